Source: an optimization exercise on an open RTL-to-GDS flow (aim: small area, a short achievable clock period and few clock cycles). Production flows keep margins and buffers that such runs may drop.
RTL that was checked went through simulation tests only; none was proved equivalent to the original.
Runs are listed by start time; runs that overlapped did not see each other's results, and the first one shown may already differ from the original design.
The series may have gaps, and a smaller design here may also do less where the tests do not look.
The RTL of run 4 was laid out without a check of its function.
No activity file was given, so power comes from the tool's default toggle rates.

===== design/flow/config.mk =====
export PLATFORM = sky130hd
export DESIGN_NAME = md5
export DESIGN_NICKNAME = md5
export VERILOG_FILES = /design/flow/design.v
export SDC_FILE = /design/flow/constraint.sdc
export NUM_CORES = 4
export LEC_CHECK = 0
export CAP_MARGIN = 20
export CORE_MARGIN = 2
export CORE_UTILIZATION = 40
export SLEW_MARGIN = 20

===== design/flow/constraint.sdc =====
create_clock -name core_clock -period 8.5 [get_ports {clk}]
set_input_delay 1.7000 -clock core_clock [delete_from_list [all_inputs] [get_ports {clk}]]
set_output_delay 1.7000 -clock core_clock [all_outputs]
set_load 0.01 [all_outputs]

===== design/flow/design.v =====
`timescale 1ns / 1ps
module md5(
    input clk,
    input reset,
    input [0:8*8-1] input_num,
    input input_valid,
    output  [0:128-1] output_hash,
    output  output_valid
);
localparam [2:0] S_WAIT = 3'b000, S_CAL_F = 3'b001, S_ROTATE = 3'b010,S_ADD = 3'b011, S_DONE = 3'b100;  
localparam [0:32*64 -1] r ={
    32'd7, 32'd12, 32'd17, 32'd22, 32'd7, 32'd12, 32'd17, 32'd22, 32'd7, 32'd12, 32'd17, 32'd22, 32'd7, 32'd12, 32'd17, 32'd22,
    32'd5, 32'd9  , 32'd14, 32'd20, 32'd5,  32'd9 , 32'd14, 32'd20, 32'd5, 32'd9  , 32'd14, 32'd20, 32'd5,  32'd9 , 32'd14, 32'd20,
    32'd4, 32'd11, 32'd16, 32'd23, 32'd4, 32'd11, 32'd16, 32'd23, 32'd4, 32'd11, 32'd16, 32'd23, 32'd4, 32'd11, 32'd16, 32'd23,
    32'd6, 32'd10, 32'd15, 32'd21, 32'd6, 32'd10, 32'd15, 32'd21, 32'd6, 32'd10, 32'd15, 32'd21, 32'd6, 32'd10, 32'd15, 32'd21
};
localparam [0:32*64-1]k = {
    32'hd76aa478, 32'he8c7b756, 32'h242070db, 32'hc1bdceee,
    32'hf57c0faf, 32'h4787c62a, 32'ha8304613, 32'hfd469501,
    32'h698098d8, 32'h8b44f7af, 32'hffff5bb1, 32'h895cd7be,
    32'h6b901122, 32'hfd987193, 32'ha679438e, 32'h49b40821,
    32'hf61e2562, 32'hc040b340, 32'h265e5a51, 32'he9b6c7aa,
    32'hd62f105d, 32'h02441453, 32'hd8a1e681, 32'he7d3fbc8,
    32'h21e1cde6, 32'hc33707d6, 32'hf4d50d87, 32'h455a14ed,
    32'ha9e3e905, 32'hfcefa3f8, 32'h676f02d9, 32'h8d2a4c8a,
    32'hfffa3942, 32'h8771f681, 32'h6d9d6122, 32'hfde5380c,
    32'ha4beea44, 32'h4bdecfa9, 32'hf6bb4b60, 32'hbebfbc70,
    32'h289b7ec6, 32'heaa127fa, 32'hd4ef3085, 32'h04881d05,
    32'hd9d4d039, 32'he6db99e5, 32'h1fa27cf8, 32'hc4ac5665,
    32'hf4292244, 32'h432aff97, 32'hab9423a7, 32'hfc93a039,
    32'h655b59c3, 32'h8f0ccc92, 32'hffeff47d, 32'h85845dd1,
    32'h6fa87e4f, 32'hfe2ce6e0, 32'ha3014314, 32'h4e0811a1,
    32'hf7537e82, 32'hbd3af235, 32'h2ad7d2bb, 32'heb86d391
};
localparam [31:0] h0 = 32'h67452301;
localparam [31:0] h1 = 32'hefcdab89;
localparam [31:0] h2 = 32'h98badcfe;
localparam [31:0] h3 = 32'h10325476;
reg [31:0] a, b, c, d, f, g, temp, temp2,temp3;
reg cal_done, cal_start;
reg [0:512-1] msg;
integer shift_amt, idx;
reg [2:0] P, P_next;
wire finished;
reg [0:128-1]  output_temp;
assign output_valid = cal_done;
assign output_hash = {  output_temp[24+:8], output_temp[16+:8], output_temp[8+:8], output_temp[0+:8],
                        output_temp[56+:8], output_temp[48+:8], output_temp[40+:8], output_temp[32+:8],
                        output_temp[88+:8], output_temp[80+:8], output_temp[72+:8], output_temp[64+:8],
                        output_temp[120+:8], output_temp[112+:8], output_temp[104+:8], output_temp[96+:8]};
assign finished = (idx >= 64);
always @(posedge clk) begin
  if (reset) output_temp <=0;
  else output_temp <= {h0+a, h1+b, h2+c, h3+d};
end
always @(posedge clk) begin
    if (reset)begin
        cal_start <= 0;
        msg <= 0;
    end
    else if (input_valid == 1)begin
        msg[0:(8*8)-1] <= {input_num[8*3+:8],input_num[8*2+:8],input_num[8*1+:8],input_num[8*0+:8],
                                        input_num[8*7+:8],input_num[8*6+:8],input_num[8*5+:8],input_num[8*4+:8]};
        msg[(32*2)+:32] <= 32'd128;
        msg[(32*14)+:32] <= 32'd64;
        cal_start <=1;
    end
    else if (P == S_DONE)begin
        cal_start <=0;
    end
end
always @(posedge clk) begin
    if (reset)begin
        f <=0;
        g<=0;
    end
    else if(P == S_CAL_F && !finished) begin
        shift_amt <= r[(idx*32)+:32];
        if(idx<16)begin
            f  <= (b & c) | ((~b) & d);
            g <= idx;
        end
        else if (idx<32)begin
            f <= (d & b) | ((~d) & c);
            g <= (5*idx + 1) % 16;
        end
        else if (idx<48)begin
            f <= b ^ c ^ d;
            g <= (3*idx + 5) % 16;  
        end
        else if (idx<64)begin
            f <= c ^ (b | (~d));
            g <= (7*idx) % 16;
        end
    end
end
reg [63:0] sum;
always @(posedge clk) begin
    if (reset)begin
        temp <= 0;
    end
    else if(P == S_ROTATE && !finished)begin
        temp <=  a+ f+  k[(idx*32)+:32]+ msg[(g*32)+:32];
    end
end
reg [31:0] d_temp;
always @(posedge clk) begin
    if (reset)begin
        idx <= 0;
        a <= h0;
        b <= h1;
        c <= h2;
        d <= h3;
    end
    else if(P == S_ADD&& !finished) begin
        d<=c;
        c<=b;
        b<= b + (   (temp<<shift_amt) | (temp>>(32-shift_amt) )  );
        a<= d;
        idx <=idx +1;
    end
end
always @(posedge clk) begin
    if (reset) cal_done <= 0;
    else if(idx >= 64) cal_done <= 1;
end
always @(posedge clk) begin
  if (reset) P <= S_WAIT;
  else P <= P_next;
end
always @(*) begin
    case (P)
        S_WAIT:
            if(cal_start) P_next = S_CAL_F;
            else P_next = S_WAIT;
        S_CAL_F:
            P_next = S_ROTATE;
        S_ROTATE:
            P_next = S_ADD;
        S_ADD:
            if (idx <= 64) P_next = S_CAL_F;
            else P_next = S_DONE;
        S_DONE:
            P_next = S_WAIT;
        default:
            P_next = S_WAIT;
    endcase
end
endmodule

===== design/flow/run.sh =====
#!/bin/bash
# synth_recipe.tcl (not shown) runs the flow's synth.tcl, then flattens the netlist and writes it again
# the make line also repeats each setting of config.mk as NAME=value (left out here)
make -C /OpenROAD-flow-scripts/flow DESIGN_CONFIG=/design/flow/config.mk WORK_HOME=/design/flow/orfs CLKGATE_MAP_FILE= SYNTH_SCRIPT=/design/flow/synth_recipe.tcl finish

==> impl_metrics.ini, run 1 <==
[setup_path]
timing.rr.start = idx[4]
crit_fanout = 18
crit_arrival_ns = 7.58
rrSetupSlack_ns = 1.46
cp-end-kind = register
worstPathRequired_ns = 9.04
crit_type = register to register
r2r_cells = 23
timing.rr.end = temp[31]
cp-start-kind = register

[routing]
avgRoutedWirePerCell_um = 22.0
via_per_inst = 5.73
first_pass_iters = 6
drc = 0
wl_mm = 122
vias = 31700
drtIter0Drc = 2682
ant_nets = 0

[clocking]
postCtsResizedCells = 0
cts-root-buf = clkbuf_16
numCtsBuffers = 51
clk_path_buf_depth = 3
cts.sinks = 433
path_clk_slew_ns = 0.07
htreeDepth = 2
postCtsHoldBufs = 0
cts_setup_buffers = 0
insertion_delay_ns = 0.67
cts_tree = built

[synth]
synthArstFlopShare_pct = 0
synth.distinct_cells = 93
ys_seq_area_share_pct = 25.4
synth_ff_type = dfxtp_1
synthCells = 4359
synth_seq_cells = 433
yosysWarningCount = 1
synth_edf_count = 5
syn_area_per_cell_um2 = 7.87
synth.cell_area_um2 = 34300
syn-num-nets = 4795

[floorplan]
num_rows = 107
dieArea_um2 = 88100
dieHeight_um = 297
core_area_um2 = 85000
ios = 196
start_util_pct = 40.3
die_x_um = 297

[timing]
slew_headroom_pct = 29.9
tns_ns = 0
fmaxAchievable_mhz = 142
post-route-period-util_pct = 82.8
timing.hold.ws_ns = 0.458
skew_ns = 0.0583
max_slew.worst_pin.slew_ns = 1.05
period_needed_ns = 7.04
drv_slew = 0
setup_violations = 0
rsz0062_at_grt = no
hold_violations = 0

[power_and_ir_drop]
vdd_ir_drop_max_mv = 0.162
p_leak_nw = 16.2
powerDensity_nw_per_um2 = 191

[global_route]
grt-ovfl-total = 0
grt_usage_pct = 26.8
grt_max_degree = 165
grt_pass1_vias = 30200
antenna_found_initial = 6
grt_pass1_wl_mm = 186

[cells_and_area]
syn_to_final_growth_pct = 13.3
fin_nets = 4781
diodes = 0
drive_gt1_share_pct = 7.18

[worst_hold_path]
min_to = a[11]
holdPathStages = 2
holdCritStartpoint = a[11]
hp-class = register to register

[place]
hpwl_mm = 90.3
io_buffer_count = 195
place.gp.congestion = 0.981

[job]
max_cap_viol_count = 0

[run_status]
outcome = no timing/DRC/antenna violations
==> area by class of cell <==
class / count / area (um^2)
Tap cell: 1144 / 1430
Multi-Input combinational cell: 3356 / 23400
Sequential cell: 433 / 8730
Timing Repair Buffer: 257 / 2460
Fill cell: 8455 / 46200
Clock inverter: 31 / 452
Inverter: 246 / 923
Clock buffer: 64 / 1410
==> synthesized netlist by cell type (all sizes together), types with 7 or more instances <==
| cell | instances | share of area (%) |
|---|---|---|
| nor2 | 457 | 5.0 |
| o22ai | 44 | 0.80 |
| mux2i | 134 | 3.9 |
| a22oi | 10 | 0.22 |
| a21oi | 463 | 6.8 |
| a31oi | 27 | 0.51 |
| o21ai | 240 | 3.6 |
| o21a | 21 | 0.46 |
| maj3 | 18 | 0.53 |
| mux2 | 49 | 1.6 |
| nor3 | 65 | 1.0 |
| o31ai | 33 | 0.74 |
| a221oi | 12 | 0.31 |
| and3 | 22 | 0.42 |
| o211ai | 69 | 1.5 |
| a2111oi | 10 | 0.26 |
| xor2 | 46 | 1.2 |
| nand3 | 96 | 1.4 |
| buf | 75 | 1.0 |
| a21o | 38 | 0.83 |
| or3 | 22 | 0.42 |
| mux4 | 45 | 3.0 |
| o2111ai | 8 | 0.20 |
| o21bai | 15 | 0.33 |
| and2 | 7 | 0.14 |
| o221ai | 34 | 0.87 |
| nand4 | 32 | 0.63 |
| a221o | 8 | 0.23 |
| or2 | 10 | 0.18 |
| nand2 | 562 | 6.2 |
| dfxtp | 428 | 25 |
| fa | 91 | 5.3 |
| xnor2 | 165 | 4.3 |
| nand2b | 31 | 0.57 |
| clkbuf | 249 | 2.7 |
| nor2b | 26 | 0.47 |
| a211oi | 58 | 1.3 |
| inv | 241 | 2.6 |
| a311oi | 20 | 0.51 |
| nor4 | 12 | 0.31 |
| a21boi | 12 | 0.26 |
| ha | 278 | 10 |
==> layer usage <==
metal | up-vias | routed length (um) | global-route usage (%)
met5 | - | 0 | 0
met1 | 15000 | 51300 | 34.7
met4 | 0 | 5990 | 12.0
met2 | 1163 | 56600 | 44.3
li1 | 15300 | - | -
met3 | 252 | 7650 | 3.62
==> where the power goes <==
part	switching (mW)	leakage [nW]	internal, mW	total (mW)
Sequential	0.266	3.54	2.21	2.48
Combinational	1.44	11.8	1.07	2.52
Clock	1.01	0.885	1.41	2.42
Total	2.72	16.2	4.69	7.41
==> per-stage QoR <==
| step | util, % | area [um^2] | power, mW | setup WS [ns] | std cells |
|---|---|---|---|---|---|
| after floorplan | - | 34300 | 4.22 | 2.70 | 4359 |
| after global placement | 43.5 | 37000 | 5.01 | 1.77 | 5436 |
| after detailed placement | 43.5 | 37000 | 5.00 | 1.66 | 5436 |
| after CTS | 45.7 | 38800 | 7.42 | 1.63 | 5531 |
| after global routing | 45.7 | 38800 | 7.80 | 1.01 | 5531 |
| final | 45.7 | 38800 | 7.41 | 1.46 | 5531 |
==> flip-flops by register name (all words and copies together), names as in the netlist <==
name / cells
msg: 65
temp: 32
g: 6
a: 32
d: 32
f: 32
idx: 32
cal_start: 1
cal_done: 1
b: 32
P: 3
c: 32
shift_amt: 5
output_temp: 128
==> how the worst max path moves through the flow <==
stage                 start       end  cells after the start
2_1_floorplan  shift_amt[1]     b[30]                     24
3_3_place_gp         idx[4]  temp[30]                     21
3_5_place_dp         idx[4]  temp[31]                     23
4_1_cts              idx[4]  temp[31]                     23
5_1_grt              idx[4]  temp[31]                     23
6_report             idx[4]  temp[31]                     23
==> worst max-delay path, cell delays in order (launching register included) <==
cell and delay [ns]:
dfxtp_1 0.76, clkinv_1 0.76, nor2_1 0.32, nor2_1 0.07, o21ai_0 0.15, o21ai_0 0.09
a2111oi_0 0.78, o21ai_0 0.27, fa_1 0.53, inv_1 0.05, fa_1 0.54, ha_1 0.19
inv_1 0.06, fa_1 0.37, nor2b_1 0.19, o31a_1 0.20, o31ai_1 0.11, a21oi_1 0.34
a31o_2 0.28, a41o_1 0.23, a31oi_1 0.12, o21ai_0 0.24, xnor2_1 0.10, o31ai_1 0.20
==> cell usage in the layout (no fill, tap or decap), types with 21 or more instances in the layout <==
master,netlist,layout
mux4_2,45,45
clkdlybuf4s50_1,0,193
o31ai_1,32,32
dfxtp_1,428,422
o21a_1,21,21
buf_4,5,59
clkbuf_16,0,51
o22ai_1,44,44
nand2_1,562,561
xor2_1,46,45
a31oi_1,26,26
a21o_1,38,38
inv_1,239,238
mux2_2,49,49
o211ai_1,69,69
nand2b_1,31,30
ha_1,278,278
o21ai_0,225,225
nor2b_1,26,26
or3_1,21,21
xnor2_1,163,159
mux2i_1,133,133
nand3_1,95,95
fa_1,91,91
nor3_1,62,60
nand4_1,31,31
a21oi_1,461,461
o221ai_1,34,34
a211oi_1,56,56
nor2_1,456,456
==> logic make-up (layout without fill, tap and decap cells) <==
kind of cell | Yosys count | count (layout) | share of synthesized area, %
AND/OR/NAND/NOR | 1360 | 1360 | 17.2
AO/OA/AOI/OAI | 1170 | 1170 | 21.1
buffers and inverters | 570 | 598 | 6.44
flip-flops | 433 | 433 | 25.4
adder cells (fa/ha/maj) | 387 | 387 | 16.0
multiplexers | 228 | 228 | 8.49
XOR/XNOR | 211 | 211 | 5.43
Testbench counts, summed over its fixed seeds: cycles 156,800.
==> run 2, diff against run 1 <==
==> design/flow/design.v (replaced) <==
`timescale 1ns / 1ps
module md5(
    input clk,
    input reset,
    input [0:8*8-1] input_num,
    input input_valid,
    output  [0:128-1] output_hash,
    output  output_valid
);
localparam [31:0] H0 = 32'h67452301;
localparam [31:0] H1 = 32'hefcdab89;
localparam [31:0] H2 = 32'h98badcfe;
localparam [31:0] H3 = 32'h10325476;
reg [31:0] ap, b, c, d;
reg [31:0] m0, m1;
reg [6:0] cnt;
reg pre, vld;
wire [31:0] w0 = {input_num[8*3+:8], input_num[8*2+:8], input_num[8*1+:8], input_num[8*0+:8]};
wire [31:0] w1 = {input_num[8*7+:8], input_num[8*6+:8], input_num[8*5+:8], input_num[8*4+:8]};
wire run = ~pre & ~vld;
wire rnd = run & ~cnt[6];
wire fin = run & cnt[6];
reg [31:0] f;
always @(*) begin
    case (cnt[5:4])
        2'd0: f = (b & c) | (~b & d);
        2'd1: f = (d & b) | (~d & c);
        2'd2: f = b ^ c ^ d;
        default: f = c ^ (b | ~d);
    endcase
end
wire [31:0] t = ap + f;
wire [31:0] t4 = {t[27:0], t[31:28]};
reg [1:0] lo;
always @(*) begin
    case ({cnt[5:4], cnt[1:0]})
        4'd0: lo = 3;  4'd1: lo = 3;  4'd2: lo = 3;  4'd3: lo = 2;
        4'd4: lo = 1;  4'd5: lo = 0;  4'd6: lo = 0;  4'd7: lo = 0;
        4'd8: lo = 0;  4'd9: lo = 2;  4'd10: lo = 2; 4'd11: lo = 3;
        4'd12: lo = 2; 4'd13: lo = 1; 4'd14: lo = 1; default: lo = 1;
    endcase
end
reg [31:0] tl;
always @(*) begin
    case (lo)
        2'd0: tl = t4;
        2'd1: tl = {t4[30:0], t4[31]};
        2'd2: tl = {t4[29:0], t4[31:30]};
        default: tl = {t4[28:0], t4[31:29]};
    endcase
end
reg [31:0] x;
always @(*) begin
    if (!rnd) x = 32'd0;
    else case (cnt[1:0])
        2'd0: x = tl;
        2'd1: x = {tl[26:0], tl[31:27]};
        2'd2: x = {tl[21:0], tl[31:22]};
        default: x = {tl[15:0], tl[31:16]};
    endcase
end
wire [31:0] y = fin ? ap : b;
wire [31:0] bn = y + x;
reg [31:0] kc;
always @(*) begin
    if (pre) kc = 32'h2e7d7303;
    else case (cnt)
        7'd0: kc = 32'he8c7b756;
        7'd1: kc = 32'h2420715b;
        7'd2: kc = 32'hc1bdceee;
        7'd3: kc = 32'hf57c0faf;
        7'd4: kc = 32'h4787c62a;
        7'd5: kc = 32'ha8304613;
        7'd6: kc = 32'hfd469501;
        7'd7: kc = 32'h698098d8;
        7'd8: kc = 32'h8b44f7af;
        7'd9: kc = 32'hffff5bb1;
        7'd10: kc = 32'h895cd7be;
        7'd11: kc = 32'h6b901122;
        7'd12: kc = 32'hfd987193;
        7'd13: kc = 32'ha67943ce;
        7'd14: kc = 32'h49b40821;
        7'd15: kc = 32'hf61e2562;
        7'd16: kc = 32'hc040b340;
        7'd17: kc = 32'h265e5a51;
        7'd18: kc = 32'he9b6c7aa;
        7'd19: kc = 32'hd62f105d;
        7'd20: kc = 32'h02441453;
        7'd21: kc = 32'hd8a1e681;
        7'd22: kc = 32'he7d3fbc8;
        7'd23: kc = 32'h21e1cde6;
        7'd24: kc = 32'hc3370816;
        7'd25: kc = 32'hf4d50d87;
        7'd26: kc = 32'h455a14ed;
        7'd27: kc = 32'ha9e3e905;
        7'd28: kc = 32'hfcefa478;
        7'd29: kc = 32'h676f02d9;
        7'd30: kc = 32'h8d2a4c8a;
        7'd31: kc = 32'hfffa3942;
        7'd32: kc = 32'h8771f681;
        7'd33: kc = 32'h6d9d6122;
        7'd34: kc = 32'hfde5384c;
        7'd35: kc = 32'ha4beea44;
        7'd36: kc = 32'h4bdecfa9;
        7'd37: kc = 32'hf6bb4b60;
        7'd38: kc = 32'hbebfbc70;
        7'd39: kc = 32'h289b7ec6;
        7'd40: kc = 32'heaa127fa;
        7'd41: kc = 32'hd4ef3085;
        7'd42: kc = 32'h04881d05;
        7'd43: kc = 32'hd9d4d039;
        7'd44: kc = 32'he6db99e5;
        7'd45: kc = 32'h1fa27cf8;
        7'd46: kc = 32'hc4ac56e5;
        7'd47: kc = 32'hf4292244;
        7'd48: kc = 32'h432aff97;
        7'd49: kc = 32'hab9423e7;
        7'd50: kc = 32'hfc93a039;
        7'd51: kc = 32'h655b59c3;
        7'd52: kc = 32'h8f0ccc92;
        7'd53: kc = 32'hffeff47d;
        7'd54: kc = 32'h85845dd1;
        7'd55: kc = 32'h6fa87e4f;
        7'd56: kc = 32'hfe2ce6e0;
        7'd57: kc = 32'ha3014314;
        7'd58: kc = 32'h4e0811a1;
        7'd59: kc = 32'hf7537e82;
        7'd60: kc = 32'hbd3af235;
        7'd61: kc = 32'h2ad7d33b;
        7'd62: kc = 32'heb86d391;
        7'd63: kc = 32'h67452301;
        7'd64: kc = 32'h10325476;
        7'd65: kc = 32'h98badcfe;
        7'd66: kc = 32'hefcdab89;
        default: kc = 32'd0;
    endcase
end
wire s0 = cnt == 7'd18 || cnt == 7'd40 || cnt == 7'd47;
wire s1 = cnt == 7'd0 || cnt == 7'd15 || cnt == 7'd35 || cnt == 7'd54;
wire [31:0] ms = pre ? w0 : ((s0 && !vld) ? m0 : ((s1 && !vld) ? m1 : 32'd0));
wire [31:0] pn = d + kc + ms;
always @(posedge clk) begin
    if (reset) begin
        pre <= 1'b1;
        vld <= 1'b0;
        cnt <= 7'd0;
        b <= H1;
        c <= H2;
        d <= H3;
    end else begin
        b <= bn;
        if (pre) begin
            if (input_valid) pre <= 1'b0;
        end else if (!vld) begin
            cnt <= cnt + 7'd1;
            c <= b;
            d <= c;
            if (cnt == 7'd66) vld <= 1'b1;
        end
    end
end
always @(posedge clk) begin
    if (!vld) ap <= pn;
end
always @(posedge clk) begin
    if (pre && input_valid) begin
        m0 <= w0;
        m1 <= w1;
    end
end
assign output_valid = vld;
assign output_hash = {d[7:0], d[15:8], d[23:16], d[31:24],
                      ap[7:0], ap[15:8], ap[23:16], ap[31:24],
                      b[7:0], b[15:8], b[23:16], b[31:24],
                      c[7:0], c[15:8], c[23:16], c[31:24]};
endmodule
==> impl_metrics.ini, run 2 <==
[run_status]
outcome = no timing/DRC/antenna violations

[clocking]
cts_setup_buffers = 0
postCtsResizedCells = 0
path_clk_slew_ns = 0.06
cts-root-buf = clkbuf_16
postCtsHoldBufs = 0
cts_tree = built
numCtsBuffers = 28
insertion_delay_ns = 0.59
clk_path_buf_depth = 3
cts.sinks = 235
htreeDepth = 1

[setup_path]
cp_num_buf_inv = 2
crit_fanout = 33
crit_start = cnt[5]
cp.depth = 29
cp_slowest_stage_delay_ns = 0.58
rrSetupSlack_ns = 0.67
slowest_stage = dfxtp_2
r2r_cells = 29
cp-end-kind = register
crit_family = compound AO/OA/AOI/OAI gates
crit_end = b[21]
crit_arrival_ns = 8.28
crit_type = register to register
timing.rr.start = cnt[5]
worstPathRequired_ns = 8.95
cp-start-kind = register
timing.rr.end = b[21]

[synth]
synth_edf_count = 96
ys_seq_area_share_pct = 27.6
synthArstFlopShare_pct = 0
yosys.area.top_type_share_pct = 14.0
syn_area_per_cell_um2 = 7.68
synth_area_leaders = edfxtp_1, dfxtp_1, ha_1
synth_seq_cells = 235
synthTopCellsByCount = nand2_1, a21oi_1, o21ai_0, nor2_1, clkbuf_1
yosys.cell_count.top_type = nand2_1
synth.cell_area_um2 = 20500
post-synth-top-area-cell = edfxtp_1
yosysWarningCount = 1
synth.distinct_cells = 75
synthCells = 2672
synth_ff_type = dfxtp_1
syn-num-nets = 2894

[place]
placed_cells = 3418
hpwl_mm = 65.0
dp_slack_ns = 0.837
io_buffer_count = 195
place.gp.congestion = 1.02

[floorplan]
ios = 196
start_util_pct = 40.3
num_rows = 83
die_x_um = 231
dieHeight_um = 231
dieArea_um2 = 53200
core_area_um2 = 51000

[timing]
post-route-period-util_pct = 92.1
fin_ws_ns = 0.673
drv_slew = 0
skew_ns = 0.0214
hold_violations = 0
fmaxAchievable_mhz = 128
tns_ns = 0
rsz0062_at_grt = no
setup_violations = 0
max_slew.worst_pin.slew_ns = 1.13
slew_headroom_pct = 24.7
period_needed_ns = 7.83

[global_route]
grt_pass1_vias = 20000
grt_max_degree = 67
grt_pass1_wl_mm = 129
grt-ovfl-total = 0
grt_usage_pct = 31.9
antenna_found_initial = 2

[cells_and_area]
mostFrequentLayoutCells = nand2_1, a21oi_1, o21ai_0, nor2_1, clkdlybuf4s50_1
final_common_cell = nand2_1
drive_gt1_share_pct = 7.24
finalNonFillerCells = 3471
syn_to_final_growth_pct = 16.9
fin_nets = 2990

[routing]
vias = 21500
via_per_inst = 6.21
avgRoutedWirePerCell_um = 25.2
first_pass_iters = 6
drtIter0Drc = 2449
wl_mm = 87.4
drc = 0
ant_nets = 0

[power_and_ir_drop]
p_leak_nw = 9.35
vdd_ir_drop_max_mv = 0.206
powerDensity_nw_per_um2 = 337

[worst_hold_path]
hp-class = register to register

[job]
max_cap_viol_count = 0
-- run 2: cell types whose count changed in the layout (fill, tap and decap cells not counted), sizes merged, moves of 68 or more --
cell,previous run,this run
a21oi,463,277
mux2i,134,52
inv,245,101
edfxtp,5,96
ha,278,121
nand2,562,338
xnor2,165,97
nor2,457,224
dfxtp,428,139
-- run 2: report_power, final --
part,switching [mW],internal (mW)
registers,0.423,1.42
logic,3.04,2.01
clock network,0.525,0.659
-- run 2: tightest hold or removal path: stages, from the launching register on --
cell and delay [ns]:
dfxtp_1 0.36, nand2_1 0.08, a21oi_1 0.06
-- run 2: logic make-up after synthesis --
family                   after synthesis  synth area share [%]
AND/OR/NAND/NOR                      848                  18.7
flip-flops                           235                  27.6
multiplexers                          85                  4.40
AO/OA/AOI/OAI                        943                  28.3
adder cells (fa/ha/maj)              155                  10.7
XOR/XNOR                             117                  5.03
buffers and inverters                289                  5.31
-- run 2: area by class of cell --
cell class | instances | area, um^2
antenna | 1 | 2.50
clock buffer | 35 | 747
clock inverter | 17 | 145
fill | 5092 | 27000
inverter | 101 | 379
multi-input combinational | 2148 | 13800
sequential | 235 | 5670
tap | 680 | 851
timing repair buffer | 254 | 2400
-- run 2: stage by stage --
step                power, mW  util (%)  hold slack [ns]  cell area, um^2
floorplan                4.93         -            0.516            20500
global placement         6.75      45.3            0.512            23100
detailed placement       6.77      45.3            0.523            23100
CTS                      7.98      47.1            0.524            24000
global route             8.57      47.1            0.569            24000
finish                   8.08      47.1            0.530            24000
-- run 2: worst min path at each step --
| stage | from | end | slack, ns | cells after the start |
|---|---|---|---|---|
| after floorplan | cnt[6] | vld | 0.52 | 2 |
| after global placement | c[31] | d[31] | 0.51 | 2 |
| after detailed placement | c[31] | d[31] | 0.52 | 2 |
| after CTS | c[31] | d[31] | 0.52 | 2 |
| after global routing | c[31] | c[31] | 0.57 | 2 |
| final | c[31] | d[31] | 0.53 | 2 |
-- run 2: routing by layer --
layer / part of all wire, % / track usage, %
met3: 7.0 / 3.45
met2: 46 / 51.3
met1: 43 / 43.6
met5: 0 / 0
met4: 4.5 / 12.9
Testbench counts for the RTL of run 2, summed over its fixed seeds: cycles 55,200.
==> run 3, diff against run 2 <==
--- a/design/flow/config.mk
+++ b/design/flow/config.mk
@@ -6,6 +6,8 @@
 export NUM_CORES = 4
 export LEC_CHECK = 0
+export ABC_CLOCK_PERIOD_IN_PS = 3500
 export CAP_MARGIN = 20
 export CORE_MARGIN = 2
-export CORE_UTILIZATION = 40
+export CORE_UTILIZATION = 50
+export SETUP_SLACK_MARGIN = 4.5
 export SLEW_MARGIN = 20
==> impl_metrics.ini, run 3 <==
[run_status]
outcome = no timing/DRC/antenna violations

[setup_path]
worstPathRequired_ns = 9.01
crit_arrival_ns = 7.17
slowest_stage = or4_4
timing.rr.start = cnt[5]
crit_start = cnt[5]
r2r_cells = 30
cp-end-kind = register
cp-start-kind = register
cp_slowest_stage_delay_ns = 0.56
crit_type = register to register
crit_fanout = 7
rrSetupSlack_ns = 1.84
timing.rr.end = b[24]
crit_end = b[24]
path_common_cell = a21o_1

[clocking]
clk_path_buf_depth = 3
numCtsBuffers = 27
htreeDepth = 1
path_clk_slew_ns = 0.06
cts-root-buf = clkbuf_16
cts_tree = built
insertion_delay_ns = 0.59
cts.sinks = 235
postCtsHoldBufs = 0

[routing]
drtIter0Drc = 2733
via_per_inst = 6.74
wl_mm = 94.7
avgRoutedWirePerCell_um = 27.4
drc = 0
vias = 23300
ant_nets = 0
first_pass_iters = 8

[timing]
hold_violations = 0
drv_slew = 0
period_needed_ns = 6.66
rsz0062_at_grt = yes
slew_headroom_pct = 25.2
fmaxAchievable_mhz = 150
post-route-period-util_pct = 78.3
skew_ns = 0.0211
max_slew.worst_pin.slew_ns = 1.12
tns_ns = 0
setup_violations = 0

[place]
hpwl_mm = 62.8
place.gp.congestion = 0.993
placed_area_um2 = 23000
io_buffer_count = 195

[global_route]
grt_pass1_vias = 21800
grt-ovfl-total = 0
grt_max_degree = 73
grt_usage_pct = 42.2
antenna_found_initial = 4
grt_pass1_wl_mm = 135

[power_and_ir_drop]
vdd_ir_drop_max_mv = 0.228
p_leak_nw = 10.5
powerDensity_nw_per_um2 = 361
report.power.total_mw = 9.84

[cells_and_area]
final_common_cell = nand2_1
finalInstanceArea_um2 = 27300
drive_gt1_share_pct = 22.0
diodes = 0
fin_nets = 3132
syn_to_final_growth_pct = 32.8
mostFrequentLayoutCells = nand2_1, o21ai_0, a21oi_1, nor2_1, clkdlybuf4s50_1

[synth]
synth_compound_area_share_pct = 28.3
synthCells = 2672
post-synth-top-area-cell = edfxtp_1
synthArstFlopShare_pct = 0
synth_edf_count = 96
syn_area_per_cell_um2 = 7.68
synth_mux_area_share_pct = 4.40
synth_top_family_by_area = compound AO/OA/AOI/OAI gates
synth.cell_area_um2 = 20500
synth.distinct_cells = 75
yosys.area_share.adder_pct = 10.7
yosys.cell_count.top_type = nand2_1
synthSimpleGateAreaFrac_pct = 18.7
synth_xor_xnor_area_share_pct = 5.03
ys_seq_area_share_pct = 27.6
yosysWarningCount = 1
yosys.area.top_type_share_pct = 14.0
syn-num-nets = 2894
synthTopCellsByCount = nand2_1, a21oi_1, o21ai_0, nor2_1, clkbuf_1
synth_area_leaders = edfxtp_1, dfxtp_1, ha_1
synth_seq_cells = 235
synth_ff_type = dfxtp_1

[floorplan]
ios = 196
num_rows = 74
start_util_pct = 50.5
core_area_um2 = 40600
die_x_um = 207
dieArea_um2 = 42700
dieHeight_um = 207

[worst_hold_path]
hp-class = register to register

[job]
max_cap_viol_count = 0
==> run 3: changes by cell type in the layout (fill, tap and decap cells not counted), sizes merged <==
cell	delta
buf	+135
clkinv	-9
clkinvlp	+6
bufbuf	+3
clkbuf	+2
inv	-2
or2	+2
bufinv	+1
diode	-1
nor2	+1
==> run 3: critical path, delay by kind of cell, from the launching register on <==
family | cells | cell delay (ns)
AOI/OAI and AO/OA | 19 | 3.76
xor gates and xnor gates | 1 | 0.16
adders and majority gates | 2 | 0.61
buffers and inverters | 3 | 0.47
DFF | 1 | 0.42
muxes | 3 | 0.47
and+or+nand+nor | 2 | 0.66
==> run 3: area by class of cell <==
| class | count | area, um^2 |
|---|---|---|
| clock buffer | 37 | 773 |
| inverter | 101 | 408 |
| fill | 3258 | 13400 |
| timing repair inverter | 2 | 13.8 |
| timing repair buffer | 392 | 3930 |
| clock inverter | 11 | 135 |
| sequential | 235 | 5700 |
| tap | 532 | 666 |
| multi-input combinational | 2151 | 15600 |
==> run 3: logic make-up (layout without fill, tap and decap cells) <==
family / count (synthesis) / count (layout)
buffers and inverters: 289 / 543
XOR/XNOR: 117 / 117
AND/OR/NAND/NOR: 848 / 851
adder cells (fa/ha/maj): 155 / 155
multiplexers: 85 / 85
AO/OA/AOI/OAI: 943 / 943
flip-flops: 235 / 235
==> run 3: repair_timing <==
item,in CTS,in global routing
pin swaps,92,110
buffers inserted,115,38
endpoints found under the setup margin,97,89
resized for setup,268,155
cloned,8,1
==> run 3: layer usage <==
metal	wire [um]	track usage [%]	vias to the layer above
li1	-	-	10200
met1	34600	52.4	11100
met2	41500	64.4	1582
met3	10500	10.2	420
met4	8150	29.7	6
met5	31	0	-
==> run 3: stage by stage <==
step,utilization [%],setup slack [ns],std cells,hold WS (ns)
after global placement,56.7,0.940,3250,0.511
final,67.1,1.84,3461,0.530
after floorplan,-,2.41,2672,0.517
after detailed placement,56.7,0.965,3251,0.526
after CTS,64.6,2.13,3422,0.534
after global routing,67.1,1.64,3461,0.575
==> run 3: how the worst min path moves through the flow <==
stage	from	end	slack, ns	cells past startpoint
finish	c[30]	d[30]	0.53	2
global route	c[30]	c[30]	0.57	2
CTS	c[30]	d[30]	0.53	2
detailed placement	c[30]	d[30]	0.53	2
global placement	c[30]	d[30]	0.51	2
floorplan	d[0]	d[0]	0.52	2
==> run 3: where the power goes <==
part	leakage (nW)	internal [mW]	switching, mW
Sequential	2.10	1.42	0.452
Combinational	8.00	2.99	3.75
Clock	0.439	0.700	0.524
==> run 4, diff against run 3 <==
--- a/design/flow/design.v
+++ b/design/flow/design.v
@@ -8,62 +8,37 @@
     output  output_valid
 );
-localparam [31:0] H0 = 32'h67452301;
 localparam [31:0] H1 = 32'hefcdab89;
 localparam [31:0] H2 = 32'h98badcfe;
 localparam [31:0] H3 = 32'h10325476;
+localparam [31:0] AP0 = 32'hd76aa477;
 reg [31:0] ap, b, c, d;
 reg [31:0] m0, m1;
 reg [6:0] cnt;
 reg pre, vld;
-wire [31:0] w0 = {input_num[8*3+:8], input_num[8*2+:8], input_num[8*1+:8], input_num[8*0+:8]};
-wire [31:0] w1 = {input_num[8*7+:8], input_num[8*6+:8], input_num[8*5+:8], input_num[8*4+:8]};
+reg fs0, fs1, fs2, fs3, fsm;    
+reg [3:0] rlo;                  
+reg [3:0] rhi;                  
 wire run = ~pre & ~vld;
-wire rnd = run & ~cnt[6];
 wire fin = run & cnt[6];
-reg [31:0] f;
-always @(*) begin
-    case (cnt[5:4])
-        2'd0: f = (b & c) | (~b & d);
-        2'd1: f = (d & b) | (~d & c);
-        2'd2: f = b ^ c ^ d;
-        default: f = c ^ (b | ~d);
-    endcase
-end
+wire [31:0] f = ({32{fs0}} & ((b & c) | (~b & d)))
+              | ({32{fs1}} & ((d & b) | (~d & c)))
+              | ({32{fs2}} & (b ^ c ^ d))
+              | ({32{fs3}} & (c ^ (b | ~d)))
+              | ({32{fsm}} & m0);
 wire [31:0] t = ap + f;
 wire [31:0] t4 = {t[27:0], t[31:28]};
-reg [1:0] lo;
-always @(*) begin
-    case ({cnt[5:4], cnt[1:0]})
-        4'd0: lo = 3;  4'd1: lo = 3;  4'd2: lo = 3;  4'd3: lo = 2;
-        4'd4: lo = 1;  4'd5: lo = 0;  4'd6: lo = 0;  4'd7: lo = 0;
-        4'd8: lo = 0;  4'd9: lo = 2;  4'd10: lo = 2; 4'd11: lo = 3;
-        4'd12: lo = 2; 4'd13: lo = 1; 4'd14: lo = 1; default: lo = 1;
-    endcase
-end
-reg [31:0] tl;
-always @(*) begin
-    case (lo)
-        2'd0: tl = t4;
-        2'd1: tl = {t4[30:0], t4[31]};
-        2'd2: tl = {t4[29:0], t4[31:30]};
-        default: tl = {t4[28:0], t4[31:29]};
-    endcase
-end
-reg [31:0] x;
-always @(*) begin
-    if (!rnd) x = 32'd0;
-    else case (cnt[1:0])
-        2'd0: x = tl;
-        2'd1: x = {tl[26:0], tl[31:27]};
-        2'd2: x = {tl[21:0], tl[31:22]};
-        default: x = {tl[15:0], tl[31:16]};
-    endcase
-end
-wire [31:0] y = fin ? ap : b;
+wire [31:0] tl = ({32{rlo[0]}} & t4)
+               | ({32{rlo[1]}} & {t4[30:0], t4[31]})
+               | ({32{rlo[2]}} & {t4[29:0], t4[31:30]})
+               | ({32{rlo[3]}} & {t4[28:0], t4[31:29]});
+wire [31:0] x = ({32{rhi[0]}} & tl)
+              | ({32{rhi[1]}} & {tl[26:0], tl[31:27]})
+              | ({32{rhi[2]}} & {tl[21:0], tl[31:22]})
+              | ({32{rhi[3]}} & {tl[15:0], tl[31:16]});
+wire [31:0] y = fin ? ap : (pre ? H1 : b);
 wire [31:0] bn = y + x;
 reg [31:0] kc;
 always @(*) begin
-    if (pre) kc = 32'h2e7d7303;
-    else case (cnt)
+    case (cnt)
         7'd0: kc = 32'he8c7b756;
         7'd1: kc = 32'h2420715b;
@@ -138,6 +113,9 @@
 wire s0 = cnt == 7'd18 || cnt == 7'd40 || cnt == 7'd47;
 wire s1 = cnt == 7'd0 || cnt == 7'd15 || cnt == 7'd35 || cnt == 7'd54;
-wire [31:0] ms = pre ? w0 : ((s0 && !vld) ? m0 : ((s1 && !vld) ? m1 : 32'd0));
+wire [31:0] ms = ({32{s0}} & m0) | ({32{s1}} & m1);
 wire [31:0] pn = d + kc + ms;
+wire [6:0] cn = pre ? 7'd0 : cnt + 7'd1;
+wire go = pre ? input_valid : run;
+wire nr = go & ~cn[6];           
 always @(posedge clk) begin
     if (reset) begin
@@ -145,26 +123,45 @@
         vld <= 1'b0;
         cnt <= 7'd0;
-        b <= H1;
-        c <= H2;
-        d <= H3;
+        fs0 <= 1'b0; fs1 <= 1'b0; fs2 <= 1'b0; fs3 <= 1'b0; fsm <= 1'b0;
+        rlo <= 4'd0;
+        rhi <= 4'd0;
     end else begin
-        b <= bn;
-        if (pre) begin
-            if (input_valid) pre <= 1'b0;
-        end else if (!vld) begin
-            cnt <= cnt + 7'd1;
-            c <= b;
-            d <= c;
+        if (go) begin
+            pre <= 1'b0;
+            cnt <= cn;
             if (cnt == 7'd66) vld <= 1'b1;
+        end
+        if (go || vld) begin
+            fsm <= nr & pre;
+            fs0 <= nr & ~pre & (cn[5:4] == 2'd0);
+            fs1 <= nr & (cn[5:4] == 2'd1);
+            fs2 <= nr & (cn[5:4] == 2'd2);
+            fs3 <= nr & (cn[5:4] == 2'd3);
+            rhi <= nr ? (4'd1 << cn[1:0]) : 4'd0;
+            case ({cn[5:4], cn[1:0]})
+                4'd0, 4'd1, 4'd2, 4'd11: rlo <= 4'b1000;
+                4'd3, 4'd9, 4'd10, 4'd12: rlo <= 4'b0100;
+                4'd4, 4'd13, 4'd14, 4'd15: rlo <= 4'b0010;
+                default: rlo <= 4'b0001;
+            endcase
         end
     end
 end
 always @(posedge clk) begin
-    if (!vld) ap <= pn;
+    b <= bn;
+    if (pre) begin
+        c <= H2;
+        d <= H3;
+        ap <= AP0;
+    end else if (!vld) begin
+        c <= b;
+        d <= c;
+        ap <= pn;
+    end
 end
 always @(posedge clk) begin
-    if (pre && input_valid) begin
-        m0 <= w0;
-        m1 <= w1;
+    if (input_valid) begin
+        m0 <= {input_num[8*3+:8], input_num[8*2+:8], input_num[8*1+:8], input_num[8*0+:8]};
+        m1 <= {input_num[8*7+:8], input_num[8*6+:8], input_num[8*5+:8], input_num[8*4+:8]};
     end
 end
==> design/flow/config.mk (replaced) <==
export PLATFORM = sky130hd
export DESIGN_NAME = md5
export DESIGN_NICKNAME = md5
export VERILOG_FILES = /design/flow/design.v
export SDC_FILE = /design/flow/constraint.sdc
export NUM_CORES = 4
export LEC_CHECK = 0
export CAP_MARGIN = 20
export CORE_MARGIN = 2
export CORE_UTILIZATION = 55
export SETUP_SLACK_MARGIN = 5
export SLEW_MARGIN = 20
==> impl_metrics.ini, run 4 <==
[run_status]
outcome = no timing/DRC/antenna violations

[power_and_ir_drop]
report.power.total_mw = 8.18
p_leak_nw = 11.2
vdd_ir_drop_max_mv = 0.226
powerDensity_nw_per_um2 = 279

[routing]
wl_mm = 100
ant_nets = 0
first_pass_iters = 13
avgRoutedWirePerCell_um = 28.4
vias = 25600
drc = 0
via_per_inst = 7.24
drtIter0Drc = 4503

[cells_and_area]
syn_to_final_growth_pct = 39.4
mostFrequentLayoutCells = nand2_1, buf_4, clkdlybuf4s50_1, nor2_1, a21oi_1
final_common_cell = nand2_1
finalInstanceArea_um2 = 29400
fin_nets = 3227
n_fill_cell = 2537
drive_gt1_share_pct = 27.2

[global_route]
grt_usage_pct = 46.6
grt_max_degree = 70
antenna_found_initial = 2
grt-ovfl-total = 0
grt_pass1_vias = 23400
grt_pass1_wl_mm = 141

[synth]
syn_area_per_cell_um2 = 7.85
synth_edf_count = 64
synthCells = 2682
yosys.area.top_type_share_pct = 17.3
syn-num-nets = 2907
synth_ff_type = dfxtp_1
yosys.cell_count.top_type = nand2_1
ys_seq_area_share_pct = 26.4
yosysWarningCount = 1
synth.cell_area_um2 = 21100
post-synth-top-area-cell = dfxtp_1
synth_seq_cells = 246
synthTopCellsByCount = nand2_1, o21ai_0, a21oi_1, nor2_1, dfxtp_1
synth_area_leaders = dfxtp_1, edfxtp_1, ha_1
synth.distinct_cells = 91
synthArstFlopShare_pct = 0

[place]
io_buffer_count = 195
place.gp.congestion = 1.10
dp_slack_ns = 1.40
hpwl_mm = 60.8
placed_area_um2 = 23600

[floorplan]
dieArea_um2 = 39900
die_x_um = 200
num_rows = 71
core_area_um2 = 37700
start_util_pct = 55.9
ios = 196
dieHeight_um = 200

[clocking]
cts-root-buf = clkbuf_16
htreeDepth = 1
cts_tree = built
insertion_delay_ns = 0.62
cts.sinks = 246
numCtsBuffers = 30
clk_path_buf_depth = 3
path_clk_slew_ns = 0.06

[timing]
slew_headroom_pct = 36.5
period_needed_ns = 6.45
timing.hold.ws_ns = 0.530
drv_slew = 0
setup_violations = 0
tns_ns = 0
max_slew.worst_pin.slew_ns = 0.953
post-route-period-util_pct = 75.9
fmaxAchievable_mhz = 155
skew_ns = 0.0265
rsz0062_at_grt = yes
fin_ws_ns = 2.05
hold_violations = 0

[setup_path]
cp_num_buf_inv = 4
worstPathRequired_ns = 9.01
crit_family = compound AO/OA/AOI/OAI gates
cp_slowest_stage_delay_ns = 0.48
slowest_stage = a211oi_4
crit_fanout = 5
crit_type = register to register
crit_arrival_ns = 6.96
cp-end-kind = register
cp-start-kind = register

[worst_hold_path]
hp-class = register to register

[job]
max_cap_viol_count = 0
run 4: area by class of cell:
type                    instances  area [um^2]  area share, %
repair inverters                7         61.3          0.209
well taps                     511          639           2.18
clock buffers                  38          821           2.80
multi-input cells            2164        16700           57.0
repair buffers                497         4870           16.6
diodes                          1         2.50        0.00852
flip-flops and latches        246         5720           19.5
clock inverters                18          218          0.742
inverters                      56          285          0.972
run 4: path summary, 6_finish.rpt:
path,start,end,slack (ns),depth (start not counted)
worst min-delay path,d[1],d[1],0.53,2
worst max-delay path,fs3,b[30],2.05,29
worst max register to register,fs3,b[30],2.05,29
worst min register to register,d[1],d[1],0.53,2
run 4: cell families after synthesis:
group | Yosys count | share of synthesized area (%)
buffers and inverters | 274 | 5.07
multiplexers | 80 | 3.83
adder cells (fa/ha/maj) | 158 | 10.6
flip-flops | 246 | 26.4
XOR/XNOR | 118 | 4.91
AND/OR/NAND/NOR | 778 | 16.3
AO/OA/AOI/OAI | 1028 | 32.9
run 4: layer usage:
metal	vias up	global-route usage, %	routed length (um)
li1	10700	-	-
met2	2258	71.9	43200
met5	-	0	12
met3	725	13.7	14200
met4	2	30.6	8980
met1	11900	56.5	34100
run 4: through the flow:
step / util, % / cells
2_1_floorplan: - / 2682
3_3_place_gp: 62.6 / 3206
3_5_place_dp: 62.6 / 3206
4_1_cts: 73.8 / 3471
5_1_grt: 77.9 / 3538
6_report: 77.9 / 3538
run 4: worst min-delay path: stages (launching register included):
cell,delay (ns)
dfxtp_4,0.37
mux2i_1,0.07
nand2_1,0.06
run 4: power breakdown:
part           leakage [nW]  switching (mW)  internal, mW
Clock                 0.494           0.572         0.805
Combinational          8.54            2.65          2.26
Sequential             2.14           0.481          1.42
Total                  11.2            3.70          4.48
run 4: timing repair:
| action | CTS | global route |
|---|---|---|
| endpoints found under the setup margin | 114 | 110 |
| hold buffers | 0 | 0 |
| pin swaps | 163 | 135 |
| gates cloned | 18 | 3 |
| setup buffers | 191 | 63 |
| resized for setup | 343 | 237 |
==> run 5, diff against run 4 <==
==> design/flow/design.v (replaced) <==
`timescale 1ns / 1ps
module md5(
    input clk,
    input reset,
    input [0:8*8-1] input_num,
    input input_valid,
    output  [0:128-1] output_hash,
    output  output_valid
);
localparam [31:0] H0 = 32'h67452301;
localparam [31:0] H1 = 32'hefcdab89;
localparam [31:0] H2 = 32'h98badcfe;
localparam [31:0] H3 = 32'h10325476;
reg [31:0] ap, b, c, d;
reg [31:0] m0, m1;
reg [6:0] cnt;
reg pre, vld;
reg [31:0] u, v;
wire [31:0] w0 = {input_num[8*3+:8], input_num[8*2+:8], input_num[8*1+:8], input_num[8*0+:8]};
wire [31:0] w1 = {input_num[8*7+:8], input_num[8*6+:8], input_num[8*5+:8], input_num[8*4+:8]};
wire run = ~pre & ~vld;
wire rnd = run & ~cnt[6];
wire fin = run & cnt[6];
wire [31:0] f = (b & u) | (~b & v);
wire [31:0] t = ap + f;
reg [3:0] lo;
always @(*) begin
    case ({cnt[5:4], cnt[1:0]})
        4'd0, 4'd1, 4'd2, 4'd11: lo = 4'b1000;
        4'd3, 4'd9, 4'd10, 4'd12: lo = 4'b0100;
        4'd4, 4'd13, 4'd14, 4'd15: lo = 4'b0010;
        default: lo = 4'b0001;
    endcase
end
wire [3:0] hi = {4{rnd}} & (4'd1 << cnt[1:0]);
wire [31:0] t4 = {t[27:0], t[31:28]};
wire [31:0] tl = ({32{lo[0]}} & t4)
               | ({32{lo[1]}} & {t4[30:0], t4[31]})
               | ({32{lo[2]}} & {t4[29:0], t4[31:30]})
               | ({32{lo[3]}} & {t4[28:0], t4[31:29]});
wire [31:0] x = ({32{hi[0]}} & tl)
              | ({32{hi[1]}} & {tl[26:0], tl[31:27]})
              | ({32{hi[2]}} & {tl[21:0], tl[31:22]})
              | ({32{hi[3]}} & {tl[15:0], tl[31:16]});
wire [31:0] y = fin ? ap : (pre ? H1 : b);
wire [31:0] bn = y + x;
wire [31:0] kr;
wire kr_new_n39, kr_new_n40, kr_new_n41, kr_new_n42, kr_new_n43, kr_new_n44, kr_new_n45, kr_new_n46;
wire kr_new_n47, kr_new_n48, kr_new_n49, kr_new_n50, kr_new_n51, kr_new_n52, kr_new_n53, kr_new_n54;
wire kr_new_n55, kr_new_n56, kr_new_n57, kr_new_n58, kr_new_n59, kr_new_n60, kr_new_n61, kr_new_n62;
wire kr_new_n63, kr_new_n64, kr_new_n65, kr_new_n66, kr_new_n67, kr_new_n68, kr_new_n69, kr_new_n70;
wire kr_new_n71, kr_new_n72, kr_new_n73, kr_new_n74, kr_new_n75, kr_new_n76, kr_new_n77, kr_new_n78;
wire kr_new_n79, kr_new_n80, kr_new_n81, kr_new_n83, kr_new_n84, kr_new_n85, kr_new_n86, kr_new_n87;
wire kr_new_n88, kr_new_n89, kr_new_n90, kr_new_n91, kr_new_n92, kr_new_n93, kr_new_n94, kr_new_n95;
wire kr_new_n96, kr_new_n97, kr_new_n98, kr_new_n99, kr_new_n100, kr_new_n101, kr_new_n102, kr_new_n103;
wire kr_new_n104, kr_new_n105, kr_new_n106, kr_new_n107, kr_new_n108, kr_new_n109, kr_new_n110, kr_new_n111;
wire kr_new_n112, kr_new_n113, kr_new_n114, kr_new_n115, kr_new_n116, kr_new_n117, kr_new_n118, kr_new_n119;
wire kr_new_n120, kr_new_n121, kr_new_n123, kr_new_n124, kr_new_n125, kr_new_n126, kr_new_n127, kr_new_n128;
wire kr_new_n129, kr_new_n130, kr_new_n131, kr_new_n132, kr_new_n133, kr_new_n134, kr_new_n135, kr_new_n136;
wire kr_new_n137, kr_new_n138, kr_new_n139, kr_new_n140, kr_new_n141, kr_new_n142, kr_new_n143, kr_new_n144;
wire kr_new_n145, kr_new_n146, kr_new_n147, kr_new_n148, kr_new_n149, kr_new_n151, kr_new_n152, kr_new_n153;
wire kr_new_n154, kr_new_n155, kr_new_n156, kr_new_n157, kr_new_n158, kr_new_n159, kr_new_n160, kr_new_n161;
wire kr_new_n162, kr_new_n163, kr_new_n164, kr_new_n165, kr_new_n166, kr_new_n167, kr_new_n168, kr_new_n169;
wire kr_new_n170, kr_new_n171, kr_new_n172, kr_new_n173, kr_new_n175, kr_new_n176, kr_new_n177, kr_new_n178;
wire kr_new_n179, kr_new_n180, kr_new_n181, kr_new_n182, kr_new_n183, kr_new_n184, kr_new_n185, kr_new_n186;
wire kr_new_n187, kr_new_n188, kr_new_n189, kr_new_n190, kr_new_n191, kr_new_n192, kr_new_n193, kr_new_n194;
wire kr_new_n195, kr_new_n196, kr_new_n197, kr_new_n198, kr_new_n199, kr_new_n201, kr_new_n202, kr_new_n203;
wire kr_new_n204, kr_new_n205, kr_new_n206, kr_new_n207, kr_new_n208, kr_new_n209, kr_new_n210, kr_new_n211;
wire kr_new_n212, kr_new_n213, kr_new_n214, kr_new_n215, kr_new_n216, kr_new_n217, kr_new_n218, kr_new_n219;
wire kr_new_n220, kr_new_n221, kr_new_n222, kr_new_n223, kr_new_n224, kr_new_n225, kr_new_n226, kr_new_n227;
wire kr_new_n229, kr_new_n230, kr_new_n231, kr_new_n232, kr_new_n233, kr_new_n234, kr_new_n235, kr_new_n236;
wire kr_new_n237, kr_new_n238, kr_new_n239, kr_new_n240, kr_new_n241, kr_new_n242, kr_new_n243, kr_new_n244;
wire kr_new_n245, kr_new_n246, kr_new_n247, kr_new_n248, kr_new_n249, kr_new_n250, kr_new_n251, kr_new_n252;
wire kr_new_n253, kr_new_n255, kr_new_n256, kr_new_n257, kr_new_n258, kr_new_n259, kr_new_n260, kr_new_n261;
wire kr_new_n262, kr_new_n263, kr_new_n264, kr_new_n265, kr_new_n266, kr_new_n267, kr_new_n268, kr_new_n269;
wire kr_new_n270, kr_new_n271, kr_new_n272, kr_new_n273, kr_new_n274, kr_new_n275, kr_new_n276, kr_new_n277;
wire kr_new_n278, kr_new_n279, kr_new_n280, kr_new_n282, kr_new_n283, kr_new_n284, kr_new_n285, kr_new_n286;
wire kr_new_n287, kr_new_n288, kr_new_n289, kr_new_n290, kr_new_n291, kr_new_n292, kr_new_n293, kr_new_n294;
wire kr_new_n295, kr_new_n296, kr_new_n297, kr_new_n298, kr_new_n299, kr_new_n300, kr_new_n301, kr_new_n302;
wire kr_new_n303, kr_new_n304, kr_new_n305, kr_new_n306, kr_new_n307, kr_new_n308, kr_new_n309, kr_new_n310;
wire kr_new_n311, kr_new_n312, kr_new_n313, kr_new_n314, kr_new_n316, kr_new_n317, kr_new_n318, kr_new_n319;
wire kr_new_n320, kr_new_n321, kr_new_n322, kr_new_n323, kr_new_n324, kr_new_n325, kr_new_n326, kr_new_n327;
wire kr_new_n328, kr_new_n329, kr_new_n330, kr_new_n331, kr_new_n333, kr_new_n334, kr_new_n335, kr_new_n336;
wire kr_new_n337, kr_new_n338, kr_new_n339, kr_new_n340, kr_new_n341, kr_new_n342, kr_new_n343, kr_new_n344;
wire kr_new_n345, kr_new_n346, kr_new_n347, kr_new_n348, kr_new_n349, kr_new_n351, kr_new_n352, kr_new_n353;
wire kr_new_n354, kr_new_n355, kr_new_n356, kr_new_n357, kr_new_n358, kr_new_n359, kr_new_n360, kr_new_n361;
wire kr_new_n362, kr_new_n363, kr_new_n364, kr_new_n365, kr_new_n366, kr_new_n367, kr_new_n368, kr_new_n370;
wire kr_new_n371, kr_new_n372, kr_new_n373, kr_new_n374, kr_new_n375, kr_new_n376, kr_new_n377, kr_new_n378;
wire kr_new_n379, kr_new_n380, kr_new_n381, kr_new_n382, kr_new_n383, kr_new_n385, kr_new_n386, kr_new_n387;
wire kr_new_n388, kr_new_n389, kr_new_n390, kr_new_n391, kr_new_n392, kr_new_n393, kr_new_n394, kr_new_n395;
wire kr_new_n396, kr_new_n397, kr_new_n399, kr_new_n400, kr_new_n401, kr_new_n402, kr_new_n403, kr_new_n404;
wire kr_new_n405, kr_new_n406, kr_new_n407, kr_new_n408, kr_new_n409, kr_new_n410, kr_new_n411, kr_new_n412;
wire kr_new_n413, kr_new_n415, kr_new_n416, kr_new_n417, kr_new_n418, kr_new_n419, kr_new_n420, kr_new_n421;
wire kr_new_n422, kr_new_n423, kr_new_n424, kr_new_n425, kr_new_n426, kr_new_n427, kr_new_n429, kr_new_n430;
wire kr_new_n431, kr_new_n432, kr_new_n433, kr_new_n434, kr_new_n435, kr_new_n436, kr_new_n437, kr_new_n438;
wire kr_new_n439, kr_new_n441, kr_new_n442, kr_new_n443, kr_new_n444, kr_new_n445, kr_new_n446, kr_new_n447;
wire kr_new_n448, kr_new_n449, kr_new_n450, kr_new_n451, kr_new_n453, kr_new_n454, kr_new_n455, kr_new_n456;
wire kr_new_n457, kr_new_n458, kr_new_n459, kr_new_n460, kr_new_n461, kr_new_n463, kr_new_n464, kr_new_n465;
wire kr_new_n466, kr_new_n467, kr_new_n468, kr_new_n469, kr_new_n470, kr_new_n471, kr_new_n472, kr_new_n473;
wire kr_new_n474, kr_new_n475, kr_new_n476, kr_new_n477, kr_new_n479, kr_new_n480, kr_new_n481, kr_new_n482;
wire kr_new_n483, kr_new_n484, kr_new_n485, kr_new_n486, kr_new_n487, kr_new_n488, kr_new_n489, kr_new_n490;
wire kr_new_n492, kr_new_n493, kr_new_n494, kr_new_n495, kr_new_n496, kr_new_n497, kr_new_n498, kr_new_n499;
wire kr_new_n500, kr_new_n501, kr_new_n503, kr_new_n504, kr_new_n505, kr_new_n506, kr_new_n507, kr_new_n508;
wire kr_new_n509, kr_new_n510, kr_new_n511, kr_new_n512, kr_new_n513, kr_new_n514, kr_new_n515, kr_new_n516;
wire kr_new_n517, kr_new_n519, kr_new_n520, kr_new_n521, kr_new_n522, kr_new_n523, kr_new_n524, kr_new_n525;
wire kr_new_n526, kr_new_n527, kr_new_n528, kr_new_n529, kr_new_n531, kr_new_n532, kr_new_n533, kr_new_n534;
wire kr_new_n535, kr_new_n536, kr_new_n537, kr_new_n538, kr_new_n539, kr_new_n540, kr_new_n542, kr_new_n543;
wire kr_new_n544, kr_new_n545, kr_new_n546, kr_new_n547, kr_new_n548, kr_new_n549, kr_new_n550, kr_new_n551;
wire kr_new_n552, kr_new_n553, kr_new_n555, kr_new_n556, kr_new_n557, kr_new_n558, kr_new_n559, kr_new_n560;
wire kr_new_n561, kr_new_n563, kr_new_n564, kr_new_n565, kr_new_n566, kr_new_n567, kr_new_n568, kr_new_n569;
wire kr_new_n570, kr_new_n571, kr_new_n572, kr_new_n573, kr_new_n574, kr_new_n575, kr_new_n576, kr_new_n577;
wire kr_new_n578, kr_new_n579, kr_new_n580, kr_new_n582, kr_new_n584, kr_new_n585, kr_new_n586, kr_new_n587;
wire kr_new_n588, kr_new_n589, kr_new_n590, kr_new_n591, kr_new_n592, kr_new_n593, kr_new_n594, kr_new_n595;
wire kr_new_n597, kr_new_n598, kr_new_n599, kr_new_n600, kr_new_n601, kr_new_n602, kr_new_n603, kr_new_n604;
wire kr_new_n605, kr_new_n606, kr_new_n607, kr_new_n608, kr_new_n609, kr_new_n610, kr_new_n611, kr_new_n612;
wire kr_new_n614, kr_new_n615;
assign kr_new_n39 = (cnt[2] & cnt[0]);
assign kr_new_n40 = (cnt[3] & kr_new_n39);
assign kr_new_n41 = (~cnt[1] & kr_new_n40);
assign kr_new_n42 = (~cnt[2] & ~cnt[0]);
assign kr_new_n43 = (~cnt[3] & ~cnt[1]);
assign kr_new_n44 = (kr_new_n42 & kr_new_n43);
assign kr_new_n45 = (cnt[5] & kr_new_n44);
assign kr_new_n46 = (~kr_new_n41 & ~kr_new_n45);
assign kr_new_n47 = (cnt[4] & ~kr_new_n46);
assign kr_new_n48 = (~cnt[2] & cnt[1]);
assign kr_new_n49 = (cnt[5] & cnt[3]);
assign kr_new_n50 = (~cnt[0] & kr_new_n49);
assign kr_new_n51 = (kr_new_n48 & kr_new_n50);
assign kr_new_n52 = (~cnt[3] & cnt[1]);
assign kr_new_n53 = (kr_new_n39 & kr_new_n52);
assign kr_new_n54 = (~kr_new_n51 & ~kr_new_n53);
assign kr_new_n55 = (cnt[5] & ~cnt[1]);
assign kr_new_n56 = (kr_new_n40 & kr_new_n55);
assign kr_new_n57 = (cnt[3] & cnt[1]);
assign kr_new_n58 = (~cnt[0] & kr_new_n57);
assign kr_new_n59 = (cnt[4] & ~cnt[2]);
assign kr_new_n60 = (kr_new_n58 & kr_new_n59);
assign kr_new_n61 = (~kr_new_n56 & ~kr_new_n60);
assign kr_new_n62 = (kr_new_n54 & kr_new_n61);
assign kr_new_n63 = (~kr_new_n47 & kr_new_n62);
assign kr_new_n64 = (~kr_new_n39 & ~kr_new_n42);
assign kr_new_n65 = (~cnt[5] & ~cnt[3]);
assign kr_new_n66 = (cnt[4] & ~kr_new_n65);
assign kr_new_n67 = (~cnt[5] & cnt[3]);
assign kr_new_n68 = (cnt[1] & kr_new_n67);
assign kr_new_n69 = (~kr_new_n43 & ~kr_new_n68);
assign kr_new_n70 = (~kr_new_n66 & ~kr_new_n69);
assign kr_new_n71 = (kr_new_n64 & kr_new_n70);
assign kr_new_n72 = (~cnt[5] & cnt[1]);
assign kr_new_n73 = (~kr_new_n55 & ~kr_new_n72);
assign kr_new_n74 = (kr_new_n40 & kr_new_n73);
assign kr_new_n75 = (cnt[5] & ~cnt[3]);
assign kr_new_n76 = (cnt[1] & kr_new_n75);
assign kr_new_n77 = (~cnt[2] & kr_new_n76);
assign kr_new_n78 = (~kr_new_n74 & ~kr_new_n77);
assign kr_new_n79 = (cnt[4] & cnt[0]);
assign kr_new_n80 = (~kr_new_n78 & kr_new_n79);
assign kr_new_n81 = (~kr_new_n71 & ~kr_new_n80);
assign kr[31] = (kr_new_n63 & kr_new_n81);
assign kr_new_n83 = (~cnt[1] & kr_new_n65);
assign kr_new_n84 = (~cnt[2] & cnt[0]);
assign kr_new_n85 = (kr_new_n83 & kr_new_n84);
assign kr_new_n86 = (~cnt[4] & ~cnt[2]);
assign kr_new_n87 = (~cnt[0] & kr_new_n86);
assign kr_new_n88 = (~kr_new_n85 & ~kr_new_n87);
assign kr_new_n89 = (cnt[5] & ~cnt[4]);
assign kr_new_n90 = (~cnt[0] & ~kr_new_n89);
assign kr_new_n91 = (~kr_new_n59 & kr_new_n90);
assign kr_new_n92 = (~cnt[5] & cnt[4]);
assign kr_new_n93 = (kr_new_n43 & ~kr_new_n92);
assign kr_new_n94 = (kr_new_n91 & kr_new_n93);
assign kr_new_n95 = (~kr_new_n48 & kr_new_n49);
assign kr_new_n96 = (~kr_new_n65 & ~kr_new_n95);
assign kr_new_n97 = (kr_new_n42 & ~kr_new_n96);
assign kr_new_n98 = (~kr_new_n40 & ~kr_new_n76);
assign kr_new_n99 = (~cnt[4] & ~kr_new_n98);
assign kr_new_n100 = (~kr_new_n97 & ~kr_new_n99);
assign kr_new_n101 = (~kr_new_n94 & kr_new_n100);
assign kr_new_n102 = (~kr_new_n88 & kr_new_n101);
assign kr_new_n103 = (~cnt[0] & kr_new_n75);
assign kr_new_n104 = (kr_new_n65 & kr_new_n79);
assign kr_new_n105 = (~kr_new_n103 & ~kr_new_n104);
assign kr_new_n106 = (cnt[2] & cnt[1]);
assign kr_new_n107 = (~kr_new_n105 & kr_new_n106);
assign kr_new_n108 = (~cnt[4] & cnt[0]);
assign kr_new_n109 = (kr_new_n76 & kr_new_n108);
assign kr_new_n110 = (~kr_new_n56 & ~kr_new_n109);
assign kr_new_n111 = (~kr_new_n107 & kr_new_n110);
assign kr_new_n112 = (kr_new_n64 & kr_new_n66);
assign kr_new_n113 = (~kr_new_n73 & kr_new_n112);
assign kr_new_n114 = (cnt[2] & ~cnt[1]);
assign kr_new_n115 = (~cnt[5] & kr_new_n108);
assign kr_new_n116 = (cnt[4] & ~cnt[0]);
assign kr_new_n117 = (~cnt[3] & kr_new_n116);
assign kr_new_n118 = (~kr_new_n115 & ~kr_new_n117);
assign kr_new_n119 = (kr_new_n114 & ~kr_new_n118);
assign kr_new_n120 = (~kr_new_n113 & ~kr_new_n119);
assign kr_new_n121 = (kr_new_n111 & kr_new_n120);
assign kr[30] = (~kr_new_n102 & kr_new_n121);
assign kr_new_n123 = (cnt[0] & kr_new_n89);
assign kr_new_n124 = (cnt[3] & kr_new_n123);
assign kr_new_n125 = (~kr_new_n103 & ~kr_new_n124);
assign kr_new_n126 = (kr_new_n89 & kr_new_n106);
assign kr_new_n127 = (cnt[0] & kr_new_n59);
assign kr_new_n128 = (kr_new_n65 & kr_new_n127);
assign kr_new_n129 = (~kr_new_n126 & ~kr_new_n128);
assign kr_new_n130 = (~kr_new_n64 & ~kr_new_n92);
assign kr_new_n131 = (kr_new_n52 & kr_new_n130);
assign kr_new_n132 = (kr_new_n129 & ~kr_new_n131);
assign kr_new_n133 = (~kr_new_n125 & kr_new_n132);
assign kr_new_n134 = (~cnt[4] & ~cnt[3]);
assign kr_new_n135 = (kr_new_n114 & kr_new_n134);
assign kr_new_n136 = (kr_new_n72 & kr_new_n86);
assign kr_new_n137 = (kr_new_n67 & ~kr_new_n114);
assign kr_new_n138 = (~kr_new_n136 & ~kr_new_n137);
assign kr_new_n139 = (~kr_new_n135 & kr_new_n138);
assign kr_new_n140 = (~cnt[0] & ~kr_new_n139);
assign kr_new_n141 = (cnt[2] & ~cnt[0]);
assign kr_new_n142 = (cnt[4] & kr_new_n141);
assign kr_new_n143 = (kr_new_n58 & ~kr_new_n142);
assign kr_new_n144 = (~cnt[1] & kr_new_n117);
assign kr_new_n145 = (~kr_new_n48 & ~kr_new_n114);
assign kr_new_n146 = (kr_new_n104 & ~kr_new_n145);
assign kr_new_n147 = (~kr_new_n144 & ~kr_new_n146);
assign kr_new_n148 = (~kr_new_n143 & kr_new_n147);
assign kr_new_n149 = (~kr_new_n140 & kr_new_n148);
assign kr[29] = (~kr_new_n133 & kr_new_n149);
assign kr_new_n151 = (cnt[1] & kr_new_n39);
assign kr_new_n152 = (~cnt[1] & kr_new_n64);
assign kr_new_n153 = (~kr_new_n151 & ~kr_new_n152);
assign kr_new_n154 = (kr_new_n67 & ~kr_new_n153);
assign kr_new_n155 = (cnt[0] & kr_new_n48);
assign kr_new_n156 = (~cnt[1] & kr_new_n116);
assign kr_new_n157 = (~kr_new_n155 & ~kr_new_n156);
assign kr_new_n158 = (kr_new_n49 & ~kr_new_n157);
assign kr_new_n159 = (kr_new_n114 & kr_new_n123);
assign kr_new_n160 = (~kr_new_n124 & ~kr_new_n159);
assign kr_new_n161 = (~kr_new_n158 & kr_new_n160);
assign kr_new_n162 = (~cnt[3] & cnt[2]);
assign kr_new_n163 = (kr_new_n79 & kr_new_n162);
assign kr_new_n164 = (~cnt[1] & kr_new_n163);
assign kr_new_n165 = (kr_new_n42 & kr_new_n76);
assign kr_new_n166 = (~kr_new_n164 & ~kr_new_n165);
assign kr_new_n167 = (kr_new_n106 & kr_new_n134);
assign kr_new_n168 = (~cnt[0] & kr_new_n167);
assign kr_new_n169 = (kr_new_n72 & kr_new_n84);
assign kr_new_n170 = (~cnt[3] & kr_new_n169);
assign kr_new_n171 = (~kr_new_n168 & ~kr_new_n170);
assign kr_new_n172 = (kr_new_n166 & kr_new_n171);
assign kr_new_n173 = (kr_new_n161 & kr_new_n172);
assign kr[28] = ~((~kr_new_n154 & kr_new_n173));
assign kr_new_n175 = (~cnt[2] & ~cnt[1]);
assign kr_new_n176 = (~cnt[5] & ~cnt[0]);
assign kr_new_n177 = (kr_new_n175 & kr_new_n176);
assign kr_new_n178 = (~kr_new_n67 & ~kr_new_n177);
assign kr_new_n179 = (kr_new_n86 & ~kr_new_n178);
assign kr_new_n180 = (kr_new_n48 & ~kr_new_n79);
assign kr_new_n181 = (~kr_new_n89 & kr_new_n180);
assign kr_new_n182 = (~kr_new_n86 & kr_new_n178);
assign kr_new_n183 = (kr_new_n181 & kr_new_n182);
assign kr_new_n184 = (~kr_new_n179 & ~kr_new_n183);
assign kr_new_n185 = (~kr_new_n56 & ~kr_new_n167);
assign kr_new_n186 = (kr_new_n39 & kr_new_n83);
assign kr_new_n187 = (~cnt[4] & cnt[3]);
assign kr_new_n188 = (kr_new_n155 & kr_new_n187);
assign kr_new_n189 = (~kr_new_n186 & ~kr_new_n188);
assign kr_new_n190 = (kr_new_n185 & kr_new_n189);
assign kr_new_n191 = (kr_new_n166 & kr_new_n190);
assign kr_new_n192 = (kr_new_n42 & kr_new_n55);
assign kr_new_n193 = (kr_new_n72 & kr_new_n79);
assign kr_new_n194 = (~kr_new_n192 & ~kr_new_n193);
assign kr_new_n195 = (~kr_new_n91 & kr_new_n194);
assign kr_new_n196 = (cnt[3] & ~kr_new_n195);
assign kr_new_n197 = (kr_new_n75 & ~kr_new_n153);
assign kr_new_n198 = (~kr_new_n196 & ~kr_new_n197);
assign kr_new_n199 = (kr_new_n191 & kr_new_n198);
assign kr[27] = ~((kr_new_n184 & kr_new_n199));
assign kr_new_n201 = (~cnt[4] & ~cnt[0]);
assign kr_new_n202 = (kr_new_n75 & kr_new_n152);
assign kr_new_n203 = (~kr_new_n68 & ~kr_new_n202);
assign kr_new_n204 = (kr_new_n201 & ~kr_new_n203);
assign kr_new_n205 = (~cnt[4] & ~cnt[1]);
assign kr_new_n206 = (kr_new_n42 & kr_new_n205);
assign kr_new_n207 = (cnt[3] & kr_new_n206);
assign kr_new_n208 = (kr_new_n55 & kr_new_n127);
assign kr_new_n209 = (~kr_new_n177 & ~kr_new_n208);
assign kr_new_n210 = (~kr_new_n207 & kr_new_n209);
assign kr_new_n211 = (kr_new_n106 & ~kr_new_n201);
assign kr_new_n212 = (~kr_new_n50 & ~kr_new_n134);
assign kr_new_n213 = (kr_new_n211 & ~kr_new_n212);
assign kr_new_n214 = (cnt[4] & cnt[3]);
assign kr_new_n215 = (cnt[0] & kr_new_n55);
assign kr_new_n216 = (kr_new_n214 & kr_new_n215);
assign kr_new_n217 = (~kr_new_n188 & ~kr_new_n216);
assign kr_new_n218 = (~kr_new_n213 & kr_new_n217);
assign kr_new_n219 = (kr_new_n64 & ~kr_new_n156);
assign kr_new_n220 = (kr_new_n65 & ~kr_new_n219);
assign kr_new_n221 = (kr_new_n43 & kr_new_n59);
assign kr_new_n222 = (~kr_new_n155 & ~kr_new_n221);
assign kr_new_n223 = (~kr_new_n67 & ~kr_new_n156);
assign kr_new_n224 = (~kr_new_n222 & ~kr_new_n223);
assign kr_new_n225 = (~kr_new_n220 & ~kr_new_n224);
assign kr_new_n226 = (kr_new_n218 & kr_new_n225);
assign kr_new_n227 = (kr_new_n210 & kr_new_n226);
assign kr[26] = (~kr_new_n204 & kr_new_n227);
assign kr_new_n229 = (~kr_new_n43 & ~kr_new_n75);
assign kr_new_n230 = (kr_new_n48 & kr_new_n79);
assign kr_new_n231 = (~kr_new_n142 & ~kr_new_n230);
assign kr_new_n232 = (~kr_new_n229 & ~kr_new_n231);
assign kr_new_n233 = (~kr_new_n142 & kr_new_n229);
assign kr_new_n234 = (~kr_new_n232 & ~kr_new_n233);
assign kr_new_n235 = (~kr_new_n75 & ~kr_new_n201);
assign kr_new_n236 = (cnt[1] & ~kr_new_n235);
assign kr_new_n237 = (~kr_new_n234 & kr_new_n236);
assign kr_new_n238 = (cnt[3] & kr_new_n84);
assign kr_new_n239 = (kr_new_n92 & kr_new_n238);
assign kr_new_n240 = (~kr_new_n123 & ~kr_new_n239);
assign kr_new_n241 = (cnt[3] & kr_new_n156);
assign kr_new_n242 = (kr_new_n240 & ~kr_new_n241);
assign kr_new_n243 = (cnt[0] & ~kr_new_n205);
assign kr_new_n244 = (~kr_new_n64 & ~kr_new_n243);
assign kr_new_n245 = (~kr_new_n242 & ~kr_new_n244);
assign kr_new_n246 = (~cnt[5] & kr_new_n162);
assign kr_new_n247 = (~kr_new_n177 & ~kr_new_n246);
assign kr_new_n248 = (kr_new_n176 & kr_new_n247);
assign kr_new_n249 = (kr_new_n65 & ~kr_new_n141);
assign kr_new_n250 = (~kr_new_n127 & kr_new_n249);
assign kr_new_n251 = (~kr_new_n77 & ~kr_new_n250);
assign kr_new_n252 = (~kr_new_n248 & kr_new_n251);
assign kr_new_n253 = (~kr_new_n245 & kr_new_n252);
assign kr[25] = (~kr_new_n237 & kr_new_n253);
assign kr_new_n255 = (cnt[4] & kr_new_n49);
assign kr_new_n256 = (cnt[0] & kr_new_n255);
assign kr_new_n257 = (kr_new_n114 & kr_new_n256);
assign kr_new_n258 = (kr_new_n129 & ~kr_new_n257);
assign kr_new_n259 = (cnt[0] & ~kr_new_n92);
assign kr_new_n260 = (~cnt[2] & ~kr_new_n259);
assign kr_new_n261 = (~kr_new_n72 & ~kr_new_n201);
assign kr_new_n262 = (~kr_new_n156 & kr_new_n261);
assign kr_new_n263 = (kr_new_n260 & kr_new_n262);
assign kr_new_n264 = (cnt[0] & ~kr_new_n49);
assign kr_new_n265 = (~kr_new_n50 & ~kr_new_n264);
assign kr_new_n266 = (kr_new_n244 & ~kr_new_n265);
assign kr_new_n267 = (~kr_new_n263 & ~kr_new_n266);
assign kr_new_n268 = (kr_new_n258 & kr_new_n267);
assign kr_new_n269 = (~cnt[5] & kr_new_n156);
assign kr_new_n270 = (cnt[1] & kr_new_n40);
assign kr_new_n271 = (~kr_new_n269 & ~kr_new_n270);
assign kr_new_n272 = (cnt[2] & ~kr_new_n79);
assign kr_new_n273 = (~kr_new_n271 & kr_new_n272);
assign kr_new_n274 = (cnt[0] & ~kr_new_n175);
assign kr_new_n275 = (cnt[5] & kr_new_n187);
assign kr_new_n276 = (~kr_new_n274 & kr_new_n275);
assign kr_new_n277 = (kr_new_n83 & ~kr_new_n141);
assign kr_new_n278 = (~kr_new_n109 & ~kr_new_n277);
assign kr_new_n279 = (~kr_new_n276 & kr_new_n278);
assign kr_new_n280 = (~kr_new_n273 & kr_new_n279);
assign kr[24] = (kr_new_n268 & kr_new_n280);
assign kr_new_n282 = (cnt[0] & ~kr_new_n65);
assign kr_new_n283 = (kr_new_n48 & ~kr_new_n282);
assign kr_new_n284 = (kr_new_n72 & kr_new_n116);
assign kr_new_n285 = (cnt[5] & cnt[4]);
assign kr_new_n286 = (kr_new_n39 & kr_new_n285);
assign kr_new_n287 = (kr_new_n141 & kr_new_n214);
assign kr_new_n288 = (~kr_new_n286 & ~kr_new_n287);
assign kr_new_n289 = (~kr_new_n284 & kr_new_n288);
assign kr_new_n290 = (~kr_new_n283 & kr_new_n289);
assign kr_new_n291 = (~kr_new_n49 & ~kr_new_n290);
assign kr_new_n292 = (~cnt[4] & kr_new_n141);
assign kr_new_n293 = (~kr_new_n155 & ~kr_new_n292);
assign kr_new_n294 = (~kr_new_n124 & ~kr_new_n135);
assign kr_new_n295 = (~kr_new_n293 & ~kr_new_n294);
assign kr_new_n296 = (~kr_new_n41 & ~kr_new_n207);
assign kr_new_n297 = (~kr_new_n295 & kr_new_n296);
assign kr_new_n298 = (~kr_new_n291 & kr_new_n297);
assign kr_new_n299 = (kr_new_n67 & ~kr_new_n156);
assign kr_new_n300 = (~kr_new_n298 & kr_new_n299);
assign kr_new_n301 = (kr_new_n156 & kr_new_n298);
assign kr_new_n302 = (kr_new_n215 & ~kr_new_n238);
assign kr_new_n303 = (~cnt[3] & kr_new_n127);
assign kr_new_n304 = (kr_new_n46 & ~kr_new_n303);
assign kr_new_n305 = (~kr_new_n302 & ~kr_new_n304);
assign kr_new_n306 = (~kr_new_n59 & ~kr_new_n270);
assign kr_new_n307 = (kr_new_n49 & ~kr_new_n306);
assign kr_new_n308 = (~kr_new_n48 & kr_new_n115);
assign kr_new_n309 = (kr_new_n70 & kr_new_n308);
assign kr_new_n310 = (~kr_new_n103 & ~kr_new_n171);
assign kr_new_n311 = (~kr_new_n309 & ~kr_new_n310);
assign kr_new_n312 = (~kr_new_n307 & kr_new_n311);
assign kr_new_n313 = (~kr_new_n305 & kr_new_n312);
assign kr_new_n314 = (~kr_new_n301 & kr_new_n313);
assign kr[23] = (~kr_new_n300 & kr_new_n314);
assign kr_new_n316 = (~kr_new_n58 & ~kr_new_n76);
assign kr_new_n317 = (kr_new_n176 & kr_new_n205);
assign kr_new_n318 = (~kr_new_n123 & ~kr_new_n317);
assign kr_new_n319 = (kr_new_n316 & kr_new_n318);
assign kr_new_n320 = (cnt[2] & ~kr_new_n319);
assign kr_new_n321 = (~kr_new_n186 & ~kr_new_n320);
assign kr_new_n322 = (kr_new_n229 & kr_new_n260);
assign kr_new_n323 = (~kr_new_n299 & kr_new_n322);
assign kr_new_n324 = (~kr_new_n75 & ~kr_new_n106);
assign kr_new_n325 = (~kr_new_n68 & kr_new_n324);
assign kr_new_n326 = (kr_new_n108 & ~kr_new_n325);
assign kr_new_n327 = (kr_new_n43 & kr_new_n108);
assign kr_new_n328 = (~kr_new_n274 & kr_new_n285);
assign kr_new_n329 = (~kr_new_n327 & ~kr_new_n328);
assign kr_new_n330 = (~kr_new_n326 & kr_new_n329);
assign kr_new_n331 = (~kr_new_n323 & kr_new_n330);
assign kr[22] = (kr_new_n321 & kr_new_n331);
assign kr_new_n333 = (~kr_new_n48 & kr_new_n89);
assign kr_new_n334 = (~kr_new_n64 & kr_new_n333);
assign kr_new_n335 = (cnt[1] & ~kr_new_n334);
assign kr_new_n336 = (~kr_new_n108 & ~kr_new_n116);
assign kr_new_n337 = (~cnt[3] & ~kr_new_n115);
assign kr_new_n338 = (~kr_new_n336 & ~kr_new_n337);
assign kr_new_n339 = (~kr_new_n335 & kr_new_n338);
assign kr_new_n340 = (~kr_new_n126 & ~kr_new_n274);
assign kr_new_n341 = (~kr_new_n259 & ~kr_new_n340);
assign kr_new_n342 = (~cnt[3] & kr_new_n48);
assign kr_new_n343 = (~kr_new_n285 & kr_new_n342);
assign kr_new_n344 = (~kr_new_n159 & ~kr_new_n343);
assign kr_new_n345 = (kr_new_n68 & kr_new_n141);
assign kr_new_n346 = (~kr_new_n163 & ~kr_new_n192);
assign kr_new_n347 = (~kr_new_n345 & kr_new_n346);
assign kr_new_n348 = (kr_new_n344 & kr_new_n347);
assign kr_new_n349 = (~kr_new_n341 & kr_new_n348);
assign kr[21] = ~((~kr_new_n339 & kr_new_n349));
assign kr_new_n351 = (~kr_new_n151 & ~kr_new_n292);
assign kr_new_n352 = (kr_new_n65 & ~kr_new_n351);
assign kr_new_n353 = (kr_new_n40 & kr_new_n89);
assign kr_new_n354 = (~kr_new_n144 & ~kr_new_n207);
assign kr_new_n355 = (~kr_new_n353 & kr_new_n354);
assign kr_new_n356 = (~kr_new_n352 & kr_new_n355);
assign kr_new_n357 = (cnt[4] & ~kr_new_n49);
assign kr_new_n358 = (cnt[2] & ~kr_new_n72);
assign kr_new_n359 = (~kr_new_n169 & ~kr_new_n358);
assign kr_new_n360 = (~kr_new_n345 & kr_new_n359);
assign kr_new_n361 = (kr_new_n357 & ~kr_new_n360);
assign kr_new_n362 = (~kr_new_n42 & ~kr_new_n145);
assign kr_new_n363 = (~cnt[4] & kr_new_n83);
assign kr_new_n364 = (kr_new_n48 & kr_new_n89);
assign kr_new_n365 = (~kr_new_n49 & ~kr_new_n364);
assign kr_new_n366 = (~kr_new_n363 & kr_new_n365);
assign kr_new_n367 = (~kr_new_n362 & ~kr_new_n366);
assign kr_new_n368 = (~kr_new_n361 & ~kr_new_n367);
assign kr[20] = (kr_new_n356 & kr_new_n368);
assign kr_new_n370 = (~kr_new_n65 & ~kr_new_n205);
assign kr_new_n371 = (~kr_new_n134 & ~kr_new_n370);
assign kr_new_n372 = (~cnt[5] & kr_new_n292);
assign kr_new_n373 = (~kr_new_n238 & ~kr_new_n372);
assign kr_new_n374 = (~kr_new_n83 & kr_new_n373);
assign kr_new_n375 = (~kr_new_n371 & ~kr_new_n374);
assign kr_new_n376 = (~cnt[3] & kr_new_n284);
assign kr_new_n377 = (~kr_new_n206 & ~kr_new_n256);
assign kr_new_n378 = (~kr_new_n376 & kr_new_n377);
assign kr_new_n379 = (kr_new_n219 & kr_new_n328);
assign kr_new_n380 = (~kr_new_n56 & ~kr_new_n165);
assign kr_new_n381 = (kr_new_n247 & kr_new_n380);
assign kr_new_n382 = (~kr_new_n379 & kr_new_n381);
assign kr_new_n383 = (kr_new_n378 & kr_new_n382);
assign kr[19] = (~kr_new_n375 & kr_new_n383);
assign kr_new_n385 = (~kr[30] & kr_new_n363);
assign kr_new_n386 = (kr_new_n48 & kr_new_n66);
assign kr_new_n387 = (~kr_new_n334 & ~kr_new_n386);
assign kr_new_n388 = (kr_new_n54 & kr_new_n387);
assign kr_new_n389 = (~kr_new_n186 & ~kr_new_n224);
assign kr_new_n390 = (kr_new_n92 & kr_new_n106);
assign kr_new_n391 = (kr_new_n238 & kr_new_n285);
assign kr_new_n392 = (~kr_new_n390 & ~kr_new_n391);
assign kr_new_n393 = (~kr_new_n50 & ~kr_new_n187);
assign kr_new_n394 = (kr_new_n114 & ~kr_new_n393);
assign kr_new_n395 = (kr_new_n392 & ~kr_new_n394);
assign kr_new_n396 = (kr_new_n389 & kr_new_n395);
assign kr_new_n397 = (kr_new_n388 & kr_new_n396);
assign kr[18] = (~kr_new_n385 & kr_new_n397);
assign kr_new_n399 = (kr_new_n141 & ~kr_new_n261);
assign kr_new_n400 = (kr_new_n184 & ~kr_new_n399);
assign kr_new_n401 = (~cnt[3] & ~kr_new_n400);
assign kr_new_n402 = (~kr_new_n230 & ~kr_new_n287);
assign kr_new_n403 = (kr_new_n67 & kr_new_n116);
assign kr_new_n404 = (kr_new_n49 & kr_new_n114);
assign kr_new_n405 = (~kr_new_n403 & ~kr_new_n404);
assign kr_new_n406 = (kr_new_n402 & kr_new_n405);
assign kr_new_n407 = (~kr_new_n109 & kr_new_n406);
assign kr_new_n408 = (cnt[2] & ~kr_new_n73);
assign kr_new_n409 = (kr_new_n282 & kr_new_n408);
assign kr_new_n410 = (kr_new_n84 & kr_new_n371);
assign kr_new_n411 = (~kr_new_n409 & ~kr_new_n410);
assign kr_new_n412 = (kr_new_n407 & kr_new_n411);
assign kr_new_n413 = (~kr_new_n47 & kr_new_n412);
assign kr[17] = ~((~kr_new_n401 & kr_new_n413));
assign kr_new_n415 = (kr_new_n114 & ~kr_new_n125);
assign kr_new_n416 = (~kr_new_n130 & kr_new_n180);
assign kr_new_n417 = (kr_new_n65 & kr_new_n108);
assign kr_new_n418 = (~kr_new_n58 & ~kr_new_n221);
assign kr_new_n419 = (~kr_new_n417 & kr_new_n418);
assign kr_new_n420 = (~kr_new_n416 & kr_new_n419);
assign kr_new_n421 = (kr_new_n67 & ~kr_new_n201);
assign kr_new_n422 = (~kr_new_n223 & ~kr_new_n421);
assign kr_new_n423 = (~kr_new_n49 & kr_new_n106);
assign kr_new_n424 = (~kr_new_n89 & kr_new_n423);
assign kr_new_n425 = (~kr_new_n371 & kr_new_n424);
assign kr_new_n426 = (~kr_new_n422 & ~kr_new_n425);
assign kr_new_n427 = (kr_new_n420 & kr_new_n426);
assign kr[16] = (~kr_new_n415 & kr_new_n427);
assign kr_new_n429 = (kr_new_n116 & kr[29]);
assign kr_new_n430 = (kr_new_n48 & ~kr_new_n240);
assign kr_new_n431 = (cnt[5] & kr_new_n114);
assign kr_new_n432 = (kr_new_n240 & kr_new_n431);
assign kr_new_n433 = (kr_new_n162 & ~kr_new_n261);
assign kr_new_n434 = (kr_new_n86 & kr_new_n176);
assign kr_new_n435 = (~kr_new_n44 & ~kr_new_n434);
assign kr_new_n436 = (~kr_new_n164 & kr_new_n435);
assign kr_new_n437 = (~kr_new_n433 & kr_new_n436);
assign kr_new_n438 = (~kr_new_n432 & kr_new_n437);
assign kr_new_n439 = (~kr_new_n430 & kr_new_n438);
assign kr[15] = ~((~kr_new_n429 & kr_new_n439));
assign kr_new_n441 = (~cnt[4] & kr_new_n72);
assign kr_new_n442 = (~kr_new_n42 & ~kr_new_n441);
assign kr_new_n443 = (~cnt[4] & kr_new_n137);
assign kr_new_n444 = (~kr_new_n39 & ~kr_new_n443);
assign kr_new_n445 = (kr_new_n73 & ~kr_new_n444);
assign kr_new_n446 = (kr_new_n134 & kr_new_n362);
assign kr_new_n447 = (kr_new_n95 & ~kr_new_n205);
assign kr_new_n448 = (~kr_new_n221 & ~kr_new_n434);
assign kr_new_n449 = (~kr_new_n447 & kr_new_n448);
assign kr_new_n450 = (~kr_new_n446 & kr_new_n449);
assign kr_new_n451 = (kr_new_n378 & kr_new_n450);
assign kr[9] = ~((~kr_new_n445 & kr_new_n451));
assign kr_new_n453 = (~kr_new_n442 & ~kr[9]);
assign kr_new_n454 = (~kr_new_n276 & ~kr_new_n303);
assign kr_new_n455 = (kr_new_n55 & ~kr_new_n454);
assign kr_new_n456 = (~cnt[1] & kr_new_n214);
assign kr_new_n457 = (~kr_new_n44 & ~kr_new_n456);
assign kr_new_n458 = (~cnt[5] & ~kr_new_n457);
assign kr_new_n459 = (kr_new_n171 & kr_new_n271);
assign kr_new_n460 = (~kr_new_n458 & kr_new_n459);
assign kr_new_n461 = (~kr_new_n455 & kr_new_n460);
assign kr[14] = (~kr_new_n453 & kr_new_n461);
assign kr_new_n463 = (~kr_new_n141 & ~kr_new_n214);
assign kr_new_n464 = (~kr_new_n90 & ~kr_new_n463);
assign kr_new_n465 = (~kr_new_n446 & ~kr_new_n464);
assign kr_new_n466 = (~cnt[1] & ~kr_new_n465);
assign kr_new_n467 = (~kr_new_n114 & ~kr_new_n342);
assign kr_new_n468 = (cnt[5] & ~kr_new_n116);
assign kr_new_n469 = (~kr_new_n64 & ~kr_new_n468);
assign kr_new_n470 = (~kr_new_n467 & kr_new_n469);
assign kr_new_n471 = (cnt[3] & ~kr_new_n470);
assign kr_new_n472 = (~kr_new_n234 & ~kr_new_n471);
assign kr_new_n473 = (~kr_new_n128 & ~kr_new_n137);
assign kr_new_n474 = (kr_new_n261 & ~kr_new_n473);
assign kr_new_n475 = (~kr_new_n58 & ~kr_new_n188);
assign kr_new_n476 = (~kr_new_n474 & kr_new_n475);
assign kr_new_n477 = (~kr_new_n472 & kr_new_n476);
assign kr[13] = (~kr_new_n466 & kr_new_n477);
assign kr_new_n479 = (cnt[0] & kr_new_n92);
assign kr_new_n480 = (~kr[25] & kr_new_n479);
assign kr_new_n481 = (kr_new_n176 & kr_new_n456);
assign kr_new_n482 = (~kr_new_n345 & ~kr_new_n481);
assign kr_new_n483 = (~kr_new_n202 & kr_new_n482);
assign kr_new_n484 = (~kr_new_n446 & ~kr_new_n470);
assign kr_new_n485 = (~kr_new_n92 & kr_new_n270);
assign kr_new_n486 = (~kr_new_n50 & ~kr_new_n214);
assign kr_new_n487 = (kr_new_n175 & ~kr_new_n486);
assign kr_new_n488 = (~kr_new_n485 & ~kr_new_n487);
assign kr_new_n489 = (kr_new_n484 & kr_new_n488);
assign kr_new_n490 = (kr_new_n483 & kr_new_n489);
assign kr[12] = (~kr_new_n480 & kr_new_n490);
assign kr_new_n492 = (kr_new_n103 & kr_new_n388);
assign kr_new_n493 = (~kr_new_n53 & ~kr_new_n390);
assign kr_new_n494 = (~kr_new_n474 & kr_new_n493);
assign kr_new_n495 = (~kr_new_n230 & ~kr_new_n345);
assign kr_new_n496 = (~kr_new_n65 & ~kr_new_n495);
assign kr_new_n497 = (~kr_new_n342 & ~kr_new_n431);
assign kr_new_n498 = (~kr_new_n51 & kr_new_n497);
assign kr_new_n499 = (~cnt[4] & ~kr_new_n498);
assign kr_new_n500 = (~kr_new_n496 & ~kr_new_n499);
assign kr_new_n501 = (kr_new_n494 & kr_new_n500);
assign kr[11] = ~((~kr_new_n492 & kr_new_n501));
assign kr_new_n503 = (kr_new_n162 & ~kr_new_n336);
assign kr_new_n504 = (kr_new_n121 & kr_new_n503);
assign kr_new_n505 = (~kr_new_n188 & ~kr_new_n303);
assign kr_new_n506 = (kr_new_n175 & kr_new_n259);
assign kr_new_n507 = (~cnt[4] & cnt[1]);
assign kr_new_n508 = (~kr_new_n175 & ~kr_new_n507);
assign kr_new_n509 = (kr_new_n50 & kr_new_n508);
assign kr_new_n510 = (~kr_new_n506 & ~kr_new_n509);
assign kr_new_n511 = (kr_new_n505 & kr_new_n510);
assign kr_new_n512 = (kr_new_n67 & ~kr_new_n293);
assign kr_new_n513 = (~kr_new_n40 & ~kr_new_n177);
assign kr_new_n514 = (cnt[4] & ~kr_new_n513);
assign kr_new_n515 = (kr_new_n78 & ~kr_new_n514);
assign kr_new_n516 = (~kr_new_n512 & kr_new_n515);
assign kr_new_n517 = (kr_new_n511 & kr_new_n516);
assign kr[10] = (~kr_new_n504 & kr_new_n517);
assign kr_new_n519 = (kr_new_n43 & ~kr_new_n321);
assign kr_new_n520 = (~kr_new_n162 & kr_new_n201);
assign kr_new_n521 = (~kr_new_n324 & kr_new_n520);
assign kr_new_n522 = (~kr_new_n519 & ~kr_new_n521);
assign kr_new_n523 = (~kr_new_n123 & ~kr_new_n522);
assign kr_new_n524 = (kr_new_n114 & kr_new_n357);
assign kr_new_n525 = (~kr_new_n43 & kr_new_n123);
assign kr_new_n526 = (~kr_new_n403 & ~kr_new_n525);
assign kr_new_n527 = (~kr_new_n524 & kr_new_n526);
assign kr_new_n528 = (~kr_new_n158 & kr_new_n527);
assign kr_new_n529 = (kr_new_n132 & kr_new_n528);
assign kr[8] = (~kr_new_n523 & kr_new_n529);
assign kr_new_n531 = (~kr_new_n286 & ~kr_new_n327);
assign kr_new_n532 = (~kr_new_n364 & kr_new_n531);
assign kr_new_n533 = (~kr_new_n165 & kr_new_n532);
assign kr_new_n534 = (kr_new_n217 & kr_new_n271);
assign kr_new_n535 = (~kr_new_n287 & ~kr_new_n423);
assign kr_new_n536 = (~kr_new_n211 & ~kr_new_n535);
assign kr_new_n537 = (~kr_new_n83 & ~kr_new_n193);
assign kr_new_n538 = (~kr_new_n39 & ~kr_new_n537);
assign kr_new_n539 = (~kr_new_n536 & ~kr_new_n538);
assign kr_new_n540 = (kr_new_n534 & kr_new_n539);
assign kr[7] = (kr_new_n533 & kr_new_n540);
assign kr_new_n542 = (kr_new_n118 & kr_new_n393);
assign kr_new_n543 = (kr_new_n48 & ~kr_new_n542);
assign kr_new_n544 = (~kr_new_n175 & kr_new_n255);
assign kr_new_n545 = (~kr_new_n186 & ~kr_new_n544);
assign kr_new_n546 = (kr_new_n57 & kr_new_n142);
assign kr_new_n547 = (~cnt[1] & kr_new_n103);
assign kr_new_n548 = (~kr_new_n546 & ~kr_new_n547);
assign kr_new_n549 = (kr_new_n545 & kr_new_n548);
assign kr_new_n550 = (kr_new_n175 & ~kr_new_n285);
assign kr_new_n551 = (kr_new_n96 & kr_new_n550);
assign kr_new_n552 = (kr_new_n373 & ~kr_new_n551);
assign kr_new_n553 = (kr_new_n549 & kr_new_n552);
assign kr[6] = (~kr_new_n543 & kr_new_n553);
assign kr_new_n555 = (~kr_new_n181 & ~kr_new_n302);
assign kr_new_n556 = (~kr_new_n443 & kr_new_n555);
assign kr_new_n557 = (kr_new_n229 & ~kr_new_n346);
assign kr_new_n558 = (~kr_new_n89 & ~kr_new_n456);
assign kr_new_n559 = (kr_new_n141 & ~kr_new_n558);
assign kr_new_n560 = (~kr_new_n557 & ~kr_new_n559);
assign kr_new_n561 = (kr_new_n556 & kr_new_n560);
assign kr[5] = ~((~kr_new_n295 & kr_new_n561));
assign kr_new_n563 = (kr[27] & kr_new_n308);
assign kr_new_n564 = (~kr_new_n188 & kr_new_n296);
assign kr_new_n565 = (cnt[5] & ~kr_new_n564);
assign kr_new_n566 = (~kr_new_n128 & ~kr_new_n216);
assign kr_new_n567 = (kr_new_n66 & kr_new_n114);
assign kr_new_n568 = (~cnt[4] & ~kr_new_n106);
assign kr_new_n569 = (kr_new_n103 & ~kr_new_n568);
assign kr_new_n570 = (~kr_new_n567 & ~kr_new_n569);
assign kr_new_n571 = (kr_new_n566 & kr_new_n570);
assign kr_new_n572 = (kr_new_n68 & kr_new_n87);
assign kr_new_n573 = (~kr_new_n481 & ~kr_new_n572);
assign kr_new_n574 = (kr_new_n90 & kr_new_n358);
assign kr_new_n575 = (~kr_new_n363 & kr_new_n574);
assign kr_new_n576 = (kr_new_n363 & ~kr_new_n574);
assign kr_new_n577 = (~kr_new_n575 & ~kr_new_n576);
assign kr_new_n578 = (kr_new_n573 & kr_new_n577);
assign kr_new_n579 = (kr_new_n571 & kr_new_n578);
assign kr_new_n580 = (~kr_new_n565 & kr_new_n579);
assign kr[4] = ~((~kr_new_n563 & kr_new_n580));
assign kr_new_n582 = (~kr_new_n114 & kr_new_n417);
assign kr[3] = ~((kr_new_n298 & ~kr_new_n582));
assign kr_new_n584 = (kr_new_n49 & kr_new_n152);
assign kr_new_n585 = (~kr_new_n170 & ~kr_new_n434);
assign kr_new_n586 = (~kr_new_n584 & kr_new_n585);
assign kr_new_n587 = (kr_new_n67 & kr_new_n244);
assign kr_new_n588 = (~kr_new_n163 & ~kr_new_n221);
assign kr_new_n589 = (~kr_new_n83 & ~kr_new_n588);
assign kr_new_n590 = (~kr_new_n587 & ~kr_new_n589);
assign kr_new_n591 = (kr_new_n586 & kr_new_n590);
assign kr_new_n592 = (~kr_new_n240 & ~kr_new_n568);
assign kr_new_n593 = (~kr_new_n276 & ~kr_new_n343);
assign kr_new_n594 = (~kr_new_n371 & ~kr_new_n593);
assign kr_new_n595 = (~kr_new_n592 & ~kr_new_n594);
assign kr[2] = ~((kr_new_n591 & kr_new_n595));
assign kr_new_n597 = (~kr_new_n163 & ~kr_new_n421);
assign kr_new_n598 = (kr_new_n145 & ~kr_new_n597);
assign kr_new_n599 = (cnt[5] & kr_new_n230);
assign kr_new_n600 = (~kr_new_n598 & ~kr_new_n599);
assign kr_new_n601 = (~kr_new_n86 & ~kr_new_n600);
assign kr_new_n602 = (cnt[5] & kr_new_n221);
assign kr_new_n603 = (~kr_new_n136 & ~kr_new_n317);
assign kr_new_n604 = (~kr_new_n207 & kr_new_n603);
assign kr_new_n605 = (~kr_new_n602 & kr_new_n604);
assign kr_new_n606 = (~kr_new_n119 & ~kr_new_n257);
assign kr_new_n607 = (kr_new_n108 & kr_new_n145);
assign kr_new_n608 = (~kr_new_n229 & kr_new_n607);
assign kr_new_n609 = (kr_new_n180 & kr_new_n371);
assign kr_new_n610 = (~kr_new_n608 & ~kr_new_n609);
assign kr_new_n611 = (kr_new_n606 & kr_new_n610);
assign kr_new_n612 = (kr_new_n605 & kr_new_n611);
assign kr[1] = ~((~kr_new_n601 & kr_new_n612));
assign kr_new_n614 = (~kr_new_n326 & kr_new_n392);
assign kr_new_n615 = (kr_new_n573 & kr_new_n614);
assign kr[0] = (kr_new_n101 & kr_new_n615);
reg [31:0] kc;
always @(*) begin
    if (pre) kc = 32'h2e7d7303;
    else if (!cnt[6]) kc = kr;
    else case (cnt[1:0])
        2'd0: kc = H3;
        2'd1: kc = H2;
        default: kc = H1;
    endcase
end
wire s0 = cnt == 7'd18 || cnt == 7'd40 || cnt == 7'd47;
wire s1 = cnt == 7'd0 || cnt == 7'd15 || cnt == 7'd35 || cnt == 7'd54;
wire [31:0] ms = pre ? w0 : (({32{s0}} & m0) | ({32{s1}} & m1));
wire [31:0] pn = d + kc + ms;
always @(posedge clk) begin
    if (reset) begin
        pre <= 1'b1;
        vld <= 1'b0;
        cnt <= 7'd0;
    end else if (pre) begin
        if (input_valid) pre <= 1'b0;
    end else if (!vld) begin
        cnt <= cnt + 7'd1;
        if (cnt == 7'd66) vld <= 1'b1;
    end
end
wire [1:0] gn = cnt[5:4] + {1'b0, &cnt[3:0]};
always @(posedge clk) begin
    if (pre) begin
        u <= H2;
        v <= H3;
    end else begin
        case (gn)
            2'd0: begin u <= b;        v <= c; end
            2'd1: begin u <= b | c;    v <= b & ~c; end
            2'd2: begin u <= ~(b ^ c); v <= b ^ c; end
            default: begin u <= ~b;    v <= ~(b ^ c); end
        endcase
    end
end
always @(posedge clk) begin
    b <= bn;
    if (!vld) ap <= pn;
    if (reset || pre) begin
        c <= H2;
        d <= H3;
    end else if (!vld) begin
        c <= b;
        d <= c;
    end
end
always @(posedge clk) begin
    if (input_valid) begin
        m0 <= w0;
        m1 <= w1;
    end
end
assign output_valid = vld;
assign output_hash = {d[7:0], d[15:8], d[23:16], d[31:24],
                      ap[7:0], ap[15:8], ap[23:16], ap[31:24],
                      b[7:0], b[15:8], b[23:16], b[31:24],
                      c[7:0], c[15:8], c[23:16], c[31:24]};
endmodule
--- a/design/flow/config.mk
+++ b/design/flow/config.mk
@@ -9,4 +9,4 @@
 export CORE_MARGIN = 2
 export CORE_UTILIZATION = 55
-export SETUP_SLACK_MARGIN = 5
+export SETUP_SLACK_MARGIN = 3
 export SLEW_MARGIN = 20
==> impl_metrics.ini, run 5 <==
[routing]
via_per_inst = 6.98
drc = 0
first_pass_iters = 8
avgRoutedWirePerCell_um = 28.2
vias = 24000
ant_nets = 0
wl_mm = 96.8
drtIter0Drc = 3454

[power_and_ir_drop]
report.power.total_mw = 10.3
p_leak_nw = 10.9
powerDensity_nw_per_um2 = 374
vdd_ir_drop_max_mv = 0.234

[floorplan]
ios = 196
num_rows = 73
dieHeight_um = 204
dieArea_um2 = 41500
core_area_um2 = 39500
start_util_pct = 55.4
die_x_um = 204

[cells_and_area]
seqCellArea_um2 = 6430
drive_gt1_share_pct = 17.5
multiInputGateArea_um2 = 15800
fin_nets = 3167
mostFrequentLayoutCells = nand2_1, nor2_1, clkdlybuf4s50_1, o21ai_0, a21oi_1
syn_to_final_growth_pct = 25.9
n_fill_cell = 2926
post-route-util_pct = 69.8
final_common_cell = nand2_1

[timing]
slew_headroom_pct = 24.6
rsz0062_at_grt = yes
skew_ns = 0.0346
hold_violations = 0
setup_violations = 0
tns_ns = 0
max_slew.worst_pin.slew_ns = 1.13
period_needed_ns = 5.95
fmaxAchievable_mhz = 168
post-route-period-util_pct = 70.0
drv_slew = 0

[synth]
synthTopCellsByCount = nand2_1, nor2_1, o21ai_0, a21oi_1, ha_1
syn_area_per_cell_um2 = 8.12
yosys.cell_count.top_type = nand2_1
synthArstFlopShare_pct = 0
synth_edf_count = 96
synth_seq_cells = 269
synth_area_leaders = dfxtp_1, edfxtp_1, ha_1
synth.distinct_cells = 80
post-synth-top-area-cell = dfxtp_1
synth_ff_type = dfxtp_1
synthCells = 2698
yosys.area.top_type_share_pct = 15.8
ys_seq_area_share_pct = 29.0
syn-num-nets = 2978
yosysWarningCount = 1
synth.cell_area_um2 = 21900

[setup_path]
crit_fanout = 5
crit_start = b[0]
cp-start-kind = register
crit_arrival_ns = 6.43
worstPathRequired_ns = 8.99
crit_type = register to register
cp-end-kind = register
timing.rr.start = b[0]

[clocking]
clk_path_buf_depth = 3
insertion_delay_ns = 0.60
htreeDepth = 1
postCtsHoldBufs = 0
cts-root-buf = clkbuf_16
cts_tree = built
cts.sinks = 269
numCtsBuffers = 31
path_clk_slew_ns = 0.08

[run_status]
outcome = no timing/DRC/antenna violations

[global_route]
antenna_found_initial = 1
top_usage_layer = met2
grt_use_met2_pct = 69.6
grt_max_degree = 95
grt_use_met1_pct = 57.5
grt_pass1_wl_mm = 141
grt-ovfl-total = 0
grt_pass1_vias = 22800
grt_usage_pct = 44.7
met3_usage_pct = 8.76

[job]
max_cap_viol_count = 0

[place]
place.gp.congestion = 1.06
io_buffer_count = 195
hpwl_mm = 66.9

[worst_hold_path]
holdCritStartpoint = c[1]
hp-class = register to register
## run 5: cell count changes after synthesis, sizes merged, moves of 20 or more
cell / previous run / this run
nand2: 365 / 287
and2: 7 / 27
a21oi: 223 / 203
nor2: 205 / 264
ha: 124 / 179
a222oi: 54 / 26
edfxtp: 64 / 96
buf: 46 / 23
mux2: 5 / 35
o21ai: 257 / 224
a22o: 39 / 11
inv: 52 / 111
## run 5: layer usage
metal	part of all wire, %	up-vias
met5	0	-
met4	7.7	0
met3	12	464
met2	44	1833
met1	37	11400
li1	-	10300
## run 5: kinds of logic after synthesis
group           Yosys count  synth area share [%]
simple gates            805                  16.3
buf+inv                 302                  5.25
compound gates          913                  27.5
xor+xnor                 98                  3.92
flops                   269                  29.0
fa+ha+maj               213                  13.3
mux                      98                  4.68
## run 5: through the flow
stage | instance area (um^2) | hold slack [ns] | std cells | setup slack (ns)
2_1_floorplan | 21900 | 0.521 | 2698 | 3.02
3_3_place_gp | 24100 | 0.481 | 3260 | 1.56
3_5_place_dp | 24100 | 0.503 | 3260 | 1.54
4_1_cts | 26800 | 0.514 | 3407 | 2.95
5_1_grt | 27600 | 0.545 | 3436 | 2.46
6_report | 27600 | 0.513 | 3437 | 2.55
## run 5: worst paths after layout
| kind | end | slack [ns] | cells past startpoint |
|---|---|---|---|
| worst min register to register | c[1] | 0.51 | 2 |
| worst max-delay path | b[20] | 2.55 | 24 |
| worst min-delay path | c[1] | 0.51 | 2 |
| worst max register to register | b[20] | 2.55 | 24 |
## run 5: area by class of cell
| class | instances | share of cell area, % |
|---|---|---|
| repair inverters | 2 | 0.0363 |
| clock inverters | 23 | 0.871 |
| well taps | 525 | 2.38 |
| flip-flops and latches | 269 | 23.3 |
| inverters | 112 | 1.57 |
| repair buffers | 344 | 11.8 |
| clock buffers | 34 | 2.92 |
| diodes | 1 | 0.00907 |
| multi-input cells | 2127 | 57.1 |
## run 5: worst max-delay path, cell delays in order, from the launching register on
cell and delay [ns]:
dfxtp_4 0.36, mux2_4 0.31, ha_4 0.17, fa_2 0.39, a211oi_4 0.31, nor4_4 0.10
buf_4 0.16, o31ai_4 0.31, nand2_2 0.16, a21oi_4 0.28, o211ai_1 0.18, a2111o_1 0.44
buf_4 0.17, a221oi_2 0.25, o21ai_2 0.13, ha_1 0.40, a21o_1 0.20, a221oi_2 0.27
nor2b_2 0.20, o21ai_2 0.09, and2_4 0.17, o21ai_1 0.12, nand2b_1 0.11, a311oi_2 0.37
xnor2_1 0.18
## run 5: where the power goes
| part | switching [mW] | leakage [nW] | total [mW] | internal [mW] |
|---|---|---|---|---|
| clock network | 0.585 | 0.509 | 1.39 | 0.808 |
| logic | 3.90 | 7.96 | 6.86 | 2.96 |
| registers | 0.426 | 2.40 | 2.07 | 1.65 |
## run 5: repair_timing
action	in CTS	in global routing
gates resized for setup	250	128
pin swaps	91	66
endpoints found under the setup margin	53	35
buffers inserted	88	27
cloned	2	2
Testbench counts for the RTL of run 5, summed over its fixed seeds: cycles 55,200.
==> run 6, diff against run 5 <==
--- a/design/flow/design.v
+++ b/design/flow/design.v
@@ -706,5 +706,25 @@
 wire s1 = cnt == 7'd0 || cnt == 7'd15 || cnt == 7'd35 || cnt == 7'd54;
 wire [31:0] ms = pre ? w0 : (({32{s0}} & m0) | ({32{s1}} & m1));
-wire [31:0] pn = d + kc + ms;
+wire [31:0] cs = d ^ kc ^ ms;
+wire [31:0] cc = {(d[30:0] & kc[30:0]) | (d[30:0] & ms[30:0]) | (kc[30:0] & ms[30:0]), 1'b0};
+reg [31:0] pg, pp;
+integer l, j;
+always @(*) begin
+    pg = cs & cc;
+    pp = cs ^ cc;
+    for (l = 0; l < 5; l = l + 1)
+        for (j = 0; j < 32; j = j + 1)
+            if (((j + 1) % (1 << (l + 1))) == 0) begin
+                pg[j] = pg[j] | (pp[j] & pg[j - (1 << l)]);
+                pp[j] = pp[j] & pp[j - (1 << l)];
+            end
+    for (l = 3; l >= 0; l = l - 1)
+        for (j = 0; j < 32; j = j + 1)
+            if (((j + 1) % (1 << (l + 1))) == (1 << l) && j >= (1 << (l + 1))) begin
+                pg[j] = pg[j] | (pp[j] & pg[j - (1 << l)]);
+                pp[j] = pp[j] & pp[j - (1 << l)];
+            end
+end
+wire [31:0] pn = cs ^ cc ^ {pg[30:0], 1'b0};
 always @(posedge clk) begin
     if (reset) begin
==> design/flow/flow/run.sh (new file) <==
#!/bin/bash
# The standard layout (standard.sh, with its standard synthesis), except that
# the input and output ports are buffered with sky130_fd_sc_hd__buf_1 instead of the
# larger cell buffer_ports picks by default. Every port still gets its own buffer.
set -euo pipefail
cd "$(dirname "${BASH_SOURCE[0]}")/.."
bash standard.sh "BUFFER_PORTS_ARGS=-buffer_cell sky130_fd_sc_hd__buf_1" finish > flow_make.log 2>&1
==> design/flow/standard.sh (new file) <==
#!/bin/bash
# synth_recipe.tcl (not shown) runs the flow's synth.tcl, then flattens the netlist and writes it again
# the make line also repeats each setting of config.mk as NAME=value (left out here)
make -C /OpenROAD-flow-scripts/flow DESIGN_CONFIG=/design/flow/config.mk WORK_HOME=/design/flow/orfs CLKGATE_MAP_FILE= SYNTH_SCRIPT=/design/flow/synth_recipe.tcl "${@:-finish}"
removed: design/flow/run.sh
==> impl_metrics.ini, run 6 <==
[run_status]
outcome = no timing/DRC/antenna violations

[synth]
syn_area_per_cell_um2 = 8.23
syn-num-nets = 2877
synthArstFlopShare_pct = 0
synth_seq_cells = 269
ys_seq_area_share_pct = 29.9
synth.distinct_cells = 74
yosys.area.top_type_share_pct = 16.3
synthCells = 2582
synth.cell_area_um2 = 21200
yosys.cell_count.top_type = nand2_1
synth_ff_type = dfxtp_1
synth_edf_count = 96
post-synth-top-area-cell = dfxtp_1
yosysWarningCount = 1
synth_area_leaders = dfxtp_1, edfxtp_1, ha_1
synthTopCellsByCount = nand2_1, nor2_1, a21oi_1, o21ai_0, ha_1

[floorplan]
core_area_um2 = 37800
dieArea_um2 = 40200
ios = 196
die_x_um = 201
start_util_pct = 56.1
num_rows = 71
dieHeight_um = 201

[cells_and_area]
finalInstanceArea_um2 = 25700
final_common_cell = nand2_1
diodes = 0
drive_gt1_share_pct = 17.0
fin_nets = 3087
mostFrequentLayoutCells = nand2_1, nor2_1, buf_1, a21oi_1, o21ai_0
syn_to_final_growth_pct = 21.1

[timing]
fmaxAchievable_mhz = 167
hold_violations = 0
post-route-period-util_pct = 70.3
rsz0062_at_grt = yes
setup_violations = 0
drv_slew = 0
max_slew.worst_pin.slew_ns = 0.968
slew_headroom_pct = 34.8
skew_ns = 0.0195
tns_ns = 0
timing.hold.ws_ns = 0.506
period_needed_ns = 5.97

[setup_path]
crit_fanout = 4
cp-end-kind = register
crit_type = register to register
crit_arrival_ns = 6.42
cp-start-kind = register
worstPathRequired_ns = 8.94

[global_route]
grt_usage_pct = 41.3
grt-ovfl-total = 0
antenna_found_initial = 0
grt_pass1_wl_mm = 129
grt_max_degree = 77
grt_pass1_vias = 21100

[routing]
drtIter0Drc = 3236
avgRoutedWirePerCell_um = 26.4
wl_mm = 87.8
drc = 0
first_pass_iters = 10
ant_nets = 0
vias = 22700
via_per_inst = 6.83

[worst_hold_path]
hp-class = register to register

[power_and_ir_drop]
p_leak_nw = 10.4
vdd_ir_drop_max_mv = 0.191
powerDensity_nw_per_um2 = 366

[clocking]
path_clk_slew_ns = 0.06
numCtsBuffers = 34
cts_tree = built
cts.sinks = 269
postCtsHoldBufs = 0
clk_path_buf_depth = 3
insertion_delay_ns = 0.56
htreeDepth = 2
cts-root-buf = clkbuf_16

[place]
place.gp.congestion = 1.10
hpwl_mm = 61.1
io_buffer_count = 195
placed_area_um2 = 22500

[job]
max_cap_viol_count = 0
## run 6: cell count changes after synthesis, moves of 15 or more
cell,change
nor2b_1,-15
nand3_1,-16
clkbuf_1,-21
mux2i_1,-23
a221o_1,-18
a211oi_1,+19
o21ai_0,-39
o22ai_1,-16
xor2_1,-18
a21o_1,-16
inv_1,+49
nor3_1,-21
## run 6: power breakdown
part | internal, mW | switching (mW) | leakage [nW] | total (mW)
clock network | 0.829 | 0.631 | 0.533 | 1.46
logic | 2.50 | 3.38 | 7.44 | 5.88
registers | 1.64 | 0.434 | 2.40 | 2.08
## run 6: per-stage QoR
step	setup slack [ns]	utilization (%)	std cells	total power [mW]
floorplan	2.96	-	2582	5.13
CTS	2.67	65.1	3273	8.56
global placement	1.69	59.5	3161	6.39
finish	2.53	68.0	3327	9.42
detailed placement	1.75	59.5	3161	6.52
global route	2.35	68.0	3327	9.86
## run 6: path summary, 6_finish.rpt
kind                            startpoint     to  slack, ns  cells past startpoint
worst max-delay path                  b[0]  b[29]       2.53                     23
worst min-delay path                 c[21]  c[21]       0.51                      2
worst max register to register        b[0]  b[29]       2.53                     23
worst min register to register       c[21]  c[21]       0.51                      2
## run 6: layer usage
metal	global-route usage, %	share of wire, %	vias up	wire length, um
met5	0	0	-	0
met4	23.8	7.1	0	6190
met3	7.82	11	396	9640
met2	63.7	43	1536	38000
met1	54.5	39	10900	33900
li1	-	-	9869	-
## run 6: cell families after synthesis
logic type / Yosys count / synth area share (%)
adders and majority gates: 228 / 15.1
muxes: 72 / 3.58
DFF: 269 / 29.9
buffers and inverters: 336 / 5.99
AOI/OAI and AO/OA: 865 / 27.3
xor gates and xnor gates: 81 / 3.34
and+or+nand+nor: 731 / 14.8
## run 6: timing repair
action | CTS | global route
endpoints found under the hold margin | 0 | 0
cloned | 2 | 2
resized for setup | 139 | 157
endpoints found under the setup margin | 41 | 35
pin swaps | 49 | 90
buffers inserted | 50 | 52
## run 6: area by class of cell
cell class | instances | area [um^2]
inverters | 161 | 623
repair inverters | 1 | 5.00
multi-input cells | 1977 | 14900
flip-flops and latches | 269 | 6420
fillers | 3066 | 12100
clock buffers | 43 | 946
repair buffers | 348 | 2060
clock inverters | 17 | 156
well taps | 511 | 639
## run 6: critical path, cell delays in order, from the launching register on
cell and delay, ns:
dfxtp_4 0.35, mux2_4 0.32, ha_4 0.17, fa_2 0.33
a21o_1 0.19, a221oi_2 0.32, or3_4 0.23, a31oi_1 0.11
a2111o_1 0.47, a222oi_1 0.36, a21boi_4 0.26, o22ai_1 0.08
or3_4 0.39, ha_4 0.32, nand2_4 0.07, o31ai_4 0.31
o31ai_4 0.12, o21ai_4 0.25, a311oi_2 0.15, o21ai_1 0.21
a21oi_2 0.09, o21a_1 0.23, o31a_1 0.29, o211a_1 0.24
Testbench counts for the RTL of run 6, summed over its fixed seeds: cycles 55,200.
==> run 7, diff against run 6 <==
--- a/design/flow/config.mk
+++ b/design/flow/config.mk
@@ -6,7 +6,10 @@
 export NUM_CORES = 4
 export LEC_CHECK = 0
+export ABC_AREA = 1
 export CAP_MARGIN = 20
 export CORE_MARGIN = 2
 export CORE_UTILIZATION = 55
+export CTS_BUF_LIST = sky130_fd_sc_hd__clkbuf_8
 export SETUP_SLACK_MARGIN = 3
 export SLEW_MARGIN = 20
+export TNS_END_PERCENT = 0
==> impl_metrics.ini, run 7 <==
[job]
max_cap_viol_count = 0

[synth]
synth_ff_type = dfxtp_1
synthTopCellsByCount = nand2_1, inv_1, a21oi_1, nor2_1, o21ai_0
synth_seq_cells = 269
synthArstFlopShare_pct = 0
synth.cell_area_um2 = 21700
yosys.area.top_type_share_pct = 16.0
synth_area_leaders = dfxtp_1, edfxtp_1, nand2_1
synth_xor_xnor_area_share_pct = 2.26
synthSimpleGateAreaFrac_pct = 25.1
syn_area_per_cell_um2 = 7.22
synthCells = 3000
yosys.cell_count.top_type = nand2_1
synth_compound_area_share_pct = 19.0
syn-num-nets = 3295
synth_mux_area_share_pct = 0.0520
yosysWarningCount = 1
yosys.area_share.adder_pct = 14.8
synth_top_family_by_area = simple AND/OR/NAND/NOR gates
synth_edf_count = 96
post-synth-top-area-cell = dfxtp_1
synth.distinct_cells = 62
ys_seq_area_share_pct = 29.3

[routing]
drc = 0
vias = 25000
via_per_inst = 6.66
drtIter0Drc = 4489
wl_mm = 103
ant_nets = 0
avgRoutedWirePerCell_um = 27.5
first_pass_iters = 10

[power_and_ir_drop]
combPwrFrac_pct = 61.1
sequentialPowerShare_pct = 25.0
powerDensity_nw_per_um2 = 358
p_int_mw = 3.94
p_sw_mw = 4.87
power.share.clock_pct = 13.9
vdd_ir_drop_max_mv = 0.201
report.power.total_mw = 8.80
p_sw_share_pct = 55.3
p_leak_nw = 11.2

[floorplan]
start_util_pct = 55.9
ios = 196
core_area_um2 = 38700
dieArea_um2 = 41000
dieHeight_um = 202
num_rows = 72
die_x_um = 202

[clocking]
path_clk_slew_ns = 0.07
clk_path_buf_depth = 3
numCtsBuffers = 46
cts-root-buf = clkbuf_8
cts_tree = built
htreeDepth = 2
insertion_delay_ns = 0.64
postCtsHoldBufs = 0
cts.sinks = 269

[timing]
post-route-period-util_pct = 66.4
slew_headroom_pct = 29.8
drv_slew = 0
tns_ns = 0
hold_violations = 0
fmaxAchievable_mhz = 177
max_slew.worst_pin.slew_ns = 1.05
skew_ns = 0.0339
setup_violations = 0
period_needed_ns = 5.65
timing.hold.ws_ns = 0.513
rsz0062_at_grt = yes

[place]
place.gp.congestion = 1.20
io_buffer_count = 195
hpwl_mm = 76.7

[worst_hold_path]
hp-class = register to register
holdPathStages = 2

[global_route]
grt_usage_pct = 48.6
grt_pass1_wl_mm = 148
grt-ovfl-total = 0
grt_max_degree = 76
antenna_found_initial = 7
grt_pass1_vias = 23800

[cells_and_area]
syn_to_final_growth_pct = 13.6
fin_nets = 3492
mostFrequentLayoutCells = nand2_1, inv_1, a21oi_1, buf_1, nor2_1
drive_gt1_share_pct = 10.6
final_common_cell = nand2_1
n_fill_cell = 3260

[setup_path]
crit_type = register to register
r2r_cells = 24
cp-start-kind = register
worstPathRequired_ns = 8.88
rrSetupSlack_ns = 2.85
crit_fanout = 10
crit_arrival_ns = 6.03
cp-end-kind = register

[run_status]
outcome = no timing/DRC/antenna violations
[run 7: changes by cell type after synthesis, moves of 32 or more]
cell,delta
nand2_1,+381
inv_1,+228
nand3_1,+143
clkbuf_1,-60
nor2_1,-57
a211oi_1,-49
a21o_1,-42
mux2i_1,-40
a22oi_1,-39
xnor2_1,-36
a222oi_1,-32
[run 7: worst max-delay path, cell delays in order, from the launching register on]
cell        delay [ns]
dfxtp_4           0.42
clkinvlp_2        0.55
nand2_1           0.37
nor2_1            0.11
a32oi_1           0.42
nand3_1           0.12
nand2_1           0.14
nand2_1           0.07
nand3_1           0.13
nand2_2           0.10
fa_1              0.45
ha_1              0.41
nand2_1           0.13
inv_1             0.09
a221oi_4          0.31
inv_1             0.11
a21oi_2           0.16
nand2_2           0.12
nand2_2           0.09
nand2_2           0.08
nand3_2           0.10
nand2_1           0.08
fa_1              0.43
xor2_1            0.27
xnor2_1           0.14
[run 7: layout make-up]
| type | count | area [um^2] | area share (%) |
|---|---|---|---|
| multi-input cells | 2202 | 13600 | 55.4 |
| flip-flops and latches | 269 | 6380 | 25.9 |
| inverters | 407 | 1590 | 6.45 |
| repair buffers | 269 | 1420 | 5.78 |
| clock buffers | 52 | 716 | 2.91 |
| well taps | 518 | 648 | 2.63 |
| clock inverters | 29 | 195 | 0.793 |
| repair inverters | 2 | 12.5 | 0.0509 |
| diodes | 3 | 7.51 | 0.0305 |
[run 7: worst paths after layout]
kind,start,to
worst min-delay path,c[0],v[0]
worst max-delay path,cnt[0],ap[31]
worst min register to register,c[0],v[0]
worst max register to register,cnt[0],ap[31]
[run 7: cell families after synthesis]
logic type,count (synthesis)
compound gates,682
xor+xnor,56
fa+ha+maj,228
buf+inv,529
flops,269
mux,1
simple gates,1235
[run 7: stage by stage]
step                std cells  cell area (um^2)  setup WS (ns)  util (%)
floorplan                3000             21700           3.42         -
CTS                      3734             24200           3.01      62.6
detailed placement       3622             22800           1.91      58.8
finish                   3751             24600           2.85      63.5
global placement         3622             22800           1.96      58.8
global route             3748             24600           2.93      63.5
[run 7: metal layers]
metal / global-route usage (%) / routed length (um) / vias up
met1: 57.7 / 34700 / 11500
met3: 13.4 / 14200 / 662
met5: 0 / 27 / -
met2: 74.1 / 43900 / 2263
met4: 38.9 / 10400 / 4
li1: - / - / 10600
[run 7: timing repair]
action	CTS	global route
setup endpoints to repair	24	29
gates resized for setup	74	74
gates cloned	3	1
buffers inserted	28	13
pin swaps	6	19
[run 7: power by group through the flow]
stage / clock network, mW / registers [mW] / logic (mW)
after floorplan: 0 / 1.91 / 3.37
after global placement: 0 / 2.13 / 4.81
after detailed placement: 0 / 2.14 / 4.93
after CTS: 1.21 / 2.12 / 5.03
after global routing: 1.26 / 2.17 / 5.76
final: 1.22 / 2.20 / 5.38
==> run 8, diff against run 7 <==
--- a/design/flow/design.v
+++ b/design/flow/design.v
@@ -706,25 +706,5 @@
 wire s1 = cnt == 7'd0 || cnt == 7'd15 || cnt == 7'd35 || cnt == 7'd54;
 wire [31:0] ms = pre ? w0 : (({32{s0}} & m0) | ({32{s1}} & m1));
-wire [31:0] cs = d ^ kc ^ ms;
-wire [31:0] cc = {(d[30:0] & kc[30:0]) | (d[30:0] & ms[30:0]) | (kc[30:0] & ms[30:0]), 1'b0};
-reg [31:0] pg, pp;
-integer l, j;
-always @(*) begin
-    pg = cs & cc;
-    pp = cs ^ cc;
-    for (l = 0; l < 5; l = l + 1)
-        for (j = 0; j < 32; j = j + 1)
-            if (((j + 1) % (1 << (l + 1))) == 0) begin
-                pg[j] = pg[j] | (pp[j] & pg[j - (1 << l)]);
-                pp[j] = pp[j] & pp[j - (1 << l)];
-            end
-    for (l = 3; l >= 0; l = l - 1)
-        for (j = 0; j < 32; j = j + 1)
-            if (((j + 1) % (1 << (l + 1))) == (1 << l) && j >= (1 << (l + 1))) begin
-                pg[j] = pg[j] | (pp[j] & pg[j - (1 << l)]);
-                pp[j] = pp[j] & pp[j - (1 << l)];
-            end
-end
-wire [31:0] pn = cs ^ cc ^ {pg[30:0], 1'b0};
+wire [31:0] pn = d + kc + ms;
 always @(posedge clk) begin
     if (reset) begin
--- a/design/flow/config.mk
+++ b/design/flow/config.mk
@@ -11,5 +11,5 @@
 export CORE_UTILIZATION = 55
 export CTS_BUF_LIST = sky130_fd_sc_hd__clkbuf_8
-export SETUP_SLACK_MARGIN = 3
+export SETUP_SLACK_MARGIN = 3.5
 export SLEW_MARGIN = 20
 export TNS_END_PERCENT = 0
==> impl_metrics.ini, run 8 <==
[synth]
post-synth-top-area-cell = dfxtp_1
syn_area_per_cell_um2 = 6.91
synth_compound_area_share_pct = 19.3
yosys.cell_count.top_type = nand2_1
synth_area_leaders = dfxtp_1, edfxtp_1, nand2_1
yosys.area.top_type_share_pct = 15.7
syn-num-nets = 3471
synth_mux_area_share_pct = 0.0511
synth.distinct_cells = 63
yosys.area_share.adder_pct = 13.2
ys_seq_area_share_pct = 28.8
synthCells = 3191
synthArstFlopShare_pct = 0
synth.cell_area_um2 = 22100
synthTopCellsByCount = nand2_1, inv_1, a21oi_1, nor2_1, o21ai_0
synth_top_family_by_area = simple AND/OR/NAND/NOR gates
synth_edf_count = 96
yosysWarningCount = 1
synth_seq_cells = 269
synthSimpleGateAreaFrac_pct = 26.7
synth_ff_type = dfxtp_1
synth_xor_xnor_area_share_pct = 2.54

[routing]
dr.max_layer_used = met5
drc = 0
ant_nets = 0
first_pass_iters = 12
avgRoutedWirePerCell_um = 26.3
drtIter0Drc = 4132
wl_mm = 103
via_per_inst = 6.56
drt-met1-wl_mm = 35.8
vias = 25800
wl_met2_mm = 44.8
wl_met3_mm = 13.5

[power_and_ir_drop]
report.power.total_mw = 8.91
vdd_ir_drop_max_mv = 0.179
powerDensity_nw_per_um2 = 357
p_leak_nw = 11.5

[floorplan]
start_util_pct = 55.6
core_area_um2 = 39600
ios = 196
die_x_um = 204
dieArea_um2 = 41700
num_rows = 73
dieHeight_um = 204

[run_status]
outcome = no timing/DRC/antenna violations

[global_route]
grt_usage_pct = 48.2
grt_max_degree = 70
antenna_found_initial = 4
grt_pass1_wl_mm = 149
grt_pass1_vias = 24300
grt-ovfl-total = 0

[setup_path]
cp-end-kind = register
timing.rr.start = cnt[4]
r2r_cells = 17
crit_fanout = 24
worstPathRequired_ns = 8.92
rrSetupSlack_ns = 3.52
cp_slowest_stage_delay_ns = 0.54
crit_type = register to register
cp-start-kind = register
crit_arrival_ns = 5.41
slowest_stage = o21ai_0
crit_path_cell_trace = buf_8 -> ha_1 -> inv_1 -> o21ai_0 -> nor3_1 -> and3_1 -> o21ai_0 -> fa_1 -> ha_1 -> nand2_1 -> nor2_1 -> inv_1 -> nor3_1 -> nand2_1 -> o21ai_1 -> a31oi_1 -> xnor2_1
timing.rr.end = ap[26]

[clocking]
cts-root-buf = clkbuf_8
clk_path_buf_depth = 3
cts.sinks = 269
cts_tree = built
insertion_delay_ns = 0.69
htreeDepth = 2
numCtsBuffers = 46
path_clk_slew_ns = 0.07

[cells_and_area]
finalNonFillerCells = 3928
drive_gt1_share_pct = 9.53
fin_nets = 3643
final_common_cell = nand2_1
mostFrequentLayoutCells = nand2_1, inv_1, a21oi_1, nor2_1, o21ai_0
syn_to_final_growth_pct = 13.2

[timing]
skew_ns = 0.0485
period_needed_ns = 4.98
post-route-period-util_pct = 58.6
drv_slew = 0
setup_violations = 0
slew_headroom_pct = 25.5
rsz0062_at_grt = yes
tns_ns = 0
fmaxAchievable_mhz = 201
max_slew.worst_pin.slew_ns = 1.12
hold_violations = 0

[worst_hold_path]
hp-class = register to register
holdCritStartpoint = c[20]
min_to = c[20]
holdPathStages = 2

[job]
max_cap_viol_count = 0

[place]
placed_cells = 3812
io_buffer_count = 195
hpwl_mm = 77.7
place.gp.congestion = 1.13
-- run 8: cell count changes in the layout (fill, tap and decap cells not counted), sizes merged, moves of 14 or more --
cell	delta
a21oi	+40
a221o	-14
a221oi	-29
buf	-20
fa	-14
inv	+17
nand2	+75
nor2	+59
o21ai	+34
-- run 8: final cells by class --
| cell class | instances | area [um^2] |
|---|---|---|
| multi-input cells | 2388 | 14200 |
| repair buffers | 246 | 1170 |
| inverters | 412 | 1580 |
| clock buffers | 53 | 729 |
| flip-flops and latches | 269 | 6430 |
| fillers | 3443 | 14700 |
| clock inverters | 33 | 243 |
| well taps | 525 | 657 |
| diodes | 2 | 5.00 |
-- run 8: critical path: cells and delay by family (launching register included) --
kind	cells	cell delay, ns
AOI/OAI and AO/OA	4	1.37
DFF	1	0.35
and+or+nand+nor	6	0.99
adders and majority gates	3	1.41
xor gates and xnor gates	1	0.15
buffers and inverters	3	0.47
-- run 8: power breakdown --
group	internal, mW	total (mW)	switching [mW]
Clock	0.669	1.30	0.629
Sequential	1.66	2.16	0.509
Combinational	1.73	5.45	3.72
-- run 8: worst max-delay path by stage --
| stage | start | to | slack, ns | depth (start not counted) |
|---|---|---|---|---|
| finish | cnt[4] | ap[26] | 3.52 | 17 |
| global route | b[9] | b[18] | 3.36 | 27 |
| CTS | b[13] | b[18] | 3.43 | 27 |
| global placement | cnt[0] | ap[26] | 2.06 | 19 |
| floorplan | input_num[6] | ap[17] | 4.20 | 14 |
| detailed placement | cnt[0] | ap[29] | 2.13 | 18 |
-- run 8: per-stage QoR --
stage / hold WS (ns) / instance area (um^2) / setup slack (ns) / utilization [%]
after CTS: 0.515 / 24400 / 3.43 / 61.5
after detailed placement: 0.499 / 23100 / 2.13 / 58.3
after global placement: 0.484 / 23100 / 2.06 / 58.3
after floorplan: 0.521 / 22100 / 4.20 / -
after global routing: 0.552 / 25000 / 3.36 / 63.0
final: 0.518 / 25000 / 3.52 / 63.0
-- run 8: logic make-up after synthesis --
| family | count (synthesis) |
|---|---|
| AOI/OAI and AO/OA | 731 |
| xor gates and xnor gates | 64 |
| adders and majority gates | 213 |
| buffers and inverters | 534 |
| DFF | 269 |
| muxes | 1 |
| and+or+nand+nor | 1379 |
-- run 8: metal layers --
layer  up-vias  GRT usage, %
li1      11100             -
met5         -             0
met2      2240          73.9
met3       614          13.0
met1     11800          57.4
met4         4          37.0
-- run 8: what timing repair did --
action | CTS | global route
setup buffers | 14 | 14
resized for setup | 48 | 149
hold buffers | 0 | 0
setup endpoints to repair | 48 | 42
pin swaps | 2 | 11
Testbench counts for the RTL of run 8, summed over its fixed seeds: cycles 55,200.
==> run 9, diff against run 8 <==
--- a/design/flow/design.v
+++ b/design/flow/design.v
@@ -12,4 +12,5 @@
 localparam [31:0] H2 = 32'h98badcfe;
 localparam [31:0] H3 = 32'h10325476;
+localparam [31:0] AP0 = 32'hd76aa477;
 reg [31:0] ap, b, c, d;
 reg [31:0] m0, m1;
@@ -45,4 +46,5 @@
 wire [31:0] y = fin ? ap : (pre ? H1 : b);
 wire [31:0] bn = y + x;
+wire [6:0] cn = pre ? 7'd0 : cnt + 7'd1;
 wire [31:0] kr;
 wire kr_new_n39, kr_new_n40, kr_new_n41, kr_new_n42, kr_new_n43, kr_new_n44, kr_new_n45, kr_new_n46;
@@ -115,25 +117,25 @@
 wire kr_new_n605, kr_new_n606, kr_new_n607, kr_new_n608, kr_new_n609, kr_new_n610, kr_new_n611, kr_new_n612;
 wire kr_new_n614, kr_new_n615;
-assign kr_new_n39 = (cnt[2] & cnt[0]);
-assign kr_new_n40 = (cnt[3] & kr_new_n39);
-assign kr_new_n41 = (~cnt[1] & kr_new_n40);
-assign kr_new_n42 = (~cnt[2] & ~cnt[0]);
-assign kr_new_n43 = (~cnt[3] & ~cnt[1]);
+assign kr_new_n39 = (cn[2] & cn[0]);
+assign kr_new_n40 = (cn[3] & kr_new_n39);
+assign kr_new_n41 = (~cn[1] & kr_new_n40);
+assign kr_new_n42 = (~cn[2] & ~cn[0]);
+assign kr_new_n43 = (~cn[3] & ~cn[1]);
 assign kr_new_n44 = (kr_new_n42 & kr_new_n43);
-assign kr_new_n45 = (cnt[5] & kr_new_n44);
+assign kr_new_n45 = (cn[5] & kr_new_n44);
 assign kr_new_n46 = (~kr_new_n41 & ~kr_new_n45);
-assign kr_new_n47 = (cnt[4] & ~kr_new_n46);
-assign kr_new_n48 = (~cnt[2] & cnt[1]);
-assign kr_new_n49 = (cnt[5] & cnt[3]);
-assign kr_new_n50 = (~cnt[0] & kr_new_n49);
+assign kr_new_n47 = (cn[4] & ~kr_new_n46);
+assign kr_new_n48 = (~cn[2] & cn[1]);
+assign kr_new_n49 = (cn[5] & cn[3]);
+assign kr_new_n50 = (~cn[0] & kr_new_n49);
 assign kr_new_n51 = (kr_new_n48 & kr_new_n50);
-assign kr_new_n52 = (~cnt[3] & cnt[1]);
+assign kr_new_n52 = (~cn[3] & cn[1]);
 assign kr_new_n53 = (kr_new_n39 & kr_new_n52);
 assign kr_new_n54 = (~kr_new_n51 & ~kr_new_n53);
-assign kr_new_n55 = (cnt[5] & ~cnt[1]);
+assign kr_new_n55 = (cn[5] & ~cn[1]);
 assign kr_new_n56 = (kr_new_n40 & kr_new_n55);
-assign kr_new_n57 = (cnt[3] & cnt[1]);
-assign kr_new_n58 = (~cnt[0] & kr_new_n57);
-assign kr_new_n59 = (cnt[4] & ~cnt[2]);
+assign kr_new_n57 = (cn[3] & cn[1]);
+assign kr_new_n58 = (~cn[0] & kr_new_n57);
+assign kr_new_n59 = (cn[4] & ~cn[2]);
 assign kr_new_n60 = (kr_new_n58 & kr_new_n59);
 assign kr_new_n61 = (~kr_new_n56 & ~kr_new_n60);
@@ -141,32 +143,32 @@
 assign kr_new_n63 = (~kr_new_n47 & kr_new_n62);
 assign kr_new_n64 = (~kr_new_n39 & ~kr_new_n42);
-assign kr_new_n65 = (~cnt[5] & ~cnt[3]);
-assign kr_new_n66 = (cnt[4] & ~kr_new_n65);
-assign kr_new_n67 = (~cnt[5] & cnt[3]);
-assign kr_new_n68 = (cnt[1] & kr_new_n67);
+assign kr_new_n65 = (~cn[5] & ~cn[3]);
+assign kr_new_n66 = (cn[4] & ~kr_new_n65);
+assign kr_new_n67 = (~cn[5] & cn[3]);
+assign kr_new_n68 = (cn[1] & kr_new_n67);
 assign kr_new_n69 = (~kr_new_n43 & ~kr_new_n68);
 assign kr_new_n70 = (~kr_new_n66 & ~kr_new_n69);
 assign kr_new_n71 = (kr_new_n64 & kr_new_n70);
-assign kr_new_n72 = (~cnt[5] & cnt[1]);
+assign kr_new_n72 = (~cn[5] & cn[1]);
 assign kr_new_n73 = (~kr_new_n55 & ~kr_new_n72);
 assign kr_new_n74 = (kr_new_n40 & kr_new_n73);
-assign kr_new_n75 = (cnt[5] & ~cnt[3]);
-assign kr_new_n76 = (cnt[1] & kr_new_n75);
-assign kr_new_n77 = (~cnt[2] & kr_new_n76);
+assign kr_new_n75 = (cn[5] & ~cn[3]);
+assign kr_new_n76 = (cn[1] & kr_new_n75);
+assign kr_new_n77 = (~cn[2] & kr_new_n76);
 assign kr_new_n78 = (~kr_new_n74 & ~kr_new_n77);
-assign kr_new_n79 = (cnt[4] & cnt[0]);
+assign kr_new_n79 = (cn[4] & cn[0]);
 assign kr_new_n80 = (~kr_new_n78 & kr_new_n79);
 assign kr_new_n81 = (~kr_new_n71 & ~kr_new_n80);
 assign kr[31] = (kr_new_n63 & kr_new_n81);
-assign kr_new_n83 = (~cnt[1] & kr_new_n65);
-assign kr_new_n84 = (~cnt[2] & cnt[0]);
+assign kr_new_n83 = (~cn[1] & kr_new_n65);
+assign kr_new_n84 = (~cn[2] & cn[0]);
 assign kr_new_n85 = (kr_new_n83 & kr_new_n84);
-assign kr_new_n86 = (~cnt[4] & ~cnt[2]);
-assign kr_new_n87 = (~cnt[0] & kr_new_n86);
+assign kr_new_n86 = (~cn[4] & ~cn[2]);
+assign kr_new_n87 = (~cn[0] & kr_new_n86);
 assign kr_new_n88 = (~kr_new_n85 & ~kr_new_n87);
-assign kr_new_n89 = (cnt[5] & ~cnt[4]);
-assign kr_new_n90 = (~cnt[0] & ~kr_new_n89);
+assign kr_new_n89 = (cn[5] & ~cn[4]);
+assign kr_new_n90 = (~cn[0] & ~kr_new_n89);
 assign kr_new_n91 = (~kr_new_n59 & kr_new_n90);
-assign kr_new_n92 = (~cnt[5] & cnt[4]);
+assign kr_new_n92 = (~cn[5] & cn[4]);
 assign kr_new_n93 = (kr_new_n43 & ~kr_new_n92);
 assign kr_new_n94 = (kr_new_n91 & kr_new_n93);
@@ -175,14 +177,14 @@
 assign kr_new_n97 = (kr_new_n42 & ~kr_new_n96);
 assign kr_new_n98 = (~kr_new_n40 & ~kr_new_n76);
-assign kr_new_n99 = (~cnt[4] & ~kr_new_n98);
+assign kr_new_n99 = (~cn[4] & ~kr_new_n98);
 assign kr_new_n100 = (~kr_new_n97 & ~kr_new_n99);
 assign kr_new_n101 = (~kr_new_n94 & kr_new_n100);
 assign kr_new_n102 = (~kr_new_n88 & kr_new_n101);
-assign kr_new_n103 = (~cnt[0] & kr_new_n75);
+assign kr_new_n103 = (~cn[0] & kr_new_n75);
 assign kr_new_n104 = (kr_new_n65 & kr_new_n79);
 assign kr_new_n105 = (~kr_new_n103 & ~kr_new_n104);
-assign kr_new_n106 = (cnt[2] & cnt[1]);
+assign kr_new_n106 = (cn[2] & cn[1]);
 assign kr_new_n107 = (~kr_new_n105 & kr_new_n106);
-assign kr_new_n108 = (~cnt[4] & cnt[0]);
+assign kr_new_n108 = (~cn[4] & cn[0]);
 assign kr_new_n109 = (kr_new_n76 & kr_new_n108);
 assign kr_new_n110 = (~kr_new_n56 & ~kr_new_n109);
@@ -190,8 +192,8 @@
 assign kr_new_n112 = (kr_new_n64 & kr_new_n66);
 assign kr_new_n113 = (~kr_new_n73 & kr_new_n112);
-assign kr_new_n114 = (cnt[2] & ~cnt[1]);
-assign kr_new_n115 = (~cnt[5] & kr_new_n108);
-assign kr_new_n116 = (cnt[4] & ~cnt[0]);
-assign kr_new_n117 = (~cnt[3] & kr_new_n116);
+assign kr_new_n114 = (cn[2] & ~cn[1]);
+assign kr_new_n115 = (~cn[5] & kr_new_n108);
+assign kr_new_n116 = (cn[4] & ~cn[0]);
+assign kr_new_n117 = (~cn[3] & kr_new_n116);
 assign kr_new_n118 = (~kr_new_n115 & ~kr_new_n117);
 assign kr_new_n119 = (kr_new_n114 & ~kr_new_n118);
@@ -199,9 +201,9 @@
 assign kr_new_n121 = (kr_new_n111 & kr_new_n120);
 assign kr[30] = (~kr_new_n102 & kr_new_n121);
-assign kr_new_n123 = (cnt[0] & kr_new_n89);
-assign kr_new_n124 = (cnt[3] & kr_new_n123);
+assign kr_new_n123 = (cn[0] & kr_new_n89);
+assign kr_new_n124 = (cn[3] & kr_new_n123);
 assign kr_new_n125 = (~kr_new_n103 & ~kr_new_n124);
 assign kr_new_n126 = (kr_new_n89 & kr_new_n106);
-assign kr_new_n127 = (cnt[0] & kr_new_n59);
+assign kr_new_n127 = (cn[0] & kr_new_n59);
 assign kr_new_n128 = (kr_new_n65 & kr_new_n127);
 assign kr_new_n129 = (~kr_new_n126 & ~kr_new_n128);
@@ -210,5 +212,5 @@
 assign kr_new_n132 = (kr_new_n129 & ~kr_new_n131);
 assign kr_new_n133 = (~kr_new_n125 & kr_new_n132);
-assign kr_new_n134 = (~cnt[4] & ~cnt[3]);
+assign kr_new_n134 = (~cn[4] & ~cn[3]);
 assign kr_new_n135 = (kr_new_n114 & kr_new_n134);
 assign kr_new_n136 = (kr_new_n72 & kr_new_n86);
@@ -216,9 +218,9 @@
 assign kr_new_n138 = (~kr_new_n136 & ~kr_new_n137);
 assign kr_new_n139 = (~kr_new_n135 & kr_new_n138);
-assign kr_new_n140 = (~cnt[0] & ~kr_new_n139);
-assign kr_new_n141 = (cnt[2] & ~cnt[0]);
-assign kr_new_n142 = (cnt[4] & kr_new_n141);
+assign kr_new_n140 = (~cn[0] & ~kr_new_n139);
+assign kr_new_n141 = (cn[2] & ~cn[0]);
+assign kr_new_n142 = (cn[4] & kr_new_n141);
 assign kr_new_n143 = (kr_new_n58 & ~kr_new_n142);
-assign kr_new_n144 = (~cnt[1] & kr_new_n117);
+assign kr_new_n144 = (~cn[1] & kr_new_n117);
 assign kr_new_n145 = (~kr_new_n48 & ~kr_new_n114);
 assign kr_new_n146 = (kr_new_n104 & ~kr_new_n145);
@@ -227,10 +229,10 @@
 assign kr_new_n149 = (~kr_new_n140 & kr_new_n148);
 assign kr[29] = (~kr_new_n133 & kr_new_n149);
-assign kr_new_n151 = (cnt[1] & kr_new_n39);
-assign kr_new_n152 = (~cnt[1] & kr_new_n64);
+assign kr_new_n151 = (cn[1] & kr_new_n39);
+assign kr_new_n152 = (~cn[1] & kr_new_n64);
 assign kr_new_n153 = (~kr_new_n151 & ~kr_new_n152);
 assign kr_new_n154 = (kr_new_n67 & ~kr_new_n153);
-assign kr_new_n155 = (cnt[0] & kr_new_n48);
-assign kr_new_n156 = (~cnt[1] & kr_new_n116);
+assign kr_new_n155 = (cn[0] & kr_new_n48);
+assign kr_new_n156 = (~cn[1] & kr_new_n116);
 assign kr_new_n157 = (~kr_new_n155 & ~kr_new_n156);
 assign kr_new_n158 = (kr_new_n49 & ~kr_new_n157);
@@ -238,19 +240,19 @@
 assign kr_new_n160 = (~kr_new_n124 & ~kr_new_n159);
 assign kr_new_n161 = (~kr_new_n158 & kr_new_n160);
-assign kr_new_n162 = (~cnt[3] & cnt[2]);
+assign kr_new_n162 = (~cn[3] & cn[2]);
 assign kr_new_n163 = (kr_new_n79 & kr_new_n162);
-assign kr_new_n164 = (~cnt[1] & kr_new_n163);
+assign kr_new_n164 = (~cn[1] & kr_new_n163);
 assign kr_new_n165 = (kr_new_n42 & kr_new_n76);
 assign kr_new_n166 = (~kr_new_n164 & ~kr_new_n165);
 assign kr_new_n167 = (kr_new_n106 & kr_new_n134);
-assign kr_new_n168 = (~cnt[0] & kr_new_n167);
+assign kr_new_n168 = (~cn[0] & kr_new_n167);
 assign kr_new_n169 = (kr_new_n72 & kr_new_n84);
-assign kr_new_n170 = (~cnt[3] & kr_new_n169);
+assign kr_new_n170 = (~cn[3] & kr_new_n169);
 assign kr_new_n171 = (~kr_new_n168 & ~kr_new_n170);
 assign kr_new_n172 = (kr_new_n166 & kr_new_n171);
 assign kr_new_n173 = (kr_new_n161 & kr_new_n172);
 assign kr[28] = ~((~kr_new_n154 & kr_new_n173));
-assign kr_new_n175 = (~cnt[2] & ~cnt[1]);
-assign kr_new_n176 = (~cnt[5] & ~cnt[0]);
+assign kr_new_n175 = (~cn[2] & ~cn[1]);
+assign kr_new_n176 = (~cn[5] & ~cn[0]);
 assign kr_new_n177 = (kr_new_n175 & kr_new_n176);
 assign kr_new_n178 = (~kr_new_n67 & ~kr_new_n177);
@@ -263,5 +265,5 @@
 assign kr_new_n185 = (~kr_new_n56 & ~kr_new_n167);
 assign kr_new_n186 = (kr_new_n39 & kr_new_n83);
-assign kr_new_n187 = (~cnt[4] & cnt[3]);
+assign kr_new_n187 = (~cn[4] & cn[3]);
 assign kr_new_n188 = (kr_new_n155 & kr_new_n187);
 assign kr_new_n189 = (~kr_new_n186 & ~kr_new_n188);
@@ -272,16 +274,16 @@
 assign kr_new_n194 = (~kr_new_n192 & ~kr_new_n193);
 assign kr_new_n195 = (~kr_new_n91 & kr_new_n194);
-assign kr_new_n196 = (cnt[3] & ~kr_new_n195);
+assign kr_new_n196 = (cn[3] & ~kr_new_n195);
 assign kr_new_n197 = (kr_new_n75 & ~kr_new_n153);
 assign kr_new_n198 = (~kr_new_n196 & ~kr_new_n197);
 assign kr_new_n199 = (kr_new_n191 & kr_new_n198);
 assign kr[27] = ~((kr_new_n184 & kr_new_n199));
-assign kr_new_n201 = (~cnt[4] & ~cnt[0]);
+assign kr_new_n201 = (~cn[4] & ~cn[0]);
 assign kr_new_n202 = (kr_new_n75 & kr_new_n152);
 assign kr_new_n203 = (~kr_new_n68 & ~kr_new_n202);
 assign kr_new_n204 = (kr_new_n201 & ~kr_new_n203);
-assign kr_new_n205 = (~cnt[4] & ~cnt[1]);
+assign kr_new_n205 = (~cn[4] & ~cn[1]);
 assign kr_new_n206 = (kr_new_n42 & kr_new_n205);
-assign kr_new_n207 = (cnt[3] & kr_new_n206);
+assign kr_new_n207 = (cn[3] & kr_new_n206);
 assign kr_new_n208 = (kr_new_n55 & kr_new_n127);
 assign kr_new_n209 = (~kr_new_n177 & ~kr_new_n208);
@@ -290,6 +292,6 @@
 assign kr_new_n212 = (~kr_new_n50 & ~kr_new_n134);
 assign kr_new_n213 = (kr_new_n211 & ~kr_new_n212);
-assign kr_new_n214 = (cnt[4] & cnt[3]);
-assign kr_new_n215 = (cnt[0] & kr_new_n55);
+assign kr_new_n214 = (cn[4] & cn[3]);
+assign kr_new_n215 = (cn[0] & kr_new_n55);
 assign kr_new_n216 = (kr_new_n214 & kr_new_n215);
 assign kr_new_n217 = (~kr_new_n188 & ~kr_new_n216);
@@ -312,15 +314,15 @@
 assign kr_new_n234 = (~kr_new_n232 & ~kr_new_n233);
 assign kr_new_n235 = (~kr_new_n75 & ~kr_new_n201);
-assign kr_new_n236 = (cnt[1] & ~kr_new_n235);
+assign kr_new_n236 = (cn[1] & ~kr_new_n235);
 assign kr_new_n237 = (~kr_new_n234 & kr_new_n236);
-assign kr_new_n238 = (cnt[3] & kr_new_n84);
+assign kr_new_n238 = (cn[3] & kr_new_n84);
 assign kr_new_n239 = (kr_new_n92 & kr_new_n238);
 assign kr_new_n240 = (~kr_new_n123 & ~kr_new_n239);
-assign kr_new_n241 = (cnt[3] & kr_new_n156);
+assign kr_new_n241 = (cn[3] & kr_new_n156);
 assign kr_new_n242 = (kr_new_n240 & ~kr_new_n241);
-assign kr_new_n243 = (cnt[0] & ~kr_new_n205);
+assign kr_new_n243 = (cn[0] & ~kr_new_n205);
 assign kr_new_n244 = (~kr_new_n64 & ~kr_new_n243);
 assign kr_new_n245 = (~kr_new_n242 & ~kr_new_n244);
-assign kr_new_n246 = (~cnt[5] & kr_new_n162);
+assign kr_new_n246 = (~cn[5] & kr_new_n162);
 assign kr_new_n247 = (~kr_new_n177 & ~kr_new_n246);
 assign kr_new_n248 = (kr_new_n176 & kr_new_n247);
@@ -331,25 +333,25 @@
 assign kr_new_n253 = (~kr_new_n245 & kr_new_n252);
 assign kr[25] = (~kr_new_n237 & kr_new_n253);
-assign kr_new_n255 = (cnt[4] & kr_new_n49);
-assign kr_new_n256 = (cnt[0] & kr_new_n255);
+assign kr_new_n255 = (cn[4] & kr_new_n49);
+assign kr_new_n256 = (cn[0] & kr_new_n255);
 assign kr_new_n257 = (kr_new_n114 & kr_new_n256);
 assign kr_new_n258 = (kr_new_n129 & ~kr_new_n257);
-assign kr_new_n259 = (cnt[0] & ~kr_new_n92);
-assign kr_new_n260 = (~cnt[2] & ~kr_new_n259);
+assign kr_new_n259 = (cn[0] & ~kr_new_n92);
+assign kr_new_n260 = (~cn[2] & ~kr_new_n259);
 assign kr_new_n261 = (~kr_new_n72 & ~kr_new_n201);
 assign kr_new_n262 = (~kr_new_n156 & kr_new_n261);
 assign kr_new_n263 = (kr_new_n260 & kr_new_n262);
-assign kr_new_n264 = (cnt[0] & ~kr_new_n49);
+assign kr_new_n264 = (cn[0] & ~kr_new_n49);
 assign kr_new_n265 = (~kr_new_n50 & ~kr_new_n264);
 assign kr_new_n266 = (kr_new_n244 & ~kr_new_n265);
 assign kr_new_n267 = (~kr_new_n263 & ~kr_new_n266);
 assign kr_new_n268 = (kr_new_n258 & kr_new_n267);
-assign kr_new_n269 = (~cnt[5] & kr_new_n156);
-assign kr_new_n270 = (cnt[1] & kr_new_n40);
+assign kr_new_n269 = (~cn[5] & kr_new_n156);
+assign kr_new_n270 = (cn[1] & kr_new_n40);
 assign kr_new_n271 = (~kr_new_n269 & ~kr_new_n270);
-assign kr_new_n272 = (cnt[2] & ~kr_new_n79);
+assign kr_new_n272 = (cn[2] & ~kr_new_n79);
 assign kr_new_n273 = (~kr_new_n271 & kr_new_n272);
-assign kr_new_n274 = (cnt[0] & ~kr_new_n175);
-assign kr_new_n275 = (cnt[5] & kr_new_n187);
+assign kr_new_n274 = (cn[0] & ~kr_new_n175);
+assign kr_new_n275 = (cn[5] & kr_new_n187);
 assign kr_new_n276 = (~kr_new_n274 & kr_new_n275);
 assign kr_new_n277 = (kr_new_n83 & ~kr_new_n141);
@@ -358,8 +360,8 @@
 assign kr_new_n280 = (~kr_new_n273 & kr_new_n279);
 assign kr[24] = (kr_new_n268 & kr_new_n280);
-assign kr_new_n282 = (cnt[0] & ~kr_new_n65);
+assign kr_new_n282 = (cn[0] & ~kr_new_n65);
 assign kr_new_n283 = (kr_new_n48 & ~kr_new_n282);
 assign kr_new_n284 = (kr_new_n72 & kr_new_n116);
-assign kr_new_n285 = (cnt[5] & cnt[4]);
+assign kr_new_n285 = (cn[5] & cn[4]);
 assign kr_new_n286 = (kr_new_n39 & kr_new_n285);
 assign kr_new_n287 = (kr_new_n141 & kr_new_n214);
@@ -368,5 +370,5 @@
 assign kr_new_n290 = (~kr_new_n283 & kr_new_n289);
 assign kr_new_n291 = (~kr_new_n49 & ~kr_new_n290);
-assign kr_new_n292 = (~cnt[4] & kr_new_n141);
+assign kr_new_n292 = (~cn[4] & kr_new_n141);
 assign kr_new_n293 = (~kr_new_n155 & ~kr_new_n292);
 assign kr_new_n294 = (~kr_new_n124 & ~kr_new_n135);
@@ -379,5 +381,5 @@
 assign kr_new_n301 = (kr_new_n156 & kr_new_n298);
 assign kr_new_n302 = (kr_new_n215 & ~kr_new_n238);
-assign kr_new_n303 = (~cnt[3] & kr_new_n127);
+assign kr_new_n303 = (~cn[3] & kr_new_n127);
 assign kr_new_n304 = (kr_new_n46 & ~kr_new_n303);
 assign kr_new_n305 = (~kr_new_n302 & ~kr_new_n304);
@@ -396,5 +398,5 @@
 assign kr_new_n318 = (~kr_new_n123 & ~kr_new_n317);
 assign kr_new_n319 = (kr_new_n316 & kr_new_n318);
-assign kr_new_n320 = (cnt[2] & ~kr_new_n319);
+assign kr_new_n320 = (cn[2] & ~kr_new_n319);
 assign kr_new_n321 = (~kr_new_n186 & ~kr_new_n320);
 assign kr_new_n322 = (kr_new_n229 & kr_new_n260);
@@ -411,12 +413,12 @@
 assign kr_new_n333 = (~kr_new_n48 & kr_new_n89);
 assign kr_new_n334 = (~kr_new_n64 & kr_new_n333);
-assign kr_new_n335 = (cnt[1] & ~kr_new_n334);
+assign kr_new_n335 = (cn[1] & ~kr_new_n334);
 assign kr_new_n336 = (~kr_new_n108 & ~kr_new_n116);
-assign kr_new_n337 = (~cnt[3] & ~kr_new_n115);
+assign kr_new_n337 = (~cn[3] & ~kr_new_n115);
 assign kr_new_n338 = (~kr_new_n336 & ~kr_new_n337);
 assign kr_new_n339 = (~kr_new_n335 & kr_new_n338);
 assign kr_new_n340 = (~kr_new_n126 & ~kr_new_n274);
 assign kr_new_n341 = (~kr_new_n259 & ~kr_new_n340);
-assign kr_new_n342 = (~cnt[3] & kr_new_n48);
+assign kr_new_n342 = (~cn[3] & kr_new_n48);
 assign kr_new_n343 = (~kr_new_n285 & kr_new_n342);
 assign kr_new_n344 = (~kr_new_n159 & ~kr_new_n343);
@@ -433,11 +435,11 @@
 assign kr_new_n355 = (~kr_new_n353 & kr_new_n354);
 assign kr_new_n356 = (~kr_new_n352 & kr_new_n355);
-assign kr_new_n357 = (cnt[4] & ~kr_new_n49);
-assign kr_new_n358 = (cnt[2] & ~kr_new_n72);
+assign kr_new_n357 = (cn[4] & ~kr_new_n49);
+assign kr_new_n358 = (cn[2] & ~kr_new_n72);
 assign kr_new_n359 = (~kr_new_n169 & ~kr_new_n358);
 assign kr_new_n360 = (~kr_new_n345 & kr_new_n359);
 assign kr_new_n361 = (kr_new_n357 & ~kr_new_n360);
 assign kr_new_n362 = (~kr_new_n42 & ~kr_new_n145);
-assign kr_new_n363 = (~cnt[4] & kr_new_n83);
+assign kr_new_n363 = (~cn[4] & kr_new_n83);
 assign kr_new_n364 = (kr_new_n48 & kr_new_n89);
 assign kr_new_n365 = (~kr_new_n49 & ~kr_new_n364);
@@ -448,9 +450,9 @@
 assign kr_new_n370 = (~kr_new_n65 & ~kr_new_n205);
 assign kr_new_n371 = (~kr_new_n134 & ~kr_new_n370);
-assign kr_new_n372 = (~cnt[5] & kr_new_n292);
+assign kr_new_n372 = (~cn[5] & kr_new_n292);
 assign kr_new_n373 = (~kr_new_n238 & ~kr_new_n372);
 assign kr_new_n374 = (~kr_new_n83 & kr_new_n373);
 assign kr_new_n375 = (~kr_new_n371 & ~kr_new_n374);
-assign kr_new_n376 = (~cnt[3] & kr_new_n284);
+assign kr_new_n376 = (~cn[3] & kr_new_n284);
 assign kr_new_n377 = (~kr_new_n206 & ~kr_new_n256);
 assign kr_new_n378 = (~kr_new_n376 & kr_new_n377);
@@ -477,5 +479,5 @@
 assign kr_new_n399 = (kr_new_n141 & ~kr_new_n261);
 assign kr_new_n400 = (kr_new_n184 & ~kr_new_n399);
-assign kr_new_n401 = (~cnt[3] & ~kr_new_n400);
+assign kr_new_n401 = (~cn[3] & ~kr_new_n400);
 assign kr_new_n402 = (~kr_new_n230 & ~kr_new_n287);
 assign kr_new_n403 = (kr_new_n67 & kr_new_n116);
@@ -484,5 +486,5 @@
 assign kr_new_n406 = (kr_new_n402 & kr_new_n405);
 assign kr_new_n407 = (~kr_new_n109 & kr_new_n406);
-assign kr_new_n408 = (cnt[2] & ~kr_new_n73);
+assign kr_new_n408 = (cn[2] & ~kr_new_n73);
 assign kr_new_n409 = (kr_new_n282 & kr_new_n408);
 assign kr_new_n410 = (kr_new_n84 & kr_new_n371);
@@ -507,5 +509,5 @@
 assign kr_new_n429 = (kr_new_n116 & kr[29]);
 assign kr_new_n430 = (kr_new_n48 & ~kr_new_n240);
-assign kr_new_n431 = (cnt[5] & kr_new_n114);
+assign kr_new_n431 = (cn[5] & kr_new_n114);
 assign kr_new_n432 = (kr_new_n240 & kr_new_n431);
 assign kr_new_n433 = (kr_new_n162 & ~kr_new_n261);
@@ -517,7 +519,7 @@
 assign kr_new_n439 = (~kr_new_n430 & kr_new_n438);
 assign kr[15] = ~((~kr_new_n429 & kr_new_n439));
-assign kr_new_n441 = (~cnt[4] & kr_new_n72);
+assign kr_new_n441 = (~cn[4] & kr_new_n72);
 assign kr_new_n442 = (~kr_new_n42 & ~kr_new_n441);
-assign kr_new_n443 = (~cnt[4] & kr_new_n137);
+assign kr_new_n443 = (~cn[4] & kr_new_n137);
 assign kr_new_n444 = (~kr_new_n39 & ~kr_new_n443);
 assign kr_new_n445 = (kr_new_n73 & ~kr_new_n444);
@@ -532,7 +534,7 @@
 assign kr_new_n454 = (~kr_new_n276 & ~kr_new_n303);
 assign kr_new_n455 = (kr_new_n55 & ~kr_new_n454);
-assign kr_new_n456 = (~cnt[1] & kr_new_n214);
+assign kr_new_n456 = (~cn[1] & kr_new_n214);
 assign kr_new_n457 = (~kr_new_n44 & ~kr_new_n456);
-assign kr_new_n458 = (~cnt[5] & ~kr_new_n457);
+assign kr_new_n458 = (~cn[5] & ~kr_new_n457);
 assign kr_new_n459 = (kr_new_n171 & kr_new_n271);
 assign kr_new_n460 = (~kr_new_n458 & kr_new_n459);
@@ -542,10 +544,10 @@
 assign kr_new_n464 = (~kr_new_n90 & ~kr_new_n463);
 assign kr_new_n465 = (~kr_new_n446 & ~kr_new_n464);
-assign kr_new_n466 = (~cnt[1] & ~kr_new_n465);
+assign kr_new_n466 = (~cn[1] & ~kr_new_n465);
 assign kr_new_n467 = (~kr_new_n114 & ~kr_new_n342);
-assign kr_new_n468 = (cnt[5] & ~kr_new_n116);
+assign kr_new_n468 = (cn[5] & ~kr_new_n116);
 assign kr_new_n469 = (~kr_new_n64 & ~kr_new_n468);
 assign kr_new_n470 = (~kr_new_n467 & kr_new_n469);
-assign kr_new_n471 = (cnt[3] & ~kr_new_n470);
+assign kr_new_n471 = (cn[3] & ~kr_new_n470);
 assign kr_new_n472 = (~kr_new_n234 & ~kr_new_n471);
 assign kr_new_n473 = (~kr_new_n128 & ~kr_new_n137);
@@ -555,5 +557,5 @@
 assign kr_new_n477 = (~kr_new_n472 & kr_new_n476);
 assign kr[13] = (~kr_new_n466 & kr_new_n477);
-assign kr_new_n479 = (cnt[0] & kr_new_n92);
+assign kr_new_n479 = (cn[0] & kr_new_n92);
 assign kr_new_n480 = (~kr[25] & kr_new_n479);
 assign kr_new_n481 = (kr_new_n176 & kr_new_n456);
@@ -575,5 +577,5 @@
 assign kr_new_n497 = (~kr_new_n342 & ~kr_new_n431);
 assign kr_new_n498 = (~kr_new_n51 & kr_new_n497);
-assign kr_new_n499 = (~cnt[4] & ~kr_new_n498);
+assign kr_new_n499 = (~cn[4] & ~kr_new_n498);
 assign kr_new_n500 = (~kr_new_n496 & ~kr_new_n499);
 assign kr_new_n501 = (kr_new_n494 & kr_new_n500);
@@ -583,5 +585,5 @@
 assign kr_new_n505 = (~kr_new_n188 & ~kr_new_n303);
 assign kr_new_n506 = (kr_new_n175 & kr_new_n259);
-assign kr_new_n507 = (~cnt[4] & cnt[1]);
+assign kr_new_n507 = (~cn[4] & cn[1]);
 assign kr_new_n508 = (~kr_new_n175 & ~kr_new_n507);
 assign kr_new_n509 = (kr_new_n50 & kr_new_n508);
@@ -590,5 +592,5 @@
 assign kr_new_n512 = (kr_new_n67 & ~kr_new_n293);
 assign kr_new_n513 = (~kr_new_n40 & ~kr_new_n177);
-assign kr_new_n514 = (cnt[4] & ~kr_new_n513);
+assign kr_new_n514 = (cn[4] & ~kr_new_n513);
 assign kr_new_n515 = (kr_new_n78 & ~kr_new_n514);
 assign kr_new_n516 = (~kr_new_n512 & kr_new_n515);
@@ -623,5 +625,5 @@
 assign kr_new_n545 = (~kr_new_n186 & ~kr_new_n544);
 assign kr_new_n546 = (kr_new_n57 & kr_new_n142);
-assign kr_new_n547 = (~cnt[1] & kr_new_n103);
+assign kr_new_n547 = (~cn[1] & kr_new_n103);
 assign kr_new_n548 = (~kr_new_n546 & ~kr_new_n547);
 assign kr_new_n549 = (kr_new_n545 & kr_new_n548);
@@ -641,8 +643,8 @@
 assign kr_new_n563 = (kr[27] & kr_new_n308);
 assign kr_new_n564 = (~kr_new_n188 & kr_new_n296);
-assign kr_new_n565 = (cnt[5] & ~kr_new_n564);
+assign kr_new_n565 = (cn[5] & ~kr_new_n564);
 assign kr_new_n566 = (~kr_new_n128 & ~kr_new_n216);
 assign kr_new_n567 = (kr_new_n66 & kr_new_n114);
-assign kr_new_n568 = (~cnt[4] & ~kr_new_n106);
+assign kr_new_n568 = (~cn[4] & ~kr_new_n106);
 assign kr_new_n569 = (kr_new_n103 & ~kr_new_n568);
 assign kr_new_n570 = (~kr_new_n567 & ~kr_new_n569);
@@ -675,8 +677,8 @@
 assign kr_new_n597 = (~kr_new_n163 & ~kr_new_n421);
 assign kr_new_n598 = (kr_new_n145 & ~kr_new_n597);
-assign kr_new_n599 = (cnt[5] & kr_new_n230);
+assign kr_new_n599 = (cn[5] & kr_new_n230);
 assign kr_new_n600 = (~kr_new_n598 & ~kr_new_n599);
 assign kr_new_n601 = (~kr_new_n86 & ~kr_new_n600);
-assign kr_new_n602 = (cnt[5] & kr_new_n221);
+assign kr_new_n602 = (cn[5] & kr_new_n221);
 assign kr_new_n603 = (~kr_new_n136 & ~kr_new_n317);
 assign kr_new_n604 = (~kr_new_n207 & kr_new_n603);
@@ -694,16 +696,18 @@
 assign kr[0] = (kr_new_n101 & kr_new_n615);
 reg [31:0] kc;
-always @(*) begin
-    if (pre) kc = 32'h2e7d7303;
-    else if (!cnt[6]) kc = kr;
-    else case (cnt[1:0])
-        2'd0: kc = H3;
-        2'd1: kc = H2;
-        default: kc = H1;
+always @(posedge clk) begin
+    if (!cn[6]) kc <= kr;
+    else case (cn[1:0])
+        2'd0: kc <= H3;
+        2'd1: kc <= H2;
+        default: kc <= H1;
     endcase
 end
-wire s0 = cnt == 7'd18 || cnt == 7'd40 || cnt == 7'd47;
-wire s1 = cnt == 7'd0 || cnt == 7'd15 || cnt == 7'd35 || cnt == 7'd54;
-wire [31:0] ms = pre ? w0 : (({32{s0}} & m0) | ({32{s1}} & m1));
+reg s0, s1;
+always @(posedge clk) begin
+    s0 <= ~pre & (cn == 7'd18 || cn == 7'd40 || cn == 7'd47);
+    s1 <= (pre & input_valid) | (~pre & (cn == 7'd0 || cn == 7'd15 || cn == 7'd35 || cn == 7'd54));
+end
+wire [31:0] ms = ({32{s0}} & m0) | ({32{s1}} & m1);
 wire [31:0] pn = d + kc + ms;
 always @(posedge clk) begin
@@ -722,6 +726,6 @@
 always @(posedge clk) begin
     if (pre) begin
-        u <= H2;
-        v <= H3;
+        u <= w0;
+        v <= w0;
     end else begin
         case (gn)
@@ -735,6 +739,7 @@
 always @(posedge clk) begin
     b <= bn;
-    if (!vld) ap <= pn;
-    if (reset || pre) begin
+    if (pre) ap <= AP0;
+    else if (!vld) ap <= pn;
+    if (pre) begin
         c <= H2;
         d <= H3;
--- a/design/flow/config.mk
+++ b/design/flow/config.mk
@@ -11,5 +11,5 @@
 export CORE_UTILIZATION = 55
 export CTS_BUF_LIST = sky130_fd_sc_hd__clkbuf_8
-export SETUP_SLACK_MARGIN = 3.5
+export SETUP_SLACK_MARGIN = 4
 export SLEW_MARGIN = 20
 export TNS_END_PERCENT = 0
==> impl_metrics.ini, run 9 <==
[clocking]
insertion_delay_ns = 0.71
cts_tree = built
cts-root-buf = clkbuf_8
htreeDepth = 2
clk_path_buf_depth = 3
numCtsBuffers = 52
postCtsHoldBufs = 0
path_clk_slew_ns = 0.07
cts.sinks = 303

[routing]
wl_mm = 115
first_pass_iters = 13
drtIter0Drc = 5316
via_per_inst = 6.64
ant_nets = 0
avgRoutedWirePerCell_um = 26.9
drc = 0
vias = 28500

[power_and_ir_drop]
power.share.clock_pct = 14.3
p_leak_nw = 13.2
powerDensity_nw_per_um2 = 369
p_sw_mw = 5.51
combPwrFrac_pct = 63.5
vdd_ir_drop_max_mv = 0.217
p_int_mw = 4.73
p_sw_share_pct = 53.8
sequentialPowerShare_pct = 22.2

[setup_path]
worstPathRequired_ns = 9.01
crit_arrival_ns = 5.39
slowest_stage = dfxtp_1
cp_num_buf_inv = 4
rrSetupSlack_ns = 3.62
crit_fanout = 13
cp_slowest_stage_delay_ns = 0.72
crit_path_cell_trace = inv_1 -> ha_1 -> inv_1 -> nor2_2 -> buf_4 -> inv_1 -> ha_1 -> nor2_1 -> nand2_1 -> a21oi_1 -> nor3_1 -> nand2_1 -> nand3_1 -> nand2_1
crit_family = simple AND/OR/NAND/NOR gates
cp-end-kind = register
cp-start-kind = register
crit_type = register to register

[cells_and_area]
mostFrequentLayoutCells = nand2_1, inv_1, o21ai_0, nand3_1, a21oi_1
drive_gt1_share_pct = 13.5
fin_nets = 3981
finalInstanceArea_um2 = 27800
final_common_cell = nand2_1
n_fill_cell = 3453
post-route-util_pct = 65.9
syn_to_final_growth_pct = 17.6

[timing]
setup_violations = 0
slew_headroom_pct = 20.7
fmaxAchievable_mhz = 205
drv_slew = 0
skew_ns = 0.0549
rsz0062_at_grt = yes
post-route-period-util_pct = 57.4
period_needed_ns = 4.88
tns_ns = 0
max_slew.worst_pin.slew_ns = 1.17
fin_ws_ns = 3.62
hold_violations = 0

[synth]
ys_seq_area_share_pct = 28.4
synth_seq_cells = 303
post-synth-top-area-cell = dfxtp_1
synth.cell_area_um2 = 23600
synth_area_leaders = dfxtp_1, nand2_1, ha_1
yosysWarningCount = 1
syn_area_per_cell_um2 = 6.75
synth.distinct_cells = 62
synth_ff_type = dfxtp_1
yosys.area.top_type_share_pct = 20.3
synth_edf_count = 64
yosys.cell_count.top_type = nand2_1
synthTopCellsByCount = nand2_1, inv_1, o21ai_0, dfxtp_1
syn-num-nets = 3776
synthArstFlopShare_pct = 0
synthCells = 3497

[global_route]
antenna_found_initial = 8
grt_usage_pct = 49.3
grt-ovfl-total = 0
grt_pass1_vias = 26100
grt_max_degree = 111
grt_pass1_wl_mm = 163

[place]
dp_slack_ns = 3.12
place.gp.congestion = 1.16
io_buffer_count = 195
placed_area_um2 = 24700
hpwl_mm = 82.8

[floorplan]
ios = 196
start_util_pct = 56.0
dieArea_um2 = 44600
core_area_um2 = 42100
dieHeight_um = 211
die_x_um = 211
num_rows = 75

[run_status]
outcome = no timing/DRC/antenna violations

[worst_hold_path]
hp-class = register to register

[job]
max_cap_viol_count = 0
==> run 9: cell types whose count changed in the layout (fill, tap and decap cells not counted), sizes merged, moves of 29 or more <==
cell and delta:
nand2 +69, a21oi -39, a22o +32, edfxtp -32, inv +159, o211ai -60, nand3 +29, buf +29
dfxtp +66, o21ai +90, nor2 -41
==> run 9: final timing paths <==
| kind | endpoint | from | depth (start not counted) |
|---|---|---|---|
| worst max-delay path | kc[14] | cnt[0] | 14 |
| worst min-delay path | d[11] | d[11] | 2 |
| worst max register to register | kc[14] | cnt[0] | 14 |
| worst min register to register | d[11] | d[11] | 2 |
==> run 9: cell type report <==
| type | instances | area, um^2 | share of cell area [%] |
|---|---|---|---|
| diodes | 10 | 25.0 | 0.0901 |
| clock inverters | 34 | 253 | 0.910 |
| repair buffers | 275 | 1340 | 4.82 |
| inverters | 581 | 2200 | 7.91 |
| multi-input cells | 2488 | 15600 | 56.1 |
| flip-flops and latches | 303 | 6810 | 24.5 |
| well taps | 539 | 674 | 2.43 |
| repair inverters | 1 | 5.00 | 0.0180 |
| clock buffers | 64 | 881 | 3.17 |
==> run 9: stage by stage <==
stage                     power (mW)  hold slack [ns]  cells
final                           10.2            0.515   4295
after global routing            10.6            0.555   4286
after CTS                       9.03            0.523   4247
after detailed placement        7.21            0.492   4130
after global placement          7.10            0.480   4130
after floorplan                 5.38            0.525   3497
==> run 9: repair_timing <==
item | 4_1_cts | 5_1_grt
setup buffers | 18 | 36
pin swaps | 19 | 90
endpoints found under the setup margin | 26 | 44
gates cloned | 1 | 2
resized for setup | 112 | 248
==> run 9: cell families after synthesis <==
| logic type | synth area share (%) |
|---|---|
| and+or+nand+nor | 26.2 |
| xor gates and xnor gates | 2.04 |
| DFF | 28.4 |
| buffers and inverters | 11.5 |
| AOI/OAI and AO/OA | 19.6 |
| adders and majority gates | 12.3 |
==> run 9: power groups by stage <==
| stage | clock network, mW | logic, mW | registers (mW) |
|---|---|---|---|
| floorplan | 0 | 3.32 | 2.06 |
| global placement | 0 | 4.94 | 2.16 |
| detailed placement | 0 | 5.02 | 2.18 |
| CTS | 1.44 | 5.40 | 2.18 |
| global route | 1.51 | 6.83 | 2.27 |
| finish | 1.47 | 6.51 | 2.27 |
==> run 9: layer usage <==
layer  global-route usage [%]  up-vias  wire (um)
li1                         -    12100          -
met1                     59.6    13000      39800
met2                     69.8     2665      45700
met3                     20.0      772      18600
met4                     37.2        8      11200
met5                        0        -         56
==> run 9: tightest hold or removal path, delay by kind of cell (launching register included) <==
kind                   cells  cell delay, ns
AO/OA/AOI/OAI              1            0.07
flip-flops                 1            0.31
buffers and inverters      1            0.09
Testbench counts for the RTL of run 9, summed over its fixed seeds: cycles 55,200.

==> re-timing with driven ports <==
The results above use ideal ports. As a check the final layouts listed here were re-extracted and re-timed, cells and wires unchanged. Step 1 (the two cells are an assumption about what drives the block):
set clk [get_ports {clk}]
set_driving_cell -lib_cell sky130_fd_sc_hd__clkbuf_16 $clk
set_driving_cell -lib_cell sky130_fd_sc_hd__buf_2 [delete_from_list [all_inputs] $clk]
Step 2 times the ports against the registers' clock, not the clock port: input delays grow and output delays shrink by t, the midpoint of the rising clock arrivals with the driver on. Three values: no drivers, after step 1, after step 2; two values: the first two.
| run | shift t [ns] | slack for setup (ns) | latest minus earliest clock arrival (ns) | worst slew at a driven data input, ns |
|---|---|---|---|---|
| run 1 | 0.710 | 1.461 / 1.461 / 1.461 | 0.059 / 0.058 | 0.07 |
| run 2 | 0.641 | 0.673 / 0.673 / 0.673 | 0.022 / 0.022 | 0.06 |
| run 3 | 0.645 | 1.843 / 1.843 / 1.843 | 0.021 / 0.021 | 0.06 |
| run 4 | 0.671 | 2.046 / 2.046 / 2.046 | 0.027 / 0.027 | 0.06 |
| run 5 | 0.644 | 2.552 / 2.552 / 2.552 | 0.036 / 0.036 | 0.05 |
| run 6 | 0.615 | 2.526 / 2.526 / 2.526 | 0.020 / 0.021 | 0.05 |
| run 7 | 0.685 | 2.855 / 2.855 / 2.855 | 0.039 / 0.039 | 0.06 |
| run 8 | 0.726 | 3.519 / 3.519 / 3.519 | 0.049 / 0.049 | 0.08 |
| run 9 | 0.741 | 3.621 / 3.621 / 3.621 | 0.059 / 0.058 | 0.06 |
After both steps setup and hold are still met in every run listed.
